Background: an optimization exercise with open tools, aiming at small area, a short achievable clock period and few clock cycles per item. Do not read the settings as production practice. At most, simulation tests tie the RTL to the original design; equivalence was not proved. Order is by start time. A run may have started before the one above it ended, and the first run may already hold edits. The series may have gaps, and a smaller design here may also do less where the tests do not look. Function not checked in runs 10 and 11: the RTL went through the layout flow alone.

===== flow/design.v =====
module top(input [31:0] p,q,
           output [31:0] gcd,y,
           output done,
           input clk,start);
  reg [31:0] u, v, x, w;
  reg        d;
  assign gcd  = u;
  assign y    = x;
  assign done = d;
  wire [31:0] uv = u | v;
  wire [31:0] below;
  assign below[0] = 1'b0;
  genvar i;
  generate for (i = 1; i < 32; i = i + 1) begin : g_pre
    assign below[i] = below[i-1] | uv[i-1];
  end endgenerate
  wire [31:0] m0 = uv & ~below;
  wire [31:0] m1 = {m0[30:0], 1'b0};
  wire s0_pu = |(u & m0);
  wire s0_pv = |(v & m0);
  wire [31:0] s0_nu = ~u;
  wire [31:0] s0_c_g = v & s0_nu;
  wire [31:0] s0_c_p = v ^ s0_nu;
  wire s0_c_n1g = s0_c_g[1] | (s0_c_p[1] & s0_c_g[0]);
  wire s0_c_n1p = s0_c_p[1] & s0_c_p[0];
  wire s0_c_n2g = s0_c_g[3] | (s0_c_p[3] & s0_c_g[2]);
  wire s0_c_n2p = s0_c_p[3] & s0_c_p[2];
  wire s0_c_n3g = s0_c_g[5] | (s0_c_p[5] & s0_c_g[4]);
  wire s0_c_n3p = s0_c_p[5] & s0_c_p[4];
  wire s0_c_n4g = s0_c_g[7] | (s0_c_p[7] & s0_c_g[6]);
  wire s0_c_n4p = s0_c_p[7] & s0_c_p[6];
  wire s0_c_n5g = s0_c_g[9] | (s0_c_p[9] & s0_c_g[8]);
  wire s0_c_n5p = s0_c_p[9] & s0_c_p[8];
  wire s0_c_n6g = s0_c_g[11] | (s0_c_p[11] & s0_c_g[10]);
  wire s0_c_n6p = s0_c_p[11] & s0_c_p[10];
  wire s0_c_n7g = s0_c_g[13] | (s0_c_p[13] & s0_c_g[12]);
  wire s0_c_n7p = s0_c_p[13] & s0_c_p[12];
  wire s0_c_n8g = s0_c_g[15] | (s0_c_p[15] & s0_c_g[14]);
  wire s0_c_n8p = s0_c_p[15] & s0_c_p[14];
  wire s0_c_n9g = s0_c_g[17] | (s0_c_p[17] & s0_c_g[16]);
  wire s0_c_n9p = s0_c_p[17] & s0_c_p[16];
  wire s0_c_n10g = s0_c_g[19] | (s0_c_p[19] & s0_c_g[18]);
  wire s0_c_n10p = s0_c_p[19] & s0_c_p[18];
  wire s0_c_n11g = s0_c_g[21] | (s0_c_p[21] & s0_c_g[20]);
  wire s0_c_n11p = s0_c_p[21] & s0_c_p[20];
  wire s0_c_n12g = s0_c_g[23] | (s0_c_p[23] & s0_c_g[22]);
  wire s0_c_n12p = s0_c_p[23] & s0_c_p[22];
  wire s0_c_n13g = s0_c_g[25] | (s0_c_p[25] & s0_c_g[24]);
  wire s0_c_n13p = s0_c_p[25] & s0_c_p[24];
  wire s0_c_n14g = s0_c_g[27] | (s0_c_p[27] & s0_c_g[26]);
  wire s0_c_n14p = s0_c_p[27] & s0_c_p[26];
  wire s0_c_n15g = s0_c_g[29] | (s0_c_p[29] & s0_c_g[28]);
  wire s0_c_n15p = s0_c_p[29] & s0_c_p[28];
  wire s0_c_n16g = s0_c_g[31] | (s0_c_p[31] & s0_c_g[30]);
  wire s0_c_n16p = s0_c_p[31] & s0_c_p[30];
  wire s0_c_n17g = s0_c_n2g | (s0_c_n2p & s0_c_n1g);
  wire s0_c_n17p = s0_c_n2p & s0_c_n1p;
  wire s0_c_n18g = s0_c_n4g | (s0_c_n4p & s0_c_n3g);
  wire s0_c_n18p = s0_c_n4p & s0_c_n3p;
  wire s0_c_n19g = s0_c_n6g | (s0_c_n6p & s0_c_n5g);
  wire s0_c_n19p = s0_c_n6p & s0_c_n5p;
  wire s0_c_n20g = s0_c_n8g | (s0_c_n8p & s0_c_n7g);
  wire s0_c_n20p = s0_c_n8p & s0_c_n7p;
  wire s0_c_n21g = s0_c_n10g | (s0_c_n10p & s0_c_n9g);
  wire s0_c_n21p = s0_c_n10p & s0_c_n9p;
  wire s0_c_n22g = s0_c_n12g | (s0_c_n12p & s0_c_n11g);
  wire s0_c_n22p = s0_c_n12p & s0_c_n11p;
  wire s0_c_n23g = s0_c_n14g | (s0_c_n14p & s0_c_n13g);
  wire s0_c_n23p = s0_c_n14p & s0_c_n13p;
  wire s0_c_n24g = s0_c_n16g | (s0_c_n16p & s0_c_n15g);
  wire s0_c_n24p = s0_c_n16p & s0_c_n15p;
  wire s0_c_n25g = s0_c_n18g | (s0_c_n18p & s0_c_n17g);
  wire s0_c_n25p = s0_c_n18p & s0_c_n17p;
  wire s0_c_n26g = s0_c_n20g | (s0_c_n20p & s0_c_n19g);
  wire s0_c_n26p = s0_c_n20p & s0_c_n19p;
  wire s0_c_n27g = s0_c_n22g | (s0_c_n22p & s0_c_n21g);
  wire s0_c_n27p = s0_c_n22p & s0_c_n21p;
  wire s0_c_n28g = s0_c_n24g | (s0_c_n24p & s0_c_n23g);
  wire s0_c_n28p = s0_c_n24p & s0_c_n23p;
  wire s0_c_n29g = s0_c_n26g | (s0_c_n26p & s0_c_n25g);
  wire s0_c_n29p = s0_c_n26p & s0_c_n25p;
  wire s0_c_n30g = s0_c_n28g | (s0_c_n28p & s0_c_n27g);
  wire s0_c_n30p = s0_c_n28p & s0_c_n27p;
  wire s0_c_n31g = s0_c_n30g | (s0_c_n30p & s0_c_n29g);
  wire s0_c_n31p = s0_c_n30p & s0_c_n29p;
  wire s0_c_n32g = s0_c_n27g | (s0_c_n27p & s0_c_n29g);
  wire s0_c_n32p = s0_c_n27p & s0_c_n29p;
  wire s0_c_n33g = s0_c_n19g | (s0_c_n19p & s0_c_n25g);
  wire s0_c_n33p = s0_c_n19p & s0_c_n25p;
  wire s0_c_n34g = s0_c_n21g | (s0_c_n21p & s0_c_n29g);
  wire s0_c_n34p = s0_c_n21p & s0_c_n29p;
  wire s0_c_n35g = s0_c_n23g | (s0_c_n23p & s0_c_n32g);
  wire s0_c_n35p = s0_c_n23p & s0_c_n32p;
  wire s0_c_n36g = s0_c_n3g | (s0_c_n3p & s0_c_n17g);
  wire s0_c_n36p = s0_c_n3p & s0_c_n17p;
  wire s0_c_n37g = s0_c_n5g | (s0_c_n5p & s0_c_n25g);
  wire s0_c_n37p = s0_c_n5p & s0_c_n25p;
  wire s0_c_n38g = s0_c_n7g | (s0_c_n7p & s0_c_n33g);
  wire s0_c_n38p = s0_c_n7p & s0_c_n33p;
  wire s0_c_n39g = s0_c_n9g | (s0_c_n9p & s0_c_n29g);
  wire s0_c_n39p = s0_c_n9p & s0_c_n29p;
  wire s0_c_n40g = s0_c_n11g | (s0_c_n11p & s0_c_n34g);
  wire s0_c_n40p = s0_c_n11p & s0_c_n34p;
  wire s0_c_n41g = s0_c_n13g | (s0_c_n13p & s0_c_n32g);
  wire s0_c_n41p = s0_c_n13p & s0_c_n32p;
  wire s0_c_n42g = s0_c_n15g | (s0_c_n15p & s0_c_n35g);
  wire s0_c_n42p = s0_c_n15p & s0_c_n35p;
  wire s0_c_n43g = s0_c_g[2] | (s0_c_p[2] & s0_c_n1g);
  wire s0_c_n43p = s0_c_p[2] & s0_c_n1p;
  wire s0_c_n44g = s0_c_g[4] | (s0_c_p[4] & s0_c_n17g);
  wire s0_c_n44p = s0_c_p[4] & s0_c_n17p;
  wire s0_c_n45g = s0_c_g[6] | (s0_c_p[6] & s0_c_n36g);
  wire s0_c_n45p = s0_c_p[6] & s0_c_n36p;
  wire s0_c_n46g = s0_c_g[8] | (s0_c_p[8] & s0_c_n25g);
  wire s0_c_n46p = s0_c_p[8] & s0_c_n25p;
  wire s0_c_n47g = s0_c_g[10] | (s0_c_p[10] & s0_c_n37g);
  wire s0_c_n47p = s0_c_p[10] & s0_c_n37p;
  wire s0_c_n48g = s0_c_g[12] | (s0_c_p[12] & s0_c_n33g);
  wire s0_c_n48p = s0_c_p[12] & s0_c_n33p;
  wire s0_c_n49g = s0_c_g[14] | (s0_c_p[14] & s0_c_n38g);
  wire s0_c_n49p = s0_c_p[14] & s0_c_n38p;
  wire s0_c_n50g = s0_c_g[16] | (s0_c_p[16] & s0_c_n29g);
  wire s0_c_n50p = s0_c_p[16] & s0_c_n29p;
  wire s0_c_n51g = s0_c_g[18] | (s0_c_p[18] & s0_c_n39g);
  wire s0_c_n51p = s0_c_p[18] & s0_c_n39p;
  wire s0_c_n52g = s0_c_g[20] | (s0_c_p[20] & s0_c_n34g);
  wire s0_c_n52p = s0_c_p[20] & s0_c_n34p;
  wire s0_c_n53g = s0_c_g[22] | (s0_c_p[22] & s0_c_n40g);
  wire s0_c_n53p = s0_c_p[22] & s0_c_n40p;
  wire s0_c_n54g = s0_c_g[24] | (s0_c_p[24] & s0_c_n32g);
  wire s0_c_n54p = s0_c_p[24] & s0_c_n32p;
  wire s0_c_n55g = s0_c_g[26] | (s0_c_p[26] & s0_c_n41g);
  wire s0_c_n55p = s0_c_p[26] & s0_c_n41p;
  wire s0_c_n56g = s0_c_g[28] | (s0_c_p[28] & s0_c_n35g);
  wire s0_c_n56p = s0_c_p[28] & s0_c_n35p;
  wire s0_c_n57g = s0_c_g[30] | (s0_c_p[30] & s0_c_n42g);
  wire s0_c_n57p = s0_c_p[30] & s0_c_n42p;
  wire [31:0] s0_c_G = {s0_c_n31g, s0_c_n57g, s0_c_n42g, s0_c_n56g, s0_c_n35g, s0_c_n55g, s0_c_n41g, s0_c_n54g, s0_c_n32g, s0_c_n53g, s0_c_n40g, s0_c_n52g, s0_c_n34g, s0_c_n51g, s0_c_n39g, s0_c_n50g, s0_c_n29g, s0_c_n49g, s0_c_n38g, s0_c_n48g, s0_c_n33g, s0_c_n47g, s0_c_n37g, s0_c_n46g, s0_c_n25g, s0_c_n45g, s0_c_n36g, s0_c_n44g, s0_c_n17g, s0_c_n43g, s0_c_n1g, s0_c_g[0]};
  wire [31:0] s0_c_P = {s0_c_n31p, s0_c_n57p, s0_c_n42p, s0_c_n56p, s0_c_n35p, s0_c_n55p, s0_c_n41p, s0_c_n54p, s0_c_n32p, s0_c_n53p, s0_c_n40p, s0_c_n52p, s0_c_n34p, s0_c_n51p, s0_c_n39p, s0_c_n50p, s0_c_n29p, s0_c_n49p, s0_c_n38p, s0_c_n48p, s0_c_n33p, s0_c_n47p, s0_c_n37p, s0_c_n46p, s0_c_n25p, s0_c_n45p, s0_c_n36p, s0_c_n44p, s0_c_n17p, s0_c_n43p, s0_c_n1p, s0_c_p[0]};
  wire s0_ge = s0_c_G[31] | s0_c_P[31];   
  wire [31:0] s0_c0 = {s0_c_G[30:0], 1'b0};
  wire [31:0] s0_c1 = {s0_c_G[30:0] | s0_c_P[30:0], 1'b1};
  wire [31:0] s0_dd = s0_c_p ^ (s0_ge ? s0_c1 : ~s0_c0);   
  wire s0_sw = s0_pv & ~s0_ge;
  wire [31:0] s0_wa = w & {32{s0_pv}};
  wire [31:0] s0_a_g = x & s0_wa;
  wire [31:0] s0_a_p = x ^ s0_wa;
  wire s0_a_n1g = s0_a_g[1] | (s0_a_p[1] & s0_a_g[0]);
  wire s0_a_n1p = s0_a_p[1] & s0_a_p[0];
  wire s0_a_n2g = s0_a_g[3] | (s0_a_p[3] & s0_a_g[2]);
  wire s0_a_n2p = s0_a_p[3] & s0_a_p[2];
  wire s0_a_n3g = s0_a_g[5] | (s0_a_p[5] & s0_a_g[4]);
  wire s0_a_n3p = s0_a_p[5] & s0_a_p[4];
  wire s0_a_n4g = s0_a_g[7] | (s0_a_p[7] & s0_a_g[6]);
  wire s0_a_n4p = s0_a_p[7] & s0_a_p[6];
  wire s0_a_n5g = s0_a_g[9] | (s0_a_p[9] & s0_a_g[8]);
  wire s0_a_n5p = s0_a_p[9] & s0_a_p[8];
  wire s0_a_n6g = s0_a_g[11] | (s0_a_p[11] & s0_a_g[10]);
  wire s0_a_n6p = s0_a_p[11] & s0_a_p[10];
  wire s0_a_n7g = s0_a_g[13] | (s0_a_p[13] & s0_a_g[12]);
  wire s0_a_n7p = s0_a_p[13] & s0_a_p[12];
  wire s0_a_n8g = s0_a_g[15] | (s0_a_p[15] & s0_a_g[14]);
  wire s0_a_n8p = s0_a_p[15] & s0_a_p[14];
  wire s0_a_n9g = s0_a_g[17] | (s0_a_p[17] & s0_a_g[16]);
  wire s0_a_n9p = s0_a_p[17] & s0_a_p[16];
  wire s0_a_n10g = s0_a_g[19] | (s0_a_p[19] & s0_a_g[18]);
  wire s0_a_n10p = s0_a_p[19] & s0_a_p[18];
  wire s0_a_n11g = s0_a_g[21] | (s0_a_p[21] & s0_a_g[20]);
  wire s0_a_n11p = s0_a_p[21] & s0_a_p[20];
  wire s0_a_n12g = s0_a_g[23] | (s0_a_p[23] & s0_a_g[22]);
  wire s0_a_n12p = s0_a_p[23] & s0_a_p[22];
  wire s0_a_n13g = s0_a_g[25] | (s0_a_p[25] & s0_a_g[24]);
  wire s0_a_n13p = s0_a_p[25] & s0_a_p[24];
  wire s0_a_n14g = s0_a_g[27] | (s0_a_p[27] & s0_a_g[26]);
  wire s0_a_n14p = s0_a_p[27] & s0_a_p[26];
  wire s0_a_n15g = s0_a_g[29] | (s0_a_p[29] & s0_a_g[28]);
  wire s0_a_n15p = s0_a_p[29] & s0_a_p[28];
  wire s0_a_n16g = s0_a_g[31] | (s0_a_p[31] & s0_a_g[30]);
  wire s0_a_n16p = s0_a_p[31] & s0_a_p[30];
  wire s0_a_n17g = s0_a_n2g | (s0_a_n2p & s0_a_n1g);
  wire s0_a_n17p = s0_a_n2p & s0_a_n1p;
  wire s0_a_n18g = s0_a_n4g | (s0_a_n4p & s0_a_n3g);
  wire s0_a_n18p = s0_a_n4p & s0_a_n3p;
  wire s0_a_n19g = s0_a_n6g | (s0_a_n6p & s0_a_n5g);
  wire s0_a_n19p = s0_a_n6p & s0_a_n5p;
  wire s0_a_n20g = s0_a_n8g | (s0_a_n8p & s0_a_n7g);
  wire s0_a_n20p = s0_a_n8p & s0_a_n7p;
  wire s0_a_n21g = s0_a_n10g | (s0_a_n10p & s0_a_n9g);
  wire s0_a_n21p = s0_a_n10p & s0_a_n9p;
  wire s0_a_n22g = s0_a_n12g | (s0_a_n12p & s0_a_n11g);
  wire s0_a_n22p = s0_a_n12p & s0_a_n11p;
  wire s0_a_n23g = s0_a_n14g | (s0_a_n14p & s0_a_n13g);
  wire s0_a_n23p = s0_a_n14p & s0_a_n13p;
  wire s0_a_n24g = s0_a_n16g | (s0_a_n16p & s0_a_n15g);
  wire s0_a_n24p = s0_a_n16p & s0_a_n15p;
  wire s0_a_n25g = s0_a_n18g | (s0_a_n18p & s0_a_n17g);
  wire s0_a_n25p = s0_a_n18p & s0_a_n17p;
  wire s0_a_n26g = s0_a_n20g | (s0_a_n20p & s0_a_n19g);
  wire s0_a_n26p = s0_a_n20p & s0_a_n19p;
  wire s0_a_n27g = s0_a_n22g | (s0_a_n22p & s0_a_n21g);
  wire s0_a_n27p = s0_a_n22p & s0_a_n21p;
  wire s0_a_n28g = s0_a_n24g | (s0_a_n24p & s0_a_n23g);
  wire s0_a_n28p = s0_a_n24p & s0_a_n23p;
  wire s0_a_n29g = s0_a_n26g | (s0_a_n26p & s0_a_n25g);
  wire s0_a_n29p = s0_a_n26p & s0_a_n25p;
  wire s0_a_n30g = s0_a_n28g | (s0_a_n28p & s0_a_n27g);
  wire s0_a_n30p = s0_a_n28p & s0_a_n27p;
  wire s0_a_n31g = s0_a_n30g | (s0_a_n30p & s0_a_n29g);
  wire s0_a_n31p = s0_a_n30p & s0_a_n29p;
  wire s0_a_n32g = s0_a_n27g | (s0_a_n27p & s0_a_n29g);
  wire s0_a_n32p = s0_a_n27p & s0_a_n29p;
  wire s0_a_n33g = s0_a_n19g | (s0_a_n19p & s0_a_n25g);
  wire s0_a_n33p = s0_a_n19p & s0_a_n25p;
  wire s0_a_n34g = s0_a_n21g | (s0_a_n21p & s0_a_n29g);
  wire s0_a_n34p = s0_a_n21p & s0_a_n29p;
  wire s0_a_n35g = s0_a_n23g | (s0_a_n23p & s0_a_n32g);
  wire s0_a_n35p = s0_a_n23p & s0_a_n32p;
  wire s0_a_n36g = s0_a_n3g | (s0_a_n3p & s0_a_n17g);
  wire s0_a_n36p = s0_a_n3p & s0_a_n17p;
  wire s0_a_n37g = s0_a_n5g | (s0_a_n5p & s0_a_n25g);
  wire s0_a_n37p = s0_a_n5p & s0_a_n25p;
  wire s0_a_n38g = s0_a_n7g | (s0_a_n7p & s0_a_n33g);
  wire s0_a_n38p = s0_a_n7p & s0_a_n33p;
  wire s0_a_n39g = s0_a_n9g | (s0_a_n9p & s0_a_n29g);
  wire s0_a_n39p = s0_a_n9p & s0_a_n29p;
  wire s0_a_n40g = s0_a_n11g | (s0_a_n11p & s0_a_n34g);
  wire s0_a_n40p = s0_a_n11p & s0_a_n34p;
  wire s0_a_n41g = s0_a_n13g | (s0_a_n13p & s0_a_n32g);
  wire s0_a_n41p = s0_a_n13p & s0_a_n32p;
  wire s0_a_n42g = s0_a_n15g | (s0_a_n15p & s0_a_n35g);
  wire s0_a_n42p = s0_a_n15p & s0_a_n35p;
  wire s0_a_n43g = s0_a_g[2] | (s0_a_p[2] & s0_a_n1g);
  wire s0_a_n43p = s0_a_p[2] & s0_a_n1p;
  wire s0_a_n44g = s0_a_g[4] | (s0_a_p[4] & s0_a_n17g);
  wire s0_a_n44p = s0_a_p[4] & s0_a_n17p;
  wire s0_a_n45g = s0_a_g[6] | (s0_a_p[6] & s0_a_n36g);
  wire s0_a_n45p = s0_a_p[6] & s0_a_n36p;
  wire s0_a_n46g = s0_a_g[8] | (s0_a_p[8] & s0_a_n25g);
  wire s0_a_n46p = s0_a_p[8] & s0_a_n25p;
  wire s0_a_n47g = s0_a_g[10] | (s0_a_p[10] & s0_a_n37g);
  wire s0_a_n47p = s0_a_p[10] & s0_a_n37p;
  wire s0_a_n48g = s0_a_g[12] | (s0_a_p[12] & s0_a_n33g);
  wire s0_a_n48p = s0_a_p[12] & s0_a_n33p;
  wire s0_a_n49g = s0_a_g[14] | (s0_a_p[14] & s0_a_n38g);
  wire s0_a_n49p = s0_a_p[14] & s0_a_n38p;
  wire s0_a_n50g = s0_a_g[16] | (s0_a_p[16] & s0_a_n29g);
  wire s0_a_n50p = s0_a_p[16] & s0_a_n29p;
  wire s0_a_n51g = s0_a_g[18] | (s0_a_p[18] & s0_a_n39g);
  wire s0_a_n51p = s0_a_p[18] & s0_a_n39p;
  wire s0_a_n52g = s0_a_g[20] | (s0_a_p[20] & s0_a_n34g);
  wire s0_a_n52p = s0_a_p[20] & s0_a_n34p;
  wire s0_a_n53g = s0_a_g[22] | (s0_a_p[22] & s0_a_n40g);
  wire s0_a_n53p = s0_a_p[22] & s0_a_n40p;
  wire s0_a_n54g = s0_a_g[24] | (s0_a_p[24] & s0_a_n32g);
  wire s0_a_n54p = s0_a_p[24] & s0_a_n32p;
  wire s0_a_n55g = s0_a_g[26] | (s0_a_p[26] & s0_a_n41g);
  wire s0_a_n55p = s0_a_p[26] & s0_a_n41p;
  wire s0_a_n56g = s0_a_g[28] | (s0_a_p[28] & s0_a_n35g);
  wire s0_a_n56p = s0_a_p[28] & s0_a_n35p;
  wire s0_a_n57g = s0_a_g[30] | (s0_a_p[30] & s0_a_n42g);
  wire s0_a_n57p = s0_a_p[30] & s0_a_n42p;
  wire [31:0] s0_a_G = {s0_a_n31g, s0_a_n57g, s0_a_n42g, s0_a_n56g, s0_a_n35g, s0_a_n55g, s0_a_n41g, s0_a_n54g, s0_a_n32g, s0_a_n53g, s0_a_n40g, s0_a_n52g, s0_a_n34g, s0_a_n51g, s0_a_n39g, s0_a_n50g, s0_a_n29g, s0_a_n49g, s0_a_n38g, s0_a_n48g, s0_a_n33g, s0_a_n47g, s0_a_n37g, s0_a_n46g, s0_a_n25g, s0_a_n45g, s0_a_n36g, s0_a_n44g, s0_a_n17g, s0_a_n43g, s0_a_n1g, s0_a_g[0]};
  wire [31:0] s0_xs = s0_a_p ^ {s0_a_G[30:0], 1'b0};
  wire [31:0] s0_un = !s0_pu ? v : s0_sw ? v : u;
  wire [31:0] s0_vn = !s0_pu ? u : s0_pv ? s0_dd : v;
  wire [31:0] s0_xn = !s0_pu ? w : s0_xs;
  wire [31:0] s0_wn = !s0_pu ? x : s0_sw ? x : w;
  wire s0_h1 = ~|(s0_vn & m1);
  reg [31:0] s0_vh, s0_wh;
  always @* begin
    s0_vh = {1'b0, s0_vn[31:1]}; s0_wh = {s0_wn[30:0], 1'b0};
    if (s0_h1) begin s0_vh = {2'b0, s0_vn[31:2]}; s0_wh = {s0_wn[29:0], 2'b0}; end
  end
  wire [31:0] u1 = s0_un;
  wire [31:0] v1 = s0_vh;
  wire [31:0] w1 = s0_wh;
  wire [31:0] x1 = s0_xn;
  wire s1_pu = |(u1 & m0);
  wire s1_pv = |(v1 & m0);
  wire [31:0] s1_nu = ~u1;
  wire [31:0] s1_c_g = v1 & s1_nu;
  wire [31:0] s1_c_p = v1 ^ s1_nu;
  wire s1_c_n1g = s1_c_g[1] | (s1_c_p[1] & s1_c_g[0]);
  wire s1_c_n1p = s1_c_p[1] & s1_c_p[0];
  wire s1_c_n2g = s1_c_g[3] | (s1_c_p[3] & s1_c_g[2]);
  wire s1_c_n2p = s1_c_p[3] & s1_c_p[2];
  wire s1_c_n3g = s1_c_g[5] | (s1_c_p[5] & s1_c_g[4]);
  wire s1_c_n3p = s1_c_p[5] & s1_c_p[4];
  wire s1_c_n4g = s1_c_g[7] | (s1_c_p[7] & s1_c_g[6]);
  wire s1_c_n4p = s1_c_p[7] & s1_c_p[6];
  wire s1_c_n5g = s1_c_g[9] | (s1_c_p[9] & s1_c_g[8]);
  wire s1_c_n5p = s1_c_p[9] & s1_c_p[8];
  wire s1_c_n6g = s1_c_g[11] | (s1_c_p[11] & s1_c_g[10]);
  wire s1_c_n6p = s1_c_p[11] & s1_c_p[10];
  wire s1_c_n7g = s1_c_g[13] | (s1_c_p[13] & s1_c_g[12]);
  wire s1_c_n7p = s1_c_p[13] & s1_c_p[12];
  wire s1_c_n8g = s1_c_g[15] | (s1_c_p[15] & s1_c_g[14]);
  wire s1_c_n8p = s1_c_p[15] & s1_c_p[14];
  wire s1_c_n9g = s1_c_g[17] | (s1_c_p[17] & s1_c_g[16]);
  wire s1_c_n9p = s1_c_p[17] & s1_c_p[16];
  wire s1_c_n10g = s1_c_g[19] | (s1_c_p[19] & s1_c_g[18]);
  wire s1_c_n10p = s1_c_p[19] & s1_c_p[18];
  wire s1_c_n11g = s1_c_g[21] | (s1_c_p[21] & s1_c_g[20]);
  wire s1_c_n11p = s1_c_p[21] & s1_c_p[20];
  wire s1_c_n12g = s1_c_g[23] | (s1_c_p[23] & s1_c_g[22]);
  wire s1_c_n12p = s1_c_p[23] & s1_c_p[22];
  wire s1_c_n13g = s1_c_g[25] | (s1_c_p[25] & s1_c_g[24]);
  wire s1_c_n13p = s1_c_p[25] & s1_c_p[24];
  wire s1_c_n14g = s1_c_g[27] | (s1_c_p[27] & s1_c_g[26]);
  wire s1_c_n14p = s1_c_p[27] & s1_c_p[26];
  wire s1_c_n15g = s1_c_g[29] | (s1_c_p[29] & s1_c_g[28]);
  wire s1_c_n15p = s1_c_p[29] & s1_c_p[28];
  wire s1_c_n16g = s1_c_g[31] | (s1_c_p[31] & s1_c_g[30]);
  wire s1_c_n16p = s1_c_p[31] & s1_c_p[30];
  wire s1_c_n17g = s1_c_n2g | (s1_c_n2p & s1_c_n1g);
  wire s1_c_n17p = s1_c_n2p & s1_c_n1p;
  wire s1_c_n18g = s1_c_n4g | (s1_c_n4p & s1_c_n3g);
  wire s1_c_n18p = s1_c_n4p & s1_c_n3p;
  wire s1_c_n19g = s1_c_n6g | (s1_c_n6p & s1_c_n5g);
  wire s1_c_n19p = s1_c_n6p & s1_c_n5p;
  wire s1_c_n20g = s1_c_n8g | (s1_c_n8p & s1_c_n7g);
  wire s1_c_n20p = s1_c_n8p & s1_c_n7p;
  wire s1_c_n21g = s1_c_n10g | (s1_c_n10p & s1_c_n9g);
  wire s1_c_n21p = s1_c_n10p & s1_c_n9p;
  wire s1_c_n22g = s1_c_n12g | (s1_c_n12p & s1_c_n11g);
  wire s1_c_n22p = s1_c_n12p & s1_c_n11p;
  wire s1_c_n23g = s1_c_n14g | (s1_c_n14p & s1_c_n13g);
  wire s1_c_n23p = s1_c_n14p & s1_c_n13p;
  wire s1_c_n24g = s1_c_n16g | (s1_c_n16p & s1_c_n15g);
  wire s1_c_n24p = s1_c_n16p & s1_c_n15p;
  wire s1_c_n25g = s1_c_n18g | (s1_c_n18p & s1_c_n17g);
  wire s1_c_n25p = s1_c_n18p & s1_c_n17p;
  wire s1_c_n26g = s1_c_n20g | (s1_c_n20p & s1_c_n19g);
  wire s1_c_n26p = s1_c_n20p & s1_c_n19p;
  wire s1_c_n27g = s1_c_n22g | (s1_c_n22p & s1_c_n21g);
  wire s1_c_n27p = s1_c_n22p & s1_c_n21p;
  wire s1_c_n28g = s1_c_n24g | (s1_c_n24p & s1_c_n23g);
  wire s1_c_n28p = s1_c_n24p & s1_c_n23p;
  wire s1_c_n29g = s1_c_n26g | (s1_c_n26p & s1_c_n25g);
  wire s1_c_n29p = s1_c_n26p & s1_c_n25p;
  wire s1_c_n30g = s1_c_n28g | (s1_c_n28p & s1_c_n27g);
  wire s1_c_n30p = s1_c_n28p & s1_c_n27p;
  wire s1_c_n31g = s1_c_n30g | (s1_c_n30p & s1_c_n29g);
  wire s1_c_n31p = s1_c_n30p & s1_c_n29p;
  wire s1_c_n32g = s1_c_n27g | (s1_c_n27p & s1_c_n29g);
  wire s1_c_n32p = s1_c_n27p & s1_c_n29p;
  wire s1_c_n33g = s1_c_n19g | (s1_c_n19p & s1_c_n25g);
  wire s1_c_n33p = s1_c_n19p & s1_c_n25p;
  wire s1_c_n34g = s1_c_n21g | (s1_c_n21p & s1_c_n29g);
  wire s1_c_n34p = s1_c_n21p & s1_c_n29p;
  wire s1_c_n35g = s1_c_n23g | (s1_c_n23p & s1_c_n32g);
  wire s1_c_n35p = s1_c_n23p & s1_c_n32p;
  wire s1_c_n36g = s1_c_n3g | (s1_c_n3p & s1_c_n17g);
  wire s1_c_n36p = s1_c_n3p & s1_c_n17p;
  wire s1_c_n37g = s1_c_n5g | (s1_c_n5p & s1_c_n25g);
  wire s1_c_n37p = s1_c_n5p & s1_c_n25p;
  wire s1_c_n38g = s1_c_n7g | (s1_c_n7p & s1_c_n33g);
  wire s1_c_n38p = s1_c_n7p & s1_c_n33p;
  wire s1_c_n39g = s1_c_n9g | (s1_c_n9p & s1_c_n29g);
  wire s1_c_n39p = s1_c_n9p & s1_c_n29p;
  wire s1_c_n40g = s1_c_n11g | (s1_c_n11p & s1_c_n34g);
  wire s1_c_n40p = s1_c_n11p & s1_c_n34p;
  wire s1_c_n41g = s1_c_n13g | (s1_c_n13p & s1_c_n32g);
  wire s1_c_n41p = s1_c_n13p & s1_c_n32p;
  wire s1_c_n42g = s1_c_n15g | (s1_c_n15p & s1_c_n35g);
  wire s1_c_n42p = s1_c_n15p & s1_c_n35p;
  wire s1_c_n43g = s1_c_g[2] | (s1_c_p[2] & s1_c_n1g);
  wire s1_c_n43p = s1_c_p[2] & s1_c_n1p;
  wire s1_c_n44g = s1_c_g[4] | (s1_c_p[4] & s1_c_n17g);
  wire s1_c_n44p = s1_c_p[4] & s1_c_n17p;
  wire s1_c_n45g = s1_c_g[6] | (s1_c_p[6] & s1_c_n36g);
  wire s1_c_n45p = s1_c_p[6] & s1_c_n36p;
  wire s1_c_n46g = s1_c_g[8] | (s1_c_p[8] & s1_c_n25g);
  wire s1_c_n46p = s1_c_p[8] & s1_c_n25p;
  wire s1_c_n47g = s1_c_g[10] | (s1_c_p[10] & s1_c_n37g);
  wire s1_c_n47p = s1_c_p[10] & s1_c_n37p;
  wire s1_c_n48g = s1_c_g[12] | (s1_c_p[12] & s1_c_n33g);
  wire s1_c_n48p = s1_c_p[12] & s1_c_n33p;
  wire s1_c_n49g = s1_c_g[14] | (s1_c_p[14] & s1_c_n38g);
  wire s1_c_n49p = s1_c_p[14] & s1_c_n38p;
  wire s1_c_n50g = s1_c_g[16] | (s1_c_p[16] & s1_c_n29g);
  wire s1_c_n50p = s1_c_p[16] & s1_c_n29p;
  wire s1_c_n51g = s1_c_g[18] | (s1_c_p[18] & s1_c_n39g);
  wire s1_c_n51p = s1_c_p[18] & s1_c_n39p;
  wire s1_c_n52g = s1_c_g[20] | (s1_c_p[20] & s1_c_n34g);
  wire s1_c_n52p = s1_c_p[20] & s1_c_n34p;
  wire s1_c_n53g = s1_c_g[22] | (s1_c_p[22] & s1_c_n40g);
  wire s1_c_n53p = s1_c_p[22] & s1_c_n40p;
  wire s1_c_n54g = s1_c_g[24] | (s1_c_p[24] & s1_c_n32g);
  wire s1_c_n54p = s1_c_p[24] & s1_c_n32p;
  wire s1_c_n55g = s1_c_g[26] | (s1_c_p[26] & s1_c_n41g);
  wire s1_c_n55p = s1_c_p[26] & s1_c_n41p;
  wire s1_c_n56g = s1_c_g[28] | (s1_c_p[28] & s1_c_n35g);
  wire s1_c_n56p = s1_c_p[28] & s1_c_n35p;
  wire s1_c_n57g = s1_c_g[30] | (s1_c_p[30] & s1_c_n42g);
  wire s1_c_n57p = s1_c_p[30] & s1_c_n42p;
  wire [31:0] s1_c_G = {s1_c_n31g, s1_c_n57g, s1_c_n42g, s1_c_n56g, s1_c_n35g, s1_c_n55g, s1_c_n41g, s1_c_n54g, s1_c_n32g, s1_c_n53g, s1_c_n40g, s1_c_n52g, s1_c_n34g, s1_c_n51g, s1_c_n39g, s1_c_n50g, s1_c_n29g, s1_c_n49g, s1_c_n38g, s1_c_n48g, s1_c_n33g, s1_c_n47g, s1_c_n37g, s1_c_n46g, s1_c_n25g, s1_c_n45g, s1_c_n36g, s1_c_n44g, s1_c_n17g, s1_c_n43g, s1_c_n1g, s1_c_g[0]};
  wire [31:0] s1_c_P = {s1_c_n31p, s1_c_n57p, s1_c_n42p, s1_c_n56p, s1_c_n35p, s1_c_n55p, s1_c_n41p, s1_c_n54p, s1_c_n32p, s1_c_n53p, s1_c_n40p, s1_c_n52p, s1_c_n34p, s1_c_n51p, s1_c_n39p, s1_c_n50p, s1_c_n29p, s1_c_n49p, s1_c_n38p, s1_c_n48p, s1_c_n33p, s1_c_n47p, s1_c_n37p, s1_c_n46p, s1_c_n25p, s1_c_n45p, s1_c_n36p, s1_c_n44p, s1_c_n17p, s1_c_n43p, s1_c_n1p, s1_c_p[0]};
  wire s1_ge = s1_c_G[31] | s1_c_P[31];   
  wire [31:0] s1_c0 = {s1_c_G[30:0], 1'b0};
  wire [31:0] s1_c1 = {s1_c_G[30:0] | s1_c_P[30:0], 1'b1};
  wire [31:0] s1_dd = s1_c_p ^ (s1_ge ? s1_c1 : ~s1_c0);   
  wire s1_sw = s1_pv & ~s1_ge;
  wire [31:0] s1_wa = w1 & {32{s1_pv}};
  wire [31:0] s1_a_g = x1 & s1_wa;
  wire [31:0] s1_a_p = x1 ^ s1_wa;
  wire s1_a_n1g = s1_a_g[1] | (s1_a_p[1] & s1_a_g[0]);
  wire s1_a_n1p = s1_a_p[1] & s1_a_p[0];
  wire s1_a_n2g = s1_a_g[3] | (s1_a_p[3] & s1_a_g[2]);
  wire s1_a_n2p = s1_a_p[3] & s1_a_p[2];
  wire s1_a_n3g = s1_a_g[5] | (s1_a_p[5] & s1_a_g[4]);
  wire s1_a_n3p = s1_a_p[5] & s1_a_p[4];
  wire s1_a_n4g = s1_a_g[7] | (s1_a_p[7] & s1_a_g[6]);
  wire s1_a_n4p = s1_a_p[7] & s1_a_p[6];
  wire s1_a_n5g = s1_a_g[9] | (s1_a_p[9] & s1_a_g[8]);
  wire s1_a_n5p = s1_a_p[9] & s1_a_p[8];
  wire s1_a_n6g = s1_a_g[11] | (s1_a_p[11] & s1_a_g[10]);
  wire s1_a_n6p = s1_a_p[11] & s1_a_p[10];
  wire s1_a_n7g = s1_a_g[13] | (s1_a_p[13] & s1_a_g[12]);
  wire s1_a_n7p = s1_a_p[13] & s1_a_p[12];
  wire s1_a_n8g = s1_a_g[15] | (s1_a_p[15] & s1_a_g[14]);
  wire s1_a_n8p = s1_a_p[15] & s1_a_p[14];
  wire s1_a_n9g = s1_a_g[17] | (s1_a_p[17] & s1_a_g[16]);
  wire s1_a_n9p = s1_a_p[17] & s1_a_p[16];
  wire s1_a_n10g = s1_a_g[19] | (s1_a_p[19] & s1_a_g[18]);
  wire s1_a_n10p = s1_a_p[19] & s1_a_p[18];
  wire s1_a_n11g = s1_a_g[21] | (s1_a_p[21] & s1_a_g[20]);
  wire s1_a_n11p = s1_a_p[21] & s1_a_p[20];
  wire s1_a_n12g = s1_a_g[23] | (s1_a_p[23] & s1_a_g[22]);
  wire s1_a_n12p = s1_a_p[23] & s1_a_p[22];
  wire s1_a_n13g = s1_a_g[25] | (s1_a_p[25] & s1_a_g[24]);
  wire s1_a_n13p = s1_a_p[25] & s1_a_p[24];
  wire s1_a_n14g = s1_a_g[27] | (s1_a_p[27] & s1_a_g[26]);
  wire s1_a_n14p = s1_a_p[27] & s1_a_p[26];
  wire s1_a_n15g = s1_a_g[29] | (s1_a_p[29] & s1_a_g[28]);
  wire s1_a_n15p = s1_a_p[29] & s1_a_p[28];
  wire s1_a_n16g = s1_a_g[31] | (s1_a_p[31] & s1_a_g[30]);
  wire s1_a_n16p = s1_a_p[31] & s1_a_p[30];
  wire s1_a_n17g = s1_a_n2g | (s1_a_n2p & s1_a_n1g);
  wire s1_a_n17p = s1_a_n2p & s1_a_n1p;
  wire s1_a_n18g = s1_a_n4g | (s1_a_n4p & s1_a_n3g);
  wire s1_a_n18p = s1_a_n4p & s1_a_n3p;
  wire s1_a_n19g = s1_a_n6g | (s1_a_n6p & s1_a_n5g);
  wire s1_a_n19p = s1_a_n6p & s1_a_n5p;
  wire s1_a_n20g = s1_a_n8g | (s1_a_n8p & s1_a_n7g);
  wire s1_a_n20p = s1_a_n8p & s1_a_n7p;
  wire s1_a_n21g = s1_a_n10g | (s1_a_n10p & s1_a_n9g);
  wire s1_a_n21p = s1_a_n10p & s1_a_n9p;
  wire s1_a_n22g = s1_a_n12g | (s1_a_n12p & s1_a_n11g);
  wire s1_a_n22p = s1_a_n12p & s1_a_n11p;
  wire s1_a_n23g = s1_a_n14g | (s1_a_n14p & s1_a_n13g);
  wire s1_a_n23p = s1_a_n14p & s1_a_n13p;
  wire s1_a_n24g = s1_a_n16g | (s1_a_n16p & s1_a_n15g);
  wire s1_a_n24p = s1_a_n16p & s1_a_n15p;
  wire s1_a_n25g = s1_a_n18g | (s1_a_n18p & s1_a_n17g);
  wire s1_a_n25p = s1_a_n18p & s1_a_n17p;
  wire s1_a_n26g = s1_a_n20g | (s1_a_n20p & s1_a_n19g);
  wire s1_a_n26p = s1_a_n20p & s1_a_n19p;
  wire s1_a_n27g = s1_a_n22g | (s1_a_n22p & s1_a_n21g);
  wire s1_a_n27p = s1_a_n22p & s1_a_n21p;
  wire s1_a_n28g = s1_a_n24g | (s1_a_n24p & s1_a_n23g);
  wire s1_a_n28p = s1_a_n24p & s1_a_n23p;
  wire s1_a_n29g = s1_a_n26g | (s1_a_n26p & s1_a_n25g);
  wire s1_a_n29p = s1_a_n26p & s1_a_n25p;
  wire s1_a_n30g = s1_a_n28g | (s1_a_n28p & s1_a_n27g);
  wire s1_a_n30p = s1_a_n28p & s1_a_n27p;
  wire s1_a_n31g = s1_a_n30g | (s1_a_n30p & s1_a_n29g);
  wire s1_a_n31p = s1_a_n30p & s1_a_n29p;
  wire s1_a_n32g = s1_a_n27g | (s1_a_n27p & s1_a_n29g);
  wire s1_a_n32p = s1_a_n27p & s1_a_n29p;
  wire s1_a_n33g = s1_a_n19g | (s1_a_n19p & s1_a_n25g);
  wire s1_a_n33p = s1_a_n19p & s1_a_n25p;
  wire s1_a_n34g = s1_a_n21g | (s1_a_n21p & s1_a_n29g);
  wire s1_a_n34p = s1_a_n21p & s1_a_n29p;
  wire s1_a_n35g = s1_a_n23g | (s1_a_n23p & s1_a_n32g);
  wire s1_a_n35p = s1_a_n23p & s1_a_n32p;
  wire s1_a_n36g = s1_a_n3g | (s1_a_n3p & s1_a_n17g);
  wire s1_a_n36p = s1_a_n3p & s1_a_n17p;
  wire s1_a_n37g = s1_a_n5g | (s1_a_n5p & s1_a_n25g);
  wire s1_a_n37p = s1_a_n5p & s1_a_n25p;
  wire s1_a_n38g = s1_a_n7g | (s1_a_n7p & s1_a_n33g);
  wire s1_a_n38p = s1_a_n7p & s1_a_n33p;
  wire s1_a_n39g = s1_a_n9g | (s1_a_n9p & s1_a_n29g);
  wire s1_a_n39p = s1_a_n9p & s1_a_n29p;
  wire s1_a_n40g = s1_a_n11g | (s1_a_n11p & s1_a_n34g);
  wire s1_a_n40p = s1_a_n11p & s1_a_n34p;
  wire s1_a_n41g = s1_a_n13g | (s1_a_n13p & s1_a_n32g);
  wire s1_a_n41p = s1_a_n13p & s1_a_n32p;
  wire s1_a_n42g = s1_a_n15g | (s1_a_n15p & s1_a_n35g);
  wire s1_a_n42p = s1_a_n15p & s1_a_n35p;
  wire s1_a_n43g = s1_a_g[2] | (s1_a_p[2] & s1_a_n1g);
  wire s1_a_n43p = s1_a_p[2] & s1_a_n1p;
  wire s1_a_n44g = s1_a_g[4] | (s1_a_p[4] & s1_a_n17g);
  wire s1_a_n44p = s1_a_p[4] & s1_a_n17p;
  wire s1_a_n45g = s1_a_g[6] | (s1_a_p[6] & s1_a_n36g);
  wire s1_a_n45p = s1_a_p[6] & s1_a_n36p;
  wire s1_a_n46g = s1_a_g[8] | (s1_a_p[8] & s1_a_n25g);
  wire s1_a_n46p = s1_a_p[8] & s1_a_n25p;
  wire s1_a_n47g = s1_a_g[10] | (s1_a_p[10] & s1_a_n37g);
  wire s1_a_n47p = s1_a_p[10] & s1_a_n37p;
  wire s1_a_n48g = s1_a_g[12] | (s1_a_p[12] & s1_a_n33g);
  wire s1_a_n48p = s1_a_p[12] & s1_a_n33p;
  wire s1_a_n49g = s1_a_g[14] | (s1_a_p[14] & s1_a_n38g);
  wire s1_a_n49p = s1_a_p[14] & s1_a_n38p;
  wire s1_a_n50g = s1_a_g[16] | (s1_a_p[16] & s1_a_n29g);
  wire s1_a_n50p = s1_a_p[16] & s1_a_n29p;
  wire s1_a_n51g = s1_a_g[18] | (s1_a_p[18] & s1_a_n39g);
  wire s1_a_n51p = s1_a_p[18] & s1_a_n39p;
  wire s1_a_n52g = s1_a_g[20] | (s1_a_p[20] & s1_a_n34g);
  wire s1_a_n52p = s1_a_p[20] & s1_a_n34p;
  wire s1_a_n53g = s1_a_g[22] | (s1_a_p[22] & s1_a_n40g);
  wire s1_a_n53p = s1_a_p[22] & s1_a_n40p;
  wire s1_a_n54g = s1_a_g[24] | (s1_a_p[24] & s1_a_n32g);
  wire s1_a_n54p = s1_a_p[24] & s1_a_n32p;
  wire s1_a_n55g = s1_a_g[26] | (s1_a_p[26] & s1_a_n41g);
  wire s1_a_n55p = s1_a_p[26] & s1_a_n41p;
  wire s1_a_n56g = s1_a_g[28] | (s1_a_p[28] & s1_a_n35g);
  wire s1_a_n56p = s1_a_p[28] & s1_a_n35p;
  wire s1_a_n57g = s1_a_g[30] | (s1_a_p[30] & s1_a_n42g);
  wire s1_a_n57p = s1_a_p[30] & s1_a_n42p;
  wire [31:0] s1_a_G = {s1_a_n31g, s1_a_n57g, s1_a_n42g, s1_a_n56g, s1_a_n35g, s1_a_n55g, s1_a_n41g, s1_a_n54g, s1_a_n32g, s1_a_n53g, s1_a_n40g, s1_a_n52g, s1_a_n34g, s1_a_n51g, s1_a_n39g, s1_a_n50g, s1_a_n29g, s1_a_n49g, s1_a_n38g, s1_a_n48g, s1_a_n33g, s1_a_n47g, s1_a_n37g, s1_a_n46g, s1_a_n25g, s1_a_n45g, s1_a_n36g, s1_a_n44g, s1_a_n17g, s1_a_n43g, s1_a_n1g, s1_a_g[0]};
  wire [31:0] s1_xs = s1_a_p ^ {s1_a_G[30:0], 1'b0};
  wire [31:0] s1_un = s1_sw ? v1 : u1;
  wire [31:0] s1_vn = s1_pv ? s1_dd : v1;
  wire [31:0] s1_xn = s1_xs;
  wire [31:0] s1_wn = s1_sw ? x1 : w1;
  wire s1_h1 = ~|(s1_vn & m1);
  reg [31:0] s1_vh, s1_wh;
  always @* begin
    s1_vh = {1'b0, s1_vn[31:1]}; s1_wh = {s1_wn[30:0], 1'b0};
    if (s1_h1) begin s1_vh = {2'b0, s1_vn[31:2]}; s1_wh = {s1_wn[29:0], 2'b0}; end
  end
  wire [31:0] u2 = s1_un;
  wire [31:0] v2 = s1_vh;
  wire [31:0] w2 = s1_wh;
  wire [31:0] x2 = s1_xn;
  wire s2_pu = |(u2 & m0);
  wire s2_pv = |(v2 & m0);
  wire [31:0] s2_nu = ~u2;
  wire [31:0] s2_c_g = v2 & s2_nu;
  wire [31:0] s2_c_p = v2 ^ s2_nu;
  wire s2_c_n1g = s2_c_g[1] | (s2_c_p[1] & s2_c_g[0]);
  wire s2_c_n1p = s2_c_p[1] & s2_c_p[0];
  wire s2_c_n2g = s2_c_g[3] | (s2_c_p[3] & s2_c_g[2]);
  wire s2_c_n2p = s2_c_p[3] & s2_c_p[2];
  wire s2_c_n3g = s2_c_g[5] | (s2_c_p[5] & s2_c_g[4]);
  wire s2_c_n3p = s2_c_p[5] & s2_c_p[4];
  wire s2_c_n4g = s2_c_g[7] | (s2_c_p[7] & s2_c_g[6]);
  wire s2_c_n4p = s2_c_p[7] & s2_c_p[6];
  wire s2_c_n5g = s2_c_g[9] | (s2_c_p[9] & s2_c_g[8]);
  wire s2_c_n5p = s2_c_p[9] & s2_c_p[8];
  wire s2_c_n6g = s2_c_g[11] | (s2_c_p[11] & s2_c_g[10]);
  wire s2_c_n6p = s2_c_p[11] & s2_c_p[10];
  wire s2_c_n7g = s2_c_g[13] | (s2_c_p[13] & s2_c_g[12]);
  wire s2_c_n7p = s2_c_p[13] & s2_c_p[12];
  wire s2_c_n8g = s2_c_g[15] | (s2_c_p[15] & s2_c_g[14]);
  wire s2_c_n8p = s2_c_p[15] & s2_c_p[14];
  wire s2_c_n9g = s2_c_g[17] | (s2_c_p[17] & s2_c_g[16]);
  wire s2_c_n9p = s2_c_p[17] & s2_c_p[16];
  wire s2_c_n10g = s2_c_g[19] | (s2_c_p[19] & s2_c_g[18]);
  wire s2_c_n10p = s2_c_p[19] & s2_c_p[18];
  wire s2_c_n11g = s2_c_g[21] | (s2_c_p[21] & s2_c_g[20]);
  wire s2_c_n11p = s2_c_p[21] & s2_c_p[20];
  wire s2_c_n12g = s2_c_g[23] | (s2_c_p[23] & s2_c_g[22]);
  wire s2_c_n12p = s2_c_p[23] & s2_c_p[22];
  wire s2_c_n13g = s2_c_g[25] | (s2_c_p[25] & s2_c_g[24]);
  wire s2_c_n13p = s2_c_p[25] & s2_c_p[24];
  wire s2_c_n14g = s2_c_g[27] | (s2_c_p[27] & s2_c_g[26]);
  wire s2_c_n14p = s2_c_p[27] & s2_c_p[26];
  wire s2_c_n15g = s2_c_g[29] | (s2_c_p[29] & s2_c_g[28]);
  wire s2_c_n15p = s2_c_p[29] & s2_c_p[28];
  wire s2_c_n16g = s2_c_g[31] | (s2_c_p[31] & s2_c_g[30]);
  wire s2_c_n16p = s2_c_p[31] & s2_c_p[30];
  wire s2_c_n17g = s2_c_n2g | (s2_c_n2p & s2_c_n1g);
  wire s2_c_n17p = s2_c_n2p & s2_c_n1p;
  wire s2_c_n18g = s2_c_n4g | (s2_c_n4p & s2_c_n3g);
  wire s2_c_n18p = s2_c_n4p & s2_c_n3p;
  wire s2_c_n19g = s2_c_n6g | (s2_c_n6p & s2_c_n5g);
  wire s2_c_n19p = s2_c_n6p & s2_c_n5p;
  wire s2_c_n20g = s2_c_n8g | (s2_c_n8p & s2_c_n7g);
  wire s2_c_n20p = s2_c_n8p & s2_c_n7p;
  wire s2_c_n21g = s2_c_n10g | (s2_c_n10p & s2_c_n9g);
  wire s2_c_n21p = s2_c_n10p & s2_c_n9p;
  wire s2_c_n22g = s2_c_n12g | (s2_c_n12p & s2_c_n11g);
  wire s2_c_n22p = s2_c_n12p & s2_c_n11p;
  wire s2_c_n23g = s2_c_n14g | (s2_c_n14p & s2_c_n13g);
  wire s2_c_n23p = s2_c_n14p & s2_c_n13p;
  wire s2_c_n24g = s2_c_n16g | (s2_c_n16p & s2_c_n15g);
  wire s2_c_n24p = s2_c_n16p & s2_c_n15p;
  wire s2_c_n25g = s2_c_n18g | (s2_c_n18p & s2_c_n17g);
  wire s2_c_n25p = s2_c_n18p & s2_c_n17p;
  wire s2_c_n26g = s2_c_n20g | (s2_c_n20p & s2_c_n19g);
  wire s2_c_n26p = s2_c_n20p & s2_c_n19p;
  wire s2_c_n27g = s2_c_n22g | (s2_c_n22p & s2_c_n21g);
  wire s2_c_n27p = s2_c_n22p & s2_c_n21p;
  wire s2_c_n28g = s2_c_n24g | (s2_c_n24p & s2_c_n23g);
  wire s2_c_n28p = s2_c_n24p & s2_c_n23p;
  wire s2_c_n29g = s2_c_n26g | (s2_c_n26p & s2_c_n25g);
  wire s2_c_n29p = s2_c_n26p & s2_c_n25p;
  wire s2_c_n30g = s2_c_n28g | (s2_c_n28p & s2_c_n27g);
  wire s2_c_n30p = s2_c_n28p & s2_c_n27p;
  wire s2_c_n31g = s2_c_n30g | (s2_c_n30p & s2_c_n29g);
  wire s2_c_n31p = s2_c_n30p & s2_c_n29p;
  wire s2_c_n32g = s2_c_n27g | (s2_c_n27p & s2_c_n29g);
  wire s2_c_n32p = s2_c_n27p & s2_c_n29p;
  wire s2_c_n33g = s2_c_n19g | (s2_c_n19p & s2_c_n25g);
  wire s2_c_n33p = s2_c_n19p & s2_c_n25p;
  wire s2_c_n34g = s2_c_n21g | (s2_c_n21p & s2_c_n29g);
  wire s2_c_n34p = s2_c_n21p & s2_c_n29p;
  wire s2_c_n35g = s2_c_n23g | (s2_c_n23p & s2_c_n32g);
  wire s2_c_n35p = s2_c_n23p & s2_c_n32p;
  wire s2_c_n36g = s2_c_n3g | (s2_c_n3p & s2_c_n17g);
  wire s2_c_n36p = s2_c_n3p & s2_c_n17p;
  wire s2_c_n37g = s2_c_n5g | (s2_c_n5p & s2_c_n25g);
  wire s2_c_n37p = s2_c_n5p & s2_c_n25p;
  wire s2_c_n38g = s2_c_n7g | (s2_c_n7p & s2_c_n33g);
  wire s2_c_n38p = s2_c_n7p & s2_c_n33p;
  wire s2_c_n39g = s2_c_n9g | (s2_c_n9p & s2_c_n29g);
  wire s2_c_n39p = s2_c_n9p & s2_c_n29p;
  wire s2_c_n40g = s2_c_n11g | (s2_c_n11p & s2_c_n34g);
  wire s2_c_n40p = s2_c_n11p & s2_c_n34p;
  wire s2_c_n41g = s2_c_n13g | (s2_c_n13p & s2_c_n32g);
  wire s2_c_n41p = s2_c_n13p & s2_c_n32p;
  wire s2_c_n42g = s2_c_n15g | (s2_c_n15p & s2_c_n35g);
  wire s2_c_n42p = s2_c_n15p & s2_c_n35p;
  wire s2_c_n43g = s2_c_g[2] | (s2_c_p[2] & s2_c_n1g);
  wire s2_c_n43p = s2_c_p[2] & s2_c_n1p;
  wire s2_c_n44g = s2_c_g[4] | (s2_c_p[4] & s2_c_n17g);
  wire s2_c_n44p = s2_c_p[4] & s2_c_n17p;
  wire s2_c_n45g = s2_c_g[6] | (s2_c_p[6] & s2_c_n36g);
  wire s2_c_n45p = s2_c_p[6] & s2_c_n36p;
  wire s2_c_n46g = s2_c_g[8] | (s2_c_p[8] & s2_c_n25g);
  wire s2_c_n46p = s2_c_p[8] & s2_c_n25p;
  wire s2_c_n47g = s2_c_g[10] | (s2_c_p[10] & s2_c_n37g);
  wire s2_c_n47p = s2_c_p[10] & s2_c_n37p;
  wire s2_c_n48g = s2_c_g[12] | (s2_c_p[12] & s2_c_n33g);
  wire s2_c_n48p = s2_c_p[12] & s2_c_n33p;
  wire s2_c_n49g = s2_c_g[14] | (s2_c_p[14] & s2_c_n38g);
  wire s2_c_n49p = s2_c_p[14] & s2_c_n38p;
  wire s2_c_n50g = s2_c_g[16] | (s2_c_p[16] & s2_c_n29g);
  wire s2_c_n50p = s2_c_p[16] & s2_c_n29p;
  wire s2_c_n51g = s2_c_g[18] | (s2_c_p[18] & s2_c_n39g);
  wire s2_c_n51p = s2_c_p[18] & s2_c_n39p;
  wire s2_c_n52g = s2_c_g[20] | (s2_c_p[20] & s2_c_n34g);
  wire s2_c_n52p = s2_c_p[20] & s2_c_n34p;
  wire s2_c_n53g = s2_c_g[22] | (s2_c_p[22] & s2_c_n40g);
  wire s2_c_n53p = s2_c_p[22] & s2_c_n40p;
  wire s2_c_n54g = s2_c_g[24] | (s2_c_p[24] & s2_c_n32g);
  wire s2_c_n54p = s2_c_p[24] & s2_c_n32p;
  wire s2_c_n55g = s2_c_g[26] | (s2_c_p[26] & s2_c_n41g);
  wire s2_c_n55p = s2_c_p[26] & s2_c_n41p;
  wire s2_c_n56g = s2_c_g[28] | (s2_c_p[28] & s2_c_n35g);
  wire s2_c_n56p = s2_c_p[28] & s2_c_n35p;
  wire s2_c_n57g = s2_c_g[30] | (s2_c_p[30] & s2_c_n42g);
  wire s2_c_n57p = s2_c_p[30] & s2_c_n42p;
  wire [31:0] s2_c_G = {s2_c_n31g, s2_c_n57g, s2_c_n42g, s2_c_n56g, s2_c_n35g, s2_c_n55g, s2_c_n41g, s2_c_n54g, s2_c_n32g, s2_c_n53g, s2_c_n40g, s2_c_n52g, s2_c_n34g, s2_c_n51g, s2_c_n39g, s2_c_n50g, s2_c_n29g, s2_c_n49g, s2_c_n38g, s2_c_n48g, s2_c_n33g, s2_c_n47g, s2_c_n37g, s2_c_n46g, s2_c_n25g, s2_c_n45g, s2_c_n36g, s2_c_n44g, s2_c_n17g, s2_c_n43g, s2_c_n1g, s2_c_g[0]};
  wire [31:0] s2_c_P = {s2_c_n31p, s2_c_n57p, s2_c_n42p, s2_c_n56p, s2_c_n35p, s2_c_n55p, s2_c_n41p, s2_c_n54p, s2_c_n32p, s2_c_n53p, s2_c_n40p, s2_c_n52p, s2_c_n34p, s2_c_n51p, s2_c_n39p, s2_c_n50p, s2_c_n29p, s2_c_n49p, s2_c_n38p, s2_c_n48p, s2_c_n33p, s2_c_n47p, s2_c_n37p, s2_c_n46p, s2_c_n25p, s2_c_n45p, s2_c_n36p, s2_c_n44p, s2_c_n17p, s2_c_n43p, s2_c_n1p, s2_c_p[0]};
  wire s2_ge = s2_c_G[31] | s2_c_P[31];   
  wire [31:0] s2_c0 = {s2_c_G[30:0], 1'b0};
  wire [31:0] s2_c1 = {s2_c_G[30:0] | s2_c_P[30:0], 1'b1};
  wire [31:0] s2_dd = s2_c_p ^ (s2_ge ? s2_c1 : ~s2_c0);   
  wire s2_sw = s2_pv & ~s2_ge;
  wire [31:0] s2_wa = w2 & {32{s2_pv}};
  wire [31:0] s2_a_g = x2 & s2_wa;
  wire [31:0] s2_a_p = x2 ^ s2_wa;
  wire s2_a_n1g = s2_a_g[1] | (s2_a_p[1] & s2_a_g[0]);
  wire s2_a_n1p = s2_a_p[1] & s2_a_p[0];
  wire s2_a_n2g = s2_a_g[3] | (s2_a_p[3] & s2_a_g[2]);
  wire s2_a_n2p = s2_a_p[3] & s2_a_p[2];
  wire s2_a_n3g = s2_a_g[5] | (s2_a_p[5] & s2_a_g[4]);
  wire s2_a_n3p = s2_a_p[5] & s2_a_p[4];
  wire s2_a_n4g = s2_a_g[7] | (s2_a_p[7] & s2_a_g[6]);
  wire s2_a_n4p = s2_a_p[7] & s2_a_p[6];
  wire s2_a_n5g = s2_a_g[9] | (s2_a_p[9] & s2_a_g[8]);
  wire s2_a_n5p = s2_a_p[9] & s2_a_p[8];
  wire s2_a_n6g = s2_a_g[11] | (s2_a_p[11] & s2_a_g[10]);
  wire s2_a_n6p = s2_a_p[11] & s2_a_p[10];
  wire s2_a_n7g = s2_a_g[13] | (s2_a_p[13] & s2_a_g[12]);
  wire s2_a_n7p = s2_a_p[13] & s2_a_p[12];
  wire s2_a_n8g = s2_a_g[15] | (s2_a_p[15] & s2_a_g[14]);
  wire s2_a_n8p = s2_a_p[15] & s2_a_p[14];
  wire s2_a_n9g = s2_a_g[17] | (s2_a_p[17] & s2_a_g[16]);
  wire s2_a_n9p = s2_a_p[17] & s2_a_p[16];
  wire s2_a_n10g = s2_a_g[19] | (s2_a_p[19] & s2_a_g[18]);
  wire s2_a_n10p = s2_a_p[19] & s2_a_p[18];
  wire s2_a_n11g = s2_a_g[21] | (s2_a_p[21] & s2_a_g[20]);
  wire s2_a_n11p = s2_a_p[21] & s2_a_p[20];
  wire s2_a_n12g = s2_a_g[23] | (s2_a_p[23] & s2_a_g[22]);
  wire s2_a_n12p = s2_a_p[23] & s2_a_p[22];
  wire s2_a_n13g = s2_a_g[25] | (s2_a_p[25] & s2_a_g[24]);
  wire s2_a_n13p = s2_a_p[25] & s2_a_p[24];
  wire s2_a_n14g = s2_a_g[27] | (s2_a_p[27] & s2_a_g[26]);
  wire s2_a_n14p = s2_a_p[27] & s2_a_p[26];
  wire s2_a_n15g = s2_a_g[29] | (s2_a_p[29] & s2_a_g[28]);
  wire s2_a_n15p = s2_a_p[29] & s2_a_p[28];
  wire s2_a_n16g = s2_a_g[31] | (s2_a_p[31] & s2_a_g[30]);
  wire s2_a_n16p = s2_a_p[31] & s2_a_p[30];
  wire s2_a_n17g = s2_a_n2g | (s2_a_n2p & s2_a_n1g);
  wire s2_a_n17p = s2_a_n2p & s2_a_n1p;
  wire s2_a_n18g = s2_a_n4g | (s2_a_n4p & s2_a_n3g);
  wire s2_a_n18p = s2_a_n4p & s2_a_n3p;
  wire s2_a_n19g = s2_a_n6g | (s2_a_n6p & s2_a_n5g);
  wire s2_a_n19p = s2_a_n6p & s2_a_n5p;
  wire s2_a_n20g = s2_a_n8g | (s2_a_n8p & s2_a_n7g);
  wire s2_a_n20p = s2_a_n8p & s2_a_n7p;
  wire s2_a_n21g = s2_a_n10g | (s2_a_n10p & s2_a_n9g);
  wire s2_a_n21p = s2_a_n10p & s2_a_n9p;
  wire s2_a_n22g = s2_a_n12g | (s2_a_n12p & s2_a_n11g);
  wire s2_a_n22p = s2_a_n12p & s2_a_n11p;
  wire s2_a_n23g = s2_a_n14g | (s2_a_n14p & s2_a_n13g);
  wire s2_a_n23p = s2_a_n14p & s2_a_n13p;
  wire s2_a_n24g = s2_a_n16g | (s2_a_n16p & s2_a_n15g);
  wire s2_a_n24p = s2_a_n16p & s2_a_n15p;
  wire s2_a_n25g = s2_a_n18g | (s2_a_n18p & s2_a_n17g);
  wire s2_a_n25p = s2_a_n18p & s2_a_n17p;
  wire s2_a_n26g = s2_a_n20g | (s2_a_n20p & s2_a_n19g);
  wire s2_a_n26p = s2_a_n20p & s2_a_n19p;
  wire s2_a_n27g = s2_a_n22g | (s2_a_n22p & s2_a_n21g);
  wire s2_a_n27p = s2_a_n22p & s2_a_n21p;
  wire s2_a_n28g = s2_a_n24g | (s2_a_n24p & s2_a_n23g);
  wire s2_a_n28p = s2_a_n24p & s2_a_n23p;
  wire s2_a_n29g = s2_a_n26g | (s2_a_n26p & s2_a_n25g);
  wire s2_a_n29p = s2_a_n26p & s2_a_n25p;
  wire s2_a_n30g = s2_a_n28g | (s2_a_n28p & s2_a_n27g);
  wire s2_a_n30p = s2_a_n28p & s2_a_n27p;
  wire s2_a_n31g = s2_a_n30g | (s2_a_n30p & s2_a_n29g);
  wire s2_a_n31p = s2_a_n30p & s2_a_n29p;
  wire s2_a_n32g = s2_a_n27g | (s2_a_n27p & s2_a_n29g);
  wire s2_a_n32p = s2_a_n27p & s2_a_n29p;
  wire s2_a_n33g = s2_a_n19g | (s2_a_n19p & s2_a_n25g);
  wire s2_a_n33p = s2_a_n19p & s2_a_n25p;
  wire s2_a_n34g = s2_a_n21g | (s2_a_n21p & s2_a_n29g);
  wire s2_a_n34p = s2_a_n21p & s2_a_n29p;
  wire s2_a_n35g = s2_a_n23g | (s2_a_n23p & s2_a_n32g);
  wire s2_a_n35p = s2_a_n23p & s2_a_n32p;
  wire s2_a_n36g = s2_a_n3g | (s2_a_n3p & s2_a_n17g);
  wire s2_a_n36p = s2_a_n3p & s2_a_n17p;
  wire s2_a_n37g = s2_a_n5g | (s2_a_n5p & s2_a_n25g);
  wire s2_a_n37p = s2_a_n5p & s2_a_n25p;
  wire s2_a_n38g = s2_a_n7g | (s2_a_n7p & s2_a_n33g);
  wire s2_a_n38p = s2_a_n7p & s2_a_n33p;
  wire s2_a_n39g = s2_a_n9g | (s2_a_n9p & s2_a_n29g);
  wire s2_a_n39p = s2_a_n9p & s2_a_n29p;
  wire s2_a_n40g = s2_a_n11g | (s2_a_n11p & s2_a_n34g);
  wire s2_a_n40p = s2_a_n11p & s2_a_n34p;
  wire s2_a_n41g = s2_a_n13g | (s2_a_n13p & s2_a_n32g);
  wire s2_a_n41p = s2_a_n13p & s2_a_n32p;
  wire s2_a_n42g = s2_a_n15g | (s2_a_n15p & s2_a_n35g);
  wire s2_a_n42p = s2_a_n15p & s2_a_n35p;
  wire s2_a_n43g = s2_a_g[2] | (s2_a_p[2] & s2_a_n1g);
  wire s2_a_n43p = s2_a_p[2] & s2_a_n1p;
  wire s2_a_n44g = s2_a_g[4] | (s2_a_p[4] & s2_a_n17g);
  wire s2_a_n44p = s2_a_p[4] & s2_a_n17p;
  wire s2_a_n45g = s2_a_g[6] | (s2_a_p[6] & s2_a_n36g);
  wire s2_a_n45p = s2_a_p[6] & s2_a_n36p;
  wire s2_a_n46g = s2_a_g[8] | (s2_a_p[8] & s2_a_n25g);
  wire s2_a_n46p = s2_a_p[8] & s2_a_n25p;
  wire s2_a_n47g = s2_a_g[10] | (s2_a_p[10] & s2_a_n37g);
  wire s2_a_n47p = s2_a_p[10] & s2_a_n37p;
  wire s2_a_n48g = s2_a_g[12] | (s2_a_p[12] & s2_a_n33g);
  wire s2_a_n48p = s2_a_p[12] & s2_a_n33p;
  wire s2_a_n49g = s2_a_g[14] | (s2_a_p[14] & s2_a_n38g);
  wire s2_a_n49p = s2_a_p[14] & s2_a_n38p;
  wire s2_a_n50g = s2_a_g[16] | (s2_a_p[16] & s2_a_n29g);
  wire s2_a_n50p = s2_a_p[16] & s2_a_n29p;
  wire s2_a_n51g = s2_a_g[18] | (s2_a_p[18] & s2_a_n39g);
  wire s2_a_n51p = s2_a_p[18] & s2_a_n39p;
  wire s2_a_n52g = s2_a_g[20] | (s2_a_p[20] & s2_a_n34g);
  wire s2_a_n52p = s2_a_p[20] & s2_a_n34p;
  wire s2_a_n53g = s2_a_g[22] | (s2_a_p[22] & s2_a_n40g);
  wire s2_a_n53p = s2_a_p[22] & s2_a_n40p;
  wire s2_a_n54g = s2_a_g[24] | (s2_a_p[24] & s2_a_n32g);
  wire s2_a_n54p = s2_a_p[24] & s2_a_n32p;
  wire s2_a_n55g = s2_a_g[26] | (s2_a_p[26] & s2_a_n41g);
  wire s2_a_n55p = s2_a_p[26] & s2_a_n41p;
  wire s2_a_n56g = s2_a_g[28] | (s2_a_p[28] & s2_a_n35g);
  wire s2_a_n56p = s2_a_p[28] & s2_a_n35p;
  wire s2_a_n57g = s2_a_g[30] | (s2_a_p[30] & s2_a_n42g);
  wire s2_a_n57p = s2_a_p[30] & s2_a_n42p;
  wire [31:0] s2_a_G = {s2_a_n31g, s2_a_n57g, s2_a_n42g, s2_a_n56g, s2_a_n35g, s2_a_n55g, s2_a_n41g, s2_a_n54g, s2_a_n32g, s2_a_n53g, s2_a_n40g, s2_a_n52g, s2_a_n34g, s2_a_n51g, s2_a_n39g, s2_a_n50g, s2_a_n29g, s2_a_n49g, s2_a_n38g, s2_a_n48g, s2_a_n33g, s2_a_n47g, s2_a_n37g, s2_a_n46g, s2_a_n25g, s2_a_n45g, s2_a_n36g, s2_a_n44g, s2_a_n17g, s2_a_n43g, s2_a_n1g, s2_a_g[0]};
  wire [31:0] s2_xs = s2_a_p ^ {s2_a_G[30:0], 1'b0};
  wire [31:0] s2_un = s2_sw ? v2 : u2;
  wire [31:0] s2_vn = s2_pv ? s2_dd : v2;
  wire [31:0] s2_xn = s2_xs;
  wire [31:0] s2_wn = s2_sw ? x2 : w2;
  wire s2_h1 = ~|(s2_vn & m1);
  reg [31:0] s2_vh, s2_wh;
  always @* begin
    s2_vh = {1'b0, s2_vn[31:1]}; s2_wh = {s2_wn[30:0], 1'b0};
    if (s2_h1) begin s2_vh = {2'b0, s2_vn[31:2]}; s2_wh = {s2_wn[29:0], 2'b0}; end
  end
  wire [31:0] nu_f = s2_un;
  wire [31:0] nv_f = s2_vh;
  wire [31:0] nw_f = s2_wh;
  wire [31:0] nx_f = s2_xn;
  wire fin = (v2 == 32'd0) | (v2 == u2);
  always @(posedge clk) begin
    if (start) begin
      u <= p - 32'd1;
      v <= q - 32'd1;
      x <= q - 32'd1;
      w <= 32'd0;
    end else begin
      u <= nu_f;
      v <= nv_f;
      x <= nx_f;
      w <= nw_f;
    end
    d <= !start & fin;
  end
endmodule

===== flow/run.sh =====
#!/bin/bash
# synth_recipe.tcl (not shown) runs the flow's synth.tcl, then flattens the netlist and writes it again
# the make line also repeats each setting of config.mk as NAME=value (left out here)
make -C /OpenROAD-flow-scripts/flow DESIGN_CONFIG=/design/flow/config.mk WORK_HOME=/design/flow/orfs CLKGATE_MAP_FILE= SYNTH_SCRIPT=/design/flow/synth_recipe.tcl finish

===== flow/config.mk =====
export PLATFORM = sky130hd
export DESIGN_NAME = top
export DESIGN_NICKNAME = top
export VERILOG_FILES = /design/flow/design.v
export SDC_FILE = /design/flow/constraint.sdc
export NUM_CORES = 4
export LEC_CHECK = 0
export CAP_MARGIN = 20
export CORE_MARGIN = 2
export CORE_UTILIZATION = 40
export SLEW_MARGIN = 20

===== flow/constraint.sdc =====
create_clock -name core_clock -period 85.0 [get_ports {clk}]
set_input_delay 17.0000 -clock core_clock [delete_from_list [all_inputs] [get_ports {clk}]]
set_output_delay 17.0000 -clock core_clock [all_outputs]
set_load 0.01 [all_outputs]

==> summary.txt, run 1 <==
Yosys
  – Synth Warn #: 1
  – Synthesized area per cell: 7.05 um^2
  – Fraction of registers with async set or reset after synthesis: 0
  – Mapped cell area: 25700 um^2
  – Number of synthesized flops with an enable pin: 0
  – Largest area contributor in the netlist: ha_1
  – Dominant register cell in the synthesized netlist: dfxtp_1
  – Synth area leaders: ha_1 11%, dfxtp_1 10%, a21oi_1 6.7%, mux2i_1 6.7%, nor2_1 5.2%
  – Post-Syn Instances: 3642
  – Post-synth cell types: 104
  – Seq cells post-synth: 128
  – Sequential fraction of the synthesis area: 0.0998
  – Share of the synthesized area in the top cell type: 0.110

Floorplan
  – FP Rows: 92
  – Core outline area: 63300 um^2
  – Die X: 257 um
  – Initial core utilization: 0.406
  – Total die area: 66200 um^2
  – Die height: 257 um
  – I/O Pins: 131

Timing
  – Unrepaired setup endpoints after global routing: no
  – Final setup fails: 0
  – Clock skew: 0.0249 ns
  – Final Hold Vio Count: 0
  – F_max: 0.0469 GHz
  – Slew Limit Fails: 0
  – Slew at the pin closest to its max-slew limit: 1.29 ns
  – Final critical-path share of the clock period: 0.251
  – Fin crit period: 21.30 ns
  – Slew headroom: 0.133
  – Setup TNS: 0 ns

Place
  – Routability Congestion: 1.06
  – # placed instances: 4514
  – IO buf count: 130
  – Hpwl dp: 101000 um

Critical path
  – Crit. End Element: register
  – Startpoint Class: primary input
  – Crit path cell chain: clkdlybuf4s50_1 -> or4_1 -> or3_1 -> or4_1 -> or4_1 -> or4_1 -> or3_1 -> or4_1 -> nor3b_1 -> xor2_1 -> nand2_1 -> o31ai_1
  – Maximum fanout along the worst path: 5
  – WP data arrival: 21.66 ns
  – CP most frequent cell: or4_1
  – Kind of critical path: in -> reg
  – Worst Path Required: 85.36 ns
  – Largest stage delay, worst path: 0.58 ns
  – Worst path slowest cell: or4_1
  – Buf/Inv on CP: 1
  – Top delay family on crit path: simple AND/OR/NAND/NOR gates

Route
  – Residual DRC: 0
  – DR WL/cell: 27.5 um
  – Via count: 29.7k
  – Via density: 6.53
  – DR iter-0 viols: 4118
  – Final WL: 125000 um
  – Routed Antenna Nets: 0
  – DR pass1 iterations: 7

Clock tree
  – CTS Buf Count: 17
  – Post-cts repair resize count: 0
  – CTS Sinks: 128
  – Max Buffers Root-to-Sink: 2
  – CTS Root Cell: clkbuf_16
  – Postcts setup bufs: 0
  – Post-CTS Hold Buffers: 0
  – Clock transition at path regs: 0.06 ns
  – Clock Latency Late Sink: 0.46 ns
  – H-tree Lvls: 4
  – CTS tree: done

Final layout
  – Share of layout cells above drive strength 1: 0.0705
  – Multi-input logic area: 21500 um^2
  – Antenna cell count: 0
  – P&R area growth vs syn: 11.1%
  – Fill cells: 6604
  – Post-Layout Cell Count: 4546
  – FF+latch area: 2560 um^2
  – Layout Nets: 4023

GRT
  – Largest net degree at the start of global routing: 85
  – Initial antenna violation count: 4
  – Vias in the first global route: 27.0k
  – Tot GR Track Use: 0.364
  – First-pass GRT wire length: 182000 um
  – Remaining Overflow, GRT: 0

Min path
  – Worst min path class: reg -> reg

Run
  – Max-Cap Viols: 0

Outcome
  – Status: complete, no violations
[through the flow]
step | hold WS [ns] | cell area [um^2] | worst slack [ns] | utilization
floorplan | 0.530 | 25700 | 64.24 | -
global placement | 0.589 | 27900 | 63.34 | 0.441
detailed placement | 0.574 | 27900 | 63.30 | 0.441
CTS | 0.588 | 28500 | 63.75 | 0.450
global route | 0.624 | 28500 | 62.50 | 0.451
finish | 0.592 | 28500 | 63.70 | 0.451
[state kept, by name (all words and copies together) (netlist names)]
name  flops
d         1
u        32
v        32
w        31
x        32
[worst register-to-register path, delay by kind of cell (launching register included)]
kind / cells / cell delay (ns)
AOI/OAI and AO/OA: 39 / 8.53
and+or+nand+nor: 22 / 6.20
buffers and inverters: 10 / 3.24
adders and majority gates: 4 / 1.18
muxes: 2 / 0.76
xor gates and xnor gates: 4 / 0.57
DFF: 1 / 0.55
[per-layer routing]
layer	share of wire	track usage	wire length (um)	vias up
li1	-	-	-	13400
met1	0.42	0.507	52900	14100
met2	0.41	0.534	51000	1845
met3	0.11	0.0733	14300	337
met4	0.056	0.172	6990	2
met5	0.00010	0	13	-
[cell usage in the layout (no fill, tap or decap), drive strengths merged, types with 65 or more instances in the layout]
master / instances
nor2: 358
a21oi: 346
nand2: 315
inv: 232
ha: 225
o21ai: 194
mux2i: 173
clkdlybuf4s50: 129
dfxtp: 128
nor3: 125
a21o: 102
xnor2: 95
buf: 89
and2: 81
nand3: 78
xor2: 67
nand2b: 65
[cell usage after synthesis, types with 38 or more instances]
library cell and number:
clkbuf_1 111, inv_1 223, xor2_1 67, fa_1 45, mux2i_1 171, mux2_2 55
dfxtp_1 128, ha_1 225, or3_1 46, nor3_1 125, nor2_1 355, o21ai_0 185
and2_1 80, a211oi_1 53, nand2_1 314, a21oi_1 346, o211ai_1 38, nand2b_1 65
a31oi_1 43, nor4_1 50, xnor2_1 94, nand3_1 77, a21o_1 102
[cells by family (layout without fill, tap and decap cells)]
family | Yosys count | after routing | share of synthesized area
compound gates | 1118 | 1118 | 0.286
xor+xnor | 162 | 162 | 0.0555
fa+ha+maj | 270 | 270 | 0.145
buf+inv | 418 | 476 | 0.0665
flops | 128 | 128 | 0.0998
mux | 233 | 233 | 0.0945
simple gates | 1313 | 1313 | 0.253
[path summary, 6_finish.rpt]
kind,startpoint,end,slack [ns],cells after the start
max,p[4],u[31]$_DFF_P_,63.70,12
max reg2reg,u[0]$_DFF_P_,x[31]$_DFF_P_,63.86,81
min,x[0]$_DFF_P_,x[0]$_DFF_P_,0.59,2
min reg2reg,x[0]$_DFF_P_,x[0]$_DFF_P_,0.59,2
[cell type report]
| cell class | count | area share |
|---|---|---|
| Tap cell | 846 | 0.0371 |
| Clock buffer | 17 | 0.0149 |
| Sequential cell | 128 | 0.0898 |
| Multi-Input combinational cell | 3096 | 0.754 |
| Clock inverter | 15 | 0.00610 |
| Timing Repair Buffer | 218 | 0.0686 |
| Inverter | 226 | 0.0297 |
Testbench counts, summed over its fixed seeds: cycles 4,252, items 384.
Power of run 1 is left out: the tool's default activity adds up to more than one toggle a clock period on the data nets, which glitch-free logic cannot reach.
==> run 2, diff against run 1 <==
--- a/flow/design.v
+++ b/flow/design.v
@@ -16,6 +16,7 @@
   end endgenerate
   wire [31:0] m0 = uv & ~below;
   wire [31:0] m1 = {m0[30:0], 1'b0};
+  wire [31:0] m2 = {m1[30:0], 1'b0};
   wire s0_pu = |(u & m0);
   wire s0_pv = |(v & m0);
   wire [31:0] s0_nu = ~u;
@@ -266,10 +267,12 @@
   wire [31:0] s0_xn = !s0_pu ? w : s0_xs;
   wire [31:0] s0_wn = !s0_pu ? x : s0_sw ? x : w;
   wire s0_h1 = ~|(s0_vn & m1);
+  wire s0_h2 = ~|(s0_vn & m2);
   reg [31:0] s0_vh, s0_wh;
   always @* begin
     s0_vh = {1'b0, s0_vn[31:1]}; s0_wh = {s0_wn[30:0], 1'b0};
     if (s0_h1) begin s0_vh = {2'b0, s0_vn[31:2]}; s0_wh = {s0_wn[29:0], 2'b0}; end
+    if (s0_h1 & s0_h2) begin s0_vh = {3'b0, s0_vn[31:3]}; s0_wh = {s0_wn[28:0], 3'b0}; end
   end
   wire [31:0] u1 = s0_un;
   wire [31:0] v1 = s0_vh;
@@ -525,10 +528,12 @@
   wire [31:0] s1_xn = s1_xs;
   wire [31:0] s1_wn = s1_sw ? x1 : w1;
   wire s1_h1 = ~|(s1_vn & m1);
+  wire s1_h2 = ~|(s1_vn & m2);
   reg [31:0] s1_vh, s1_wh;
   always @* begin
     s1_vh = {1'b0, s1_vn[31:1]}; s1_wh = {s1_wn[30:0], 1'b0};
     if (s1_h1) begin s1_vh = {2'b0, s1_vn[31:2]}; s1_wh = {s1_wn[29:0], 2'b0}; end
+    if (s1_h1 & s1_h2) begin s1_vh = {3'b0, s1_vn[31:3]}; s1_wh = {s1_wn[28:0], 3'b0}; end
   end
   wire [31:0] u2 = s1_un;
   wire [31:0] v2 = s1_vh;
@@ -784,21 +789,26 @@
   wire [31:0] s2_xn = s2_xs;
   wire [31:0] s2_wn = s2_sw ? x2 : w2;
   wire s2_h1 = ~|(s2_vn & m1);
+  wire s2_h2 = ~|(s2_vn & m2);
   reg [31:0] s2_vh, s2_wh;
   always @* begin
     s2_vh = {1'b0, s2_vn[31:1]}; s2_wh = {s2_wn[30:0], 1'b0};
     if (s2_h1) begin s2_vh = {2'b0, s2_vn[31:2]}; s2_wh = {s2_wn[29:0], 2'b0}; end
+    if (s2_h1 & s2_h2) begin s2_vh = {3'b0, s2_vn[31:3]}; s2_wh = {s2_wn[28:0], 3'b0}; end
   end
   wire [31:0] nu_f = s2_un;
   wire [31:0] nv_f = s2_vh;
   wire [31:0] nw_f = s2_wh;
   wire [31:0] nx_f = s2_xn;
+  wire [31:0] pm1, qm1;
+  dec32 dec_p (.a(p), .y(pm1));
+  dec32 dec_q (.a(q), .y(qm1));
   wire fin = (v2 == 32'd0) | (v2 == u2);
   always @(posedge clk) begin
     if (start) begin
-      u <= p - 32'd1;
-      v <= q - 32'd1;
-      x <= q - 32'd1;
+      u <= pm1;
+      v <= qm1;
+      x <= qm1;
       w <= 32'd0;
     end else begin
       u <= nu_f;
@@ -809,3 +819,12 @@
     d <= !start & fin;
   end
 endmodule
+module dec32(input [31:0] a, output [31:0] y);
+  wire [31:0] z;   
+  assign z[0] = 1'b1;
+  genvar i;
+  generate for (i = 1; i < 32; i = i + 1) begin : g_z
+    assign z[i] = ~|a[i-1:0];
+  end endgenerate
+  assign y = a ^ z;
+endmodule
--- a/flow/config.mk
+++ b/flow/config.mk
@@ -5,7 +5,9 @@
 export SDC_FILE = /design/flow/constraint.sdc
 export NUM_CORES = 4
 export LEC_CHECK = 0
+export ABC_AREA = 1
 export CAP_MARGIN = 20
 export CORE_MARGIN = 2
 export CORE_UTILIZATION = 40
 export SLEW_MARGIN = 20
+export SYNTH_HIERARCHICAL = 1
==> summary.txt, run 2 <==
Clock tree
  – Max Buffers Root-to-Sink: 2
  – CTS Root Cell: clkbuf_16
  – Clock transition at path regs: 0.06 ns
  – CTS tree: done
  – CTS Sinks: 128
  – Postcts setup bufs: 0
  – H-tree Lvls: 4
  – Post-CTS Hold Buffers: 0
  – Clock Latency Late Sink: 0.51 ns
  – CTS Buf Count: 17
  – Post-cts repair resize count: 0

GRT
  – Remaining Overflow, GRT: 0
  – First-pass GRT wire length: 178000 um
  – Tot GR Track Use: 0.334
  – Vias in the first global route: 28.1k
  – Largest net degree at the start of global routing: 84
  – Initial antenna violation count: 2

Yosys
  – Mapped cell area: 27400 um^2
  – Post-synth cell types: 68
  – Synth area leaders: nand2_1 21%, ha_1 11%, dfxtp_1 9.4%, nand3_1 8.8%, o21ai_0 8.3%
  – Sequential fraction of the synthesis area: 0.0935
  – Post-Syn Instances: 4813
  – Synthesized area per cell: 5.69 um^2
  – Dominant register cell in the synthesized netlist: dfxtp_1
  – Share of the synthesized area in the top cell type: 0.205
  – Largest area contributor in the netlist: nand2_1
  – Number of synthesized flops with an enable pin: 0
  – Seq cells post-synth: 128
  – Top-count cell post-synth: nand2_1
  – Fraction of registers with async set or reset after synthesis: 0
  – Synth Warn #: 7
  – Top cells by count, synth: 1497 x nand2_1, 541 x inv_1, 482 x nand3_1

Critical path
  – Kind of critical path: reg -> reg
  – Buf/Inv on CP: 12
  – Largest stage delay, worst path: 0.77 ns
  – Crit. End Element: register
  – Startpoint Class: register
  – Worst Path Required: 85.35 ns
  – Top delay family on crit path: simple AND/OR/NAND/NOR gates
  – Worst path slowest cell: o21ai_0
  – WP data arrival: 24.83 ns
  – CP most frequent cell: nand2_1
  – Maximum fanout along the worst path: 72

Route
  – DR iter-0 viols: 4114
  – DR WL/cell: 21.2 um
  – Final WL: 120000 um
  – Via count: 32.0k
  – Via density: 5.63
  – DR pass1 iterations: 7
  – Residual DRC: 0
  – Routed Antenna Nets: 0

Final layout
  – Largest regs: u: 32 flops, v: 32 flops, x: 32 flops
  – Finished layout cell area: 29300 um^2
  – Post-Layout Cell Count: 5677
  – Layout Nets: 5135
  – P&R area growth vs syn: 6.87%
  – Share of layout cells above drive strength 1: 0.0556
  – Commonest non-fill, non-tap cells in the layout: 1496 x nand2_1, 540 x inv_1, 481 x nand3_1
  – Antenna cell count: 0
  – Commonest non-fill, non-tap cell in the layout: nand2_1

Timing
  – Fin crit period: 24.48 ns
  – Slew Limit Fails: 0
  – Slew at the pin closest to its max-slew limit: 1.19 ns
  – PnR worst setup slack: 60.52 ns
  – Final critical-path share of the clock period: 0.288
  – F_max: 0.0409 GHz
  – Clock skew: 0.0168 ns
  – Final setup fails: 0
  – Setup TNS: 0 ns
  – Unrepaired setup endpoints after global routing: no
  – Final Hold Vio Count: 0
  – Slew headroom: 0.203

Place
  – Hpwl dp: 98500 um
  – Routability Congestion: 1.01
  – Pre-CTS setup slack: 60.93 ns
  – IO buf count: 130
  – Placed cell areas: 28700 um^2
  – # placed instances: 5645

Min path
  – Worst min path class: reg -> reg

Outcome
  – Status: complete, no violations

Floorplan
  – I/O Pins: 131
  – Die height: 266 um
  – Initial core utilization: 0.406
  – Total die area: 70600 um^2
  – FP Rows: 95
  – Core outline area: 67500 um^2
  – Die X: 266 um

Run
  – Max-Cap Viols: 0
run 2: metrics by stage:
step	utilization	hold WS (ns)
after global placement	0.425	0.636
final	0.434	0.649
after floorplan	-	0.546
after CTS	0.434	0.651
after global routing	0.434	0.680
after detailed placement	0.425	0.638
run 2: kinds of logic (layout without fill, tap and decap cells):
group / Yosys count / after routing / synth area share
AND/OR/NAND/NOR: 2739 / 2739 / 0.445
XOR/XNOR: 126 / 126 / 0.0403
AO/OA/AOI/OAI: 770 / 770 / 0.152
buffers and inverters: 771 / 762 / 0.130
flip-flops: 128 / 128 / 0.0935
multiplexers: 1 / 1 / 0.000365
adder cells (fa/ha/maj): 278 / 278 / 0.139
run 2: final timing paths:
kind                                    from             to  slack [ns]  cells past startpoint
worst min-delay path            x[0]$_DFF_P_   x[0]$_DFF_P_        0.65                      2
worst max register to register  u[0]$_DFF_P_  x[31]$_DFF_P_       60.52                    113
worst min register to register  x[0]$_DFF_P_   x[0]$_DFF_P_        0.65                      2
worst max-delay path            u[0]$_DFF_P_  x[31]$_DFF_P_       60.52                    113
run 2: modules after synthesis, one instance, submodules excluded:
module  cells inside  area [um^2]
top             4533        26000
dec32            140          703
run 2: area by class of cell:
class | count | area [um^2]
Fill cell | 7485 | 38200
Multi-Input combinational cell | 3914 | 21400
Sequential cell | 128 | 2560
Inverter | 566 | 2140
Timing Repair Buffer | 164 | 1570
Tap cell | 873 | 1090
Clock buffer | 18 | 429
Clock inverter | 14 | 131
run 2: worst min-delay path, cell delays in order (launching register included):
cell and delay (ns):
dfxtp_1 0.36, nand2_1 0.15, o21ai_0 0.08
run 2: routing by layer:
metal,part of all wire,wire length [um],GRT usage,up-vias
met3,0.12,14100,0.0717,153
met4,0.032,3840,0.104,0
met2,0.39,46900,0.463,1598
met5,0,0,0,-
met1,0.46,55500,0.505,14600
li1,-,-,-,15600
Testbench counts for the RTL of run 2, summed over its fixed seeds: cycles 3,758, items 384.
Power of run 2 is left out for the same reason.
==> run 3, diff against run 2 <==
==> flow/design.v (replaced) <==
module top(input [31:0] p,q,
           output [31:0] gcd,y,
           output done,
           input clk,start);
  reg [31:0] u, v, x, w;
  reg        d;
  assign gcd  = u;
  assign y    = x;
  assign done = d;
  wire [31:0] uv = u | v;
  wire [31:0] below;
  assign below[0] = 1'b0;
  genvar i;
  generate for (i = 1; i < 32; i = i + 1) begin : g_pre
    assign below[i] = below[i-1] | uv[i-1];
  end endgenerate
  wire [31:0] m0 = uv & ~below;
  wire [31:0] m1 = {m0[30:0], 1'b0};
  wire [31:0] m2 = {m1[30:0], 1'b0};
  wire s0_pu = |(u & m0);
  wire s0_pv = |(v & m0);
  wire s0_ge; wire [31:0] s0_dd, s0_xs;
  absdiff32 s0_cmp (.v(v), .u(u), .dd(s0_dd), .ge(s0_ge));
  wire s0_sw = s0_pv & ~s0_ge;
  add32 s0_add (.a(x), .b(w & {32{s0_pv}}), .s(s0_xs));
  wire [31:0] s0_un = !s0_pu ? v : s0_sw ? v : u;
  wire [31:0] s0_vn = !s0_pu ? u : s0_pv ? s0_dd : v;
  wire [31:0] s0_xn = !s0_pu ? w : s0_xs;
  wire [31:0] s0_wn = !s0_pu ? x : s0_sw ? x : w;
  wire s0_h1 = ~|(s0_vn & m1);
  wire s0_h2 = ~|(s0_vn & m2);
  reg [31:0] s0_vh, s0_wh;
  always @* begin
    s0_vh = {1'b0, s0_vn[31:1]}; s0_wh = {s0_wn[30:0], 1'b0};
    if (s0_h1) begin s0_vh = {2'b0, s0_vn[31:2]}; s0_wh = {s0_wn[29:0], 2'b0}; end
    if (s0_h1 & s0_h2) begin s0_vh = {3'b0, s0_vn[31:3]}; s0_wh = {s0_wn[28:0], 3'b0}; end
  end
  wire [31:0] u1 = s0_un;
  wire [31:0] v1 = s0_vh;
  wire [31:0] w1 = s0_wh;
  wire [31:0] x1 = s0_xn;
  wire s1_pu = |(u1 & m0);
  wire s1_pv = |(v1 & m0);
  wire s1_ge; wire [31:0] s1_dd, s1_xs;
  absdiff32 s1_cmp (.v(v1), .u(u1), .dd(s1_dd), .ge(s1_ge));
  wire s1_sw = s1_pv & ~s1_ge;
  add32 s1_add (.a(x1), .b(w1 & {32{s1_pv}}), .s(s1_xs));
  wire [31:0] s1_un = s1_sw ? v1 : u1;
  wire [31:0] s1_vn = s1_pv ? s1_dd : v1;
  wire [31:0] s1_xn = s1_xs;
  wire [31:0] s1_wn = s1_sw ? x1 : w1;
  wire s1_h1 = ~|(s1_vn & m1);
  wire s1_h2 = ~|(s1_vn & m2);
  reg [31:0] s1_vh, s1_wh;
  always @* begin
    s1_vh = {1'b0, s1_vn[31:1]}; s1_wh = {s1_wn[30:0], 1'b0};
    if (s1_h1) begin s1_vh = {2'b0, s1_vn[31:2]}; s1_wh = {s1_wn[29:0], 2'b0}; end
    if (s1_h1 & s1_h2) begin s1_vh = {3'b0, s1_vn[31:3]}; s1_wh = {s1_wn[28:0], 3'b0}; end
  end
  wire [31:0] u2 = s1_un;
  wire [31:0] v2 = s1_vh;
  wire [31:0] w2 = s1_wh;
  wire [31:0] x2 = s1_xn;
  wire s2_pu = |(u2 & m0);
  wire s2_pv = |(v2 & m0);
  wire s2_ge; wire [31:0] s2_dd, s2_xs;
  absdiff32 s2_cmp (.v(v2), .u(u2), .dd(s2_dd), .ge(s2_ge));
  wire s2_sw = s2_pv & ~s2_ge;
  add32 s2_add (.a(x2), .b(w2 & {32{s2_pv}}), .s(s2_xs));
  wire [31:0] s2_un = s2_sw ? v2 : u2;
  wire [31:0] s2_vn = s2_pv ? s2_dd : v2;
  wire [31:0] s2_xn = s2_xs;
  wire [31:0] s2_wn = s2_sw ? x2 : w2;
  wire s2_h1 = ~|(s2_vn & m1);
  wire s2_h2 = ~|(s2_vn & m2);
  reg [31:0] s2_vh, s2_wh;
  always @* begin
    s2_vh = {1'b0, s2_vn[31:1]}; s2_wh = {s2_wn[30:0], 1'b0};
    if (s2_h1) begin s2_vh = {2'b0, s2_vn[31:2]}; s2_wh = {s2_wn[29:0], 2'b0}; end
    if (s2_h1 & s2_h2) begin s2_vh = {3'b0, s2_vn[31:3]}; s2_wh = {s2_wn[28:0], 3'b0}; end
  end
  wire [31:0] nu_f = s2_un;
  wire [31:0] nv_f = s2_vh;
  wire [31:0] nw_f = s2_wh;
  wire [31:0] nx_f = s2_xn;
  wire [31:0] pm1, qm1;
  dec32 dec_p (.a(p), .y(pm1));
  dec32 dec_q (.a(q), .y(qm1));
  wire fin = (v2 == 32'd0) | (v2 == u2);
  always @(posedge clk) begin
    if (start) begin
      u <= pm1;
      v <= qm1;
      x <= qm1;
      w <= 32'd0;
    end else begin
      u <= nu_f;
      v <= nv_f;
      x <= nx_f;
      w <= nw_f;
    end
    d <= !start & fin;
  end
endmodule
module dec32(input [31:0] a, output [31:0] y);
  wire [31:0] z;   
  assign z[0] = 1'b1;
  genvar i;
  generate for (i = 1; i < 32; i = i + 1) begin : g_z
    assign z[i] = ~|a[i-1:0];
  end endgenerate
  assign y = a ^ z;
endmodule
module absdiff32(input [31:0] v, input [31:0] u, output [31:0] dd, output ge);
  wire [31:0] nu = ~u;
  wire [31:0] c_g = v & nu;
  wire [31:0] c_p = v ^ nu;
  wire c_n1g = c_g[1] | (c_p[1] & c_g[0]);
  wire c_n1p = c_p[1] & c_p[0];
  wire c_n2g = c_g[3] | (c_p[3] & c_g[2]);
  wire c_n2p = c_p[3] & c_p[2];
  wire c_n3g = c_g[5] | (c_p[5] & c_g[4]);
  wire c_n3p = c_p[5] & c_p[4];
  wire c_n4g = c_g[7] | (c_p[7] & c_g[6]);
  wire c_n4p = c_p[7] & c_p[6];
  wire c_n5g = c_g[9] | (c_p[9] & c_g[8]);
  wire c_n5p = c_p[9] & c_p[8];
  wire c_n6g = c_g[11] | (c_p[11] & c_g[10]);
  wire c_n6p = c_p[11] & c_p[10];
  wire c_n7g = c_g[13] | (c_p[13] & c_g[12]);
  wire c_n7p = c_p[13] & c_p[12];
  wire c_n8g = c_g[15] | (c_p[15] & c_g[14]);
  wire c_n8p = c_p[15] & c_p[14];
  wire c_n9g = c_g[17] | (c_p[17] & c_g[16]);
  wire c_n9p = c_p[17] & c_p[16];
  wire c_n10g = c_g[19] | (c_p[19] & c_g[18]);
  wire c_n10p = c_p[19] & c_p[18];
  wire c_n11g = c_g[21] | (c_p[21] & c_g[20]);
  wire c_n11p = c_p[21] & c_p[20];
  wire c_n12g = c_g[23] | (c_p[23] & c_g[22]);
  wire c_n12p = c_p[23] & c_p[22];
  wire c_n13g = c_g[25] | (c_p[25] & c_g[24]);
  wire c_n13p = c_p[25] & c_p[24];
  wire c_n14g = c_g[27] | (c_p[27] & c_g[26]);
  wire c_n14p = c_p[27] & c_p[26];
  wire c_n15g = c_g[29] | (c_p[29] & c_g[28]);
  wire c_n15p = c_p[29] & c_p[28];
  wire c_n16g = c_g[31] | (c_p[31] & c_g[30]);
  wire c_n16p = c_p[31] & c_p[30];
  wire c_n17g = c_g[2] | (c_p[2] & c_n1g);
  wire c_n17p = c_p[2] & c_n1p;
  wire c_n18g = c_n2g | (c_n2p & c_n1g);
  wire c_n18p = c_n2p & c_n1p;
  wire c_n19g = c_g[6] | (c_p[6] & c_n3g);
  wire c_n19p = c_p[6] & c_n3p;
  wire c_n20g = c_n4g | (c_n4p & c_n3g);
  wire c_n20p = c_n4p & c_n3p;
  wire c_n21g = c_g[10] | (c_p[10] & c_n5g);
  wire c_n21p = c_p[10] & c_n5p;
  wire c_n22g = c_n6g | (c_n6p & c_n5g);
  wire c_n22p = c_n6p & c_n5p;
  wire c_n23g = c_g[14] | (c_p[14] & c_n7g);
  wire c_n23p = c_p[14] & c_n7p;
  wire c_n24g = c_n8g | (c_n8p & c_n7g);
  wire c_n24p = c_n8p & c_n7p;
  wire c_n25g = c_g[18] | (c_p[18] & c_n9g);
  wire c_n25p = c_p[18] & c_n9p;
  wire c_n26g = c_n10g | (c_n10p & c_n9g);
  wire c_n26p = c_n10p & c_n9p;
  wire c_n27g = c_g[22] | (c_p[22] & c_n11g);
  wire c_n27p = c_p[22] & c_n11p;
  wire c_n28g = c_n12g | (c_n12p & c_n11g);
  wire c_n28p = c_n12p & c_n11p;
  wire c_n29g = c_g[26] | (c_p[26] & c_n13g);
  wire c_n29p = c_p[26] & c_n13p;
  wire c_n30g = c_n14g | (c_n14p & c_n13g);
  wire c_n30p = c_n14p & c_n13p;
  wire c_n31g = c_g[30] | (c_p[30] & c_n15g);
  wire c_n31p = c_p[30] & c_n15p;
  wire c_n32g = c_n16g | (c_n16p & c_n15g);
  wire c_n32p = c_n16p & c_n15p;
  wire c_n33g = c_g[4] | (c_p[4] & c_n18g);
  wire c_n33p = c_p[4] & c_n18p;
  wire c_n34g = c_n3g | (c_n3p & c_n18g);
  wire c_n34p = c_n3p & c_n18p;
  wire c_n35g = c_n19g | (c_n19p & c_n18g);
  wire c_n35p = c_n19p & c_n18p;
  wire c_n36g = c_n20g | (c_n20p & c_n18g);
  wire c_n36p = c_n20p & c_n18p;
  wire c_n37g = c_g[12] | (c_p[12] & c_n22g);
  wire c_n37p = c_p[12] & c_n22p;
  wire c_n38g = c_n7g | (c_n7p & c_n22g);
  wire c_n38p = c_n7p & c_n22p;
  wire c_n39g = c_n23g | (c_n23p & c_n22g);
  wire c_n39p = c_n23p & c_n22p;
  wire c_n40g = c_n24g | (c_n24p & c_n22g);
  wire c_n40p = c_n24p & c_n22p;
  wire c_n41g = c_g[20] | (c_p[20] & c_n26g);
  wire c_n41p = c_p[20] & c_n26p;
  wire c_n42g = c_n11g | (c_n11p & c_n26g);
  wire c_n42p = c_n11p & c_n26p;
  wire c_n43g = c_n27g | (c_n27p & c_n26g);
  wire c_n43p = c_n27p & c_n26p;
  wire c_n44g = c_n28g | (c_n28p & c_n26g);
  wire c_n44p = c_n28p & c_n26p;
  wire c_n45g = c_g[28] | (c_p[28] & c_n30g);
  wire c_n45p = c_p[28] & c_n30p;
  wire c_n46g = c_n15g | (c_n15p & c_n30g);
  wire c_n46p = c_n15p & c_n30p;
  wire c_n47g = c_n31g | (c_n31p & c_n30g);
  wire c_n47p = c_n31p & c_n30p;
  wire c_n48g = c_n32g | (c_n32p & c_n30g);
  wire c_n48p = c_n32p & c_n30p;
  wire c_n49g = c_g[8] | (c_p[8] & c_n36g);
  wire c_n49p = c_p[8] & c_n36p;
  wire c_n50g = c_n5g | (c_n5p & c_n36g);
  wire c_n50p = c_n5p & c_n36p;
  wire c_n51g = c_n21g | (c_n21p & c_n36g);
  wire c_n51p = c_n21p & c_n36p;
  wire c_n52g = c_n22g | (c_n22p & c_n36g);
  wire c_n52p = c_n22p & c_n36p;
  wire c_n53g = c_n37g | (c_n37p & c_n36g);
  wire c_n53p = c_n37p & c_n36p;
  wire c_n54g = c_n38g | (c_n38p & c_n36g);
  wire c_n54p = c_n38p & c_n36p;
  wire c_n55g = c_n39g | (c_n39p & c_n36g);
  wire c_n55p = c_n39p & c_n36p;
  wire c_n56g = c_n40g | (c_n40p & c_n36g);
  wire c_n56p = c_n40p & c_n36p;
  wire c_n57g = c_g[24] | (c_p[24] & c_n44g);
  wire c_n57p = c_p[24] & c_n44p;
  wire c_n58g = c_n13g | (c_n13p & c_n44g);
  wire c_n58p = c_n13p & c_n44p;
  wire c_n59g = c_n29g | (c_n29p & c_n44g);
  wire c_n59p = c_n29p & c_n44p;
  wire c_n60g = c_n30g | (c_n30p & c_n44g);
  wire c_n60p = c_n30p & c_n44p;
  wire c_n61g = c_n45g | (c_n45p & c_n44g);
  wire c_n61p = c_n45p & c_n44p;
  wire c_n62g = c_n46g | (c_n46p & c_n44g);
  wire c_n62p = c_n46p & c_n44p;
  wire c_n63g = c_n47g | (c_n47p & c_n44g);
  wire c_n63p = c_n47p & c_n44p;
  wire c_n64g = c_n48g | (c_n48p & c_n44g);
  wire c_n64p = c_n48p & c_n44p;
  wire c_n65g = c_g[16] | (c_p[16] & c_n56g);
  wire c_n65p = c_p[16] & c_n56p;
  wire c_n66g = c_n9g | (c_n9p & c_n56g);
  wire c_n66p = c_n9p & c_n56p;
  wire c_n67g = c_n25g | (c_n25p & c_n56g);
  wire c_n67p = c_n25p & c_n56p;
  wire c_n68g = c_n26g | (c_n26p & c_n56g);
  wire c_n68p = c_n26p & c_n56p;
  wire c_n69g = c_n41g | (c_n41p & c_n56g);
  wire c_n69p = c_n41p & c_n56p;
  wire c_n70g = c_n42g | (c_n42p & c_n56g);
  wire c_n70p = c_n42p & c_n56p;
  wire c_n71g = c_n43g | (c_n43p & c_n56g);
  wire c_n71p = c_n43p & c_n56p;
  wire c_n72g = c_n44g | (c_n44p & c_n56g);
  wire c_n72p = c_n44p & c_n56p;
  wire c_n73g = c_n57g | (c_n57p & c_n56g);
  wire c_n73p = c_n57p & c_n56p;
  wire c_n74g = c_n58g | (c_n58p & c_n56g);
  wire c_n74p = c_n58p & c_n56p;
  wire c_n75g = c_n59g | (c_n59p & c_n56g);
  wire c_n75p = c_n59p & c_n56p;
  wire c_n76g = c_n60g | (c_n60p & c_n56g);
  wire c_n76p = c_n60p & c_n56p;
  wire c_n77g = c_n61g | (c_n61p & c_n56g);
  wire c_n77p = c_n61p & c_n56p;
  wire c_n78g = c_n62g | (c_n62p & c_n56g);
  wire c_n78p = c_n62p & c_n56p;
  wire c_n79g = c_n63g | (c_n63p & c_n56g);
  wire c_n79p = c_n63p & c_n56p;
  wire c_n80g = c_n64g | (c_n64p & c_n56g);
  wire c_n80p = c_n64p & c_n56p;
  wire [31:0] c_G = {c_n80g, c_n79g, c_n78g, c_n77g, c_n76g, c_n75g, c_n74g, c_n73g, c_n72g, c_n71g, c_n70g, c_n69g, c_n68g, c_n67g, c_n66g, c_n65g, c_n56g, c_n55g, c_n54g, c_n53g, c_n52g, c_n51g, c_n50g, c_n49g, c_n36g, c_n35g, c_n34g, c_n33g, c_n18g, c_n17g, c_n1g, c_g[0]};
  wire [31:0] c_P = {c_n80p, c_n79p, c_n78p, c_n77p, c_n76p, c_n75p, c_n74p, c_n73p, c_n72p, c_n71p, c_n70p, c_n69p, c_n68p, c_n67p, c_n66p, c_n65p, c_n56p, c_n55p, c_n54p, c_n53p, c_n52p, c_n51p, c_n50p, c_n49p, c_n36p, c_n35p, c_n34p, c_n33p, c_n18p, c_n17p, c_n1p, c_p[0]};
  assign ge = c_G[31] | c_P[31];
  wire [31:0] c0 = {c_G[30:0], 1'b0};
  wire [31:0] c1 = {c_G[30:0] | c_P[30:0], 1'b1};
  assign dd = c_p ^ (ge ? c1 : ~c0);
endmodule
module add32(input [31:0] a, input [31:0] b, output [31:0] s);
  wire [31:0] a_g = a & b;
  wire [31:0] a_p = a ^ b;
  wire a_n1g = a_g[1] | (a_p[1] & a_g[0]);
  wire a_n1p = a_p[1] & a_p[0];
  wire a_n2g = a_g[3] | (a_p[3] & a_g[2]);
  wire a_n2p = a_p[3] & a_p[2];
  wire a_n3g = a_g[5] | (a_p[5] & a_g[4]);
  wire a_n3p = a_p[5] & a_p[4];
  wire a_n4g = a_g[7] | (a_p[7] & a_g[6]);
  wire a_n4p = a_p[7] & a_p[6];
  wire a_n5g = a_g[9] | (a_p[9] & a_g[8]);
  wire a_n5p = a_p[9] & a_p[8];
  wire a_n6g = a_g[11] | (a_p[11] & a_g[10]);
  wire a_n6p = a_p[11] & a_p[10];
  wire a_n7g = a_g[13] | (a_p[13] & a_g[12]);
  wire a_n7p = a_p[13] & a_p[12];
  wire a_n8g = a_g[15] | (a_p[15] & a_g[14]);
  wire a_n8p = a_p[15] & a_p[14];
  wire a_n9g = a_g[17] | (a_p[17] & a_g[16]);
  wire a_n9p = a_p[17] & a_p[16];
  wire a_n10g = a_g[19] | (a_p[19] & a_g[18]);
  wire a_n10p = a_p[19] & a_p[18];
  wire a_n11g = a_g[21] | (a_p[21] & a_g[20]);
  wire a_n11p = a_p[21] & a_p[20];
  wire a_n12g = a_g[23] | (a_p[23] & a_g[22]);
  wire a_n12p = a_p[23] & a_p[22];
  wire a_n13g = a_g[25] | (a_p[25] & a_g[24]);
  wire a_n13p = a_p[25] & a_p[24];
  wire a_n14g = a_g[27] | (a_p[27] & a_g[26]);
  wire a_n14p = a_p[27] & a_p[26];
  wire a_n15g = a_g[29] | (a_p[29] & a_g[28]);
  wire a_n15p = a_p[29] & a_p[28];
  wire a_n16g = a_g[31] | (a_p[31] & a_g[30]);
  wire a_n16p = a_p[31] & a_p[30];
  wire a_n17g = a_g[2] | (a_p[2] & a_n1g);
  wire a_n17p = a_p[2] & a_n1p;
  wire a_n18g = a_n2g | (a_n2p & a_n1g);
  wire a_n18p = a_n2p & a_n1p;
  wire a_n19g = a_g[6] | (a_p[6] & a_n3g);
  wire a_n19p = a_p[6] & a_n3p;
  wire a_n20g = a_n4g | (a_n4p & a_n3g);
  wire a_n20p = a_n4p & a_n3p;
  wire a_n21g = a_g[10] | (a_p[10] & a_n5g);
  wire a_n21p = a_p[10] & a_n5p;
  wire a_n22g = a_n6g | (a_n6p & a_n5g);
  wire a_n22p = a_n6p & a_n5p;
  wire a_n23g = a_g[14] | (a_p[14] & a_n7g);
  wire a_n23p = a_p[14] & a_n7p;
  wire a_n24g = a_n8g | (a_n8p & a_n7g);
  wire a_n24p = a_n8p & a_n7p;
  wire a_n25g = a_g[18] | (a_p[18] & a_n9g);
  wire a_n25p = a_p[18] & a_n9p;
  wire a_n26g = a_n10g | (a_n10p & a_n9g);
  wire a_n26p = a_n10p & a_n9p;
  wire a_n27g = a_g[22] | (a_p[22] & a_n11g);
  wire a_n27p = a_p[22] & a_n11p;
  wire a_n28g = a_n12g | (a_n12p & a_n11g);
  wire a_n28p = a_n12p & a_n11p;
  wire a_n29g = a_g[26] | (a_p[26] & a_n13g);
  wire a_n29p = a_p[26] & a_n13p;
  wire a_n30g = a_n14g | (a_n14p & a_n13g);
  wire a_n30p = a_n14p & a_n13p;
  wire a_n31g = a_g[30] | (a_p[30] & a_n15g);
  wire a_n31p = a_p[30] & a_n15p;
  wire a_n32g = a_n16g | (a_n16p & a_n15g);
  wire a_n32p = a_n16p & a_n15p;
  wire a_n33g = a_g[4] | (a_p[4] & a_n18g);
  wire a_n33p = a_p[4] & a_n18p;
  wire a_n34g = a_n3g | (a_n3p & a_n18g);
  wire a_n34p = a_n3p & a_n18p;
  wire a_n35g = a_n19g | (a_n19p & a_n18g);
  wire a_n35p = a_n19p & a_n18p;
  wire a_n36g = a_n20g | (a_n20p & a_n18g);
  wire a_n36p = a_n20p & a_n18p;
  wire a_n37g = a_g[12] | (a_p[12] & a_n22g);
  wire a_n37p = a_p[12] & a_n22p;
  wire a_n38g = a_n7g | (a_n7p & a_n22g);
  wire a_n38p = a_n7p & a_n22p;
  wire a_n39g = a_n23g | (a_n23p & a_n22g);
  wire a_n39p = a_n23p & a_n22p;
  wire a_n40g = a_n24g | (a_n24p & a_n22g);
  wire a_n40p = a_n24p & a_n22p;
  wire a_n41g = a_g[20] | (a_p[20] & a_n26g);
  wire a_n41p = a_p[20] & a_n26p;
  wire a_n42g = a_n11g | (a_n11p & a_n26g);
  wire a_n42p = a_n11p & a_n26p;
  wire a_n43g = a_n27g | (a_n27p & a_n26g);
  wire a_n43p = a_n27p & a_n26p;
  wire a_n44g = a_n28g | (a_n28p & a_n26g);
  wire a_n44p = a_n28p & a_n26p;
  wire a_n45g = a_g[28] | (a_p[28] & a_n30g);
  wire a_n45p = a_p[28] & a_n30p;
  wire a_n46g = a_n15g | (a_n15p & a_n30g);
  wire a_n46p = a_n15p & a_n30p;
  wire a_n47g = a_n31g | (a_n31p & a_n30g);
  wire a_n47p = a_n31p & a_n30p;
  wire a_n48g = a_n32g | (a_n32p & a_n30g);
  wire a_n48p = a_n32p & a_n30p;
  wire a_n49g = a_g[8] | (a_p[8] & a_n36g);
  wire a_n49p = a_p[8] & a_n36p;
  wire a_n50g = a_n5g | (a_n5p & a_n36g);
  wire a_n50p = a_n5p & a_n36p;
  wire a_n51g = a_n21g | (a_n21p & a_n36g);
  wire a_n51p = a_n21p & a_n36p;
  wire a_n52g = a_n22g | (a_n22p & a_n36g);
  wire a_n52p = a_n22p & a_n36p;
  wire a_n53g = a_n37g | (a_n37p & a_n36g);
  wire a_n53p = a_n37p & a_n36p;
  wire a_n54g = a_n38g | (a_n38p & a_n36g);
  wire a_n54p = a_n38p & a_n36p;
  wire a_n55g = a_n39g | (a_n39p & a_n36g);
  wire a_n55p = a_n39p & a_n36p;
  wire a_n56g = a_n40g | (a_n40p & a_n36g);
  wire a_n56p = a_n40p & a_n36p;
  wire a_n57g = a_g[24] | (a_p[24] & a_n44g);
  wire a_n57p = a_p[24] & a_n44p;
  wire a_n58g = a_n13g | (a_n13p & a_n44g);
  wire a_n58p = a_n13p & a_n44p;
  wire a_n59g = a_n29g | (a_n29p & a_n44g);
  wire a_n59p = a_n29p & a_n44p;
  wire a_n60g = a_n30g | (a_n30p & a_n44g);
  wire a_n60p = a_n30p & a_n44p;
  wire a_n61g = a_n45g | (a_n45p & a_n44g);
  wire a_n61p = a_n45p & a_n44p;
  wire a_n62g = a_n46g | (a_n46p & a_n44g);
  wire a_n62p = a_n46p & a_n44p;
  wire a_n63g = a_n47g | (a_n47p & a_n44g);
  wire a_n63p = a_n47p & a_n44p;
  wire a_n64g = a_n48g | (a_n48p & a_n44g);
  wire a_n64p = a_n48p & a_n44p;
  wire a_n65g = a_g[16] | (a_p[16] & a_n56g);
  wire a_n65p = a_p[16] & a_n56p;
  wire a_n66g = a_n9g | (a_n9p & a_n56g);
  wire a_n66p = a_n9p & a_n56p;
  wire a_n67g = a_n25g | (a_n25p & a_n56g);
  wire a_n67p = a_n25p & a_n56p;
  wire a_n68g = a_n26g | (a_n26p & a_n56g);
  wire a_n68p = a_n26p & a_n56p;
  wire a_n69g = a_n41g | (a_n41p & a_n56g);
  wire a_n69p = a_n41p & a_n56p;
  wire a_n70g = a_n42g | (a_n42p & a_n56g);
  wire a_n70p = a_n42p & a_n56p;
  wire a_n71g = a_n43g | (a_n43p & a_n56g);
  wire a_n71p = a_n43p & a_n56p;
  wire a_n72g = a_n44g | (a_n44p & a_n56g);
  wire a_n72p = a_n44p & a_n56p;
  wire a_n73g = a_n57g | (a_n57p & a_n56g);
  wire a_n73p = a_n57p & a_n56p;
  wire a_n74g = a_n58g | (a_n58p & a_n56g);
  wire a_n74p = a_n58p & a_n56p;
  wire a_n75g = a_n59g | (a_n59p & a_n56g);
  wire a_n75p = a_n59p & a_n56p;
  wire a_n76g = a_n60g | (a_n60p & a_n56g);
  wire a_n76p = a_n60p & a_n56p;
  wire a_n77g = a_n61g | (a_n61p & a_n56g);
  wire a_n77p = a_n61p & a_n56p;
  wire a_n78g = a_n62g | (a_n62p & a_n56g);
  wire a_n78p = a_n62p & a_n56p;
  wire a_n79g = a_n63g | (a_n63p & a_n56g);
  wire a_n79p = a_n63p & a_n56p;
  wire a_n80g = a_n64g | (a_n64p & a_n56g);
  wire a_n80p = a_n64p & a_n56p;
  wire [31:0] a_G = {a_n80g, a_n79g, a_n78g, a_n77g, a_n76g, a_n75g, a_n74g, a_n73g, a_n72g, a_n71g, a_n70g, a_n69g, a_n68g, a_n67g, a_n66g, a_n65g, a_n56g, a_n55g, a_n54g, a_n53g, a_n52g, a_n51g, a_n50g, a_n49g, a_n36g, a_n35g, a_n34g, a_n33g, a_n18g, a_n17g, a_n1g, a_g[0]};
  assign s = a_p ^ {a_G[30:0], 1'b0};
endmodule
--- a/flow/config.mk
+++ b/flow/config.mk
@@ -5,7 +5,6 @@
 export SDC_FILE = /design/flow/constraint.sdc
 export NUM_CORES = 4
 export LEC_CHECK = 0
-export ABC_AREA = 1
 export CAP_MARGIN = 20
 export CORE_MARGIN = 2
 export CORE_UTILIZATION = 40
==> summary.txt, run 3 <==
Clock tree
  – CTS Buf Count: 17
  – Clock Latency Late Sink: 0.52 ns
  – Post-CTS Hold Buffers: 0
  – H-tree Lvls: 4
  – CTS Root Cell: clkbuf_16
  – Clock transition at path regs: 0.07 ns
  – Max Buffers Root-to-Sink: 2
  – CTS Sinks: 128
  – Postcts setup bufs: 0
  – Post-cts repair resize count: 0
  – CTS tree: done

Timing
  – Final critical-path share of the clock period: 0.228
  – Slew headroom: 0.181
  – Slew at the pin closest to its max-slew limit: 1.22 ns
  – Final setup fails: 0
  – Unrepaired setup endpoints after global routing: no
  – Slew Limit Fails: 0
  – F_max: 0.0517 GHz
  – Setup TNS: 0 ns
  – Fin crit period: 19.36 ns
  – Clock skew: 0.0222 ns
  – Final Hold Vio Count: 0

Floorplan
  – Die X: 269 um
  – Die height: 269 um
  – Initial core utilization: 0.403
  – FP Rows: 97
  – Core outline area: 69800 um^2
  – Total die area: 72400 um^2
  – I/O Pins: 131

Route
  – Routed Antenna Nets: 0
  – Met1 Routed Length: 52700 um
  – Final WL: 128000 um
  – DR pass1 iterations: 6
  – Met2 Wirelength: 51800 um
  – Top Layer Used: met5
  – Residual DRC: 0
  – Via density: 6.36
  – DR iter-0 viols: 4081
  – Routed met3 length: 15100 um
  – DR WL/cell: 26.0 um
  – Via count: 31.4k

GRT
  – Vias in the first global route: 28.7k
  – Tot GR Track Use: 0.346
  – Initial antenna violation count: 5
  – First-pass GRT wire length: 188000 um
  – Remaining Overflow, GRT: 0
  – Largest net degree at the start of global routing: 118

Final layout
  – Layout Nets: 4252
  – Post-Layout Cell Count: 4928
  – P&R area growth vs syn: 9.97%
  – Share of layout cells above drive strength 1: 0.0936
  – Largest regs: u: 32 flops, v: 32 flops, x: 32 flops
  – Commonest non-fill, non-tap cell in the layout: nand2_1
  – Commonest non-fill, non-tap cells in the layout: 488 x nand2_1, 315 x mux2i_1, 308 x nor2_1

Place
  – IO buf count: 130
  – Hpwl dp: 101000 um
  – Routability Congestion: 1.09
  – # placed instances: 4890

Yosys
  – Mapped cell area: 28100 um^2
  – Post-Syn Instances: 3950
  – Synthesized area per cell: 7.11 um^2
  – Synth Warn #: 7

Critical path
  – Buf/Inv on CP: 6
  – Worst Path Required: 85.36 ns
  – Largest stage delay, worst path: 0.73 ns
  – R2R Setup Slk: 65.64 ns
  – Top delay family on crit path: compound AO/OA/AOI/OAI gates
  – Crit. End Element: register
  – Startpoint Class: register
  – Worst path slowest cell: a31oi_4
  – Maximum fanout along the worst path: 72
  – WP data arrival: 19.72 ns
  – Kind of critical path: reg -> reg

Run
  – Max-Cap Viols: 0

Outcome
  – Status: complete, no violations

Min path
  – Worst min path class: reg -> reg
[run 3: final timing paths]
path	start	end	cells past startpoint
max	v[3]$_DFF_P_	v[13]$_DFF_P_	56
min	w[24]$_SDFF_PP0_	w[26]$_SDFF_PP0_	10
max reg2reg	v[3]$_DFF_P_	v[13]$_DFF_P_	56
min reg2reg	w[24]$_SDFF_PP0_	w[26]$_SDFF_PP0_	10
[run 3: worst reg2reg max path: cells and delay by family (launching register included)]
family,cells,cell delay (ns)
xor+xnor,3,0.42
flops,1,0.72
simple gates,11,3.22
buf+inv,6,3.02
fa+ha+maj,3,1.26
mux,5,2.18
compound gates,28,8.42
[run 3: final cells by class]
type                       instances  area, um^2
tap                              940        1180
clock inverter                    15         214
antenna                            3        7.51
fill                            7295       38900
timing repair buffer             211        1950
multi-input combinational       3340       23500
sequential                       128        2560
clock buffer                      17         425
inverter                         274        1030
[run 3: routing by layer]
metal  track usage  vias up
met1         0.454    14700
met4         0.207        4
met3        0.0991      403
li1              -    14400
met2         0.498     1851
met5       0.00473        -
[run 3: metrics by stage]
| step | setup WS [ns] | util | area (um^2) | hold slack [ns] |
|---|---|---|---|---|
| 4_1_cts | 66.05 | 0.442 | 30800 | 1.11 |
| 5_1_grt | 65.02 | 0.443 | 30900 | 1.23 |
| 3_5_place_dp | 65.50 | 0.432 | 30200 | 1.10 |
| 3_3_place_gp | 65.56 | 0.432 | 30200 | 1.10 |
| 6_report | 65.64 | 0.443 | 30900 | 1.11 |
| 2_1_floorplan | 66.49 | - | 28100 | 0.830 |
Testbench counts for the RTL of run 3, summed over its fixed seeds: cycles 3,758, items 384.
Power of run 3 is left out for the same reason.
==> run 4, diff against run 3 <==
--- a/flow/config.mk
+++ b/flow/config.mk
@@ -5,6 +5,7 @@
 export SDC_FILE = /design/flow/constraint.sdc
 export NUM_CORES = 4
 export LEC_CHECK = 0
+export ABC_AREA = 1
 export CAP_MARGIN = 20
 export CORE_MARGIN = 2
 export CORE_UTILIZATION = 40
==> summary.txt, run 4 <==
Timing
  – Slew Limit Fails: 0
  – Final critical-path share of the clock period: 0.227
  – Fin crit period: 19.28 ns
  – Slew headroom: 0.226
  – Clock skew: 0.0199 ns
  – Unrepaired setup endpoints after global routing: no
  – Slew at the pin closest to its max-slew limit: 1.15 ns
  – Final Hold Vio Count: 0
  – F_max: 0.0519 GHz
  – Setup TNS: 0 ns
  – Final setup fails: 0

Run
  – Max-Cap Viols: 0

Clock tree
  – CTS Buf Count: 17
  – Max Buffers Root-to-Sink: 2
  – CTS tree: done
  – Post-CTS Hold Buffers: 0
  – CTS Root Cell: clkbuf_16
  – Clock Latency Late Sink: 0.49 ns
  – CTS Sinks: 128
  – Clock transition at path regs: 0.07 ns
  – Postcts setup bufs: 0
  – Post-cts repair resize count: 0
  – H-tree Lvls: 4

Route
  – DR iter-0 viols: 4845
  – DR WL/cell: 19.5 um
  – Final WL: 140000 um
  – Routed Antenna Nets: 0
  – Via density: 5.49
  – DR pass1 iterations: 9
  – Residual DRC: 0
  – Via count: 39.3k

Yosys
  – Synth Warn #: 7
  – Post-Syn Instances: 6118
  – Mapped cell area: 31400 um^2
  – Synthesized area per cell: 5.14 um^2

Outcome
  – Status: complete, no violations

Min path
  – Worst hold endpoint: x[31]$_DFF_P_
  – Worst min path class: reg -> reg
  – Worst hold path startpoint: w[31]$_SDFF_PP0_
  – Hold Path Depth: 10

Final layout
  – Antenna cell count: 0
  – Fill cells: 8838
  – Layout Nets: 6389
  – Share of layout cells above drive strength 1: 0.0591
  – P&R area growth vs syn: 7.04%
  – Largest regs: u: 32 flops, v: 32 flops, x: 32 flops
  – Commonest non-fill, non-tap cell in the layout: nand2_1
  – Commonest non-fill, non-tap cells in the layout: 2281 x nand2_1, 842 x inv_1, 711 x nand3_1

Floorplan
  – Die X: 284 um
  – Initial core utilization: 0.405
  – Core outline area: 77600 um^2
  – I/O Pins: 131
  – Die height: 284 um
  – Total die area: 80900 um^2
  – FP Rows: 102

Critical path
  – Worst reg2reg path depth: 89
  – CP most frequent cell: nand2_1
  – Startpoint Class: register
  – Worst Path Required: 85.38 ns
  – Crit. End Element: register
  – Maximum fanout along the worst path: 94
  – Largest stage delay, worst path: 0.85 ns
  – WP data arrival: 19.66 ns
  – Worst R2R Start: u[0]$_DFF_P_
  – Top delay family on crit path: simple AND/OR/NAND/NOR gates
  – Number of cells on the critical path: 89
  – RR Endpoint: v[28]$_DFF_P_
  – Buf/Inv on CP: 15
  – R2R Setup Slk: 65.72 ns
  – Worst path slowest cell: nand2_2
  – Kind of critical path: reg -> reg

Place
  – Routability Congestion: 1.04
  – Hpwl dp: 114000 um
  – IO buf count: 130

GRT
  – Largest net degree at the start of global routing: 95
  – Remaining Overflow, GRT: 0
  – Initial antenna violation count: 5
  – Tot GR Track Use: 0.335
  – Vias in the first global route: 34.2k
  – First-pass GRT wire length: 209000 um
## run 4: per-layer routing
| layer | GRT usage | vias to the layer above | routed length [um] |
|---|---|---|---|
| met1 | 0.480 | 17900 | 62800 |
| met2 | 0.494 | 1930 | 56400 |
| met4 | 0.101 | 2 | 4140 |
| met3 | 0.0757 | 219 | 16500 |
| met5 | 0 | - | 13 |
| li1 | - | 19300 | - |
## run 4: final cells by class
| cell class | count | area [um^2] | area share |
|---|---|---|---|
| Clock inverter | 10 | 113 | 0.00335 |
| Multi-Input combinational cell | 4912 | 24300 | 0.721 |
| Inverter | 874 | 3300 | 0.0981 |
| Sequential cell | 128 | 2560 | 0.0761 |
| Clock buffer | 22 | 454 | 0.0135 |
| Timing Repair Buffer | 176 | 1640 | 0.0488 |
| Tap cell | 1040 | 1300 | 0.0387 |
## run 4: how the worst max path moves through the flow
stage	endpoint	from
after floorplan	u[17]$_DFF_P_	p[0]
after global placement	x[17]$_DFF_P_	q[0]
after detailed placement	v[17]$_DFF_P_	q[0]
after CTS	gcd[31]	u[31]$_DFF_P_
after global routing	w[4]$_SDFF_PP0_	u[0]$_DFF_P_
final	v[28]$_DFF_P_	u[0]$_DFF_P_
## run 4: worst register-to-register path, delay by kind of cell, from the launching register on
kind,cells,cell delay [ns]
buf+inv,15,4.81
flops,1,0.50
simple gates,68,11.89
compound gates,4,1.21
fa+ha+maj,2,0.75
## run 4: per-stage QoR
| stage | hold WS [ns] | utilization | setup slack (ns) | cell area (um^2) | cells |
|---|---|---|---|---|---|
| after global placement | 1.23 | 0.426 | 66.04 | 33100 | 7130 |
| after CTS | 1.26 | 0.434 | 66.09 | 33700 | 7162 |
| after detailed placement | 1.24 | 0.426 | 66.03 | 33100 | 7130 |
| final | 1.27 | 0.434 | 65.72 | 33700 | 7162 |
| after floorplan | 0.732 | - | 66.75 | 31500 | 6122 |
| after global routing | 1.35 | 0.434 | 64.58 | 33700 | 7162 |
Power of run 4 is left out for the same reason.
==> run 5, diff against run 4 <==
==> flow/design.v (replaced) <==
module top(input [31:0] p,q,
           output [31:0] gcd,y,
           output done,
           input clk,start);
  reg [31:0] u, v, x, w;
  reg        d;
  assign gcd  = u;
  assign y    = x;
  assign done = d;
  wire [31:0] uv = u | v;
  wire [31:0] below;
  assign below[0] = 1'b0;
  genvar i;
  generate for (i = 1; i < 32; i = i + 1) begin : g_pre
    assign below[i] = below[i-1] | uv[i-1];
  end endgenerate
  wire [31:0] m0 = uv & ~below;
  wire [31:0] m1 = {m0[30:0], 1'b0};
  wire [31:0] m2 = {m1[30:0], 1'b0};
  wire s0_pu = |(u & m0);
  wire s0_pv = |(v & m0);
  wire [31:0] s0_nu = ~u;
  wire [31:0] s0_c_g = v & s0_nu;
  wire [31:0] s0_c_p = v ^ s0_nu;
  wire s0_c_n1g = s0_c_g[1] | (s0_c_p[1] & s0_c_g[0]);
  wire s0_c_n1p = s0_c_p[1] & s0_c_p[0];
  wire s0_c_n2g = s0_c_g[3] | (s0_c_p[3] & s0_c_g[2]);
  wire s0_c_n2p = s0_c_p[3] & s0_c_p[2];
  wire s0_c_n3g = s0_c_g[5] | (s0_c_p[5] & s0_c_g[4]);
  wire s0_c_n3p = s0_c_p[5] & s0_c_p[4];
  wire s0_c_n4g = s0_c_g[7] | (s0_c_p[7] & s0_c_g[6]);
  wire s0_c_n4p = s0_c_p[7] & s0_c_p[6];
  wire s0_c_n5g = s0_c_g[9] | (s0_c_p[9] & s0_c_g[8]);
  wire s0_c_n5p = s0_c_p[9] & s0_c_p[8];
  wire s0_c_n6g = s0_c_g[11] | (s0_c_p[11] & s0_c_g[10]);
  wire s0_c_n6p = s0_c_p[11] & s0_c_p[10];
  wire s0_c_n7g = s0_c_g[13] | (s0_c_p[13] & s0_c_g[12]);
  wire s0_c_n7p = s0_c_p[13] & s0_c_p[12];
  wire s0_c_n8g = s0_c_g[15] | (s0_c_p[15] & s0_c_g[14]);
  wire s0_c_n8p = s0_c_p[15] & s0_c_p[14];
  wire s0_c_n9g = s0_c_g[17] | (s0_c_p[17] & s0_c_g[16]);
  wire s0_c_n9p = s0_c_p[17] & s0_c_p[16];
  wire s0_c_n10g = s0_c_g[19] | (s0_c_p[19] & s0_c_g[18]);
  wire s0_c_n10p = s0_c_p[19] & s0_c_p[18];
  wire s0_c_n11g = s0_c_g[21] | (s0_c_p[21] & s0_c_g[20]);
  wire s0_c_n11p = s0_c_p[21] & s0_c_p[20];
  wire s0_c_n12g = s0_c_g[23] | (s0_c_p[23] & s0_c_g[22]);
  wire s0_c_n12p = s0_c_p[23] & s0_c_p[22];
  wire s0_c_n13g = s0_c_g[25] | (s0_c_p[25] & s0_c_g[24]);
  wire s0_c_n13p = s0_c_p[25] & s0_c_p[24];
  wire s0_c_n14g = s0_c_g[27] | (s0_c_p[27] & s0_c_g[26]);
  wire s0_c_n14p = s0_c_p[27] & s0_c_p[26];
  wire s0_c_n15g = s0_c_g[29] | (s0_c_p[29] & s0_c_g[28]);
  wire s0_c_n15p = s0_c_p[29] & s0_c_p[28];
  wire s0_c_n16g = s0_c_g[31] | (s0_c_p[31] & s0_c_g[30]);
  wire s0_c_n16p = s0_c_p[31] & s0_c_p[30];
  wire s0_c_n17g = s0_c_n2g | (s0_c_n2p & s0_c_n1g);
  wire s0_c_n17p = s0_c_n2p & s0_c_n1p;
  wire s0_c_n18g = s0_c_n4g | (s0_c_n4p & s0_c_n3g);
  wire s0_c_n18p = s0_c_n4p & s0_c_n3p;
  wire s0_c_n19g = s0_c_n6g | (s0_c_n6p & s0_c_n5g);
  wire s0_c_n19p = s0_c_n6p & s0_c_n5p;
  wire s0_c_n20g = s0_c_n8g | (s0_c_n8p & s0_c_n7g);
  wire s0_c_n20p = s0_c_n8p & s0_c_n7p;
  wire s0_c_n21g = s0_c_n10g | (s0_c_n10p & s0_c_n9g);
  wire s0_c_n21p = s0_c_n10p & s0_c_n9p;
  wire s0_c_n22g = s0_c_n12g | (s0_c_n12p & s0_c_n11g);
  wire s0_c_n22p = s0_c_n12p & s0_c_n11p;
  wire s0_c_n23g = s0_c_n14g | (s0_c_n14p & s0_c_n13g);
  wire s0_c_n23p = s0_c_n14p & s0_c_n13p;
  wire s0_c_n24g = s0_c_n16g | (s0_c_n16p & s0_c_n15g);
  wire s0_c_n24p = s0_c_n16p & s0_c_n15p;
  wire s0_c_n25g = s0_c_n18g | (s0_c_n18p & s0_c_n17g);
  wire s0_c_n25p = s0_c_n18p & s0_c_n17p;
  wire s0_c_n26g = s0_c_n20g | (s0_c_n20p & s0_c_n19g);
  wire s0_c_n26p = s0_c_n20p & s0_c_n19p;
  wire s0_c_n27g = s0_c_n22g | (s0_c_n22p & s0_c_n21g);
  wire s0_c_n27p = s0_c_n22p & s0_c_n21p;
  wire s0_c_n28g = s0_c_n24g | (s0_c_n24p & s0_c_n23g);
  wire s0_c_n28p = s0_c_n24p & s0_c_n23p;
  wire s0_c_n29g = s0_c_n26g | (s0_c_n26p & s0_c_n25g);
  wire s0_c_n29p = s0_c_n26p & s0_c_n25p;
  wire s0_c_n30g = s0_c_n28g | (s0_c_n28p & s0_c_n27g);
  wire s0_c_n30p = s0_c_n28p & s0_c_n27p;
  wire s0_c_n31g = s0_c_n30g | (s0_c_n30p & s0_c_n29g);
  wire s0_c_n31p = s0_c_n30p & s0_c_n29p;
  wire s0_c_n32g = s0_c_n27g | (s0_c_n27p & s0_c_n29g);
  wire s0_c_n32p = s0_c_n27p & s0_c_n29p;
  wire s0_c_n33g = s0_c_n19g | (s0_c_n19p & s0_c_n25g);
  wire s0_c_n33p = s0_c_n19p & s0_c_n25p;
  wire s0_c_n34g = s0_c_n21g | (s0_c_n21p & s0_c_n29g);
  wire s0_c_n34p = s0_c_n21p & s0_c_n29p;
  wire s0_c_n35g = s0_c_n23g | (s0_c_n23p & s0_c_n32g);
  wire s0_c_n35p = s0_c_n23p & s0_c_n32p;
  wire s0_c_n36g = s0_c_n3g | (s0_c_n3p & s0_c_n17g);
  wire s0_c_n36p = s0_c_n3p & s0_c_n17p;
  wire s0_c_n37g = s0_c_n5g | (s0_c_n5p & s0_c_n25g);
  wire s0_c_n37p = s0_c_n5p & s0_c_n25p;
  wire s0_c_n38g = s0_c_n7g | (s0_c_n7p & s0_c_n33g);
  wire s0_c_n38p = s0_c_n7p & s0_c_n33p;
  wire s0_c_n39g = s0_c_n9g | (s0_c_n9p & s0_c_n29g);
  wire s0_c_n39p = s0_c_n9p & s0_c_n29p;
  wire s0_c_n40g = s0_c_n11g | (s0_c_n11p & s0_c_n34g);
  wire s0_c_n40p = s0_c_n11p & s0_c_n34p;
  wire s0_c_n41g = s0_c_n13g | (s0_c_n13p & s0_c_n32g);
  wire s0_c_n41p = s0_c_n13p & s0_c_n32p;
  wire s0_c_n42g = s0_c_n15g | (s0_c_n15p & s0_c_n35g);
  wire s0_c_n42p = s0_c_n15p & s0_c_n35p;
  wire s0_c_n43g = s0_c_g[2] | (s0_c_p[2] & s0_c_n1g);
  wire s0_c_n43p = s0_c_p[2] & s0_c_n1p;
  wire s0_c_n44g = s0_c_g[4] | (s0_c_p[4] & s0_c_n17g);
  wire s0_c_n44p = s0_c_p[4] & s0_c_n17p;
  wire s0_c_n45g = s0_c_g[6] | (s0_c_p[6] & s0_c_n36g);
  wire s0_c_n45p = s0_c_p[6] & s0_c_n36p;
  wire s0_c_n46g = s0_c_g[8] | (s0_c_p[8] & s0_c_n25g);
  wire s0_c_n46p = s0_c_p[8] & s0_c_n25p;
  wire s0_c_n47g = s0_c_g[10] | (s0_c_p[10] & s0_c_n37g);
  wire s0_c_n47p = s0_c_p[10] & s0_c_n37p;
  wire s0_c_n48g = s0_c_g[12] | (s0_c_p[12] & s0_c_n33g);
  wire s0_c_n48p = s0_c_p[12] & s0_c_n33p;
  wire s0_c_n49g = s0_c_g[14] | (s0_c_p[14] & s0_c_n38g);
  wire s0_c_n49p = s0_c_p[14] & s0_c_n38p;
  wire s0_c_n50g = s0_c_g[16] | (s0_c_p[16] & s0_c_n29g);
  wire s0_c_n50p = s0_c_p[16] & s0_c_n29p;
  wire s0_c_n51g = s0_c_g[18] | (s0_c_p[18] & s0_c_n39g);
  wire s0_c_n51p = s0_c_p[18] & s0_c_n39p;
  wire s0_c_n52g = s0_c_g[20] | (s0_c_p[20] & s0_c_n34g);
  wire s0_c_n52p = s0_c_p[20] & s0_c_n34p;
  wire s0_c_n53g = s0_c_g[22] | (s0_c_p[22] & s0_c_n40g);
  wire s0_c_n53p = s0_c_p[22] & s0_c_n40p;
  wire s0_c_n54g = s0_c_g[24] | (s0_c_p[24] & s0_c_n32g);
  wire s0_c_n54p = s0_c_p[24] & s0_c_n32p;
  wire s0_c_n55g = s0_c_g[26] | (s0_c_p[26] & s0_c_n41g);
  wire s0_c_n55p = s0_c_p[26] & s0_c_n41p;
  wire s0_c_n56g = s0_c_g[28] | (s0_c_p[28] & s0_c_n35g);
  wire s0_c_n56p = s0_c_p[28] & s0_c_n35p;
  wire s0_c_n57g = s0_c_g[30] | (s0_c_p[30] & s0_c_n42g);
  wire s0_c_n57p = s0_c_p[30] & s0_c_n42p;
  wire [31:0] s0_c_G = {s0_c_n31g, s0_c_n57g, s0_c_n42g, s0_c_n56g, s0_c_n35g, s0_c_n55g, s0_c_n41g, s0_c_n54g, s0_c_n32g, s0_c_n53g, s0_c_n40g, s0_c_n52g, s0_c_n34g, s0_c_n51g, s0_c_n39g, s0_c_n50g, s0_c_n29g, s0_c_n49g, s0_c_n38g, s0_c_n48g, s0_c_n33g, s0_c_n47g, s0_c_n37g, s0_c_n46g, s0_c_n25g, s0_c_n45g, s0_c_n36g, s0_c_n44g, s0_c_n17g, s0_c_n43g, s0_c_n1g, s0_c_g[0]};
  wire [31:0] s0_c_P = {s0_c_n31p, s0_c_n57p, s0_c_n42p, s0_c_n56p, s0_c_n35p, s0_c_n55p, s0_c_n41p, s0_c_n54p, s0_c_n32p, s0_c_n53p, s0_c_n40p, s0_c_n52p, s0_c_n34p, s0_c_n51p, s0_c_n39p, s0_c_n50p, s0_c_n29p, s0_c_n49p, s0_c_n38p, s0_c_n48p, s0_c_n33p, s0_c_n47p, s0_c_n37p, s0_c_n46p, s0_c_n25p, s0_c_n45p, s0_c_n36p, s0_c_n44p, s0_c_n17p, s0_c_n43p, s0_c_n1p, s0_c_p[0]};
  wire s0_ge = s0_c_G[31] | s0_c_P[31];   
  wire [31:0] s0_c0 = {s0_c_G[30:0], 1'b0};
  wire [31:0] s0_c1 = {s0_c_G[30:0] | s0_c_P[30:0], 1'b1};
  wire [31:0] s0_dd = s0_c_p ^ (s0_ge ? s0_c1 : ~s0_c0);   
  wire s0_sw = s0_pv & ~s0_ge;
  wire [31:0] s0_wa = w & {32{s0_pv}};
  wire [31:0] s0_a_g = x & s0_wa;
  wire [31:0] s0_a_p = x ^ s0_wa;
  wire s0_a_n1g = s0_a_g[1] | (s0_a_p[1] & s0_a_g[0]);
  wire s0_a_n1p = s0_a_p[1] & s0_a_p[0];
  wire s0_a_n2g = s0_a_g[3] | (s0_a_p[3] & s0_a_g[2]);
  wire s0_a_n2p = s0_a_p[3] & s0_a_p[2];
  wire s0_a_n3g = s0_a_g[5] | (s0_a_p[5] & s0_a_g[4]);
  wire s0_a_n3p = s0_a_p[5] & s0_a_p[4];
  wire s0_a_n4g = s0_a_g[7] | (s0_a_p[7] & s0_a_g[6]);
  wire s0_a_n4p = s0_a_p[7] & s0_a_p[6];
  wire s0_a_n5g = s0_a_g[9] | (s0_a_p[9] & s0_a_g[8]);
  wire s0_a_n5p = s0_a_p[9] & s0_a_p[8];
  wire s0_a_n6g = s0_a_g[11] | (s0_a_p[11] & s0_a_g[10]);
  wire s0_a_n6p = s0_a_p[11] & s0_a_p[10];
  wire s0_a_n7g = s0_a_g[13] | (s0_a_p[13] & s0_a_g[12]);
  wire s0_a_n7p = s0_a_p[13] & s0_a_p[12];
  wire s0_a_n8g = s0_a_g[15] | (s0_a_p[15] & s0_a_g[14]);
  wire s0_a_n8p = s0_a_p[15] & s0_a_p[14];
  wire s0_a_n9g = s0_a_g[17] | (s0_a_p[17] & s0_a_g[16]);
  wire s0_a_n9p = s0_a_p[17] & s0_a_p[16];
  wire s0_a_n10g = s0_a_g[19] | (s0_a_p[19] & s0_a_g[18]);
  wire s0_a_n10p = s0_a_p[19] & s0_a_p[18];
  wire s0_a_n11g = s0_a_g[21] | (s0_a_p[21] & s0_a_g[20]);
  wire s0_a_n11p = s0_a_p[21] & s0_a_p[20];
  wire s0_a_n12g = s0_a_g[23] | (s0_a_p[23] & s0_a_g[22]);
  wire s0_a_n12p = s0_a_p[23] & s0_a_p[22];
  wire s0_a_n13g = s0_a_g[25] | (s0_a_p[25] & s0_a_g[24]);
  wire s0_a_n13p = s0_a_p[25] & s0_a_p[24];
  wire s0_a_n14g = s0_a_g[27] | (s0_a_p[27] & s0_a_g[26]);
  wire s0_a_n14p = s0_a_p[27] & s0_a_p[26];
  wire s0_a_n15g = s0_a_g[29] | (s0_a_p[29] & s0_a_g[28]);
  wire s0_a_n15p = s0_a_p[29] & s0_a_p[28];
  wire s0_a_n16g = s0_a_g[31] | (s0_a_p[31] & s0_a_g[30]);
  wire s0_a_n16p = s0_a_p[31] & s0_a_p[30];
  wire s0_a_n17g = s0_a_n2g | (s0_a_n2p & s0_a_n1g);
  wire s0_a_n17p = s0_a_n2p & s0_a_n1p;
  wire s0_a_n18g = s0_a_n4g | (s0_a_n4p & s0_a_n3g);
  wire s0_a_n18p = s0_a_n4p & s0_a_n3p;
  wire s0_a_n19g = s0_a_n6g | (s0_a_n6p & s0_a_n5g);
  wire s0_a_n19p = s0_a_n6p & s0_a_n5p;
  wire s0_a_n20g = s0_a_n8g | (s0_a_n8p & s0_a_n7g);
  wire s0_a_n20p = s0_a_n8p & s0_a_n7p;
  wire s0_a_n21g = s0_a_n10g | (s0_a_n10p & s0_a_n9g);
  wire s0_a_n21p = s0_a_n10p & s0_a_n9p;
  wire s0_a_n22g = s0_a_n12g | (s0_a_n12p & s0_a_n11g);
  wire s0_a_n22p = s0_a_n12p & s0_a_n11p;
  wire s0_a_n23g = s0_a_n14g | (s0_a_n14p & s0_a_n13g);
  wire s0_a_n23p = s0_a_n14p & s0_a_n13p;
  wire s0_a_n24g = s0_a_n16g | (s0_a_n16p & s0_a_n15g);
  wire s0_a_n24p = s0_a_n16p & s0_a_n15p;
  wire s0_a_n25g = s0_a_n18g | (s0_a_n18p & s0_a_n17g);
  wire s0_a_n25p = s0_a_n18p & s0_a_n17p;
  wire s0_a_n26g = s0_a_n20g | (s0_a_n20p & s0_a_n19g);
  wire s0_a_n26p = s0_a_n20p & s0_a_n19p;
  wire s0_a_n27g = s0_a_n22g | (s0_a_n22p & s0_a_n21g);
  wire s0_a_n27p = s0_a_n22p & s0_a_n21p;
  wire s0_a_n28g = s0_a_n24g | (s0_a_n24p & s0_a_n23g);
  wire s0_a_n28p = s0_a_n24p & s0_a_n23p;
  wire s0_a_n29g = s0_a_n26g | (s0_a_n26p & s0_a_n25g);
  wire s0_a_n29p = s0_a_n26p & s0_a_n25p;
  wire s0_a_n30g = s0_a_n28g | (s0_a_n28p & s0_a_n27g);
  wire s0_a_n30p = s0_a_n28p & s0_a_n27p;
  wire s0_a_n31g = s0_a_n30g | (s0_a_n30p & s0_a_n29g);
  wire s0_a_n31p = s0_a_n30p & s0_a_n29p;
  wire s0_a_n32g = s0_a_n27g | (s0_a_n27p & s0_a_n29g);
  wire s0_a_n32p = s0_a_n27p & s0_a_n29p;
  wire s0_a_n33g = s0_a_n19g | (s0_a_n19p & s0_a_n25g);
  wire s0_a_n33p = s0_a_n19p & s0_a_n25p;
  wire s0_a_n34g = s0_a_n21g | (s0_a_n21p & s0_a_n29g);
  wire s0_a_n34p = s0_a_n21p & s0_a_n29p;
  wire s0_a_n35g = s0_a_n23g | (s0_a_n23p & s0_a_n32g);
  wire s0_a_n35p = s0_a_n23p & s0_a_n32p;
  wire s0_a_n36g = s0_a_n3g | (s0_a_n3p & s0_a_n17g);
  wire s0_a_n36p = s0_a_n3p & s0_a_n17p;
  wire s0_a_n37g = s0_a_n5g | (s0_a_n5p & s0_a_n25g);
  wire s0_a_n37p = s0_a_n5p & s0_a_n25p;
  wire s0_a_n38g = s0_a_n7g | (s0_a_n7p & s0_a_n33g);
  wire s0_a_n38p = s0_a_n7p & s0_a_n33p;
  wire s0_a_n39g = s0_a_n9g | (s0_a_n9p & s0_a_n29g);
  wire s0_a_n39p = s0_a_n9p & s0_a_n29p;
  wire s0_a_n40g = s0_a_n11g | (s0_a_n11p & s0_a_n34g);
  wire s0_a_n40p = s0_a_n11p & s0_a_n34p;
  wire s0_a_n41g = s0_a_n13g | (s0_a_n13p & s0_a_n32g);
  wire s0_a_n41p = s0_a_n13p & s0_a_n32p;
  wire s0_a_n42g = s0_a_n15g | (s0_a_n15p & s0_a_n35g);
  wire s0_a_n42p = s0_a_n15p & s0_a_n35p;
  wire s0_a_n43g = s0_a_g[2] | (s0_a_p[2] & s0_a_n1g);
  wire s0_a_n43p = s0_a_p[2] & s0_a_n1p;
  wire s0_a_n44g = s0_a_g[4] | (s0_a_p[4] & s0_a_n17g);
  wire s0_a_n44p = s0_a_p[4] & s0_a_n17p;
  wire s0_a_n45g = s0_a_g[6] | (s0_a_p[6] & s0_a_n36g);
  wire s0_a_n45p = s0_a_p[6] & s0_a_n36p;
  wire s0_a_n46g = s0_a_g[8] | (s0_a_p[8] & s0_a_n25g);
  wire s0_a_n46p = s0_a_p[8] & s0_a_n25p;
  wire s0_a_n47g = s0_a_g[10] | (s0_a_p[10] & s0_a_n37g);
  wire s0_a_n47p = s0_a_p[10] & s0_a_n37p;
  wire s0_a_n48g = s0_a_g[12] | (s0_a_p[12] & s0_a_n33g);
  wire s0_a_n48p = s0_a_p[12] & s0_a_n33p;
  wire s0_a_n49g = s0_a_g[14] | (s0_a_p[14] & s0_a_n38g);
  wire s0_a_n49p = s0_a_p[14] & s0_a_n38p;
  wire s0_a_n50g = s0_a_g[16] | (s0_a_p[16] & s0_a_n29g);
  wire s0_a_n50p = s0_a_p[16] & s0_a_n29p;
  wire s0_a_n51g = s0_a_g[18] | (s0_a_p[18] & s0_a_n39g);
  wire s0_a_n51p = s0_a_p[18] & s0_a_n39p;
  wire s0_a_n52g = s0_a_g[20] | (s0_a_p[20] & s0_a_n34g);
  wire s0_a_n52p = s0_a_p[20] & s0_a_n34p;
  wire s0_a_n53g = s0_a_g[22] | (s0_a_p[22] & s0_a_n40g);
  wire s0_a_n53p = s0_a_p[22] & s0_a_n40p;
  wire s0_a_n54g = s0_a_g[24] | (s0_a_p[24] & s0_a_n32g);
  wire s0_a_n54p = s0_a_p[24] & s0_a_n32p;
  wire s0_a_n55g = s0_a_g[26] | (s0_a_p[26] & s0_a_n41g);
  wire s0_a_n55p = s0_a_p[26] & s0_a_n41p;
  wire s0_a_n56g = s0_a_g[28] | (s0_a_p[28] & s0_a_n35g);
  wire s0_a_n56p = s0_a_p[28] & s0_a_n35p;
  wire s0_a_n57g = s0_a_g[30] | (s0_a_p[30] & s0_a_n42g);
  wire s0_a_n57p = s0_a_p[30] & s0_a_n42p;
  wire [31:0] s0_a_G = {s0_a_n31g, s0_a_n57g, s0_a_n42g, s0_a_n56g, s0_a_n35g, s0_a_n55g, s0_a_n41g, s0_a_n54g, s0_a_n32g, s0_a_n53g, s0_a_n40g, s0_a_n52g, s0_a_n34g, s0_a_n51g, s0_a_n39g, s0_a_n50g, s0_a_n29g, s0_a_n49g, s0_a_n38g, s0_a_n48g, s0_a_n33g, s0_a_n47g, s0_a_n37g, s0_a_n46g, s0_a_n25g, s0_a_n45g, s0_a_n36g, s0_a_n44g, s0_a_n17g, s0_a_n43g, s0_a_n1g, s0_a_g[0]};
  wire [31:0] s0_xs = s0_a_p ^ {s0_a_G[30:0], 1'b0};
  wire [31:0] s0_un = !s0_pu ? v : s0_sw ? v : u;
  wire [31:0] s0_vn = !s0_pu ? u : s0_pv ? s0_dd : v;
  wire [31:0] s0_xn = !s0_pu ? w : s0_xs;
  wire [31:0] s0_wn = !s0_pu ? x : s0_sw ? x : w;
  wire s0_h1 = ~|(s0_vn & m1);
  wire s0_h2 = ~|(s0_vn & m2);
  reg [31:0] s0_vh, s0_wh;
  always @* begin
    s0_vh = {1'b0, s0_vn[31:1]}; s0_wh = {s0_wn[30:0], 1'b0};
    if (s0_h1) begin s0_vh = {2'b0, s0_vn[31:2]}; s0_wh = {s0_wn[29:0], 2'b0}; end
    if (s0_h1 & s0_h2) begin s0_vh = {3'b0, s0_vn[31:3]}; s0_wh = {s0_wn[28:0], 3'b0}; end
  end
  wire [31:0] u1 = s0_un;
  wire [31:0] v1 = s0_vh;
  wire [31:0] w1 = s0_wh;
  wire [31:0] x1 = s0_xn;
  wire s1_pu = |(u1 & m0);
  wire s1_pv = |(v1 & m0);
  wire [31:0] s1_nu = ~u1;
  wire [31:0] s1_c_g = v1 & s1_nu;
  wire [31:0] s1_c_p = v1 ^ s1_nu;
  wire s1_c_n1g = s1_c_g[1] | (s1_c_p[1] & s1_c_g[0]);
  wire s1_c_n1p = s1_c_p[1] & s1_c_p[0];
  wire s1_c_n2g = s1_c_g[3] | (s1_c_p[3] & s1_c_g[2]);
  wire s1_c_n2p = s1_c_p[3] & s1_c_p[2];
  wire s1_c_n3g = s1_c_g[5] | (s1_c_p[5] & s1_c_g[4]);
  wire s1_c_n3p = s1_c_p[5] & s1_c_p[4];
  wire s1_c_n4g = s1_c_g[7] | (s1_c_p[7] & s1_c_g[6]);
  wire s1_c_n4p = s1_c_p[7] & s1_c_p[6];
  wire s1_c_n5g = s1_c_g[9] | (s1_c_p[9] & s1_c_g[8]);
  wire s1_c_n5p = s1_c_p[9] & s1_c_p[8];
  wire s1_c_n6g = s1_c_g[11] | (s1_c_p[11] & s1_c_g[10]);
  wire s1_c_n6p = s1_c_p[11] & s1_c_p[10];
  wire s1_c_n7g = s1_c_g[13] | (s1_c_p[13] & s1_c_g[12]);
  wire s1_c_n7p = s1_c_p[13] & s1_c_p[12];
  wire s1_c_n8g = s1_c_g[15] | (s1_c_p[15] & s1_c_g[14]);
  wire s1_c_n8p = s1_c_p[15] & s1_c_p[14];
  wire s1_c_n9g = s1_c_g[17] | (s1_c_p[17] & s1_c_g[16]);
  wire s1_c_n9p = s1_c_p[17] & s1_c_p[16];
  wire s1_c_n10g = s1_c_g[19] | (s1_c_p[19] & s1_c_g[18]);
  wire s1_c_n10p = s1_c_p[19] & s1_c_p[18];
  wire s1_c_n11g = s1_c_g[21] | (s1_c_p[21] & s1_c_g[20]);
  wire s1_c_n11p = s1_c_p[21] & s1_c_p[20];
  wire s1_c_n12g = s1_c_g[23] | (s1_c_p[23] & s1_c_g[22]);
  wire s1_c_n12p = s1_c_p[23] & s1_c_p[22];
  wire s1_c_n13g = s1_c_g[25] | (s1_c_p[25] & s1_c_g[24]);
  wire s1_c_n13p = s1_c_p[25] & s1_c_p[24];
  wire s1_c_n14g = s1_c_g[27] | (s1_c_p[27] & s1_c_g[26]);
  wire s1_c_n14p = s1_c_p[27] & s1_c_p[26];
  wire s1_c_n15g = s1_c_g[29] | (s1_c_p[29] & s1_c_g[28]);
  wire s1_c_n15p = s1_c_p[29] & s1_c_p[28];
  wire s1_c_n16g = s1_c_g[31] | (s1_c_p[31] & s1_c_g[30]);
  wire s1_c_n16p = s1_c_p[31] & s1_c_p[30];
  wire s1_c_n17g = s1_c_n2g | (s1_c_n2p & s1_c_n1g);
  wire s1_c_n17p = s1_c_n2p & s1_c_n1p;
  wire s1_c_n18g = s1_c_n4g | (s1_c_n4p & s1_c_n3g);
  wire s1_c_n18p = s1_c_n4p & s1_c_n3p;
  wire s1_c_n19g = s1_c_n6g | (s1_c_n6p & s1_c_n5g);
  wire s1_c_n19p = s1_c_n6p & s1_c_n5p;
  wire s1_c_n20g = s1_c_n8g | (s1_c_n8p & s1_c_n7g);
  wire s1_c_n20p = s1_c_n8p & s1_c_n7p;
  wire s1_c_n21g = s1_c_n10g | (s1_c_n10p & s1_c_n9g);
  wire s1_c_n21p = s1_c_n10p & s1_c_n9p;
  wire s1_c_n22g = s1_c_n12g | (s1_c_n12p & s1_c_n11g);
  wire s1_c_n22p = s1_c_n12p & s1_c_n11p;
  wire s1_c_n23g = s1_c_n14g | (s1_c_n14p & s1_c_n13g);
  wire s1_c_n23p = s1_c_n14p & s1_c_n13p;
  wire s1_c_n24g = s1_c_n16g | (s1_c_n16p & s1_c_n15g);
  wire s1_c_n24p = s1_c_n16p & s1_c_n15p;
  wire s1_c_n25g = s1_c_n18g | (s1_c_n18p & s1_c_n17g);
  wire s1_c_n25p = s1_c_n18p & s1_c_n17p;
  wire s1_c_n26g = s1_c_n20g | (s1_c_n20p & s1_c_n19g);
  wire s1_c_n26p = s1_c_n20p & s1_c_n19p;
  wire s1_c_n27g = s1_c_n22g | (s1_c_n22p & s1_c_n21g);
  wire s1_c_n27p = s1_c_n22p & s1_c_n21p;
  wire s1_c_n28g = s1_c_n24g | (s1_c_n24p & s1_c_n23g);
  wire s1_c_n28p = s1_c_n24p & s1_c_n23p;
  wire s1_c_n29g = s1_c_n26g | (s1_c_n26p & s1_c_n25g);
  wire s1_c_n29p = s1_c_n26p & s1_c_n25p;
  wire s1_c_n30g = s1_c_n28g | (s1_c_n28p & s1_c_n27g);
  wire s1_c_n30p = s1_c_n28p & s1_c_n27p;
  wire s1_c_n31g = s1_c_n30g | (s1_c_n30p & s1_c_n29g);
  wire s1_c_n31p = s1_c_n30p & s1_c_n29p;
  wire s1_c_n32g = s1_c_n27g | (s1_c_n27p & s1_c_n29g);
  wire s1_c_n32p = s1_c_n27p & s1_c_n29p;
  wire s1_c_n33g = s1_c_n19g | (s1_c_n19p & s1_c_n25g);
  wire s1_c_n33p = s1_c_n19p & s1_c_n25p;
  wire s1_c_n34g = s1_c_n21g | (s1_c_n21p & s1_c_n29g);
  wire s1_c_n34p = s1_c_n21p & s1_c_n29p;
  wire s1_c_n35g = s1_c_n23g | (s1_c_n23p & s1_c_n32g);
  wire s1_c_n35p = s1_c_n23p & s1_c_n32p;
  wire s1_c_n36g = s1_c_n3g | (s1_c_n3p & s1_c_n17g);
  wire s1_c_n36p = s1_c_n3p & s1_c_n17p;
  wire s1_c_n37g = s1_c_n5g | (s1_c_n5p & s1_c_n25g);
  wire s1_c_n37p = s1_c_n5p & s1_c_n25p;
  wire s1_c_n38g = s1_c_n7g | (s1_c_n7p & s1_c_n33g);
  wire s1_c_n38p = s1_c_n7p & s1_c_n33p;
  wire s1_c_n39g = s1_c_n9g | (s1_c_n9p & s1_c_n29g);
  wire s1_c_n39p = s1_c_n9p & s1_c_n29p;
  wire s1_c_n40g = s1_c_n11g | (s1_c_n11p & s1_c_n34g);
  wire s1_c_n40p = s1_c_n11p & s1_c_n34p;
  wire s1_c_n41g = s1_c_n13g | (s1_c_n13p & s1_c_n32g);
  wire s1_c_n41p = s1_c_n13p & s1_c_n32p;
  wire s1_c_n42g = s1_c_n15g | (s1_c_n15p & s1_c_n35g);
  wire s1_c_n42p = s1_c_n15p & s1_c_n35p;
  wire s1_c_n43g = s1_c_g[2] | (s1_c_p[2] & s1_c_n1g);
  wire s1_c_n43p = s1_c_p[2] & s1_c_n1p;
  wire s1_c_n44g = s1_c_g[4] | (s1_c_p[4] & s1_c_n17g);
  wire s1_c_n44p = s1_c_p[4] & s1_c_n17p;
  wire s1_c_n45g = s1_c_g[6] | (s1_c_p[6] & s1_c_n36g);
  wire s1_c_n45p = s1_c_p[6] & s1_c_n36p;
  wire s1_c_n46g = s1_c_g[8] | (s1_c_p[8] & s1_c_n25g);
  wire s1_c_n46p = s1_c_p[8] & s1_c_n25p;
  wire s1_c_n47g = s1_c_g[10] | (s1_c_p[10] & s1_c_n37g);
  wire s1_c_n47p = s1_c_p[10] & s1_c_n37p;
  wire s1_c_n48g = s1_c_g[12] | (s1_c_p[12] & s1_c_n33g);
  wire s1_c_n48p = s1_c_p[12] & s1_c_n33p;
  wire s1_c_n49g = s1_c_g[14] | (s1_c_p[14] & s1_c_n38g);
  wire s1_c_n49p = s1_c_p[14] & s1_c_n38p;
  wire s1_c_n50g = s1_c_g[16] | (s1_c_p[16] & s1_c_n29g);
  wire s1_c_n50p = s1_c_p[16] & s1_c_n29p;
  wire s1_c_n51g = s1_c_g[18] | (s1_c_p[18] & s1_c_n39g);
  wire s1_c_n51p = s1_c_p[18] & s1_c_n39p;
  wire s1_c_n52g = s1_c_g[20] | (s1_c_p[20] & s1_c_n34g);
  wire s1_c_n52p = s1_c_p[20] & s1_c_n34p;
  wire s1_c_n53g = s1_c_g[22] | (s1_c_p[22] & s1_c_n40g);
  wire s1_c_n53p = s1_c_p[22] & s1_c_n40p;
  wire s1_c_n54g = s1_c_g[24] | (s1_c_p[24] & s1_c_n32g);
  wire s1_c_n54p = s1_c_p[24] & s1_c_n32p;
  wire s1_c_n55g = s1_c_g[26] | (s1_c_p[26] & s1_c_n41g);
  wire s1_c_n55p = s1_c_p[26] & s1_c_n41p;
  wire s1_c_n56g = s1_c_g[28] | (s1_c_p[28] & s1_c_n35g);
  wire s1_c_n56p = s1_c_p[28] & s1_c_n35p;
  wire s1_c_n57g = s1_c_g[30] | (s1_c_p[30] & s1_c_n42g);
  wire s1_c_n57p = s1_c_p[30] & s1_c_n42p;
  wire [31:0] s1_c_G = {s1_c_n31g, s1_c_n57g, s1_c_n42g, s1_c_n56g, s1_c_n35g, s1_c_n55g, s1_c_n41g, s1_c_n54g, s1_c_n32g, s1_c_n53g, s1_c_n40g, s1_c_n52g, s1_c_n34g, s1_c_n51g, s1_c_n39g, s1_c_n50g, s1_c_n29g, s1_c_n49g, s1_c_n38g, s1_c_n48g, s1_c_n33g, s1_c_n47g, s1_c_n37g, s1_c_n46g, s1_c_n25g, s1_c_n45g, s1_c_n36g, s1_c_n44g, s1_c_n17g, s1_c_n43g, s1_c_n1g, s1_c_g[0]};
  wire [31:0] s1_c_P = {s1_c_n31p, s1_c_n57p, s1_c_n42p, s1_c_n56p, s1_c_n35p, s1_c_n55p, s1_c_n41p, s1_c_n54p, s1_c_n32p, s1_c_n53p, s1_c_n40p, s1_c_n52p, s1_c_n34p, s1_c_n51p, s1_c_n39p, s1_c_n50p, s1_c_n29p, s1_c_n49p, s1_c_n38p, s1_c_n48p, s1_c_n33p, s1_c_n47p, s1_c_n37p, s1_c_n46p, s1_c_n25p, s1_c_n45p, s1_c_n36p, s1_c_n44p, s1_c_n17p, s1_c_n43p, s1_c_n1p, s1_c_p[0]};
  wire s1_ge = s1_c_G[31] | s1_c_P[31];   
  wire [31:0] s1_c0 = {s1_c_G[30:0], 1'b0};
  wire [31:0] s1_c1 = {s1_c_G[30:0] | s1_c_P[30:0], 1'b1};
  wire [31:0] s1_dd = s1_c_p ^ (s1_ge ? s1_c1 : ~s1_c0);   
  wire s1_sw = s1_pv & ~s1_ge;
  wire [31:0] s1_wa = w1 & {32{s1_pv}};
  wire [31:0] s1_a_g = x1 & s1_wa;
  wire [31:0] s1_a_p = x1 ^ s1_wa;
  wire s1_a_n1g = s1_a_g[1] | (s1_a_p[1] & s1_a_g[0]);
  wire s1_a_n1p = s1_a_p[1] & s1_a_p[0];
  wire s1_a_n2g = s1_a_g[3] | (s1_a_p[3] & s1_a_g[2]);
  wire s1_a_n2p = s1_a_p[3] & s1_a_p[2];
  wire s1_a_n3g = s1_a_g[5] | (s1_a_p[5] & s1_a_g[4]);
  wire s1_a_n3p = s1_a_p[5] & s1_a_p[4];
  wire s1_a_n4g = s1_a_g[7] | (s1_a_p[7] & s1_a_g[6]);
  wire s1_a_n4p = s1_a_p[7] & s1_a_p[6];
  wire s1_a_n5g = s1_a_g[9] | (s1_a_p[9] & s1_a_g[8]);
  wire s1_a_n5p = s1_a_p[9] & s1_a_p[8];
  wire s1_a_n6g = s1_a_g[11] | (s1_a_p[11] & s1_a_g[10]);
  wire s1_a_n6p = s1_a_p[11] & s1_a_p[10];
  wire s1_a_n7g = s1_a_g[13] | (s1_a_p[13] & s1_a_g[12]);
  wire s1_a_n7p = s1_a_p[13] & s1_a_p[12];
  wire s1_a_n8g = s1_a_g[15] | (s1_a_p[15] & s1_a_g[14]);
  wire s1_a_n8p = s1_a_p[15] & s1_a_p[14];
  wire s1_a_n9g = s1_a_g[17] | (s1_a_p[17] & s1_a_g[16]);
  wire s1_a_n9p = s1_a_p[17] & s1_a_p[16];
  wire s1_a_n10g = s1_a_g[19] | (s1_a_p[19] & s1_a_g[18]);
  wire s1_a_n10p = s1_a_p[19] & s1_a_p[18];
  wire s1_a_n11g = s1_a_g[21] | (s1_a_p[21] & s1_a_g[20]);
  wire s1_a_n11p = s1_a_p[21] & s1_a_p[20];
  wire s1_a_n12g = s1_a_g[23] | (s1_a_p[23] & s1_a_g[22]);
  wire s1_a_n12p = s1_a_p[23] & s1_a_p[22];
  wire s1_a_n13g = s1_a_g[25] | (s1_a_p[25] & s1_a_g[24]);
  wire s1_a_n13p = s1_a_p[25] & s1_a_p[24];
  wire s1_a_n14g = s1_a_g[27] | (s1_a_p[27] & s1_a_g[26]);
  wire s1_a_n14p = s1_a_p[27] & s1_a_p[26];
  wire s1_a_n15g = s1_a_g[29] | (s1_a_p[29] & s1_a_g[28]);
  wire s1_a_n15p = s1_a_p[29] & s1_a_p[28];
  wire s1_a_n16g = s1_a_g[31] | (s1_a_p[31] & s1_a_g[30]);
  wire s1_a_n16p = s1_a_p[31] & s1_a_p[30];
  wire s1_a_n17g = s1_a_n2g | (s1_a_n2p & s1_a_n1g);
  wire s1_a_n17p = s1_a_n2p & s1_a_n1p;
  wire s1_a_n18g = s1_a_n4g | (s1_a_n4p & s1_a_n3g);
  wire s1_a_n18p = s1_a_n4p & s1_a_n3p;
  wire s1_a_n19g = s1_a_n6g | (s1_a_n6p & s1_a_n5g);
  wire s1_a_n19p = s1_a_n6p & s1_a_n5p;
  wire s1_a_n20g = s1_a_n8g | (s1_a_n8p & s1_a_n7g);
  wire s1_a_n20p = s1_a_n8p & s1_a_n7p;
  wire s1_a_n21g = s1_a_n10g | (s1_a_n10p & s1_a_n9g);
  wire s1_a_n21p = s1_a_n10p & s1_a_n9p;
  wire s1_a_n22g = s1_a_n12g | (s1_a_n12p & s1_a_n11g);
  wire s1_a_n22p = s1_a_n12p & s1_a_n11p;
  wire s1_a_n23g = s1_a_n14g | (s1_a_n14p & s1_a_n13g);
  wire s1_a_n23p = s1_a_n14p & s1_a_n13p;
  wire s1_a_n24g = s1_a_n16g | (s1_a_n16p & s1_a_n15g);
  wire s1_a_n24p = s1_a_n16p & s1_a_n15p;
  wire s1_a_n25g = s1_a_n18g | (s1_a_n18p & s1_a_n17g);
  wire s1_a_n25p = s1_a_n18p & s1_a_n17p;
  wire s1_a_n26g = s1_a_n20g | (s1_a_n20p & s1_a_n19g);
  wire s1_a_n26p = s1_a_n20p & s1_a_n19p;
  wire s1_a_n27g = s1_a_n22g | (s1_a_n22p & s1_a_n21g);
  wire s1_a_n27p = s1_a_n22p & s1_a_n21p;
  wire s1_a_n28g = s1_a_n24g | (s1_a_n24p & s1_a_n23g);
  wire s1_a_n28p = s1_a_n24p & s1_a_n23p;
  wire s1_a_n29g = s1_a_n26g | (s1_a_n26p & s1_a_n25g);
  wire s1_a_n29p = s1_a_n26p & s1_a_n25p;
  wire s1_a_n30g = s1_a_n28g | (s1_a_n28p & s1_a_n27g);
  wire s1_a_n30p = s1_a_n28p & s1_a_n27p;
  wire s1_a_n31g = s1_a_n30g | (s1_a_n30p & s1_a_n29g);
  wire s1_a_n31p = s1_a_n30p & s1_a_n29p;
  wire s1_a_n32g = s1_a_n27g | (s1_a_n27p & s1_a_n29g);
  wire s1_a_n32p = s1_a_n27p & s1_a_n29p;
  wire s1_a_n33g = s1_a_n19g | (s1_a_n19p & s1_a_n25g);
  wire s1_a_n33p = s1_a_n19p & s1_a_n25p;
  wire s1_a_n34g = s1_a_n21g | (s1_a_n21p & s1_a_n29g);
  wire s1_a_n34p = s1_a_n21p & s1_a_n29p;
  wire s1_a_n35g = s1_a_n23g | (s1_a_n23p & s1_a_n32g);
  wire s1_a_n35p = s1_a_n23p & s1_a_n32p;
  wire s1_a_n36g = s1_a_n3g | (s1_a_n3p & s1_a_n17g);
  wire s1_a_n36p = s1_a_n3p & s1_a_n17p;
  wire s1_a_n37g = s1_a_n5g | (s1_a_n5p & s1_a_n25g);
  wire s1_a_n37p = s1_a_n5p & s1_a_n25p;
  wire s1_a_n38g = s1_a_n7g | (s1_a_n7p & s1_a_n33g);
  wire s1_a_n38p = s1_a_n7p & s1_a_n33p;
  wire s1_a_n39g = s1_a_n9g | (s1_a_n9p & s1_a_n29g);
  wire s1_a_n39p = s1_a_n9p & s1_a_n29p;
  wire s1_a_n40g = s1_a_n11g | (s1_a_n11p & s1_a_n34g);
  wire s1_a_n40p = s1_a_n11p & s1_a_n34p;
  wire s1_a_n41g = s1_a_n13g | (s1_a_n13p & s1_a_n32g);
  wire s1_a_n41p = s1_a_n13p & s1_a_n32p;
  wire s1_a_n42g = s1_a_n15g | (s1_a_n15p & s1_a_n35g);
  wire s1_a_n42p = s1_a_n15p & s1_a_n35p;
  wire s1_a_n43g = s1_a_g[2] | (s1_a_p[2] & s1_a_n1g);
  wire s1_a_n43p = s1_a_p[2] & s1_a_n1p;
  wire s1_a_n44g = s1_a_g[4] | (s1_a_p[4] & s1_a_n17g);
  wire s1_a_n44p = s1_a_p[4] & s1_a_n17p;
  wire s1_a_n45g = s1_a_g[6] | (s1_a_p[6] & s1_a_n36g);
  wire s1_a_n45p = s1_a_p[6] & s1_a_n36p;
  wire s1_a_n46g = s1_a_g[8] | (s1_a_p[8] & s1_a_n25g);
  wire s1_a_n46p = s1_a_p[8] & s1_a_n25p;
  wire s1_a_n47g = s1_a_g[10] | (s1_a_p[10] & s1_a_n37g);
  wire s1_a_n47p = s1_a_p[10] & s1_a_n37p;
  wire s1_a_n48g = s1_a_g[12] | (s1_a_p[12] & s1_a_n33g);
  wire s1_a_n48p = s1_a_p[12] & s1_a_n33p;
  wire s1_a_n49g = s1_a_g[14] | (s1_a_p[14] & s1_a_n38g);
  wire s1_a_n49p = s1_a_p[14] & s1_a_n38p;
  wire s1_a_n50g = s1_a_g[16] | (s1_a_p[16] & s1_a_n29g);
  wire s1_a_n50p = s1_a_p[16] & s1_a_n29p;
  wire s1_a_n51g = s1_a_g[18] | (s1_a_p[18] & s1_a_n39g);
  wire s1_a_n51p = s1_a_p[18] & s1_a_n39p;
  wire s1_a_n52g = s1_a_g[20] | (s1_a_p[20] & s1_a_n34g);
  wire s1_a_n52p = s1_a_p[20] & s1_a_n34p;
  wire s1_a_n53g = s1_a_g[22] | (s1_a_p[22] & s1_a_n40g);
  wire s1_a_n53p = s1_a_p[22] & s1_a_n40p;
  wire s1_a_n54g = s1_a_g[24] | (s1_a_p[24] & s1_a_n32g);
  wire s1_a_n54p = s1_a_p[24] & s1_a_n32p;
  wire s1_a_n55g = s1_a_g[26] | (s1_a_p[26] & s1_a_n41g);
  wire s1_a_n55p = s1_a_p[26] & s1_a_n41p;
  wire s1_a_n56g = s1_a_g[28] | (s1_a_p[28] & s1_a_n35g);
  wire s1_a_n56p = s1_a_p[28] & s1_a_n35p;
  wire s1_a_n57g = s1_a_g[30] | (s1_a_p[30] & s1_a_n42g);
  wire s1_a_n57p = s1_a_p[30] & s1_a_n42p;
  wire [31:0] s1_a_G = {s1_a_n31g, s1_a_n57g, s1_a_n42g, s1_a_n56g, s1_a_n35g, s1_a_n55g, s1_a_n41g, s1_a_n54g, s1_a_n32g, s1_a_n53g, s1_a_n40g, s1_a_n52g, s1_a_n34g, s1_a_n51g, s1_a_n39g, s1_a_n50g, s1_a_n29g, s1_a_n49g, s1_a_n38g, s1_a_n48g, s1_a_n33g, s1_a_n47g, s1_a_n37g, s1_a_n46g, s1_a_n25g, s1_a_n45g, s1_a_n36g, s1_a_n44g, s1_a_n17g, s1_a_n43g, s1_a_n1g, s1_a_g[0]};
  wire [31:0] s1_xs = s1_a_p ^ {s1_a_G[30:0], 1'b0};
  wire [31:0] s1_un = s1_sw ? v1 : u1;
  wire [31:0] s1_vn = s1_pv ? s1_dd : v1;
  wire [31:0] s1_xn = s1_xs;
  wire [31:0] s1_wn = s1_sw ? x1 : w1;
  wire s1_h1 = ~|(s1_vn & m1);
  wire s1_h2 = ~|(s1_vn & m2);
  reg [31:0] s1_vh, s1_wh;
  always @* begin
    s1_vh = {1'b0, s1_vn[31:1]}; s1_wh = {s1_wn[30:0], 1'b0};
    if (s1_h1) begin s1_vh = {2'b0, s1_vn[31:2]}; s1_wh = {s1_wn[29:0], 2'b0}; end
    if (s1_h1 & s1_h2) begin s1_vh = {3'b0, s1_vn[31:3]}; s1_wh = {s1_wn[28:0], 3'b0}; end
  end
  wire [31:0] nu_f = s1_un;
  wire [31:0] nv_f = s1_vh;
  wire [31:0] nw_f = s1_wh;
  wire [31:0] nx_f = s1_xn;
  wire [31:0] pm1, qm1;
  dec32 dec_p (.a(p), .y(pm1));
  dec32 dec_q (.a(q), .y(qm1));
  wire fin = (v1 == 32'd0) | (v1 == u1);
  always @(posedge clk) begin
    if (start) begin
      u <= pm1;
      v <= qm1;
      x <= qm1;
      w <= 32'd0;
    end else begin
      u <= nu_f;
      v <= nv_f;
      x <= nx_f;
      w <= nw_f;
    end
    d <= !start & fin;
  end
endmodule
module dec32(input [31:0] a, output [31:0] y);
  wire [31:0] z;   
  assign z[0] = 1'b1;
  genvar i;
  generate for (i = 1; i < 32; i = i + 1) begin : g_z
    assign z[i] = ~|a[i-1:0];
  end endgenerate
  assign y = a ^ z;
endmodule
==> summary.txt, run 5 <==
Min path
  – Worst min path class: reg -> reg
  – Worst hold path startpoint: x[0]$_DFF_P_

Place
  – Hpwl dp: 62000 um
  – IO buf count: 130
  – Routability Congestion: 0.974
  – Placed cell areas: 22300 um^2

Floorplan
  – Total die area: 53400 um^2
  – Core outline area: 51200 um^2
  – Die height: 231 um
  – Die X: 231 um
  – FP Rows: 83
  – I/O Pins: 131
  – Initial core utilization: 0.403

Final layout
  – Largest regs: u: 32 flops, v: 32 flops, x: 32 flops
  – Finished layout cell area: 22900 um^2
  – Share of layout cells above drive strength 1: 0.0462
  – Layout Nets: 3975
  – Antenna cell count: 0
  – Commonest non-fill, non-tap cells in the layout: 1107 x nand2_1, 486 x inv_1, 402 x nand3_1
  – Commonest non-fill, non-tap cell in the layout: nand2_1
  – P&R area growth vs syn: 10.9%
  – Fill cells: 5699
  – Final Core Density: 0.447

Outcome
  – Status: complete, no violations

Timing
  – Fin crit period: 18.61 ns
  – Final setup fails: 0
  – Setup TNS: 0 ns
  – F_max: 0.0537 GHz
  – Final critical-path share of the clock period: 0.219
  – Hold WS: 0.647 ns
  – Final Hold Vio Count: 0
  – Slew at the pin closest to its max-slew limit: 1.08 ns
  – Unrepaired setup endpoints after global routing: no
  – Slew headroom: 0.282
  – Slew Limit Fails: 0
  – Clock skew: 0.0169 ns

Yosys
  – Post-synth cell types: 58
  – Dominant register cell in the synthesized netlist: dfxtp_1
  – Synth area leaders: nand2_1 20%, dfxtp_1 12%, ha_1 10%, nand3_1 9.8%, inv_1 8.9%
  – Synth Warn #: 7
  – Sequential fraction of the synthesis area: 0.124
  – Post-Syn Instances: 3683
  – Number of synthesized flops with an enable pin: 0
  – Synthesized area per cell: 5.60 um^2
  – Mapped cell area: 20600 um^2
  – Share of the synthesized area in the top cell type: 0.201
  – Largest area contributor in the netlist: nand2_1
  – Seq cells post-synth: 128
  – Fraction of registers with async set or reset after synthesis: 0
  – Top-count cell post-synth: nand2_1
  – Top cells by count, synth: 1107 x nand2_1, 488 x inv_1, 402 x nand3_1

GRT
  – Initial antenna violation count: 0
  – Remaining Overflow, GRT: 0
  – Tot GR Track Use: 0.295
  – Largest net degree at the start of global routing: 100
  – First-pass GRT wire length: 123000 um
  – Vias in the first global route: 21.6k

Clock tree
  – Clock Latency Late Sink: 0.51 ns
  – Max Buffers Root-to-Sink: 2
  – Post-cts repair resize count: 0
  – Post-CTS Hold Buffers: 0
  – CTS Sinks: 128
  – CTS Buf Count: 17
  – H-tree Lvls: 4
  – Postcts setup bufs: 0
  – Clock transition at path regs: 0.08 ns
  – CTS tree: done
  – CTS Root Cell: clkbuf_16

Route
  – DR pass1 iterations: 7
  – Via count: 23.6k
  – DR WL/cell: 17.9 um
  – Residual DRC: 0
  – Via density: 5.37
  – DR iter-0 viols: 2371
  – Final WL: 79000 um
  – Routed Antenna Nets: 0

Critical path
  – Crit. End Element: output port
  – Crit path cell chain: clkdlybuf4s50_1
  – Worst path slowest cell: clkdlybuf4s50_1
  – Startpoint Class: register
  – Maximum fanout along the worst path: 4
  – WP data arrival: 1.61 ns
  – Top delay family on crit path: buffers and inverters
  – Worst R2R Start: u[0]$_DFF_P_
  – Buf/Inv on CP: 1
  – Kind of critical path: reg -> out
  – Largest stage delay, worst path: 0.60 ns
  – Worst Path Required: 68.00 ns
  – Worst setup path startpoint: x[2]$_DFF_P_

Run
  – Max-Cap Viols: 0
run 5: cells by family after synthesis:
logic type,share of synthesized area
fa+ha+maj,0.133
xor+xnor,0.0348
compound gates,0.144
buf+inv,0.130
simple gates,0.433
mux,0.000971
flops,0.124
run 5: metrics by stage:
step / std cells / setup slack [ns]
floorplan: 3683 / 66.75
global route: 4400 / 66.25
finish: 4400 / 66.39
CTS: 4400 / 66.37
global placement: 4367 / 65.95
detailed placement: 4368 / 65.91
run 5: layer usage:
metal | GRT usage | vias to the layer above | part of all wire
met3 | 0.0365 | 129 | 0.067
met4 | 0.133 | 0 | 0.045
met5 | 0 | - | 0
met2 | 0.471 | 869 | 0.44
li1 | - | 11900 | -
met1 | 0.398 | 10700 | 0.45
run 5: layout make-up:
type / instances / area (um^2) / share of cell area
Clock buffer: 18 / 429 / 0.0188
Sequential cell: 128 / 2560 / 0.112
Inverter: 507 / 1920 / 0.0837
Timing Repair Buffer: 155 / 1510 / 0.0658
Multi-Input combinational cell: 2898 / 15400 / 0.674
Clock inverter: 14 / 203 / 0.00886
Tap cell: 680 / 851 / 0.0372
run 5: final timing paths:
kind,slack [ns],cells past startpoint,end
max,66.39,1,y[2]
min,0.65,2,x[0]$_DFF_P_
max reg2reg,70.07,68,x[31]$_DFF_P_
min reg2reg,0.65,2,x[0]$_DFF_P_
run 5: per-module statistics from Yosys, one instance, submodules excluded:
module  area [um^2]  times used  flops+latches
top           19200           1            128
dec32           703           2              0
Testbench counts for the RTL of run 5, summed over its fixed seeds: cycles 5,347, items 384.
Power of run 5 is left out for the same reason.
==> run 6, diff against run 5 <==
==> flow/design.v: back to that of run 3 <==
==> flow/flow/run.sh (new file) <==
#!/bin/bash
# The standard layout, with two changes in how it is made:
#  - repair_timing aims for 67.5 ns of setup slack at the design's 85 ns clock
#    (the SDC is unchanged), so the resizer works on the real critical paths;
#  - ports are buffered with buf_4 instead of the slow default delay buffer.
set -euo pipefail
bash standard.sh SETUP_SLACK_MARGIN=67.5 "BUFFER_PORTS_ARGS=-buffer_cell sky130_fd_sc_hd__buf_4" finish > standard_flow.log 2>&1
==> flow/standard.sh (new file) <==
#!/bin/bash
# synth_recipe.tcl (not shown) runs the flow's synth.tcl, then flattens the netlist and writes it again
# the make line also repeats each setting of config.mk as NAME=value (left out here)
make -C /OpenROAD-flow-scripts/flow DESIGN_CONFIG=/design/flow/config.mk WORK_HOME=/design/flow/orfs CLKGATE_MAP_FILE= SYNTH_SCRIPT=/design/flow/synth_recipe.tcl "${@:-finish}"
--- a/flow/config.mk
+++ b/flow/config.mk
@@ -5,7 +5,6 @@
 export SDC_FILE = /design/flow/constraint.sdc
 export NUM_CORES = 4
 export LEC_CHECK = 0
-export ABC_AREA = 1
 export CAP_MARGIN = 20
 export CORE_MARGIN = 2
 export CORE_UTILIZATION = 40
removed: flow/run.sh
==> summary.txt, run 6 <==
Final layout
  – Share of layout cells above drive strength 1: 0.214
  – Commonest non-fill, non-tap cells in the layout: 455 x nand2_1, 315 x mux2i_1, 297 x nor2_1
  – P&R area growth vs syn: 21.4%
  – Layout Nets: 4421
  – Fill cells: 6992
  – Largest regs: u: 32 flops, v: 32 flops, x: 32 flops
  – Commonest non-fill, non-tap cell in the layout: nand2_1

Floorplan
  – I/O Pins: 131
  – Die X: 269 um
  – Core outline area: 69800 um^2
  – Total die area: 72400 um^2
  – Initial core utilization: 0.403
  – FP Rows: 97
  – Die height: 269 um

Route
  – Residual DRC: 0
  – DR WL/cell: 28.4 um
  – DR pass1 iterations: 7
  – Via density: 6.48
  – Via count: 33.0k
  – Routed Antenna Nets: 0
  – Final WL: 145000 um
  – DR iter-0 viols: 4278

Timing
  – Slew headroom: 0.164
  – Clock skew: 0.0197 ns
  – Setup TNS: 0 ns
  – Fin crit period: 18.38 ns
  – F_max: 0.0544 GHz
  – Unrepaired setup endpoints after global routing: yes
  – Final critical-path share of the clock period: 0.216
  – Slew Limit Fails: 0
  – Slew at the pin closest to its max-slew limit: 1.25 ns
  – Final setup fails: 0
  – Final Hold Vio Count: 0

Yosys
  – Synth Warn #: 7
  – Synthesized area per cell: 7.11 um^2
  – Post-Syn Instances: 3950
  – Mapped cell area: 28100 um^2

Critical path
  – Kind of critical path: in -> reg
  – Largest stage delay, worst path: 0.31 ns
  – Worst path slowest cell: nor3b_4
  – Worst Path Required: 85.41 ns
  – Startpoint Class: primary input
  – Crit path cell chain: buf_8 -> clkinv_8 -> ha_4 -> nor3b_4 -> nand4_4 -> buf_6 -> buf_12 -> nor3_4 -> xor2_1 -> nand2_2 -> o31a_1 -> o21ai_1
  – WP data arrival: 18.79 ns
  – Crit. End Element: register
  – Maximum fanout along the worst path: 4
  – Buf/Inv on CP: 4
  – Top delay family on crit path: simple AND/OR/NAND/NOR gates

Clock tree
  – CTS Buf Count: 17
  – Clock transition at path regs: 0.06 ns
  – Max Buffers Root-to-Sink: 2
  – CTS tree: done
  – Clock Latency Late Sink: 0.50 ns
  – H-tree Lvls: 4
  – CTS Root Cell: clkbuf_16
  – CTS Sinks: 128
  – Post-CTS Hold Buffers: 0

GRT
  – Remaining Overflow, GRT: 0
  – First-pass GRT wire length: 205000 um
  – Vias in the first global route: 30.1k
  – Tot GR Track Use: 0.385
  – Largest net degree at the start of global routing: 106
  – Initial antenna violation count: 13

Place
  – IO buf count: 130
  – Hpwl dp: 109000 um
  – Routability Congestion: 1.13

Outcome
  – Status: complete, no violations

Min path
  – Worst min path class: reg -> reg

Run
  – Max-Cap Viols: 0
run 6: cell types whose count changed in the layout (fill, tap and decap cells not counted), sizes merged, moves of 86 or more:
| cell | change |
|---|---|
| clkdlybuf4s50 | -129 |
| nand2 | -641 |
| xnor2 | +86 |
| a21oi | +160 |
| buf | +348 |
| nand3 | -350 |
| mux2 | +88 |
| mux2i | +313 |
| inv | -236 |
run 6: what timing repair did:
item,CTS,global route
resized for setup,426,111
cloned,4,1
setup buffers,113,36
endpoints found under the setup margin,192,189
pin swaps,54,59
run 6: worst paths after layout:
path                            slack, ns       startpoint          endpoint  cells after the start
worst max-delay path                66.62             q[0]     v[13]$_DFF_P_                     12
worst min-delay path                 1.10  w[1]$_SDFF_PP0_      x[1]$_DFF_P_                      6
worst max register to register      67.88     u[0]$_DFF_P_  w[31]$_SDFF_PP0_                     55
worst min register to register       1.10  w[1]$_SDFF_PP0_      x[1]$_DFF_P_                      6
run 6: metal layers:
layer | routed length [um] | global-route usage | vias up
met2 | 57600 | 0.539 | 2066
met3 | 18600 | 0.133 | 491
met4 | 9410 | 0.221 | 14
met5 | 104 | 0 | -
li1 | - | - | 14700
met1 | 59200 | 0.508 | 15700
run 6: through the flow:
stage / hold slack, ns / area [um^2] / instances / util / setup WS, ns
after global placement: 1.09 / 30300 / 4908 / 0.434 / 65.58
after detailed placement: 1.08 / 30300 / 4908 / 0.434 / 65.61
final: 1.10 / 34100 / 5097 / 0.489 / 66.62
after CTS: 1.09 / 33400 / 5057 / 0.478 / 66.72
after floorplan: 0.819 / 28600 / 3954 / - / 66.60
after global routing: 1.19 / 34100 / 5095 / 0.489 / 66.57
run 6: cell type report:
| class | instances | area [um^2] | area share |
|---|---|---|---|
| diodes | 3 | 7.51 | 0.000220 |
| clock buffers | 18 | 429 | 0.0126 |
| clock inverters | 14 | 208 | 0.00609 |
| inverters | 274 | 1090 | 0.0320 |
| multi-input cells | 3343 | 24800 | 0.728 |
| flip-flops and latches | 128 | 2770 | 0.0811 |
| well taps | 940 | 1180 | 0.0345 |
| repair buffers | 377 | 3610 | 0.106 |
run 6: worst register-to-register path, delay by kind of cell (launching register included):
kind	cells	cell delay, ns
XOR/XNOR	2	0.78
AND/OR/NAND/NOR	12	3.74
flip-flops	1	0.39
multiplexers	5	1.94
buffers and inverters	8	2.45
AO/OA/AOI/OAI	26	6.83
adder cells (fa/ha/maj)	2	0.92
Testbench counts for the RTL of run 6, summed over its fixed seeds: cycles 3,758, items 384.
Power of run 6 is left out for the same reason.
==> run 7, diff against run 6 <==
==> flow/design.v: back to that of run 2 <==
==> flow/flow/run.sh (replaced) <==
#!/bin/bash
# The standard layout, with two changes in how it is made:
#  - repair_timing aims for 66.5 ns of setup slack at the design's 85 ns clock
#    (the SDC is unchanged), so the resizer works on the real critical paths;
#  - ports are buffered with buf_4 instead of the slow default delay buffer.
set -euo pipefail
bash standard.sh SETUP_SLACK_MARGIN=66.5 "BUFFER_PORTS_ARGS=-buffer_cell sky130_fd_sc_hd__buf_4" finish > standard_flow.log 2>&1
--- a/flow/config.mk
+++ b/flow/config.mk
@@ -5,6 +5,7 @@
 export SDC_FILE = /design/flow/constraint.sdc
 export NUM_CORES = 4
 export LEC_CHECK = 0
+export ABC_AREA = 1
 export CAP_MARGIN = 20
 export CORE_MARGIN = 2
 export CORE_UTILIZATION = 40
==> summary.txt, run 7 <==
Yosys
  – Mapped cell area: 27400 um^2
  – Seq cells post-synth: 128
  – Synth Warn #: 7
  – Top cells by count, synth: 1497 x nand2_1, 541 x inv_1, 482 x nand3_1
  – Post-synth cell types: 68
  – Fraction of registers with async set or reset after synthesis: 0
  – Largest area contributor in the netlist: nand2_1
  – Sequential fraction of the synthesis area: 0.0935
  – Dominant register cell in the synthesized netlist: dfxtp_1
  – Synth area leaders: nand2_1 21%, ha_1 11%, dfxtp_1 9.4%, nand3_1 8.8%, o21ai_0 8.3%
  – Number of synthesized flops with an enable pin: 0
  – Share of the synthesized area in the top cell type: 0.205
  – Post-Syn Instances: 4813
  – Synthesized area per cell: 5.69 um^2
  – Top-count cell post-synth: nand2_1

Floorplan
  – Die height: 266 um
  – Initial core utilization: 0.406
  – FP Rows: 95
  – Total die area: 70600 um^2
  – Die X: 266 um
  – Core outline area: 67500 um^2
  – I/O Pins: 131

Place
  – IO buf count: 130
  – Routability Congestion: 1.04
  – Hpwl dp: 97200 um
  – # placed instances: 5646

Timing
  – Slew headroom: 0.147
  – Final setup fails: 0
  – Unrepaired setup endpoints after global routing: yes
  – Clock skew: 0.0372 ns
  – Setup TNS: 0 ns
  – Final Hold Vio Count: 0
  – Slew at the pin closest to its max-slew limit: 1.27 ns
  – F_max: 0.0537 GHz
  – Fin crit period: 18.61 ns
  – Final critical-path share of the clock period: 0.219
  – Slew Limit Fails: 0

Clock tree
  – H-tree Lvls: 4
  – CTS Sinks: 128
  – CTS Root Cell: clkbuf_16
  – Clock transition at path regs: 0.10 ns
  – Post-CTS Hold Buffers: 0
  – Clock Latency Late Sink: 0.53 ns
  – CTS tree: done
  – Max Buffers Root-to-Sink: 2
  – CTS Buf Count: 17

Final layout
  – Post-Layout Cell Count: 5775
  – Layout Nets: 5226
  – Commonest non-fill, non-tap cell in the layout: nand2_1
  – Largest regs: u: 32 flops, v: 32 flops, x: 32 flops
  – Share of layout cells above drive strength 1: 0.113
  – Commonest non-fill, non-tap cells in the layout: 1487 x nand2_1, 533 x inv_1, 480 x nand3_1
  – Fill cells: 7444
  – Final Core Density: 0.453
  – P&R area growth vs syn: 11.5%

Critical path
  – Worst R2R Start: v[0]$_DFF_P_
  – RR Endpoint: v[30]$_DFF_P_
  – Top delay family on crit path: buffers and inverters
  – Worst path slowest cell: o21ai_0
  – CP most frequent cell: buf_4
  – Crit path cell chain: buf_4 -> clkinvlp_4 -> buf_4 -> buf_4 -> o21ai_0 -> o21ai_0
  – Startpoint Class: primary input
  – Crit. End Element: register
  – Buf/Inv on CP: 4
  – Largest stage delay, worst path: 0.69 ns
  – Number of cells on the critical path: 6
  – R2R Setup Slk: 67.44 ns
  – WP data arrival: 18.94 ns
  – Worst reg2reg path depth: 103
  – Maximum fanout along the worst path: 47
  – Worst Path Required: 85.33 ns
  – Kind of critical path: in -> reg

Route
  – Via count: 33.0k
  – Residual DRC: 0
  – Final WL: 125000 um
  – DR pass1 iterations: 9
  – Via density: 5.71
  – DR iter-0 viols: 4585
  – DR WL/cell: 21.7 um
  – Routed Antenna Nets: 1

Min path
  – Hold Path Depth: 2
  – Worst hold endpoint: x[0]$_DFF_P_
  – Worst min path class: reg -> reg
  – Worst hold path startpoint: x[0]$_DFF_P_

Outcome
  – Status: failed layout checks
  – Blocking Checks: antenna violations

GRT
  – Tot GR Track Use: 0.340
  – First-pass GRT wire length: 181000 um
  – Largest net degree at the start of global routing: 94
  – Remaining Overflow, GRT: 0
  – Vias in the first global route: 28.4k
  – Initial antenna violation count: 4

Run
  – Max-Cap Viols: 0
[run 7: final cells by class]
| class | instances | area (um^2) | share of cell area |
|---|---|---|---|
| timing repair inverter | 1 | 8.76 | 0.000287 |
| inverter | 566 | 2200 | 0.0719 |
| multi-input combinational | 3926 | 21900 | 0.715 |
| clock inverter | 14 | 204 | 0.00667 |
| timing repair buffer | 242 | 2180 | 0.0714 |
| antenna | 7 | 17.5 | 0.000573 |
| tap | 873 | 1090 | 0.0357 |
| clock buffer | 18 | 429 | 0.0140 |
| sequential | 128 | 2560 | 0.0839 |
[run 7: metrics by stage]
stage / setup slack [ns] / hold WS [ns] / instance area [um^2]
floorplan: 66.76 / 0.546 / 27400
global placement: 61.99 / 0.633 / 28400
detailed placement: 61.33 / 0.631 / 28400
CTS: 66.42 / 0.657 / 29600
global route: 66.27 / 0.689 / 30500
finish: 66.39 / 0.668 / 30600
[run 7: worst register-to-register path, delay by kind of cell (launching register included)]
| family | cells | cell delay (ns) |
|---|---|---|
| xor+xnor | 1 | 0.17 |
| fa+ha+maj | 3 | 0.88 |
| flops | 1 | 0.34 |
| simple gates | 64 | 9.35 |
| buf+inv | 15 | 2.91 |
| compound gates | 20 | 3.74 |
[run 7: cells by family after synthesis]
| family | share of synthesized area |
|---|---|
| simple gates | 0.445 |
| buf+inv | 0.130 |
| compound gates | 0.152 |
| fa+ha+maj | 0.139 |
| flops | 0.0935 |
| xor+xnor | 0.0403 |
| mux | 0.000365 |
[run 7: worst max path at each step]
stage | slack, ns | to | start
after global routing | 66.27 | x[31]$_DFF_P_ | u[2]$_DFF_P_
after global placement | 61.99 | x[31]$_DFF_P_ | u[0]$_DFF_P_
after detailed placement | 61.33 | x[31]$_DFF_P_ | u[0]$_DFF_P_
after floorplan | 66.76 | x[17]$_DFF_P_ | q[0]
final | 66.39 | u[1]$_DFF_P_ | start
after CTS | 66.42 | x[31]$_DFF_P_ | u[3]$_DFF_P_
[run 7: metal layers]
| metal | track usage | vias up | share of wire |
|---|---|---|---|
| met4 | 0.115 | 2 | 0.036 |
| met2 | 0.488 | 1840 | 0.40 |
| li1 | - | 15800 | - |
| met1 | 0.495 | 15200 | 0.44 |
| met3 | 0.0774 | 194 | 0.12 |
| met5 | 0 | - | 0.00010 |
[run 7: what timing repair did]
action / CTS / global route
gates cloned: 13 / 8
resized for setup: 63 / 90
pin swaps: 14 / 37
buffers inserted: 17 / 52
setup endpoints to repair: 122 / 84
[run 7: modules after synthesis, one instance, submodules excluded]
module	times used	flops+latches	area, um^2
dec32	2	0	703
top	1	128	26000
Testbench counts for the RTL of run 7, summed over its fixed seeds: cycles 3,758, items 384.
Power of run 7 is left out for the same reason.
==> run 8, diff against run 7 <==
==> flow/design.v: back to that of run 3 <==
--- a/flow/config.mk
+++ b/flow/config.mk
@@ -5,7 +5,6 @@
 export SDC_FILE = /design/flow/constraint.sdc
 export NUM_CORES = 4
 export LEC_CHECK = 0
-export ABC_AREA = 1
 export CAP_MARGIN = 20
 export CORE_MARGIN = 2
 export CORE_UTILIZATION = 40
==> summary.txt, run 8 <==
Outcome
  – Status: complete, no violations

Final layout
  – Commonest non-fill, non-tap cells in the layout: 488 x nand2_1, 313 x mux2i_1, 308 x nor2_1
  – P&R area growth vs syn: 8.98%
  – Share of layout cells above drive strength 1: 0.130
  – Fill cells: 7370
  – Commonest non-fill, non-tap cell in the layout: nand2_1
  – Layout Nets: 4262
  – Multi-input logic area: 23600 um^2
  – FF+latch area: 2560 um^2
  – Largest regs: u: 32 flops, v: 32 flops, x: 32 flops

Critical path
  – Buf/Inv on CP: 1
  – Crit path cell chain: buf_4
  – Crit. End Element: output port
  – Worst R2R Start: v[13]$_DFF_P_
  – WP data arrival: 1.52 ns
  – Maximum fanout along the worst path: 7
  – Startpoint Class: register
  – Largest stage delay, worst path: 0.79 ns
  – RR Endpoint: w[29]$_SDFF_PP0_
  – Worst Path Required: 68.00 ns
  – R2R Setup Slk: 66.98 ns
  – Worst reg2reg path depth: 54
  – Top delay family on crit path: flip-flops
  – Kind of critical path: reg -> out
  – Worst path slowest cell: dfxtp_1

Timing
  – Clock skew: 0.0162 ns
  – Setup TNS: 0 ns
  – Final Hold Vio Count: 0
  – Slew headroom: 0.138
  – Unrepaired setup endpoints after global routing: yes
  – F_max: 0.0540 GHz
  – Final setup fails: 0
  – Slew Limit Fails: 0
  – Slew at the pin closest to its max-slew limit: 1.28 ns
  – Final critical-path share of the clock period: 0.218
  – Fin crit period: 18.52 ns

Yosys
  – Synth Warn #: 7
  – Post-Syn Instances: 3950
  – Synthesized area per cell: 7.11 um^2
  – Mapped cell area: 28100 um^2

GRT
  – Tot GR Track Use: 0.350
  – Vias in the first global route: 29.1k
  – Met3 usage in global routing: 0.0723
  – First-pass GRT wire length: 189000 um
  – Initial antenna violation count: 6
  – Largest net degree at the start of global routing: 95
  – Met1 GRT Util: 0.444
  – GRT met2 Usage: 0.538
  – Remaining Overflow, GRT: 0
  – Busiest grt layer: met2

Clock tree
  – CTS Buf Count: 17
  – CTS Sinks: 128
  – Clock Latency Late Sink: 0.49 ns
  – Max Buffers Root-to-Sink: 2
  – CTS Root Cell: clkbuf_16
  – H-tree Lvls: 4
  – Clock transition at path regs: 0.07 ns
  – CTS tree: done

Route
  – DR iter-0 viols: 3906
  – Routed Antenna Nets: 0
  – DR pass1 iterations: 6
  – DR WL/cell: 26.3 um
  – Via count: 31.2k
  – Residual DRC: 0
  – Final WL: 130000 um
  – Via density: 6.31

Min path
  – Hold Path Depth: 10
  – Worst min path class: reg -> reg
  – Worst hold path startpoint: w[23]$_SDFF_PP0_
  – Worst hold endpoint: w[25]$_SDFF_PP0_

Place
  – Routability Congestion: 1.05
  – Hpwl dp: 102000 um
  – IO buf count: 130

Floorplan
  – Die height: 269 um
  – FP Rows: 97
  – Initial core utilization: 0.403
  – Core outline area: 69800 um^2
  – Die X: 269 um
  – Total die area: 72400 um^2
  – I/O Pins: 131

Run
  – Max-Cap Viols: 0
run 8: cell count changes in the layout (fill, tap and decap cells not counted), moves of 40 or more:
| cell | previous run | this run |
|---|---|---|
| nand2_1 | 1487 | 488 |
| nand3_1 | 480 | 56 |
| mux2i_1 | 1 | 313 |
| inv_1 | 533 | 272 |
| o21ai_0 | 446 | 283 |
| a21oi_1 | 118 | 270 |
| nor2_1 | 427 | 308 |
| mux2_2 | 0 | 79 |
| xnor2_1 | 25 | 103 |
| and2_1 | 10 | 79 |
| nand2_2 | 64 | 1 |
| a21o_1 | 7 | 63 |
| nand4_1 | 81 | 39 |
| nand2b_1 | 0 | 40 |
run 8: what timing repair did:
action                     CTS  global route
resized for setup            5            21
setup endpoints to repair   59            69
pin swaps                    1             6
hold buffers                 0             0
buffers inserted             5             6
gates cloned                 1             1
run 8: how the worst max path moves through the flow:
stage	slack (ns)	cells past startpoint	endpoint	start
5_1_grt	66.47	60	w[29]$_SDFF_PP0_	u[9]$_DFF_P_
6_report	66.48	1	gcd[22]	u[22]$_DFF_P_
3_5_place_dp	65.20	4	v[26]$_DFF_P_	start
3_3_place_gp	65.30	4	w[29]$_SDFF_PP0_	start
2_1_floorplan	66.49	10	v[15]$_DFF_P_	q[0]
4_1_cts	66.51	11	v[22]$_DFF_P_	q[0]
run 8: layer usage:
metal,vias to the layer above,part of all wire
met5,-,0.00030
met4,6,0.070
met3,418,0.10
met2,1648,0.43
met1,14700,0.40
li1,14400,-
run 8: area by class of cell:
cell class	count	area share
inverter	274	0.0337
sequential	128	0.0837
clock buffer	17	0.0139
tap	940	0.0384
clock inverter	15	0.00409
multi-input combinational	3341	0.771
antenna	2	0.000163
timing repair inverter	1	0.000245
timing repair buffer	219	0.0550
run 8: per-stage QoR:
stage | util | area (um^2) | cells | hold slack (ns) | setup WS [ns]
2_1_floorplan | - | 28100 | 3954 | 0.830 | 66.49
3_3_place_gp | 0.428 | 29800 | 4890 | 1.09 | 65.30
3_5_place_dp | 0.428 | 29800 | 4890 | 1.10 | 65.20
4_1_cts | 0.437 | 30500 | 4928 | 1.12 | 66.51
5_1_grt | 0.439 | 30600 | 4935 | 1.22 | 66.47
6_report | 0.439 | 30600 | 4937 | 1.10 | 66.48
Testbench counts for the RTL of run 8, summed over its fixed seeds: cycles 3,758, items 384.
Power of run 8 is left out for the same reason.
==> run 9, diff against run 8 <==
==> flow/design.v: back to that of run 5 <==
--- a/flow/config.mk
+++ b/flow/config.mk
@@ -5,6 +5,7 @@
 export SDC_FILE = /design/flow/constraint.sdc
 export NUM_CORES = 4
 export LEC_CHECK = 0
+export ABC_AREA = 1
 export CAP_MARGIN = 20
 export CORE_MARGIN = 2
 export CORE_UTILIZATION = 40
==> summary.txt, run 9 <==
Critical path
  – Startpoint Class: primary input
  – Worst R2R Start: u[0]$_DFF_P_
  – Worst setup path startpoint: q[8]
  – Maximum fanout along the worst path: 15
  – Worst reg2reg path depth: 72
  – Kind of critical path: in -> reg
  – Crit. End Element: register
  – Worst Path Required: 85.41 ns
  – R2R Setup Slk: 69.98 ns
  – WP data arrival: 18.60 ns

Yosys
  – Post-Syn Instances: 3683
  – Synth Warn #: 7
  – Top-count cell post-synth: nand2_1
  – Seq cells post-synth: 128
  – Post-synth cell types: 58
  – Synth area leaders: nand2_1 20%, dfxtp_1 12%, ha_1 10%, nand3_1 9.8%, inv_1 8.9%
  – Dominant register cell in the synthesized netlist: dfxtp_1
  – Fraction of registers with async set or reset after synthesis: 0
  – Number of synthesized flops with an enable pin: 0
  – Mapped cell area: 20600 um^2
  – Share of the synthesized area in the top cell type: 0.201
  – Largest area contributor in the netlist: nand2_1
  – Top cells by count, synth: 1107 x nand2_1, 488 x inv_1, 402 x nand3_1
  – Synthesized area per cell: 5.60 um^2
  – Sequential fraction of the synthesis area: 0.124

GRT
  – Remaining Overflow, GRT: 0
  – Vias in the first global route: 21.4k
  – Largest net degree at the start of global routing: 90
  – First-pass GRT wire length: 124000 um
  – Tot GR Track Use: 0.299
  – Initial antenna violation count: 0

Timing
  – Slew headroom: 0.348
  – Slew at the pin closest to its max-slew limit: 0.970 ns
  – Fin crit period: 18.19 ns
  – F_max: 0.0550 GHz
  – Final Hold Vio Count: 0
  – Unrepaired setup endpoints after global routing: no
  – Clock skew: 0.0171 ns
  – Final critical-path share of the clock period: 0.214
  – Setup TNS: 0 ns
  – Slew Limit Fails: 0
  – Final setup fails: 0

Floorplan
  – I/O Pins: 131
  – Die height: 231 um
  – Total die area: 53400 um^2
  – Core outline area: 51200 um^2
  – FP Rows: 83
  – Die X: 231 um
  – Initial core utilization: 0.403

Min path
  – Worst min path class: reg -> reg
  – Hold Path Depth: 2
  – Worst hold path startpoint: x[0]$_DFF_P_

Route
  – Routed Antenna Nets: 0
  – Via density: 5.38
  – DR iter-0 viols: 2292
  – Via count: 23.7k
  – Final WL: 79600 um
  – DR WL/cell: 18.1 um
  – DR pass1 iterations: 7
  – Residual DRC: 0

Clock tree
  – Max Buffers Root-to-Sink: 2
  – Post-CTS Hold Buffers: 0
  – H-tree Lvls: 4
  – CTS tree: done
  – CTS Buf Count: 17
  – CTS Root Cell: clkbuf_16
  – CTS Sinks: 128
  – Clock transition at path regs: 0.06 ns
  – Clock Latency Late Sink: 0.50 ns

Final layout
  – Commonest non-fill, non-tap cells in the layout: 1107 x nand2_1, 487 x inv_1, 402 x nand3_1
  – Commonest non-fill, non-tap cell in the layout: nand2_1
  – Share of layout cells above drive strength 1: 0.0814
  – P&R area growth vs syn: 9.27%
  – Layout Nets: 3978
  – Antenna cell count: 0
  – Largest regs: u: 32 flops, v: 32 flops, x: 32 flops

Place
  – Hpwl dp: 62800 um
  – Routability Congestion: 0.989
  – IO buf count: 130

Outcome
  – Status: complete, no violations

Run
  – Max-Cap Viols: 0
-- run 9: path summary, 6_finish.rpt --
check / to
hold reg to reg: x[0]$_DFF_P_
setup / recovery: x[17]$_DFF_P_
hold / removal: x[0]$_DFF_P_
setup reg to reg: x[31]$_DFF_P_
-- run 9: modules after synthesis (local to each module, per instance) --
module	flops+latches	cells inside	area, um^2
top	128	3403	19200
dec32	0	140	703
-- run 9: cells by family (layout without fill, tap and decap cells) --
family	count (synthesis)	after routing	synth area share
flops	128	128	0.124
xor+xnor	82	82	0.0348
simple gates	2065	2065	0.433
buf+inv	657	697	0.130
mux	2	2	0.000971
fa+ha+maj	202	202	0.133
compound gates	547	547	0.144
-- run 9: area by class of cell --
cell class | instances | area [um^2]
Sequential cell | 128 | 2560
Inverter | 507 | 1920
Fill cell | 5720 | 28700
Clock inverter | 14 | 153
Timing Repair Buffer | 158 | 1200
Tap cell | 680 | 851
Clock buffer | 18 | 439
Multi-Input combinational cell | 2898 | 15400
-- run 9: critical path: stages --
cell and delay [ns]:
buf_4 0.12, nor2_1 0.16, nand2_1 0.15, nor2_4 0.29, nand2_4 0.12, inv_6 0.14, ha_1 0.17, xor2_1 0.20
nand2_1 0.12, o21ai_0 0.13
-- run 9: per-stage QoR --
stage	std cells	instance area [um^2]	hold slack, ns	worst slack [ns]	util
after floorplan	3683	20600	0.527	66.75	-
after detailed placement	4369	21900	0.660	66.12	0.428
final	4403	22500	0.668	66.81	0.440
after CTS	4401	22500	0.674	66.63	0.440
after global routing	4403	22500	0.695	66.65	0.440
after global placement	4369	21900	0.664	66.15	0.428
-- run 9: repair_timing --
action,in CTS,in global routing
buffers inserted,0,2
setup endpoints to repair,0,1
gates resized for setup,0,1
-- run 9: per-layer routing --
| layer | routed length [um] | track usage | up-vias |
|---|---|---|---|
| li1 | - | - | 11900 |
| met1 | 35900 | 0.408 | 10700 |
| met2 | 34900 | 0.470 | 907 |
| met3 | 5550 | 0.0424 | 144 |
| met4 | 3260 | 0.129 | 0 |
| met5 | 0 | 0 | - |
Testbench counts for the RTL of run 9, summed over its fixed seeds: cycles 5,347, items 384.
Power of run 9 is left out for the same reason.
==> run 10, diff against run 9 <==
==> flow/design.v (replaced) <==
module top(input [31:0] p,q,
           output [31:0] gcd,y,
           output done,
           input clk,start);
  reg [31:0] u, v, x, w;
  reg        d;
  assign gcd  = u;
  assign y    = x;
  assign done = d;
  wire [31:0] uv = u | v;
  wire [31:0] below;
  assign below[0] = 1'b0;
  genvar i;
  generate for (i = 1; i < 32; i = i + 1) begin : g_pre
    assign below[i] = below[i-1] | uv[i-1];
  end endgenerate
  wire [31:0] m0 = uv & ~below;
  wire [31:0] m1 = {m0[30:0], 1'b0};
  wire [31:0] m2 = {m1[30:0], 1'b0};
  wire s0_pu = |(u & m0);
  wire s0_pv = |(v & m0);
  wire s0_ge; wire [31:0] s0_dd, s0_xs;
  absdiff32 s0_cmp (.v(v), .u(u), .dd(s0_dd), .ge(s0_ge));
  wire s0_sw = s0_pv & ~s0_ge;
  add32 s0_add (.a(x), .b(w & {32{s0_pv}}), .s(s0_xs));
  wire [31:0] s0_un = !s0_pu ? v : s0_sw ? v : u;
  wire [31:0] s0_vn = !s0_pu ? u : s0_pv ? s0_dd : v;
  wire [31:0] s0_xn = !s0_pu ? w : s0_xs;
  wire [31:0] s0_wn = !s0_pu ? x : s0_sw ? x : w;
  wire s0_h1 = ~|(s0_vn & m1);
  wire s0_h2 = ~|(s0_vn & m2);
  reg [31:0] s0_vh, s0_wh;
  always @* begin
    s0_vh = {1'b0, s0_vn[31:1]}; s0_wh = {s0_wn[30:0], 1'b0};
    if (s0_h1) begin s0_vh = {2'b0, s0_vn[31:2]}; s0_wh = {s0_wn[29:0], 2'b0}; end
    if (s0_h1 & s0_h2) begin s0_vh = {3'b0, s0_vn[31:3]}; s0_wh = {s0_wn[28:0], 3'b0}; end
  end
  wire [31:0] u1 = s0_un;
  wire [31:0] v1 = s0_vh;
  wire [31:0] w1 = s0_wh;
  wire [31:0] x1 = s0_xn;
  wire s1_pu = |(u1 & m0);
  wire s1_pv = |(v1 & m0);
  wire s1_ge; wire [31:0] s1_dd, s1_xs;
  absdiff32 s1_cmp (.v(v1), .u(u1), .dd(s1_dd), .ge(s1_ge));
  wire s1_sw = s1_pv & ~s1_ge;
  add32 s1_add (.a(x1), .b(w1 & {32{s1_pv}}), .s(s1_xs));
  wire [31:0] s1_un = s1_sw ? v1 : u1;
  wire [31:0] s1_vn = s1_pv ? s1_dd : v1;
  wire [31:0] s1_xn = s1_xs;
  wire [31:0] s1_wn = s1_sw ? x1 : w1;
  wire s1_h1 = ~|(s1_vn & m1);
  wire s1_h2 = ~|(s1_vn & m2);
  reg [31:0] s1_vh, s1_wh;
  always @* begin
    s1_vh = {1'b0, s1_vn[31:1]}; s1_wh = {s1_wn[30:0], 1'b0};
    if (s1_h1) begin s1_vh = {2'b0, s1_vn[31:2]}; s1_wh = {s1_wn[29:0], 2'b0}; end
    if (s1_h1 & s1_h2) begin s1_vh = {3'b0, s1_vn[31:3]}; s1_wh = {s1_wn[28:0], 3'b0}; end
  end
  wire [31:0] u2 = s1_un;
  wire [31:0] v2 = s1_vh;
  wire [31:0] w2 = s1_wh;
  wire [31:0] x2 = s1_xn;
  wire s2_pu = |(u2 & m0);
  wire s2_pv = |(v2 & m0);
  wire s2_ge; wire [31:0] s2_dd, s2_xs;
  absdiff32 s2_cmp (.v(v2), .u(u2), .dd(s2_dd), .ge(s2_ge));
  wire s2_sw = s2_pv & ~s2_ge;
  add32 s2_add (.a(x2), .b(w2 & {32{s2_pv}}), .s(s2_xs));
  wire [31:0] s2_un = s2_sw ? v2 : u2;
  wire [31:0] s2_vn = s2_pv ? s2_dd : v2;
  wire [31:0] s2_xn = s2_xs;
  wire [31:0] s2_wn = s2_sw ? x2 : w2;
  wire s2_h1 = ~|(s2_vn & m1);
  wire s2_h2 = ~|(s2_vn & m2);
  reg [31:0] s2_vh, s2_wh;
  always @* begin
    s2_vh = {1'b0, s2_vn[31:1]}; s2_wh = {s2_wn[30:0], 1'b0};
    if (s2_h1) begin s2_vh = {2'b0, s2_vn[31:2]}; s2_wh = {s2_wn[29:0], 2'b0}; end
    if (s2_h1 & s2_h2) begin s2_vh = {3'b0, s2_vn[31:3]}; s2_wh = {s2_wn[28:0], 3'b0}; end
  end
  wire [31:0] nu_f = s2_un;
  wire [31:0] nv_f = s2_vh;
  wire [31:0] nw_f = s2_wh;
  wire [31:0] nx_f = s2_xn;
  wire [31:0] pm1, qm1;
  dec32 dec_p (.a(p), .y(pm1));
  dec32 dec_q (.a(q), .y(qm1));
  wire fin = (v2 == 32'd0) | (v2 == u2);
  always @(posedge clk) begin
    if (start) begin
      u <= pm1;
      v <= qm1;
      x <= qm1;
      w <= 32'd0;
    end else begin
      u <= nu_f;
      v <= nv_f;
      x <= nx_f;
      w <= nw_f;
    end
    d <= !start & fin;
  end
endmodule
module dec32(input [31:0] a, output [31:0] y);
  wire [31:0] z;   
  assign z[0] = 1'b1;
  genvar i;
  generate for (i = 1; i < 32; i = i + 1) begin : g_z
    assign z[i] = ~|a[i-1:0];
  end endgenerate
  assign y = a ^ z;
endmodule
module absdiff32(input [31:0] v, input [31:0] u, output [31:0] dd, output ge);
  wire [31:0] nu = ~u;
  wire [31:0] c_g = v & nu;
  wire [31:0] c_p = v ^ nu;
  wire c_n1g = c_g[1] | (c_p[1] & c_g[0]);
  wire c_n1p = c_p[1] & c_p[0];
  wire c_n2g = c_g[3] | (c_p[3] & c_g[2]);
  wire c_n2p = c_p[3] & c_p[2];
  wire c_n3g = c_g[5] | (c_p[5] & c_g[4]);
  wire c_n3p = c_p[5] & c_p[4];
  wire c_n4g = c_g[7] | (c_p[7] & c_g[6]);
  wire c_n4p = c_p[7] & c_p[6];
  wire c_n5g = c_g[9] | (c_p[9] & c_g[8]);
  wire c_n5p = c_p[9] & c_p[8];
  wire c_n6g = c_g[11] | (c_p[11] & c_g[10]);
  wire c_n6p = c_p[11] & c_p[10];
  wire c_n7g = c_g[13] | (c_p[13] & c_g[12]);
  wire c_n7p = c_p[13] & c_p[12];
  wire c_n8g = c_g[15] | (c_p[15] & c_g[14]);
  wire c_n8p = c_p[15] & c_p[14];
  wire c_n9g = c_g[17] | (c_p[17] & c_g[16]);
  wire c_n9p = c_p[17] & c_p[16];
  wire c_n10g = c_g[19] | (c_p[19] & c_g[18]);
  wire c_n10p = c_p[19] & c_p[18];
  wire c_n11g = c_g[21] | (c_p[21] & c_g[20]);
  wire c_n11p = c_p[21] & c_p[20];
  wire c_n12g = c_g[23] | (c_p[23] & c_g[22]);
  wire c_n12p = c_p[23] & c_p[22];
  wire c_n13g = c_g[25] | (c_p[25] & c_g[24]);
  wire c_n13p = c_p[25] & c_p[24];
  wire c_n14g = c_g[27] | (c_p[27] & c_g[26]);
  wire c_n14p = c_p[27] & c_p[26];
  wire c_n15g = c_g[29] | (c_p[29] & c_g[28]);
  wire c_n15p = c_p[29] & c_p[28];
  wire c_n16g = c_g[31] | (c_p[31] & c_g[30]);
  wire c_n16p = c_p[31] & c_p[30];
  wire c_n17g = c_n2g | (c_n2p & c_n1g);
  wire c_n17p = c_n2p & c_n1p;
  wire c_n18g = c_n4g | (c_n4p & c_n3g);
  wire c_n18p = c_n4p & c_n3p;
  wire c_n19g = c_n6g | (c_n6p & c_n5g);
  wire c_n19p = c_n6p & c_n5p;
  wire c_n20g = c_n8g | (c_n8p & c_n7g);
  wire c_n20p = c_n8p & c_n7p;
  wire c_n21g = c_n10g | (c_n10p & c_n9g);
  wire c_n21p = c_n10p & c_n9p;
  wire c_n22g = c_n12g | (c_n12p & c_n11g);
  wire c_n22p = c_n12p & c_n11p;
  wire c_n23g = c_n14g | (c_n14p & c_n13g);
  wire c_n23p = c_n14p & c_n13p;
  wire c_n24g = c_n16g | (c_n16p & c_n15g);
  wire c_n24p = c_n16p & c_n15p;
  wire c_n25g = c_n18g | (c_n18p & c_n17g);
  wire c_n25p = c_n18p & c_n17p;
  wire c_n26g = c_n20g | (c_n20p & c_n19g);
  wire c_n26p = c_n20p & c_n19p;
  wire c_n27g = c_n22g | (c_n22p & c_n21g);
  wire c_n27p = c_n22p & c_n21p;
  wire c_n28g = c_n24g | (c_n24p & c_n23g);
  wire c_n28p = c_n24p & c_n23p;
  wire c_n29g = c_n26g | (c_n26p & c_n25g);
  wire c_n29p = c_n26p & c_n25p;
  wire c_n30g = c_n28g | (c_n28p & c_n27g);
  wire c_n30p = c_n28p & c_n27p;
  wire c_n31g = c_n30g | (c_n30p & c_n29g);
  wire c_n31p = c_n30p & c_n29p;
  wire c_n32g = c_n27g | (c_n27p & c_n29g);
  wire c_n32p = c_n27p & c_n29p;
  wire c_n33g = c_n19g | (c_n19p & c_n25g);
  wire c_n33p = c_n19p & c_n25p;
  wire c_n34g = c_n21g | (c_n21p & c_n29g);
  wire c_n34p = c_n21p & c_n29p;
  wire c_n35g = c_n23g | (c_n23p & c_n32g);
  wire c_n35p = c_n23p & c_n32p;
  wire c_n36g = c_n3g | (c_n3p & c_n17g);
  wire c_n36p = c_n3p & c_n17p;
  wire c_n37g = c_n5g | (c_n5p & c_n25g);
  wire c_n37p = c_n5p & c_n25p;
  wire c_n38g = c_n7g | (c_n7p & c_n33g);
  wire c_n38p = c_n7p & c_n33p;
  wire c_n39g = c_n9g | (c_n9p & c_n29g);
  wire c_n39p = c_n9p & c_n29p;
  wire c_n40g = c_n11g | (c_n11p & c_n34g);
  wire c_n40p = c_n11p & c_n34p;
  wire c_n41g = c_n13g | (c_n13p & c_n32g);
  wire c_n41p = c_n13p & c_n32p;
  wire c_n42g = c_n15g | (c_n15p & c_n35g);
  wire c_n42p = c_n15p & c_n35p;
  wire c_n43g = c_g[2] | (c_p[2] & c_n1g);
  wire c_n43p = c_p[2] & c_n1p;
  wire c_n44g = c_g[4] | (c_p[4] & c_n17g);
  wire c_n44p = c_p[4] & c_n17p;
  wire c_n45g = c_g[6] | (c_p[6] & c_n36g);
  wire c_n45p = c_p[6] & c_n36p;
  wire c_n46g = c_g[8] | (c_p[8] & c_n25g);
  wire c_n46p = c_p[8] & c_n25p;
  wire c_n47g = c_g[10] | (c_p[10] & c_n37g);
  wire c_n47p = c_p[10] & c_n37p;
  wire c_n48g = c_g[12] | (c_p[12] & c_n33g);
  wire c_n48p = c_p[12] & c_n33p;
  wire c_n49g = c_g[14] | (c_p[14] & c_n38g);
  wire c_n49p = c_p[14] & c_n38p;
  wire c_n50g = c_g[16] | (c_p[16] & c_n29g);
  wire c_n50p = c_p[16] & c_n29p;
  wire c_n51g = c_g[18] | (c_p[18] & c_n39g);
  wire c_n51p = c_p[18] & c_n39p;
  wire c_n52g = c_g[20] | (c_p[20] & c_n34g);
  wire c_n52p = c_p[20] & c_n34p;
  wire c_n53g = c_g[22] | (c_p[22] & c_n40g);
  wire c_n53p = c_p[22] & c_n40p;
  wire c_n54g = c_g[24] | (c_p[24] & c_n32g);
  wire c_n54p = c_p[24] & c_n32p;
  wire c_n55g = c_g[26] | (c_p[26] & c_n41g);
  wire c_n55p = c_p[26] & c_n41p;
  wire c_n56g = c_g[28] | (c_p[28] & c_n35g);
  wire c_n56p = c_p[28] & c_n35p;
  wire c_n57g = c_g[30] | (c_p[30] & c_n42g);
  wire c_n57p = c_p[30] & c_n42p;
  wire [31:0] c_G = {c_n31g, c_n57g, c_n42g, c_n56g, c_n35g, c_n55g, c_n41g, c_n54g, c_n32g, c_n53g, c_n40g, c_n52g, c_n34g, c_n51g, c_n39g, c_n50g, c_n29g, c_n49g, c_n38g, c_n48g, c_n33g, c_n47g, c_n37g, c_n46g, c_n25g, c_n45g, c_n36g, c_n44g, c_n17g, c_n43g, c_n1g, c_g[0]};
  wire [31:0] c_P = {c_n31p, c_n57p, c_n42p, c_n56p, c_n35p, c_n55p, c_n41p, c_n54p, c_n32p, c_n53p, c_n40p, c_n52p, c_n34p, c_n51p, c_n39p, c_n50p, c_n29p, c_n49p, c_n38p, c_n48p, c_n33p, c_n47p, c_n37p, c_n46p, c_n25p, c_n45p, c_n36p, c_n44p, c_n17p, c_n43p, c_n1p, c_p[0]};
  assign ge = c_G[31] | c_P[31];
  wire [31:0] c0 = {c_G[30:0], 1'b0};
  wire [31:0] c1 = {c_G[30:0] | c_P[30:0], 1'b1};
  assign dd = c_p ^ (ge ? c1 : ~c0);
endmodule
module add32(input [31:0] a, input [31:0] b, output [31:0] s);
  wire [31:0] a_g = a & b;
  wire [31:0] a_p = a ^ b;
  wire a_n1g = a_g[1] | (a_p[1] & a_g[0]);
  wire a_n1p = a_p[1] & a_p[0];
  wire a_n2g = a_g[3] | (a_p[3] & a_g[2]);
  wire a_n2p = a_p[3] & a_p[2];
  wire a_n3g = a_g[5] | (a_p[5] & a_g[4]);
  wire a_n3p = a_p[5] & a_p[4];
  wire a_n4g = a_g[7] | (a_p[7] & a_g[6]);
  wire a_n4p = a_p[7] & a_p[6];
  wire a_n5g = a_g[9] | (a_p[9] & a_g[8]);
  wire a_n5p = a_p[9] & a_p[8];
  wire a_n6g = a_g[11] | (a_p[11] & a_g[10]);
  wire a_n6p = a_p[11] & a_p[10];
  wire a_n7g = a_g[13] | (a_p[13] & a_g[12]);
  wire a_n7p = a_p[13] & a_p[12];
  wire a_n8g = a_g[15] | (a_p[15] & a_g[14]);
  wire a_n8p = a_p[15] & a_p[14];
  wire a_n9g = a_g[17] | (a_p[17] & a_g[16]);
  wire a_n9p = a_p[17] & a_p[16];
  wire a_n10g = a_g[19] | (a_p[19] & a_g[18]);
  wire a_n10p = a_p[19] & a_p[18];
  wire a_n11g = a_g[21] | (a_p[21] & a_g[20]);
  wire a_n11p = a_p[21] & a_p[20];
  wire a_n12g = a_g[23] | (a_p[23] & a_g[22]);
  wire a_n12p = a_p[23] & a_p[22];
  wire a_n13g = a_g[25] | (a_p[25] & a_g[24]);
  wire a_n13p = a_p[25] & a_p[24];
  wire a_n14g = a_g[27] | (a_p[27] & a_g[26]);
  wire a_n14p = a_p[27] & a_p[26];
  wire a_n15g = a_g[29] | (a_p[29] & a_g[28]);
  wire a_n15p = a_p[29] & a_p[28];
  wire a_n16g = a_g[31] | (a_p[31] & a_g[30]);
  wire a_n16p = a_p[31] & a_p[30];
  wire a_n17g = a_n2g | (a_n2p & a_n1g);
  wire a_n17p = a_n2p & a_n1p;
  wire a_n18g = a_n4g | (a_n4p & a_n3g);
  wire a_n18p = a_n4p & a_n3p;
  wire a_n19g = a_n6g | (a_n6p & a_n5g);
  wire a_n19p = a_n6p & a_n5p;
  wire a_n20g = a_n8g | (a_n8p & a_n7g);
  wire a_n20p = a_n8p & a_n7p;
  wire a_n21g = a_n10g | (a_n10p & a_n9g);
  wire a_n21p = a_n10p & a_n9p;
  wire a_n22g = a_n12g | (a_n12p & a_n11g);
  wire a_n22p = a_n12p & a_n11p;
  wire a_n23g = a_n14g | (a_n14p & a_n13g);
  wire a_n23p = a_n14p & a_n13p;
  wire a_n24g = a_n16g | (a_n16p & a_n15g);
  wire a_n24p = a_n16p & a_n15p;
  wire a_n25g = a_n18g | (a_n18p & a_n17g);
  wire a_n25p = a_n18p & a_n17p;
  wire a_n26g = a_n20g | (a_n20p & a_n19g);
  wire a_n26p = a_n20p & a_n19p;
  wire a_n27g = a_n22g | (a_n22p & a_n21g);
  wire a_n27p = a_n22p & a_n21p;
  wire a_n28g = a_n24g | (a_n24p & a_n23g);
  wire a_n28p = a_n24p & a_n23p;
  wire a_n29g = a_n26g | (a_n26p & a_n25g);
  wire a_n29p = a_n26p & a_n25p;
  wire a_n30g = a_n28g | (a_n28p & a_n27g);
  wire a_n30p = a_n28p & a_n27p;
  wire a_n31g = a_n30g | (a_n30p & a_n29g);
  wire a_n31p = a_n30p & a_n29p;
  wire a_n32g = a_n27g | (a_n27p & a_n29g);
  wire a_n32p = a_n27p & a_n29p;
  wire a_n33g = a_n19g | (a_n19p & a_n25g);
  wire a_n33p = a_n19p & a_n25p;
  wire a_n34g = a_n21g | (a_n21p & a_n29g);
  wire a_n34p = a_n21p & a_n29p;
  wire a_n35g = a_n23g | (a_n23p & a_n32g);
  wire a_n35p = a_n23p & a_n32p;
  wire a_n36g = a_n3g | (a_n3p & a_n17g);
  wire a_n36p = a_n3p & a_n17p;
  wire a_n37g = a_n5g | (a_n5p & a_n25g);
  wire a_n37p = a_n5p & a_n25p;
  wire a_n38g = a_n7g | (a_n7p & a_n33g);
  wire a_n38p = a_n7p & a_n33p;
  wire a_n39g = a_n9g | (a_n9p & a_n29g);
  wire a_n39p = a_n9p & a_n29p;
  wire a_n40g = a_n11g | (a_n11p & a_n34g);
  wire a_n40p = a_n11p & a_n34p;
  wire a_n41g = a_n13g | (a_n13p & a_n32g);
  wire a_n41p = a_n13p & a_n32p;
  wire a_n42g = a_n15g | (a_n15p & a_n35g);
  wire a_n42p = a_n15p & a_n35p;
  wire a_n43g = a_g[2] | (a_p[2] & a_n1g);
  wire a_n43p = a_p[2] & a_n1p;
  wire a_n44g = a_g[4] | (a_p[4] & a_n17g);
  wire a_n44p = a_p[4] & a_n17p;
  wire a_n45g = a_g[6] | (a_p[6] & a_n36g);
  wire a_n45p = a_p[6] & a_n36p;
  wire a_n46g = a_g[8] | (a_p[8] & a_n25g);
  wire a_n46p = a_p[8] & a_n25p;
  wire a_n47g = a_g[10] | (a_p[10] & a_n37g);
  wire a_n47p = a_p[10] & a_n37p;
  wire a_n48g = a_g[12] | (a_p[12] & a_n33g);
  wire a_n48p = a_p[12] & a_n33p;
  wire a_n49g = a_g[14] | (a_p[14] & a_n38g);
  wire a_n49p = a_p[14] & a_n38p;
  wire a_n50g = a_g[16] | (a_p[16] & a_n29g);
  wire a_n50p = a_p[16] & a_n29p;
  wire a_n51g = a_g[18] | (a_p[18] & a_n39g);
  wire a_n51p = a_p[18] & a_n39p;
  wire a_n52g = a_g[20] | (a_p[20] & a_n34g);
  wire a_n52p = a_p[20] & a_n34p;
  wire a_n53g = a_g[22] | (a_p[22] & a_n40g);
  wire a_n53p = a_p[22] & a_n40p;
  wire a_n54g = a_g[24] | (a_p[24] & a_n32g);
  wire a_n54p = a_p[24] & a_n32p;
  wire a_n55g = a_g[26] | (a_p[26] & a_n41g);
  wire a_n55p = a_p[26] & a_n41p;
  wire a_n56g = a_g[28] | (a_p[28] & a_n35g);
  wire a_n56p = a_p[28] & a_n35p;
  wire a_n57g = a_g[30] | (a_p[30] & a_n42g);
  wire a_n57p = a_p[30] & a_n42p;
  wire [31:0] a_G = {a_n31g, a_n57g, a_n42g, a_n56g, a_n35g, a_n55g, a_n41g, a_n54g, a_n32g, a_n53g, a_n40g, a_n52g, a_n34g, a_n51g, a_n39g, a_n50g, a_n29g, a_n49g, a_n38g, a_n48g, a_n33g, a_n47g, a_n37g, a_n46g, a_n25g, a_n45g, a_n36g, a_n44g, a_n17g, a_n43g, a_n1g, a_g[0]};
  assign s = a_p ^ {a_G[30:0], 1'b0};
endmodule
--- a/flow/config.mk
+++ b/flow/config.mk
@@ -5,7 +5,6 @@
 export SDC_FILE = /design/flow/constraint.sdc
 export NUM_CORES = 4
 export LEC_CHECK = 0
-export ABC_AREA = 1
 export CAP_MARGIN = 20
 export CORE_MARGIN = 2
 export CORE_UTILIZATION = 40
==> summary.txt, run 10 <==
Outcome
  – Status: complete, no violations

Min path
  – Worst hold endpoint: x[31]$_DFF_P_
  – Hold Path Depth: 7
  – Worst hold path startpoint: w[31]$_SDFF_PP0_
  – Worst min path class: reg -> reg

Route
  – Via density: 6.34
  – Final WL: 133000 um
  – DR pass1 iterations: 6
  – DR WL/cell: 27.0 um
  – Residual DRC: 0
  – Via count: 31.2k
  – Routed Antenna Nets: 0
  – DR iter-0 viols: 3654

Yosys
  – Synthesized area per cell: 7.21 um^2
  – Mapped cell area: 28400 um^2
  – Post-Syn Instances: 3932
  – Synth Warn #: 7

Timing
  – Setup TNS: 0 ns
  – Slew headroom: 0.120
  – Clock skew: 0.0221 ns
  – Unrepaired setup endpoints after global routing: no
  – Fin crit period: 18.48 ns
  – Slew at the pin closest to its max-slew limit: 1.31 ns
  – Final critical-path share of the clock period: 0.217
  – Final setup fails: 0
  – F_max: 0.0541 GHz
  – Final Hold Vio Count: 0
  – Slew Limit Fails: 0

Clock tree
  – H-tree Lvls: 4
  – Max Buffers Root-to-Sink: 2
  – CTS Root Cell: clkbuf_16
  – CTS Buf Count: 17
  – Post-CTS Hold Buffers: 0
  – Clock Latency Late Sink: 0.49 ns
  – CTS Sinks: 128
  – CTS tree: done
  – Clock transition at path regs: 0.08 ns

Final layout
  – Commonest non-fill, non-tap cell in the layout: nand2_1
  – Share of layout cells above drive strength 1: 0.130
  – Antenna cell count: 0
  – Multi-input logic area: 23800 um^2
  – Largest regs: u: 32 flops, v: 32 flops, x: 32 flops
  – Layout Nets: 4289
  – Post-Layout Cell Count: 4932
  – Fill cells: 7508
  – Commonest non-fill, non-tap cells in the layout: 452 x nand2_1, 316 x inv_1, 312 x nor2_1
  – P&R area growth vs syn: 9.14%
  – FF+latch area: 2560 um^2
  – Final Core Density: 0.441

Floorplan
  – I/O Pins: 131
  – Total die area: 73000 um^2
  – Die height: 270 um
  – Core outline area: 70100 um^2
  – Die X: 270 um
  – FP Rows: 97
  – Initial core utilization: 0.404

Run
  – Max-Cap Viols: 0

Critical path
  – Crit path cell chain: buf_4
  – Worst R2R Start: v[6]$_DFF_P_
  – Worst reg2reg path depth: 50
  – Buf/Inv on CP: 1
  – Crit. End Element: output port
  – RR Endpoint: v[26]$_DFF_P_
  – Startpoint Class: register
  – Largest stage delay, worst path: 0.77 ns
  – R2R Setup Slk: 67.11 ns
  – Worst Path Required: 68.00 ns
  – Kind of critical path: reg -> out
  – WP data arrival: 1.48 ns
  – Worst path slowest cell: dfxtp_1
  – Top delay family on crit path: flip-flops
  – Maximum fanout along the worst path: 8

GRT
  – Largest net degree at the start of global routing: 86
  – First-pass GRT wire length: 193000 um
  – Vias in the first global route: 29.0k
  – Remaining Overflow, GRT: 0
  – Tot GR Track Use: 0.351
  – Initial antenna violation count: 3

Place
  – IO buf count: 130
  – # placed instances: 4882
  – Hpwl dp: 105000 um
  – Routability Congestion: 1.07
## run 10: worst register-to-register path, delay by kind of cell, from the launching register on
kind                     cells  cell delay (ns)
buffers and inverters        8             3.35
AO/OA/AOI/OAI               20             5.29
flip-flops                   1             0.54
XOR/XNOR                     2             0.74
AND/OR/NAND/NOR             12             5.14
adder cells (fa/ha/maj)      2             0.75
multiplexers                 6             2.01
## run 10: area by class of cell
class | count | area share
Clock inverter | 13 | 0.00348
Inverter | 322 | 0.0393
Clock buffer | 19 | 0.0143
Tap cell | 940 | 0.0380
Timing Repair Buffer | 217 | 0.0535
Multi-Input combinational cell | 3293 | 0.769
Sequential cell | 128 | 0.0829
## run 10: timing repair
item / in CTS / in global routing
endpoints found under the setup margin: 46 / 71
pin swaps: 2 / 5
gates cloned: 1 / 0
resized for setup: 2 / 19
endpoints found under the hold margin: 0 / 0
setup buffers: 3 / 14
## run 10: stage by stage
step | setup slack, ns | hold WS [ns] | instance area [um^2]
floorplan | 66.49 | 0.830 | 28400
global placement | 65.92 | 1.03 | 30200
detailed placement | 65.93 | 1.04 | 30200
CTS | 66.53 | 1.08 | 30800
global route | 66.50 | 1.16 | 30900
finish | 66.52 | 1.08 | 30900
## run 10: how the worst max path moves through the flow
stage                             start            end  slack [ns]  cells after the start
after floorplan                    q[0]  v[15]$_DFF_P_       66.49                     10
after global placement             q[0]  v[22]$_DFF_P_       65.92                     10
after detailed placement           q[0]  v[22]$_DFF_P_       65.93                     10
after CTS                 u[16]$_DFF_P_        gcd[16]       66.53                      1
after global routing               q[0]  v[27]$_DFF_P_       66.50                     11
final                     u[28]$_DFF_P_        gcd[28]       66.52                      1
## run 10: routing by layer
layer / part of all wire / up-vias / track usage
li1: - / 14300 / -
met1: 0.41 / 14900 / 0.461
met2: 0.43 / 1653 / 0.547
met3: 0.093 / 339 / 0.0568
met4: 0.063 / 2 / 0.193
met5: 0.000098 / - / 0
Power of run 10 is left out for the same reason.
==> run 11, diff against run 10 <==
==> flow/design.v (replaced) <==
module top(input [31:0] p,q,
           output [31:0] gcd,y,
           output done,
           input clk,start);
  reg [31:0] u, v, x, w;
  reg        d;
  assign gcd  = u;
  assign y    = x;
  assign done = d;
  wire [31:0] uv = u | v;
  wire [31:0] below;
  assign below[0] = 1'b0;
  genvar i;
  generate for (i = 1; i < 32; i = i + 1) begin : g_pre
    assign below[i] = below[i-1] | uv[i-1];
  end endgenerate
  wire [31:0] m0 = uv & ~below;
  wire [31:0] m1 = {m0[30:0], 1'b0};
  wire [31:0] m2 = {m1[30:0], 1'b0};
  wire s0_pu = |(u & m0);
  wire s0_pv = |(v & m0);
  wire s0_ge, s0_eq; wire [31:0] s0_dd, s0_xs;
  wire [31:0] s0_xq;
  absdiff32 s0_cmp (.v(v), .u(u), .dd(s0_dd), .ge(s0_ge), .eq(s0_eq), .xq(s0_xq));
  wire s0_sw = s0_pv & ~s0_ge;
  add32 s0_add (.a(x), .b(w & {32{s0_pv}}), .s(s0_xs));
  wire [31:0] s0_un = !s0_pu ? v : s0_sw ? v : u;
  wire [31:0] s0_vn = !s0_pu ? u : s0_pv ? s0_dd : v;
  wire [31:0] s0_xn = !s0_pu ? w : s0_xs;
  wire [31:0] s0_wn = !s0_pu ? x : s0_sw ? x : w;
  wire s0_h1 = ~|(s0_vn & m1);
  wire s0_h2 = ~|(s0_vn & m2);
  reg [31:0] s0_vh, s0_wh;
  always @* begin
    s0_vh = {1'b0, s0_vn[31:1]}; s0_wh = {s0_wn[30:0], 1'b0};
    if (s0_h1) begin s0_vh = {2'b0, s0_vn[31:2]}; s0_wh = {s0_wn[29:0], 2'b0}; end
    if (s0_h1 & s0_h2) begin s0_vh = {3'b0, s0_vn[31:3]}; s0_wh = {s0_wn[28:0], 3'b0}; end
  end
  wire [31:0] u1 = s0_un;
  wire [31:0] v1 = s0_vh;
  wire [31:0] w1 = s0_wh;
  wire [31:0] x1 = s0_xn;
  wire s1_pu = |(u1 & m0);
  wire s1_pv = |(v1 & m0);
  wire s1_ge, s1_eq; wire [31:0] s1_dd, s1_xs;
  wire [31:0] s1_xq;
  absdiff32 s1_cmp (.v(v1), .u(u1), .dd(s1_dd), .ge(s1_ge), .eq(s1_eq), .xq(s1_xq));
  wire s1_sw = s1_pv & ~s1_ge;
  add32 s1_add (.a(x1), .b(w1 & {32{s1_pv}}), .s(s1_xs));
  wire [31:0] s1_un = s1_sw ? v1 : u1;
  wire [31:0] s1_vn = s1_pv ? s1_dd : v1;
  wire [31:0] s1_xn = s1_xs;
  wire [31:0] s1_wn = s1_sw ? x1 : w1;
  wire s1_h1 = ~|(s1_vn & m1);
  wire s1_h2 = ~|(s1_vn & m2);
  reg [31:0] s1_vh, s1_wh;
  always @* begin
    s1_vh = {1'b0, s1_vn[31:1]}; s1_wh = {s1_wn[30:0], 1'b0};
    if (s1_h1) begin s1_vh = {2'b0, s1_vn[31:2]}; s1_wh = {s1_wn[29:0], 2'b0}; end
    if (s1_h1 & s1_h2) begin s1_vh = {3'b0, s1_vn[31:3]}; s1_wh = {s1_wn[28:0], 3'b0}; end
  end
  wire [31:0] u2 = s1_un;
  wire [31:0] v2 = s1_vh;
  wire [31:0] w2 = s1_wh;
  wire [31:0] x2 = s1_xn;
  wire s2_pu = |(u2 & m0);
  wire s2_pv = |(v2 & m0);
  wire s2_ge, s2_eq; wire [31:0] s2_dd, s2_xs;
  wire [31:0] s2_xq;
  absdiff32 s2_cmp (.v(v2), .u(u2), .dd(s2_dd), .ge(s2_ge), .eq(s2_eq), .xq(s2_xq));
  wire s2_sw = s2_pv & ~s2_ge;
  add32 s2_add (.a(x2), .b(w2 & {32{s2_pv}}), .s(s2_xs));
  wire [31:0] s2_un = s2_sw ? v2 : u2;
  wire [31:0] s2_vn = s2_pv ? s2_dd : v2;
  wire [31:0] s2_xn = s2_xs;
  wire [31:0] s2_wn = s2_sw ? x2 : w2;
  wire s2_h1 = ~|(s2_vn & m1);
  wire s2_h2 = ~|(s2_vn & m2);
  reg [31:0] s2_vh, s2_wh;
  always @* begin
    s2_vh = {1'b0, s2_vn[31:1]}; s2_wh = {s2_wn[30:0], 1'b0};
    if (s2_h1) begin s2_vh = {2'b0, s2_vn[31:2]}; s2_wh = {s2_wn[29:0], 2'b0}; end
    if (s2_h1 & s2_h2) begin s2_vh = {3'b0, s2_vn[31:3]}; s2_wh = {s2_wn[28:0], 3'b0}; end
  end
  wire [31:0] nu_f = s2_un;
  wire [31:0] nv_f = s2_vh;
  wire [31:0] nw_f = s2_wh;
  wire [31:0] nx_f = s2_xn;
  wire [31:0] pm1, qm1;
  dec32 dec_p (.a(p), .y(pm1));
  dec32 dec_q (.a(q), .y(qm1));
  wire fin = (v2 == 32'd0) | s2_eq;
  always @(posedge clk) begin
    if (start) begin
      u <= pm1;
      v <= qm1;
      x <= qm1;
      w <= 32'd0;
    end else begin
      u <= nu_f;
      v <= nv_f;
      x <= nx_f;
      w <= nw_f;
    end
    d <= !start & fin;
  end
endmodule
module dec32(input [31:0] a, output [31:0] y);
  wire [31:0] z;   
  assign z[0] = 1'b1;
  genvar i;
  generate for (i = 1; i < 32; i = i + 1) begin : g_z
    assign z[i] = ~|a[i-1:0];
  end endgenerate
  assign y = a ^ z;
endmodule
module absdiff32(input [31:0] v, input [31:0] u, output [31:0] dd, output ge, output eq,
                 output [31:0] xq);
  wire [31:0] nu = ~u;
  wire [31:0] c_g = v & nu;
  wire [31:0] c_p = v ^ nu;
  wire c_n1g = c_g[1] | (c_p[1] & c_g[0]);
  wire c_n1p = c_p[1] & c_p[0];
  wire c_n2g = c_g[3] | (c_p[3] & c_g[2]);
  wire c_n2p = c_p[3] & c_p[2];
  wire c_n3g = c_g[5] | (c_p[5] & c_g[4]);
  wire c_n3p = c_p[5] & c_p[4];
  wire c_n4g = c_g[7] | (c_p[7] & c_g[6]);
  wire c_n4p = c_p[7] & c_p[6];
  wire c_n5g = c_g[9] | (c_p[9] & c_g[8]);
  wire c_n5p = c_p[9] & c_p[8];
  wire c_n6g = c_g[11] | (c_p[11] & c_g[10]);
  wire c_n6p = c_p[11] & c_p[10];
  wire c_n7g = c_g[13] | (c_p[13] & c_g[12]);
  wire c_n7p = c_p[13] & c_p[12];
  wire c_n8g = c_g[15] | (c_p[15] & c_g[14]);
  wire c_n8p = c_p[15] & c_p[14];
  wire c_n9g = c_g[17] | (c_p[17] & c_g[16]);
  wire c_n9p = c_p[17] & c_p[16];
  wire c_n10g = c_g[19] | (c_p[19] & c_g[18]);
  wire c_n10p = c_p[19] & c_p[18];
  wire c_n11g = c_g[21] | (c_p[21] & c_g[20]);
  wire c_n11p = c_p[21] & c_p[20];
  wire c_n12g = c_g[23] | (c_p[23] & c_g[22]);
  wire c_n12p = c_p[23] & c_p[22];
  wire c_n13g = c_g[25] | (c_p[25] & c_g[24]);
  wire c_n13p = c_p[25] & c_p[24];
  wire c_n14g = c_g[27] | (c_p[27] & c_g[26]);
  wire c_n14p = c_p[27] & c_p[26];
  wire c_n15g = c_g[29] | (c_p[29] & c_g[28]);
  wire c_n15p = c_p[29] & c_p[28];
  wire c_n16g = c_g[31] | (c_p[31] & c_g[30]);
  wire c_n16p = c_p[31] & c_p[30];
  wire c_n17g = c_g[2] | (c_p[2] & c_n1g);
  wire c_n17p = c_p[2] & c_n1p;
  wire c_n18g = c_n2g | (c_n2p & c_n1g);
  wire c_n18p = c_n2p & c_n1p;
  wire c_n19g = c_g[6] | (c_p[6] & c_n3g);
  wire c_n19p = c_p[6] & c_n3p;
  wire c_n20g = c_n4g | (c_n4p & c_n3g);
  wire c_n20p = c_n4p & c_n3p;
  wire c_n21g = c_g[10] | (c_p[10] & c_n5g);
  wire c_n21p = c_p[10] & c_n5p;
  wire c_n22g = c_n6g | (c_n6p & c_n5g);
  wire c_n22p = c_n6p & c_n5p;
  wire c_n23g = c_g[14] | (c_p[14] & c_n7g);
  wire c_n23p = c_p[14] & c_n7p;
  wire c_n24g = c_n8g | (c_n8p & c_n7g);
  wire c_n24p = c_n8p & c_n7p;
  wire c_n25g = c_g[18] | (c_p[18] & c_n9g);
  wire c_n25p = c_p[18] & c_n9p;
  wire c_n26g = c_n10g | (c_n10p & c_n9g);
  wire c_n26p = c_n10p & c_n9p;
  wire c_n27g = c_g[22] | (c_p[22] & c_n11g);
  wire c_n27p = c_p[22] & c_n11p;
  wire c_n28g = c_n12g | (c_n12p & c_n11g);
  wire c_n28p = c_n12p & c_n11p;
  wire c_n29g = c_g[26] | (c_p[26] & c_n13g);
  wire c_n29p = c_p[26] & c_n13p;
  wire c_n30g = c_n14g | (c_n14p & c_n13g);
  wire c_n30p = c_n14p & c_n13p;
  wire c_n31g = c_g[30] | (c_p[30] & c_n15g);
  wire c_n31p = c_p[30] & c_n15p;
  wire c_n32g = c_n16g | (c_n16p & c_n15g);
  wire c_n32p = c_n16p & c_n15p;
  wire c_n33g = c_g[4] | (c_p[4] & c_n18g);
  wire c_n33p = c_p[4] & c_n18p;
  wire c_n34g = c_n3g | (c_n3p & c_n18g);
  wire c_n34p = c_n3p & c_n18p;
  wire c_n35g = c_n19g | (c_n19p & c_n18g);
  wire c_n35p = c_n19p & c_n18p;
  wire c_n36g = c_n20g | (c_n20p & c_n18g);
  wire c_n36p = c_n20p & c_n18p;
  wire c_n37g = c_g[12] | (c_p[12] & c_n22g);
  wire c_n37p = c_p[12] & c_n22p;
  wire c_n38g = c_n7g | (c_n7p & c_n22g);
  wire c_n38p = c_n7p & c_n22p;
  wire c_n39g = c_n23g | (c_n23p & c_n22g);
  wire c_n39p = c_n23p & c_n22p;
  wire c_n40g = c_n24g | (c_n24p & c_n22g);
  wire c_n40p = c_n24p & c_n22p;
  wire c_n41g = c_g[20] | (c_p[20] & c_n26g);
  wire c_n41p = c_p[20] & c_n26p;
  wire c_n42g = c_n11g | (c_n11p & c_n26g);
  wire c_n42p = c_n11p & c_n26p;
  wire c_n43g = c_n27g | (c_n27p & c_n26g);
  wire c_n43p = c_n27p & c_n26p;
  wire c_n44g = c_n28g | (c_n28p & c_n26g);
  wire c_n44p = c_n28p & c_n26p;
  wire c_n45g = c_g[28] | (c_p[28] & c_n30g);
  wire c_n45p = c_p[28] & c_n30p;
  wire c_n46g = c_n15g | (c_n15p & c_n30g);
  wire c_n46p = c_n15p & c_n30p;
  wire c_n47g = c_n31g | (c_n31p & c_n30g);
  wire c_n47p = c_n31p & c_n30p;
  wire c_n48g = c_n32g | (c_n32p & c_n30g);
  wire c_n48p = c_n32p & c_n30p;
  wire c_n49g = c_g[8] | (c_p[8] & c_n36g);
  wire c_n49p = c_p[8] & c_n36p;
  wire c_n50g = c_n5g | (c_n5p & c_n36g);
  wire c_n50p = c_n5p & c_n36p;
  wire c_n51g = c_n21g | (c_n21p & c_n36g);
  wire c_n51p = c_n21p & c_n36p;
  wire c_n52g = c_n22g | (c_n22p & c_n36g);
  wire c_n52p = c_n22p & c_n36p;
  wire c_n53g = c_n37g | (c_n37p & c_n36g);
  wire c_n53p = c_n37p & c_n36p;
  wire c_n54g = c_n38g | (c_n38p & c_n36g);
  wire c_n54p = c_n38p & c_n36p;
  wire c_n55g = c_n39g | (c_n39p & c_n36g);
  wire c_n55p = c_n39p & c_n36p;
  wire c_n56g = c_n40g | (c_n40p & c_n36g);
  wire c_n56p = c_n40p & c_n36p;
  wire c_n57g = c_g[24] | (c_p[24] & c_n44g);
  wire c_n57p = c_p[24] & c_n44p;
  wire c_n58g = c_n13g | (c_n13p & c_n44g);
  wire c_n58p = c_n13p & c_n44p;
  wire c_n59g = c_n29g | (c_n29p & c_n44g);
  wire c_n59p = c_n29p & c_n44p;
  wire c_n60g = c_n30g | (c_n30p & c_n44g);
  wire c_n60p = c_n30p & c_n44p;
  wire c_n61g = c_n45g | (c_n45p & c_n44g);
  wire c_n61p = c_n45p & c_n44p;
  wire c_n62g = c_n46g | (c_n46p & c_n44g);
  wire c_n62p = c_n46p & c_n44p;
  wire c_n63g = c_n47g | (c_n47p & c_n44g);
  wire c_n63p = c_n47p & c_n44p;
  wire c_n64g = c_n48g | (c_n48p & c_n44g);
  wire c_n64p = c_n48p & c_n44p;
  wire c_n65g = c_g[16] | (c_p[16] & c_n56g);
  wire c_n65p = c_p[16] & c_n56p;
  wire c_n66g = c_n9g | (c_n9p & c_n56g);
  wire c_n66p = c_n9p & c_n56p;
  wire c_n67g = c_n25g | (c_n25p & c_n56g);
  wire c_n67p = c_n25p & c_n56p;
  wire c_n68g = c_n26g | (c_n26p & c_n56g);
  wire c_n68p = c_n26p & c_n56p;
  wire c_n69g = c_n41g | (c_n41p & c_n56g);
  wire c_n69p = c_n41p & c_n56p;
  wire c_n70g = c_n42g | (c_n42p & c_n56g);
  wire c_n70p = c_n42p & c_n56p;
  wire c_n71g = c_n43g | (c_n43p & c_n56g);
  wire c_n71p = c_n43p & c_n56p;
  wire c_n72g = c_n44g | (c_n44p & c_n56g);
  wire c_n72p = c_n44p & c_n56p;
  wire c_n73g = c_n57g | (c_n57p & c_n56g);
  wire c_n73p = c_n57p & c_n56p;
  wire c_n74g = c_n58g | (c_n58p & c_n56g);
  wire c_n74p = c_n58p & c_n56p;
  wire c_n75g = c_n59g | (c_n59p & c_n56g);
  wire c_n75p = c_n59p & c_n56p;
  wire c_n76g = c_n60g | (c_n60p & c_n56g);
  wire c_n76p = c_n60p & c_n56p;
  wire c_n77g = c_n61g | (c_n61p & c_n56g);
  wire c_n77p = c_n61p & c_n56p;
  wire c_n78g = c_n62g | (c_n62p & c_n56g);
  wire c_n78p = c_n62p & c_n56p;
  wire c_n79g = c_n63g | (c_n63p & c_n56g);
  wire c_n79p = c_n63p & c_n56p;
  wire c_n80g = c_n64g | (c_n64p & c_n56g);
  wire c_n80p = c_n64p & c_n56p;
  wire [31:0] c_G = {c_n80g, c_n79g, c_n78g, c_n77g, c_n76g, c_n75g, c_n74g, c_n73g, c_n72g, c_n71g, c_n70g, c_n69g, c_n68g, c_n67g, c_n66g, c_n65g, c_n56g, c_n55g, c_n54g, c_n53g, c_n52g, c_n51g, c_n50g, c_n49g, c_n36g, c_n35g, c_n34g, c_n33g, c_n18g, c_n17g, c_n1g, c_g[0]};
  wire [31:0] c_P = {c_n80p, c_n79p, c_n78p, c_n77p, c_n76p, c_n75p, c_n74p, c_n73p, c_n72p, c_n71p, c_n70p, c_n69p, c_n68p, c_n67p, c_n66p, c_n65p, c_n56p, c_n55p, c_n54p, c_n53p, c_n52p, c_n51p, c_n50p, c_n49p, c_n36p, c_n35p, c_n34p, c_n33p, c_n18p, c_n17p, c_n1p, c_p[0]};
  assign ge = c_G[31] | c_P[31];
  assign eq = c_P[31];   
  assign xq = ~c_p;       
  wire [31:0] c0 = {c_G[30:0], 1'b0};
  wire [31:0] c1 = {c_G[30:0] | c_P[30:0], 1'b1};
  assign dd = c_p ^ (ge ? c1 : ~c0);
endmodule
module add32(input [31:0] a, input [31:0] b, output [31:0] s);
  wire [31:0] a_g = a & b;
  wire [31:0] a_p = a ^ b;
  wire a_n1g = a_g[1] | (a_p[1] & a_g[0]);
  wire a_n1p = a_p[1] & a_p[0];
  wire a_n2g = a_g[3] | (a_p[3] & a_g[2]);
  wire a_n2p = a_p[3] & a_p[2];
  wire a_n3g = a_g[5] | (a_p[5] & a_g[4]);
  wire a_n3p = a_p[5] & a_p[4];
  wire a_n4g = a_g[7] | (a_p[7] & a_g[6]);
  wire a_n4p = a_p[7] & a_p[6];
  wire a_n5g = a_g[9] | (a_p[9] & a_g[8]);
  wire a_n5p = a_p[9] & a_p[8];
  wire a_n6g = a_g[11] | (a_p[11] & a_g[10]);
  wire a_n6p = a_p[11] & a_p[10];
  wire a_n7g = a_g[13] | (a_p[13] & a_g[12]);
  wire a_n7p = a_p[13] & a_p[12];
  wire a_n8g = a_g[15] | (a_p[15] & a_g[14]);
  wire a_n8p = a_p[15] & a_p[14];
  wire a_n9g = a_g[17] | (a_p[17] & a_g[16]);
  wire a_n9p = a_p[17] & a_p[16];
  wire a_n10g = a_g[19] | (a_p[19] & a_g[18]);
  wire a_n10p = a_p[19] & a_p[18];
  wire a_n11g = a_g[21] | (a_p[21] & a_g[20]);
  wire a_n11p = a_p[21] & a_p[20];
  wire a_n12g = a_g[23] | (a_p[23] & a_g[22]);
  wire a_n12p = a_p[23] & a_p[22];
  wire a_n13g = a_g[25] | (a_p[25] & a_g[24]);
  wire a_n13p = a_p[25] & a_p[24];
  wire a_n14g = a_g[27] | (a_p[27] & a_g[26]);
  wire a_n14p = a_p[27] & a_p[26];
  wire a_n15g = a_g[29] | (a_p[29] & a_g[28]);
  wire a_n15p = a_p[29] & a_p[28];
  wire a_n16g = a_g[31] | (a_p[31] & a_g[30]);
  wire a_n16p = a_p[31] & a_p[30];
  wire a_n17g = a_g[2] | (a_p[2] & a_n1g);
  wire a_n17p = a_p[2] & a_n1p;
  wire a_n18g = a_n2g | (a_n2p & a_n1g);
  wire a_n18p = a_n2p & a_n1p;
  wire a_n19g = a_g[6] | (a_p[6] & a_n3g);
  wire a_n19p = a_p[6] & a_n3p;
  wire a_n20g = a_n4g | (a_n4p & a_n3g);
  wire a_n20p = a_n4p & a_n3p;
  wire a_n21g = a_g[10] | (a_p[10] & a_n5g);
  wire a_n21p = a_p[10] & a_n5p;
  wire a_n22g = a_n6g | (a_n6p & a_n5g);
  wire a_n22p = a_n6p & a_n5p;
  wire a_n23g = a_g[14] | (a_p[14] & a_n7g);
  wire a_n23p = a_p[14] & a_n7p;
  wire a_n24g = a_n8g | (a_n8p & a_n7g);
  wire a_n24p = a_n8p & a_n7p;
  wire a_n25g = a_g[18] | (a_p[18] & a_n9g);
  wire a_n25p = a_p[18] & a_n9p;
  wire a_n26g = a_n10g | (a_n10p & a_n9g);
  wire a_n26p = a_n10p & a_n9p;
  wire a_n27g = a_g[22] | (a_p[22] & a_n11g);
  wire a_n27p = a_p[22] & a_n11p;
  wire a_n28g = a_n12g | (a_n12p & a_n11g);
  wire a_n28p = a_n12p & a_n11p;
  wire a_n29g = a_g[26] | (a_p[26] & a_n13g);
  wire a_n29p = a_p[26] & a_n13p;
  wire a_n30g = a_n14g | (a_n14p & a_n13g);
  wire a_n30p = a_n14p & a_n13p;
  wire a_n31g = a_g[30] | (a_p[30] & a_n15g);
  wire a_n31p = a_p[30] & a_n15p;
  wire a_n32g = a_n16g | (a_n16p & a_n15g);
  wire a_n32p = a_n16p & a_n15p;
  wire a_n33g = a_g[4] | (a_p[4] & a_n18g);
  wire a_n33p = a_p[4] & a_n18p;
  wire a_n34g = a_n3g | (a_n3p & a_n18g);
  wire a_n34p = a_n3p & a_n18p;
  wire a_n35g = a_n19g | (a_n19p & a_n18g);
  wire a_n35p = a_n19p & a_n18p;
  wire a_n36g = a_n20g | (a_n20p & a_n18g);
  wire a_n36p = a_n20p & a_n18p;
  wire a_n37g = a_g[12] | (a_p[12] & a_n22g);
  wire a_n37p = a_p[12] & a_n22p;
  wire a_n38g = a_n7g | (a_n7p & a_n22g);
  wire a_n38p = a_n7p & a_n22p;
  wire a_n39g = a_n23g | (a_n23p & a_n22g);
  wire a_n39p = a_n23p & a_n22p;
  wire a_n40g = a_n24g | (a_n24p & a_n22g);
  wire a_n40p = a_n24p & a_n22p;
  wire a_n41g = a_g[20] | (a_p[20] & a_n26g);
  wire a_n41p = a_p[20] & a_n26p;
  wire a_n42g = a_n11g | (a_n11p & a_n26g);
  wire a_n42p = a_n11p & a_n26p;
  wire a_n43g = a_n27g | (a_n27p & a_n26g);
  wire a_n43p = a_n27p & a_n26p;
  wire a_n44g = a_n28g | (a_n28p & a_n26g);
  wire a_n44p = a_n28p & a_n26p;
  wire a_n45g = a_g[28] | (a_p[28] & a_n30g);
  wire a_n45p = a_p[28] & a_n30p;
  wire a_n46g = a_n15g | (a_n15p & a_n30g);
  wire a_n46p = a_n15p & a_n30p;
  wire a_n47g = a_n31g | (a_n31p & a_n30g);
  wire a_n47p = a_n31p & a_n30p;
  wire a_n48g = a_n32g | (a_n32p & a_n30g);
  wire a_n48p = a_n32p & a_n30p;
  wire a_n49g = a_g[8] | (a_p[8] & a_n36g);
  wire a_n49p = a_p[8] & a_n36p;
  wire a_n50g = a_n5g | (a_n5p & a_n36g);
  wire a_n50p = a_n5p & a_n36p;
  wire a_n51g = a_n21g | (a_n21p & a_n36g);
  wire a_n51p = a_n21p & a_n36p;
  wire a_n52g = a_n22g | (a_n22p & a_n36g);
  wire a_n52p = a_n22p & a_n36p;
  wire a_n53g = a_n37g | (a_n37p & a_n36g);
  wire a_n53p = a_n37p & a_n36p;
  wire a_n54g = a_n38g | (a_n38p & a_n36g);
  wire a_n54p = a_n38p & a_n36p;
  wire a_n55g = a_n39g | (a_n39p & a_n36g);
  wire a_n55p = a_n39p & a_n36p;
  wire a_n56g = a_n40g | (a_n40p & a_n36g);
  wire a_n56p = a_n40p & a_n36p;
  wire a_n57g = a_g[24] | (a_p[24] & a_n44g);
  wire a_n57p = a_p[24] & a_n44p;
  wire a_n58g = a_n13g | (a_n13p & a_n44g);
  wire a_n58p = a_n13p & a_n44p;
  wire a_n59g = a_n29g | (a_n29p & a_n44g);
  wire a_n59p = a_n29p & a_n44p;
  wire a_n60g = a_n30g | (a_n30p & a_n44g);
  wire a_n60p = a_n30p & a_n44p;
  wire a_n61g = a_n45g | (a_n45p & a_n44g);
  wire a_n61p = a_n45p & a_n44p;
  wire a_n62g = a_n46g | (a_n46p & a_n44g);
  wire a_n62p = a_n46p & a_n44p;
  wire a_n63g = a_n47g | (a_n47p & a_n44g);
  wire a_n63p = a_n47p & a_n44p;
  wire a_n64g = a_n48g | (a_n48p & a_n44g);
  wire a_n64p = a_n48p & a_n44p;
  wire a_n65g = a_g[16] | (a_p[16] & a_n56g);
  wire a_n65p = a_p[16] & a_n56p;
  wire a_n66g = a_n9g | (a_n9p & a_n56g);
  wire a_n66p = a_n9p & a_n56p;
  wire a_n67g = a_n25g | (a_n25p & a_n56g);
  wire a_n67p = a_n25p & a_n56p;
  wire a_n68g = a_n26g | (a_n26p & a_n56g);
  wire a_n68p = a_n26p & a_n56p;
  wire a_n69g = a_n41g | (a_n41p & a_n56g);
  wire a_n69p = a_n41p & a_n56p;
  wire a_n70g = a_n42g | (a_n42p & a_n56g);
  wire a_n70p = a_n42p & a_n56p;
  wire a_n71g = a_n43g | (a_n43p & a_n56g);
  wire a_n71p = a_n43p & a_n56p;
  wire a_n72g = a_n44g | (a_n44p & a_n56g);
  wire a_n72p = a_n44p & a_n56p;
  wire a_n73g = a_n57g | (a_n57p & a_n56g);
  wire a_n73p = a_n57p & a_n56p;
  wire a_n74g = a_n58g | (a_n58p & a_n56g);
  wire a_n74p = a_n58p & a_n56p;
  wire a_n75g = a_n59g | (a_n59p & a_n56g);
  wire a_n75p = a_n59p & a_n56p;
  wire a_n76g = a_n60g | (a_n60p & a_n56g);
  wire a_n76p = a_n60p & a_n56p;
  wire a_n77g = a_n61g | (a_n61p & a_n56g);
  wire a_n77p = a_n61p & a_n56p;
  wire a_n78g = a_n62g | (a_n62p & a_n56g);
  wire a_n78p = a_n62p & a_n56p;
  wire a_n79g = a_n63g | (a_n63p & a_n56g);
  wire a_n79p = a_n63p & a_n56p;
  wire a_n80g = a_n64g | (a_n64p & a_n56g);
  wire a_n80p = a_n64p & a_n56p;
  wire [31:0] a_G = {a_n80g, a_n79g, a_n78g, a_n77g, a_n76g, a_n75g, a_n74g, a_n73g, a_n72g, a_n71g, a_n70g, a_n69g, a_n68g, a_n67g, a_n66g, a_n65g, a_n56g, a_n55g, a_n54g, a_n53g, a_n52g, a_n51g, a_n50g, a_n49g, a_n36g, a_n35g, a_n34g, a_n33g, a_n18g, a_n17g, a_n1g, a_g[0]};
  assign s = a_p ^ {a_G[30:0], 1'b0};
endmodule
--- a/flow/config.mk
+++ b/flow/config.mk
@@ -7,6 +7,6 @@
 export LEC_CHECK = 0
 export CAP_MARGIN = 20
 export CORE_MARGIN = 2
-export CORE_UTILIZATION = 40
+export CORE_UTILIZATION = 35
 export SLEW_MARGIN = 20
 export SYNTH_HIERARCHICAL = 1
==> summary.txt, run 11 <==
Floorplan
  – Die X: 286 um
  – Die height: 286 um
  – Initial core utilization: 0.353
  – I/O Pins: 131
  – Total die area: 82000 um^2
  – FP Rows: 103
  – Core outline area: 79000 um^2

GRT
  – Initial antenna violation count: 9
  – First-pass GRT wire length: 217000 um
  – Largest net degree at the start of global routing: 106
  – Tot GR Track Use: 0.356
  – Vias in the first global route: 31.8k
  – Remaining Overflow, GRT: 0

Clock tree
  – H-tree Lvls: 4
  – Max Buffers Root-to-Sink: 2
  – CTS tree: done
  – CTS Root Cell: clkbuf_16
  – Clock Latency Late Sink: 0.51 ns
  – CTS Buf Count: 17
  – Clock transition at path regs: 0.07 ns
  – CTS Sinks: 128

Route
  – Routed met3 length: 16600 um
  – Final WL: 152000 um
  – Met2 Wirelength: 63600 um
  – DR pass1 iterations: 6
  – Routed Antenna Nets: 0
  – Met1 Routed Length: 60200 um
  – Via density: 6.46
  – Top Layer Used: met5
  – DR WL/cell: 28.9 um
  – DR iter-0 viols: 4268
  – Residual DRC: 0
  – Via count: 34.0k

Critical path
  – Crit. End Element: output port
  – Top delay family on crit path: flip-flops
  – Number of cells on the critical path: 1
  – Worst Path Required: 68.00 ns
  – Crit path cell chain: buf_4
  – Buf/Inv on CP: 1
  – WP data arrival: 1.51 ns
  – Startpoint Class: register
  – Kind of critical path: reg -> out
  – Worst reg2reg path depth: 64
  – Largest stage delay, worst path: 0.76 ns
  – Maximum fanout along the worst path: 7
  – Worst path slowest cell: dfxtp_1

Outcome
  – Status: complete, no violations

Min path
  – Hold Path Depth: 7
  – Worst min path class: reg -> reg

Timing
  – F_max: 0.0540 GHz
  – Unrepaired setup endpoints after global routing: yes
  – Fin crit period: 18.51 ns
  – Slew headroom: 0.0795
  – Slew Limit Fails: 0
  – Final critical-path share of the clock period: 0.218
  – Slew at the pin closest to its max-slew limit: 1.37 ns
  – Final Hold Vio Count: 0
  – Clock skew: 0.0232 ns
  – Setup TNS: 0 ns
  – Final setup fails: 0

Final layout
  – P&R area growth vs syn: 12.1%
  – Share of layout cells above drive strength 1: 0.142
  – Layout Nets: 4469
  – Commonest non-fill, non-tap cells in the layout: 534 x nand2_1, 378 x a21oi_1, 361 x nor2_1
  – Commonest non-fill, non-tap cell in the layout: nand2_1
  – Largest regs: u: 32 flops, v: 32 flops, x: 32 flops
  – Fill cells: 8451

Place
  – Hpwl dp: 118000 um
  – Routability Congestion: 1.08
  – IO buf count: 130

Yosys
  – Synth Warn #: 7
  – Mapped cell area: 27900 um^2
  – Post-Syn Instances: 4125
  – Synthesized area per cell: 6.77 um^2

Run
  – Max-Cap Viols: 0
==> run 11: area by class of cell <==
type,instances,area [um^2],share of cell area
Antenna cell,5,12.5,0.000400
Clock buffer,18,439,0.0140
Clock inverter,14,149,0.00476
Inverter,334,1270,0.0406
Multi-Input combinational cell,3433,23400,0.747
Sequential cell,128,2570,0.0822
Tap cell,1050,1310,0.0420
Timing Repair Buffer,275,2170,0.0694
==> run 11: worst paths after layout <==
check | from | endpoint | slack, ns
worst min register to register | w[31]$_SDFF_PP0_ | x[31]$_DFF_P_ | 1.15
worst max-delay path | u[28]$_DFF_P_ | gcd[28] | 66.49
worst min-delay path | w[31]$_SDFF_PP0_ | x[31]$_DFF_P_ | 1.15
worst max register to register | v[7]$_DFF_P_ | v[5]$_DFF_P_ | 66.87
==> run 11: per-stage QoR <==
stage	cells	area (um^2)	utilization	worst slack, ns	hold slack (ns)
finish	5257	31300	0.396	66.49	1.15
global route	5252	31300	0.396	66.40	1.16
CTS	5234	31000	0.392	66.51	1.13
detailed placement	5196	30200	0.382	65.43	1.10
global placement	5195	30200	0.382	65.43	1.13
floorplan	4129	27900	-	66.53	0.818
==> run 11: routing by layer <==
| layer | track usage | vias up |
|---|---|---|
| met2 | 0.538 | 2153 |
| met5 | 0 | - |
| li1 | - | 15200 |
| met1 | 0.451 | 16100 |
| met4 | 0.223 | 8 |
| met3 | 0.0917 | 555 |
==> run 11: repair_timing <==
| action | 4_1_cts | 5_1_grt |
|---|---|---|
| gates resized for setup | 27 | 36 |
| pin swaps | 6 | 13 |
| hold buffers | 0 | 0 |
| hold endpoints to repair | 0 | 0 |
| setup endpoints to repair | 93 | 76 |
| cloned | 0 | 4 |
| buffers inserted | 6 | 13 |
Power of run 11 is left out for the same reason.

==> port drivers added, routing unchanged <==
The results above use ideal ports. As a check the final layouts listed here were re-extracted and re-timed, cells and wires unchanged. Step 1 sets driving cells, clkbuf_16 on the clock port and buf_2 on the other inputs (assumed; they add their load-dependent delay and slew). Step 2 also shifts input and output timing later by t, the mid clock arrival at the registers, as if the neighbouring blocks saw the same clock. a / b / c = ideal / step 1 / step 2; a / b = the first two.
| run | shift t [ns] | setup WS [ns] | hold WS [ns] | worst slew at a driven data input, ns |
|---|---|---|---|---|
| run 1 | 0.510 | 63.698 / 63.736 / 63.226 | 0.592 / 0.592 / 0.592 | 0.08 |
| run 2 | 0.560 | 60.525 / 60.525 / 60.525 | 0.649 / 0.649 / 0.649 | 0.06 |
| run 3 | 0.574 | 65.642 / 65.642 / 65.471 | 1.113 / 1.113 / 1.113 | 0.05 |
| run 4 | 0.544 | 65.718 / 65.718 / 65.718 | 1.268 / 1.268 / 1.268 | 0.14 |
| run 5 | 0.562 | 66.395 / 66.333 / 65.938 | 0.647 / 0.647 / 0.647 | 0.04 |
| run 6 | 0.549 | 66.617 / 66.633 / 66.084 | 1.096 / 1.096 / 1.096 | 0.16 |
| run 7 | 0.575 | 66.387 / 66.425 / 65.850 | 0.668 / 0.668 / 0.668 | 0.06 |
| run 8 | 0.548 | 66.482 / 66.413 / 66.092 | 1.104 / 1.104 / 1.104 | 0.11 |
| run 9 | 0.550 | 66.810 / 66.777 / 66.295 | 0.668 / 0.668 / 0.668 | 0.05 |
| run 10 | 0.549 | 66.516 / 66.451 / 66.106 | 1.076 / 1.076 / 1.076 | 0.09 |
| run 11 | 0.568 | 66.486 / 66.416 / 66.015 | 1.147 / 1.147 / 1.147 | 0.05 |
For run 7, which loses most, drivers alone change the setup slack by +0.038 ns; drivers and shift together by -0.537 ns.
